Source: an optimization exercise on an open RTL-to-GDS flow (aim: small area). Production flows keep margins and buffers that such runs may drop. RTL that was checked went through simulation tests only; none was proved equivalent to the original. Runs are listed by start time; runs that overlapped did not see each other's results, and the first one shown may already differ from the original design. Not every run is shown, and edits may drop behaviour that the tests do not exercise. The RTL of runs 15, 31 and 32 was laid out without a check of its function. The clock port is modelled as an ideal driver; clocking choices that lean on that would not hold on a real chip. No activity file was given, so power comes from the tool's default toggle rates.

**run.sh**
```bash
#!/bin/bash
# synth_recipe.tcl (not shown) runs the flow's synth.tcl, then flattens the netlist and writes it again
# the make line also repeats each setting of config.mk as NAME=value (left out here)
make -C /OpenROAD-flow-scripts/flow DESIGN_CONFIG=/design/flow/config.mk WORK_HOME=/design/flow/orfs CLKGATE_MAP_FILE= SYNTH_SCRIPT=/design/flow/synth_recipe.tcl finish
```
**config.mk**
```make
export PLATFORM = sky130hd
export DESIGN_NAME = uart_string_loopback
export DESIGN_NICKNAME = uart_string_loopback
export VERILOG_FILES = /design/flow/design.v
export SDC_FILE = /design/flow/constraint.sdc
export NUM_CORES = 4
export LEC_CHECK = 0
export CAP_MARGIN = 20
export CORE_MARGIN = 2
export CORE_UTILIZATION = 40
export SLEW_MARGIN = 20
```
**constraint.sdc**
```tcl
create_clock -name core_clock -period 20.0 [get_ports {clk}]
set_input_delay 4.0000 -clock core_clock [delete_from_list [all_inputs] [get_ports {clk}]]
set_output_delay 4.0000 -clock core_clock [all_outputs]
set_load 0.01 [all_outputs]
```
**design.v**
```verilog
module uart_rx(
    input clk,          
    input rst_n,        
    input rx,           
    output reg [7:0] data_out,   
    output reg valid           
);
    parameter BAUD_DIV = 434;    
    localparam IDLE  = 2'd0,
               START = 2'd1,
               DATA  = 2'd2,
               STOP  = 2'd3;
    reg [1:0] state;
    reg [12:0] counter;    
    reg [3:0] bit_index;   
    reg [7:0] rx_shift;    
    always @(posedge clk or negedge rst_n) begin
        if (!rst_n) begin
            state     <= IDLE;
            counter   <= 0;
            bit_index <= 0;
            rx_shift  <= 0;
            data_out  <= 0;
            valid     <= 0;
        end else begin
            case (state)
                IDLE: begin
                    valid <= 0;
                    counter <= 0;
                    bit_index <= 0;
                    if (rx == 1'b0) begin   
                        state <= START;
                    end
                    else state <= IDLE;
                end
                START: begin
                    if (counter < (BAUD_DIV >> 1)) begin
                        counter <= counter + 1;
                    end else begin
                        if (rx == 1'b0) begin
                            counter <= 0;
                            state <= DATA;
                        end else begin
                            state <= IDLE;   
                        end
                    end
                end
                DATA: begin
                    if (counter < BAUD_DIV - 1) begin
                        counter <= counter + 1;
                    end else begin
                        counter <= 0;
                        rx_shift[bit_index] <= rx;
                        if (bit_index < 7)
                            bit_index <= bit_index + 1;
                        else begin
                            bit_index <= 0;
                            state <= STOP;
                        end
                    end
                end
                STOP: begin
                    if (counter < BAUD_DIV - 1) begin
                        counter <= counter + 1;
                    end else begin
                        counter <= 0;
                        if (rx == 1'b1) begin
                            data_out <= rx_shift;
                            valid <= 1;
                        end
                        state <= IDLE;
                    end
                end
                default: state <= IDLE;
            endcase
        end
    end
endmodule
module uart_tx(
    input clk,               
    input rst_n,             
    input trigger,           
    input [7:0] data_in,     
    output reg tx,           
    output reg busy          
);
    parameter BAUD_DIV = 434;    
    localparam STATE_IDLE  = 2'd0,
               STATE_START = 2'd1,
               STATE_DATA  = 2'd2,
               STATE_STOP  = 2'd3;
    reg [1:0] state;
    reg [12:0] baud_counter;  
    reg [3:0] bit_index;      
    reg [7:0] tx_shift;       
    always @(posedge clk or negedge rst_n) begin
        if (!rst_n) begin
            state       <= STATE_IDLE;
            tx          <= 1'b1;   
            baud_counter<= 0;
            bit_index   <= 0;
            busy        <= 0;
        end else begin
            case(state)
                STATE_IDLE: begin
                    tx          <= 1'b1;
                    baud_counter<= 0;
                    bit_index   <= 0;
                    busy        <= 0;
                    if (trigger) begin
                        busy     <= 1;
                        tx_shift <= data_in;   
                        state    <= STATE_START;
                    end
                end
                STATE_START: begin
                    tx <= 1'b0;  
                    if (baud_counter < BAUD_DIV-1)
                        baud_counter <= baud_counter + 1;
                    else begin
                        baud_counter <= 0;
                        state <= STATE_DATA;
                    end
                end
                STATE_DATA: begin
                    tx <= tx_shift[0];  
                    if (baud_counter < BAUD_DIV-1)
                        baud_counter <= baud_counter + 1;
                    else begin
                        baud_counter <= 0;
                        tx_shift <= {1'b0, tx_shift[7:1]};
                        if (bit_index < 7)
                            bit_index <= bit_index + 1;
                        else begin
                            bit_index <= 0;
                            state <= STATE_STOP;
                        end
                    end
                end
                STATE_STOP: begin
                    tx <= 1'b1;  
                    if (baud_counter < BAUD_DIV-1)
                        baud_counter <= baud_counter + 1;
                    else begin
                        baud_counter <= 0;
                        state <= STATE_IDLE;
                    end
                end
                default: state <= STATE_IDLE;
            endcase
        end
    end
endmodule
module uart_string_loopback (
    input  wire clk,
    input  wire rst_n,
    input  wire rx,
    output wire tx
);
parameter BUFFER_SIZE = 32;  
parameter DATA_WIDTH = 8;      
reg [DATA_WIDTH-1:0] buffer [0:BUFFER_SIZE-1];  
reg [$clog2(BUFFER_SIZE)-1:0] write_ptr;        
reg [$clog2(BUFFER_SIZE)-1:0] read_ptr;         
wire [DATA_WIDTH-1:0] rx_data;                  
wire rx_valid;                                  
reg [DATA_WIDTH-1:0] tx_data;                   
reg trigger;                                    
wire tx_busy;                                   
reg full, empty;                                
reg [31:0] rx_count;                            
reg [31:0] tx_count;                            
wire buffer_full  = (write_ptr == read_ptr - 1) || (write_ptr == BUFFER_SIZE-1 && read_ptr == 0);
wire buffer_empty = (write_ptr == read_ptr);
uart_rx uart_rx_inst (
    .clk(clk),
    .rst_n(rst_n),
    .rx(rx),
    .data_out(rx_data),
    .valid(rx_valid)
);
uart_tx uart_tx_inst (
    .clk(clk),
    .rst_n(rst_n),
    .trigger(trigger),
    .data_in(tx_data),
    .tx(tx),
    .busy(tx_busy)
);
always @(posedge clk or negedge rst_n) begin
    if (!rst_n) begin
        write_ptr <= 0;
        read_ptr  <= 0;
        trigger   <= 0;
        full      <= 0;
        empty     <= 1;
        rx_count  <= 0;
        tx_count  <= 0;
    end else begin
        if (rx_valid && !buffer_full) begin
            buffer[write_ptr] <= rx_data;
            write_ptr <= (write_ptr == BUFFER_SIZE-1) ? 0 : write_ptr + 1;
            rx_count <= rx_count + 1;
        end
        if (!tx_busy && !buffer_empty && !trigger) begin
            tx_data <= buffer[read_ptr];
            trigger <= 1;
            read_ptr <= (read_ptr == BUFFER_SIZE-1) ? 0 : read_ptr + 1;
            tx_count <= tx_count + 1; 
        end 
		  else begin
            trigger <= 0;
        end
    end
end
endmodule
```
==> results.json, run 1 <==
{
  "pwr-share-seq": 0.406,
  "portBuffers": 3,
  "clockRootBuffer": "clkbuf_16",
  "clk_pin_slew_ns": 0.06,
  "postCtsHoldBufs": 0,
  "cts_buffer_depth": 3,
  "cp_num_buf_inv": 2,
  "min-delay-path-class": "reg -> reg",
  "worstSetupStartpointType": "input pin",
  "synth_commonest_cells": "272 x edfxtp_1, 67 x dfrtp_1, 58 x nand2_1",
  "row_count": 70,
  "synth_enable_flop_cells": 272,
  "crit_type": "in -> reg",
  "hpwl_um": 26100,
  "diodes": 0,
  "yosysWarningCount": 4,
  "cts_resized": 0,
  "internal-power_w": 0.00141,
  "cts_tree": "yes",
  "critPathCaptureType": "register",
  "avgViaCountPerCell": 6.10,
  "p_sw_w": 0.000750,
  "syn_to_final_growth_pct": 10.7,
  "drv_cap": 0,
  "postRouteAntennaNets": 0,
  "post-route-period-util": 0.295,
  "worstPathRequired_ns": 20.15,
  "drt-pass1-iter-count": 8,
  "synthCells": 1054,
  "fillers": 3170,
  "setup-tns-final_ns": 0,
  "drive_gt1_frac": 0.139,
  "die-height_um": 196,
  "htreeDepth": 2,
  "vias": 9428,
  "slew_violations": 0,
  "ys_ff_latch": 340,
  "die_area_mm2": 0.0385,
  "drt_iter0_drc": 1292,
  "yosys.area.top_type": "edfxtp_1",
  "synth_most_common_cell": "edfxtp_1",
  "post_cts_buffers": 0,
  "rsz0062_at_grt": "false",
  "finalHoldViolCount": 0,
  "grt_usage": 0.218,
  "grt_pass1_vias": 9196,
  "hold_depth": 1,
  "clkSinkCount": 340,
  "gp_congestion": 0.971,
  "vdd.ir_drop.worst_mv": 0.0815,
  "dieWidth_um": 196,
  "insertion_delay_ns": 0.55,
  "crit_arrival_ns": 6.05,
  "wl_um": 41600,
  "crit_slowest_cell": "nor4b_2",
  "powerDensity_mw_per_mm2": 132,
  "synth_top_area_share": 0.553,
  "regArea_mm2": 0.00988,
  "fin_skew_ns": 0.0305,
  "synth-async-reset-ratio": 0.200,
  "swShare": 0.347,
  "grt_start_max_net_pins": 77,
  "final_nets": 1080,
  "worst_pin_slew_ns": 1.06,
  "syn_area_per_cell_um2": 14.0,
  "syn_area_mm2": 0.0148,
  "reg2reg_depth": 7,
  "gr-total-overflow": 0,
  "p_leak_nw": 5.73,
  "cp_max_fo": 19,
  "io_pins": 4,
  "synthDistinctLibCells": 85,
  "max_freq_ghz": 0.169,
  "drc": 0,
  "p_comb_frac": 0.301,
  "wl_per_cell_um": 26.9,
  "period_needed_ns": 5.90,
  "max_stage_delay_ns": 0.81,
  "status": "complete, no violations",
  "antenna_found_initial": 1,
  "cp_cell_sequence": "buf_4, inv_1, nor2_1, nand2_1, nor4b_2",
  "cp.depth": 5,
  "p_total_w": 0.00216,
  "slew_headroom": 0.290,
  "finalSetupViolations": 0,
  "core_mm2": 0.0365,
  "multiInputGateArea_mm2": 0.00451,
  "grt_pass1_wl_um": 61700,
  "ys_seq_area_frac": 0.668,
  "synthFlopType": "edfxtp_1",
  "cts_made_buffers": 37,
  "initial_utilization": 0.404,
  "crit_family": "simple AND/OR/NAND/NOR gates",
  "p_clk_frac": 0.293,
  "netlist_top_cells_area": "edfxtp_1 55%, dfrtp_1 11%, mux2_2 3.1%"
}
[registers in the layout (all words and copies together), names as in the netlist, 2 cells and up, named ones only]
signal and count:
buffer 256, read_ptr 5, tx_data 8, uart_rx_inst.bit_index 4, uart_rx_inst.counter 13, uart_rx_inst.data_out 8, uart_rx_inst.rx_shift 8, uart_tx_inst.baud_counter 13
uart_tx_inst.bit_index 4, uart_tx_inst.state 2, uart_tx_inst.tx_shift 8, write_ptr 5
[layer usage]
metal	share of wire	wire length, um	global-route usage	vias to the layer above
li1	-	-	-	4096
met1	0.42	17600	0.309	4696
met2	0.44	18200	0.327	516
met3	0.093	3870	0.0456	120
met4	0.046	1910	0.0946	0
met5	0	0	0	-
[stage by stage]
step	util	area, um^2	hold WS (ns)	cells	worst slack (ns)
2_1_floorplan	-	14800	0.439	1057	14.52
3_3_place_gp	0.416	15200	0.458	1480	13.59
3_5_place_dp	0.416	15200	0.465	1480	13.53
4_1_cts	0.446	16300	0.472	1546	14.05
5_1_grt	0.448	16300	0.490	1546	14.03
6_report	0.448	16300	0.465	1546	14.10
[kinds of logic (layout without fill, tap and decap cells)]
group / after synthesis / count (layout) / share of synthesized area
AO/OA/AOI/OAI: 220 / 220 / 0.111
XOR/XNOR: 17 / 17 / 0.0101
adder cells (fa/ha/maj): 26 / 26 / 0.0220
buffers and inverters: 95 / 116 / 0.0312
flip-flops: 340 / 340 / 0.668
multiplexers: 66 / 66 / 0.0507
other: 1 / 4 / 0.000254
AND/OR/NAND/NOR: 289 / 289 / 0.106
[power groups by stage]
stage,logic [W],clock network [W],registers (W)
final,0.000650,0.000632,0.000876
after global placement,0.000624,0,0.000888
after detailed placement,0.000627,0,0.000889
after CTS,0.000630,0.000638,0.000875
after floorplan,0.000437,0,0.000869
after global routing,0.000686,0.000663,0.000881
[cells in the final DEF (no fill, tap or decap), types with 23 or more instances in the layout]
| cell type | n |
|---|---|
| nand2_1 | 58 |
| a22oi_1 | 29 |
| ha_1 | 26 |
| mux2_2 | 40 |
| edfxtp_1 | 272 |
| o21ai_0 | 39 |
| nand3_1 | 51 |
| clkbuf_16 | 39 |
| inv_1 | 29 |
| mux2i_1 | 23 |
| dfrtp_1 | 58 |
| nor2_1 | 44 |
[cell type report]
| cell class | instances | share of cell area |
|---|---|---|
| flip-flops and latches | 340 | 0.605 |
| multi-input cells | 622 | 0.276 |
| clock buffers | 54 | 0.0638 |
| well taps | 468 | 0.0358 |
| repair buffers | 19 | 0.00903 |
| inverters | 31 | 0.00712 |
| clock inverters | 12 | 0.00360 |
[final timing paths]
check,end,slack [ns],start
max in group asynchronous,uart_rx_inst.data_out[5],15.57,rst_n
hold reg to reg,uart_tx_inst.baud_counter[0],0.47,uart_tx_inst.baud_counter[0]
hold / removal,uart_tx_inst.baud_counter[0],0.47,uart_tx_inst.baud_counter[0]
setup reg to reg,tx_data[2],15.77,read_ptr[4]
setup / recovery,buffer[5][1],14.10,rst_n
min in group asynchronous,read_ptr[1],3.36,rst_n
[worst register-to-register path, stage by stage (launching register included)]
cell and delay (ns):
dfrtp_2 0.33, buf_4 0.72, clkinv_1 0.72, ha_1 0.57
a222oi_1 0.50, o311ai_0 0.30, a2111oi_0 0.56, a31oi_1 0.24
==> run 2, diff against run 1 <==
==> design.v (replaced) <==
module uart_rx (
    input        clk,
    input        rst_n,
    input        rx,
    input  [2:0] sel,        
    output       wbit,
    output       valid,      
    output       shift_en    
);
    localparam [3:0] STOP  = 4'b0000,
                     VALID = 4'b0001,   
                     IDLE  = 4'b0011,
                     START = 4'b0111;   
    reg [3:0] ph;
    reg [8:0] counter;       
    reg [7:0] rx_shift;
    wire idle  = ~ph[3] & ~ph[2] & ph[0];    
    wire start = ~ph[3] & ph[2];
    wire stop  = ~ph[3] & ~ph[0] & ~ph[2];
    wire term  = (counter == 9'd433);
    assign valid    = (ph == VALID);
    assign shift_en = ph[3] & term;
    assign wbit     = rx_shift[sel];
    always @(posedge clk or negedge rst_n) begin
        if (!rst_n)
            ph <= IDLE;
        else if (idle)
            ph <= rx ? IDLE : START;
        else if (term) begin
            if (start)
                ph <= rx ? IDLE : ph + 4'd1;
            else if (stop)
                ph <= rx ? VALID : IDLE;
            else
                ph <= ph + 4'd1;
        end
    end
    always @(posedge clk) begin
        if (idle)
            counter <= 9'd216;
        else if (term)
            counter <= 9'd0;
        else
            counter <= counter + 9'd1;
        if (shift_en)
            rx_shift <= {rx, rx_shift[7:1]};
    end
endmodule
module uart_tx (
    input        clk,
    input        rst_n,
    input        start,      
    input        cap,        
    input        din,
    output [2:0] bsel,
    output reg   frame,
    output reg   tx
);
    reg [8:0] bc;
    reg [3:0] ph;            
    reg       nb;
    wire tick = frame & (bc == 9'd433);
    assign bsel = ph[2:0];
    always @(posedge clk) begin
        if (start) begin
            bc <= 9'd432;
            ph <= 4'd15;
        end else begin
            bc <= (bc == 9'd433) ? 9'd0 : bc + 9'd1;
            if (tick)
                ph <= ph + 4'd1;
        end
        if (cap)
            nb <= din;
    end
    always @(posedge clk or negedge rst_n) begin
        if (!rst_n) begin
            frame <= 1'b0;
            tx    <= 1'b1;
        end else begin
            if (start)
                frame <= 1'b1;
            else if (tick && ph == 4'd9)
                frame <= 1'b0;
            if (tick)
                tx <= ph[3] ? ~ph[2] : nb;
        end
    end
endmodule
module uart_string_loopback (
    input  wire clk,
    input  wire rst_n,
    input  wire rx,
    output wire tx
);
reg  [255:0] ring;
reg  [7:0]   cnt;
reg  [4:0]   write_ptr;
reg  [4:0]   read_ptr;
reg          acc;            
wire       wbit, valid, shift_en, frame;
wire [2:0] bsel;
wire full   = (write_ptr + 5'd1) == read_ptr;
wire empty  = write_ptr == read_ptr;
wire start  = ~frame & ~empty;
wire wen    = acc & (cnt[7:3] == write_ptr);
wire din    = wen ? wbit : ring[255];
wire cap    = cnt == {read_ptr, bsel};
uart_rx uart_rx_inst (
    .clk(clk),
    .rst_n(rst_n),
    .rx(rx),
    .sel(cnt[2:0]),
    .wbit(wbit),
    .valid(valid),
    .shift_en(shift_en)
);
uart_tx uart_tx_inst (
    .clk(clk),
    .rst_n(rst_n),
    .start(start),
    .cap(cap),
    .din(din),
    .bsel(bsel),
    .frame(frame),
    .tx(tx)
);
always @(posedge clk) begin
    ring <= {ring[254:0], din};
    cnt  <= cnt + 8'd1;
end
always @(posedge clk or negedge rst_n) begin
    if (!rst_n) begin
        write_ptr <= 5'd0;
        read_ptr  <= 5'd0;
        acc       <= 1'b0;
    end else begin
        if (valid && !full) begin
            write_ptr <= write_ptr + 5'd1;
            acc       <= 1'b1;
        end else if (shift_en)
            acc <= 1'b0;
        if (start)
            read_ptr <= read_ptr + 5'd1;
    end
end
endmodule
==> results.json, run 2 <==
{
  "status": "complete, no violations",
  "place_area_mm2": 0.00812,
  "final_util": 0.467,
  "fin_skew_ns": 0.00968,
  "ys_seq_area_frac": 0.825,
  "synth_top_area_share": 0.735,
  "drv_cap": 0,
  "synthCells": 511,
  "wl_per_cell_um": 11.6,
  "synth_enable_flop_cells": 9,
  "io_pins": 4,
  "crit_family": "flip-flops",
  "die_area_mm2": 0.0206,
  "worst_pin_slew_ns": 0.778,
  "post-route-period-util": 0.279,
  "worstPathRequired_ns": 16.00,
  "drt-pass1-iter-count": 4,
  "portBuffers": 3,
  "antenna_found_initial": 0,
  "drt_iter0_drc": 111,
  "crit_slowest_cell": "dfstp_2",
  "drive_gt1_frac": 0.101,
  "drc": 0,
  "period_needed_ns": 5.58,
  "grt_usage": 0.0993,
  "yosysWarningCount": 3,
  "finalHoldViolCount": 0,
  "gr-total-overflow": 0,
  "post_cts_buffers": 0,
  "regArea_mm2": 0.00642,
  "rsz0062_at_grt": "false",
  "core_mm2": 0.0193,
  "syn_to_final_growth_pct": 15.6,
  "finalSetupViolations": 0,
  "worst_slack_ns": 14.42,
  "worstSetupStartpointType": "register",
  "grt_pass1_wl_um": 16700,
  "synthFlopType": "dfxtp_1",
  "cp_cell_sequence": "clkdlybuf4s50_1",
  "row_count": 51,
  "postRouteAntennaNets": 0,
  "min-delay-path-class": "reg -> reg",
  "cp_max_fo": 2,
  "crit_arrival_ns": 1.58,
  "cts_buffer_depth": 3,
  "dieWidth_um": 144,
  "preCtsSetupSlack_ns": 14.83,
  "grt_pass1_vias": 3473,
  "initial_utilization": 0.404,
  "slew_headroom": 0.480,
  "netlist_top_cells_area": "dfxtp_1 73%, dfrtp_1 4.5%, edfxtp_1 3.5%",
  "syn_area_mm2": 0.00779,
  "ys_ff_latch": 312,
  "layout_commonest_cell": "dfxtp_1",
  "synthDistinctLibCells": 45,
  "diodes": 0,
  "insertion_delay_ns": 0.53,
  "grt_start_max_net_pins": 18,
  "postCtsHoldBufs": 0,
  "setup-tns-final_ns": 0,
  "cts_resized": 0,
  "die-height_um": 144,
  "gp_congestion": 0.733,
  "synth_commonest_cells": "286 x dfxtp_1, 27 x xnor2_1, 22 x nor2_1",
  "htreeDepth": 1,
  "clockRootBuffer": "clkbuf_16",
  "max_freq_ghz": 0.179,
  "cts_tree": "yes",
  "multiInputGateArea_mm2": 0.00131,
  "clk_pin_slew_ns": 0.06,
  "final_cell_area_mm2": 0.00900,
  "hpwl_um": 5420,
  "syn_area_per_cell_um2": 15.2,
  "vias": 3366,
  "wl_um": 9470,
  "most-common-layout-cells": "286 x dfxtp_1, 29 x clkbuf_16, 27 x xnor2_1",
  "cts_made_buffers": 28,
  "avgViaCountPerCell": 4.11,
  "final_nets": 551,
  "yosys.area.top_type": "dfxtp_1",
  "largest_register_ffs": 256,
  "synth-async-reset-ratio": 0.0545,
  "cp_num_buf_inv": 1,
  "critPathCaptureType": "output port",
  "max_stage_delay_ns": 0.53,
  "synth_most_common_cell": "dfxtp_1",
  "fillers": 1695,
  "slew_violations": 0,
  "clkSinkCount": 312,
  "top_regs": "ring (256), uart_rx_inst.counter (9), uart_tx_inst.bc (9)",
  "crit_type": "reg -> out",
  "largest-register": "ring"
}
run 2: cell count changes after synthesis, moves of 19 or more:
cell	before	now
a22oi_1	29	0
buf_2	20	1
dfrtp_1	67	14
dfxtp_1	0	286
edfxtp_1	272	9
inv_1	29	8
mux2_2	40	2
mux2i_1	23	2
nand2_1	58	20
nand3_1	51	21
nor2_1	44	22
nor3_1	34	3
o21ai_0	39	13
xnor2_1	8	27
run 2: worst paths after layout:
path | end | slack, ns | startpoint | cells after the start
max in group asynchronous | uart_tx_inst.frame | 15.58 | rst_n | 1
worst max register to register | uart_rx_inst.rx_shift[0] | 18.05 | uart_rx_inst.counter[2] | 4
worst max-delay path | tx | 14.42 | uart_tx_inst.tx | 1
worst min-delay path | ring[4] | 0.32 | ring[3] | 0
worst min register to register | ring[4] | 0.32 | ring[3] | 0
min in group asynchronous | uart_rx_inst.ph[2] | 3.93 | rst_n | 1
run 2: kinds of logic after synthesis:
| family | after synthesis | share of synthesized area |
|---|---|---|
| flops | 312 | 0.825 |
| buf+inv | 15 | 0.00755 |
| compound gates | 28 | 0.0233 |
| simple gates | 91 | 0.0615 |
| mux | 6 | 0.0112 |
| fa+ha+maj | 11 | 0.0177 |
| xor+xnor | 48 | 0.0540 |
run 2: metal layers:
layer	up-vias	routed length [um]	track usage	part of all wire
li1	1712	-	-	-
met1	1579	4860	0.140	0.51
met4	0	291	0.0387	0.031
met2	49	3960	0.146	0.42
met5	-	0	0	0
met3	26	366	0.0263	0.039
run 2: per-stage QoR:
step / hold WS, ns / cells
floorplan: 0.310 / 511
global placement: 0.313 / 772
detailed placement: 0.312 / 772
CTS: 0.325 / 819
global route: 0.326 / 819
finish: 0.323 / 819
run 2: area by class of cell:
class                   instances  share of cell area
flip-flops and latches        312               0.714
inverters                       8             0.00334
multi-input cells             184               0.145
well taps                     265              0.0368
clock buffers                  38              0.0877
repair buffers                  3             0.00334
clock inverters                 9              0.0100
Power of run 2 is not shown: the default activity estimate is doubtful for this run.
==> run 3, diff against run 2 <==
--- a/config.mk
+++ b/config.mk
@@ -9,3 +9,6 @@
 export CORE_MARGIN = 2
-export CORE_UTILIZATION = 40
+export CORE_UTILIZATION = 60
+export CTS_BUF_LIST = sky130_fd_sc_hd__clkbuf_4
+export CTS_CLUSTER_DIAMETER = 40
+export CTS_CLUSTER_SIZE = 12
 export SLEW_MARGIN = 20
==> results.json, run 3 <==
{
  "status": "complete, no violations",
  "drt_iter0_drc": 101,
  "final_cells": 726,
  "clkSinkCount": 312,
  "grt_usage": 0.137,
  "crit_type": "reg -> out",
  "cts_resized": 0,
  "hpwl_um": 5050,
  "postRouteAntennaNets": 0,
  "gr-total-overflow": 0,
  "dp_cells": 679,
  "row_count": 41,
  "largest-register": "ring",
  "fin_skew_ns": 0.0366,
  "critPathCaptureType": "output port",
  "synth_commonest_cells": "286 x dfxtp_1, 27 x xnor2_1, 22 x nor2_1",
  "synth_most_common_cell": "dfxtp_1",
  "finalHoldViolCount": 0,
  "synthCells": 511,
  "layout_commonest_cell": "dfxtp_1",
  "grt_pass1_wl_um": 15700,
  "crit_family": "flip-flops",
  "cts_made_buffers": 34,
  "yosys.area.top_type": "dfxtp_1",
  "cp_num_buf_inv": 1,
  "max_stage_delay_ns": 0.55,
  "die-height_um": 118,
  "initial_utilization": 0.615,
  "synthAdderAreaFrac": 0.0177,
  "wl_per_cell_um": 12.1,
  "diodes": 0,
  "fillers": 961,
  "drv_cap": 0,
  "synth.area.mux_share": 0.0112,
  "antenna_found_initial": 0,
  "worstSetupStartpointType": "register",
  "synth-simple-area-share": 0.0615,
  "grt_start_max_net_pins": 18,
  "max_freq_ghz": 0.178,
  "syn_area_per_cell_um2": 15.2,
  "worstPathRequired_ns": 16.00,
  "postCtsHoldBufs": 0,
  "synth_top_family_by_area": "simple AND/OR/NAND/NOR gates",
  "crit_slowest_cell": "dfstp_2",
  "cts_tree": "yes",
  "slew_violations": 0,
  "cts_buffer_depth": 3,
  "rsz0062_at_grt": "false",
  "synth-async-reset-ratio": 0.0545,
  "syn_area_mm2": 0.00779,
  "cp_cell_sequence": "clkdlybuf4s50_1",
  "die_area_mm2": 0.0139,
  "avgViaCountPerCell": 4.62,
  "post_cts_buffers": 0,
  "finalSetupViolations": 0,
  "synth_enable_flop_cells": 9,
  "syn_to_final_growth_pct": 7.29,
  "drive_gt1_frac": 0.110,
  "crit_arrival_ns": 1.63,
  "portBuffers": 3,
  "clockRootBuffer": "clkbuf_4",
  "synth-compound-area-share": 0.0233,
  "drt-pass1-iter-count": 4,
  "period_needed_ns": 5.63,
  "slew_headroom": 0.476,
  "synthDistinctLibCells": 45,
  "htreeDepth": 2,
  "drc": 0,
  "clk_pin_slew_ns": 0.12,
  "synth-xor-area-share": 0.0540,
  "wl_um": 8800,
  "synthFlopType": "dfxtp_1",
  "largest_register_ffs": 256,
  "worst_pin_slew_ns": 0.783,
  "netlist_top_cells_area": "dfxtp_1 73%, dfrtp_1 4.5%, edfxtp_1 3.5%",
  "grt_pass1_vias": 3392,
  "final_nets": 557,
  "most-common-layout-cells": "286 x dfxtp_1, 41 x clkbuf_4, 27 x xnor2_1",
  "setup-tns-final_ns": 0,
  "ys_ff_latch": 312,
  "dieWidth_um": 118,
  "insertion_delay_ns": 0.57,
  "post-route-period-util": 0.282,
  "yosysWarningCount": 3,
  "core_mm2": 0.0127,
  "min-delay-path-class": "reg -> reg",
  "gp_congestion": 0.741,
  "ys_seq_area_frac": 0.825,
  "cp_max_fo": 2,
  "vias": 3353,
  "top_regs": "ring (256), uart_rx_inst.counter (9), uart_tx_inst.bc (9)",
  "synth_top_area_share": 0.735,
  "io_pins": 4
}
## run 3: cell counts after synthesis
Identical to the previous run, type by type.
## run 3: per-stage QoR
| step | worst slack [ns] | util | area (um^2) | hold slack [ns] |
|---|---|---|---|---|
| 6_report | 14.37 | 0.660 | 8360 | 0.318 |
| 5_1_grt | 14.28 | 0.660 | 8360 | 0.319 |
| 4_1_cts | 14.31 | 0.660 | 8360 | 0.321 |
| 3_5_place_dp | 14.82 | 0.632 | 8010 | 0.312 |
| 3_3_place_gp | 14.93 | 0.632 | 8010 | 0.312 |
| 2_1_floorplan | 15.47 | - | 7790 | 0.310 |
## run 3: path summary, 6_finish.rpt
kind / slack [ns] / to / from / depth (start not counted)
max in group asynchronous: 15.60 / write_ptr[4] / rst_n / 1
min in group asynchronous: 3.87 / write_ptr[1] / rst_n / 1
max reg2reg: 18.02 / uart_rx_inst.rx_shift[3] / uart_rx_inst.counter[3] / 4
max: 14.37 / tx / uart_tx_inst.tx / 1
min: 0.32 / ring[39] / ring[38] / 0
min reg2reg: 0.32 / ring[39] / ring[38] / 0
## run 3: per-layer routing
metal  GRT usage  vias up  part of all wire
met4      0.0527        0             0.025
met3      0.0436       19             0.044
li1            -     1724                 -
met1       0.200     1568              0.52
met5           0        -                 0
met2       0.191       42              0.41
## run 3: cell type report
| type | instances | area (um^2) | share of cell area |
|---|---|---|---|
| repair buffers | 3 | 30.0 | 0.00359 |
| well taps | 172 | 215 | 0.0257 |
| clock buffers | 41 | 308 | 0.0368 |
| multi-input cells | 184 | 1310 | 0.156 |
| inverters | 8 | 30.0 | 0.00359 |
| flip-flops and latches | 312 | 6420 | 0.769 |
| clock inverters | 6 | 43.8 | 0.00524 |
## run 3: cells by family after synthesis
group                      Yosys count
DFF                                312
and+or+nand+nor                     91
xor gates and xnor gates            48
AOI/OAI and AO/OA                   28
buffers and inverters               15
adders and majority gates           11
muxes                                6
Power of run 3 is not shown: the default activity estimate is doubtful for this run.
==> run 4, diff against run 3 <==
--- a/config.mk
+++ b/config.mk
@@ -10,5 +10,5 @@
 export CORE_UTILIZATION = 60
-export CTS_BUF_LIST = sky130_fd_sc_hd__clkbuf_4
-export CTS_CLUSTER_DIAMETER = 40
-export CTS_CLUSTER_SIZE = 12
+export CTS_BUF_LIST = sky130_fd_sc_hd__clkbuf_8
+export CTS_CLUSTER_DIAMETER = 50
+export CTS_CLUSTER_SIZE = 20
 export SLEW_MARGIN = 20
==> results.json, run 4 <==
{
  "postRouteAntennaNets": 0,
  "die-height_um": 118,
  "period_needed_ns": 5.56,
  "slew_headroom": 0.499,
  "drive_gt1_frac": 0.0852,
  "rsz0062_at_grt": "false",
  "io_pins": 4,
  "cp_num_buf_inv": 1,
  "grt_pass1_wl_um": 15500,
  "dieWidth_um": 118,
  "vias": 3274,
  "wl_um": 8730,
  "syn_area_per_cell_um2": 15.2,
  "netlist_top_cells_area": "dfxtp_1 73%, dfrtp_1 4.5%, edfxtp_1 3.5%",
  "crit_arrival_ns": 1.56,
  "portBuffers": 3,
  "core_mm2": 0.0127,
  "synth_commonest_cells": "286 x dfxtp_1, 27 x xnor2_1, 22 x nor2_1",
  "gp_congestion": 0.741,
  "place_area_mm2": 0.00801,
  "die_area_mm2": 0.0139,
  "cts_resized": 0,
  "slew_violations": 0,
  "synth_enable_flop_cells": 9,
  "synthCells": 511,
  "finalHoldViolCount": 0,
  "top_regs": "ring (256), uart_rx_inst.counter (9), uart_tx_inst.bc (9)",
  "clockRootBuffer": "clkbuf_8",
  "reg2reg_depth": 4,
  "final_cells": 712,
  "final_nets": 545,
  "diodes": 0,
  "most-common-layout-cells": "286 x dfxtp_1, 27 x xnor2_1, 23 x clkbuf_8",
  "finalSetupViolations": 0,
  "cp_max_fo": 2,
  "gr-total-overflow": 0,
  "largest-register": "ring",
  "fin_skew_ns": 0.0193,
  "post_cts_buffers": 0,
  "crit_family": "flip-flops",
  "min_to": "ring[232]",
  "clkSinkCount": 312,
  "ys_ff_latch": 312,
  "wl_per_cell_um": 12.3,
  "timing.rr.end": "uart_rx_inst.rx_shift[3]",
  "grt_usage": 0.135,
  "min_from": "ring[231]",
  "cts_made_buffers": 22,
  "drt-pass1-iter-count": 4,
  "crit_slowest_cell": "dfstp_2",
  "syn_area_mm2": 0.00779,
  "setup-tns-final_ns": 0,
  "max_freq_ghz": 0.180,
  "grt_start_max_net_pins": 22,
  "postCtsHoldBufs": 0,
  "clk_pin_slew_ns": 0.11,
  "drt_iter0_drc": 108,
  "drv_cap": 0,
  "cts_tree": "yes",
  "layout_commonest_cell": "dfxtp_1",
  "syn_to_final_growth_pct": 8.35,
  "critPathCaptureType": "output port",
  "dp_cells": 679,
  "synthDistinctLibCells": 45,
  "crit_type": "reg -> out",
  "synth-async-reset-ratio": 0.0545,
  "insertion_delay_ns": 0.52,
  "r2r_slack_ns": 18.02,
  "cts_buffer_depth": 3,
  "worstPathRequired_ns": 16.00,
  "avgViaCountPerCell": 4.60,
  "largest_register_ffs": 256,
  "fillers": 934,
  "row_count": 41,
  "worstSetupStartpointType": "register",
  "regArea_mm2": 0.00642,
  "final_cell_area_mm2": 0.00844,
  "max_stage_delay_ns": 0.54,
  "antenna_found_initial": 0,
  "synth_top_area_share": 0.735,
  "drc": 0,
  "multiInputGateArea_mm2": 0.00131,
  "htreeDepth": 1,
  "yosys.area.top_type": "dfxtp_1",
  "r2r-start": "uart_rx_inst.counter[3]",
  "synthFlopType": "dfxtp_1",
  "hpwl_um": 5050,
  "yosysWarningCount": 3,
  "ys_seq_area_frac": 0.825,
  "final_util": 0.666,
  "worst_pin_slew_ns": 0.749,
  "cp_cell_sequence": "clkdlybuf4s50_1",
  "hold_depth": 0,
  "post-route-period-util": 0.278,
  "synth_most_common_cell": "dfxtp_1",
  "status": "complete, no violations",
  "grt_pass1_vias": 3296,
  "initial_utilization": 0.615,
  "min-delay-path-class": "reg -> reg"
}
## run 4: cell counts after synthesis
Identical to the previous run, type by type.
## run 4: area by class of cell
class,instances,area share
Clock inverter,10,0.0139
Clock buffer,23,0.0375
Inverter,8,0.00356
Tap cell,172,0.0255
Sequential cell,312,0.761
Multi-Input combinational cell,184,0.155
Timing Repair Buffer,3,0.00356
## run 4: logic make-up after synthesis
| kind of cell | synth area share |
|---|---|
| xor gates and xnor gates | 0.0540 |
| adders and majority gates | 0.0177 |
| buffers and inverters | 0.00755 |
| muxes | 0.0112 |
| and+or+nand+nor | 0.0615 |
| DFF | 0.825 |
| AOI/OAI and AO/OA | 0.0233 |
## run 4: worst max-delay path by stage
stage | start | to | slack, ns | depth (start not counted)
after floorplan | uart_tx_inst.tx | tx | 15.47 | 0
after global placement | rx | uart_rx_inst.ph[2] | 14.93 | 3
after detailed placement | rx | uart_rx_inst.ph[1] | 14.82 | 5
after CTS | uart_tx_inst.tx | tx | 14.40 | 1
after global routing | uart_tx_inst.tx | tx | 14.39 | 1
final | uart_tx_inst.tx | tx | 14.44 | 1
## run 4: metrics by stage
step                hold slack [ns]  setup WS (ns)
detailed placement            0.312          14.82
CTS                           0.330          14.40
finish                        0.323          14.44
global route                  0.321          14.39
floorplan                     0.310          15.47
global placement              0.312          14.93
## run 4: routing by layer
layer	GRT usage	up-vias	part of all wire
met1	0.205	1524	0.53
li1	-	1692	-
met5	0	-	0
met4	0.0550	0	0.035
met2	0.188	35	0.40
met3	0.0276	23	0.029
Power of run 4 is not shown: the default activity estimate is doubtful for this run.
==> run 5, diff against run 4 <==
--- a/config.mk
+++ b/config.mk
@@ -10,5 +10,2 @@
 export CORE_UTILIZATION = 60
-export CTS_BUF_LIST = sky130_fd_sc_hd__clkbuf_8
-export CTS_CLUSTER_DIAMETER = 50
-export CTS_CLUSTER_SIZE = 20
 export SLEW_MARGIN = 20
==> results.json, run 5 <==
{
  "crit_slowest_cell": "dfstp_2",
  "clk_pin_slew_ns": 0.06,
  "top_regs": "ring (256), uart_rx_inst.counter (9), uart_tx_inst.bc (9)",
  "synth_top_area_share": 0.735,
  "syn_area_mm2": 0.00779,
  "postCtsHoldBufs": 0,
  "antenna_found_initial": 0,
  "hpwl_um": 5050,
  "drive_gt1_frac": 0.110,
  "cts_tree": "yes",
  "drc": 0,
  "synthCells": 511,
  "fin_skew_ns": 0.0180,
  "portBuffers": 3,
  "htreeDepth": 1,
  "row_count": 41,
  "largest-register": "ring",
  "min-delay-path-class": "reg -> reg",
  "cp.depth": 1,
  "drt-pass1-iter-count": 4,
  "synthDistinctLibCells": 45,
  "crit_type": "reg -> out",
  "worstPathRequired_ns": 16.00,
  "crit_family": "flip-flops",
  "worstSetupStartpointType": "register",
  "final_nets": 550,
  "yosys.area.top_type": "dfxtp_1",
  "syn_to_final_growth_pct": 14.1,
  "cp_max_fo": 2,
  "grt_start_max_net_pins": 18,
  "most-common-layout-cells": "286 x dfxtp_1, 27 x xnor2_1, 27 x clkbuf_16",
  "synthFlopType": "dfxtp_1",
  "crit_arrival_ns": 1.57,
  "synth_enable_flop_cells": 9,
  "layout_commonest_cell": "dfxtp_1",
  "status": "complete, no violations",
  "grt_usage": 0.146,
  "diodes": 0,
  "cp_cell_sequence": "clkdlybuf4s50_1",
  "reg2reg_depth": 4,
  "rsz0062_at_grt": "false",
  "post-route-period-util": 0.278,
  "period_needed_ns": 5.57,
  "netlist_top_cells_area": "dfxtp_1 73%, dfrtp_1 4.5%, edfxtp_1 3.5%",
  "grt_pass1_wl_um": 16800,
  "drt_iter0_drc": 142,
  "wl_per_cell_um": 13.0,
  "die_area_mm2": 0.0139,
  "gp_congestion": 0.741,
  "slew_violations": 0,
  "cts_made_buffers": 27,
  "cts_buffer_depth": 3,
  "synth_commonest_cells": "286 x dfxtp_1, 27 x xnor2_1, 22 x nor2_1",
  "hold_depth": 0,
  "finalHoldViolCount": 0,
  "vias": 3351,
  "drv_cap": 0,
  "max_freq_ghz": 0.180,
  "gr-total-overflow": 0,
  "ys_seq_area_frac": 0.825,
  "worst_pin_slew_ns": 0.755,
  "ys_ff_latch": 312,
  "yosysWarningCount": 3,
  "avgViaCountPerCell": 4.60,
  "io_pins": 4,
  "cts_resized": 0,
  "critPathCaptureType": "output port",
  "wl_um": 9440,
  "dieWidth_um": 118,
  "postRouteAntennaNets": 0,
  "largest_register_ffs": 256,
  "initial_utilization": 0.615,
  "core_mm2": 0.0127,
  "post_cts_buffers": 0,
  "grt_pass1_vias": 3484,
  "clockRootBuffer": "clkbuf_16",
  "finalSetupViolations": 0,
  "insertion_delay_ns": 0.52,
  "setup-tns-final_ns": 0,
  "die-height_um": 118,
  "clkSinkCount": 312,
  "cp_num_buf_inv": 1,
  "synth-async-reset-ratio": 0.0545,
  "synth_most_common_cell": "dfxtp_1",
  "max_stage_delay_ns": 0.53,
  "syn_area_per_cell_um2": 15.2,
  "slew_headroom": 0.495
}
==> run 5: worst register-to-register path: stages, from the launching register on <==
cell     delay (ns)
dfxtp_1        0.35
or4b_4         0.55
nor3_4         0.36
nand2_1        0.14
inv_1          0.26
==> run 5: final timing paths <==
kind                                         startpoint                       end  slack [ns]
min in group asynchronous                         rst_n              write_ptr[1]        3.92
max in group asynchronous                         rst_n              write_ptr[4]       15.59
worst max-delay path                    uart_tx_inst.tx                        tx       14.43
worst min-delay path                            ring[8]                   ring[9]        0.32
worst max register to register  uart_rx_inst.counter[2]  uart_rx_inst.rx_shift[3]       18.03
worst min register to register                  ring[8]                   ring[9]        0.32
==> run 5: layout make-up <==
| class | count | area, um^2 |
|---|---|---|
| multi-input cells | 184 | 1310 |
| clock buffers | 37 | 783 |
| well taps | 172 | 215 |
| repair buffers | 3 | 30.0 |
| clock inverters | 12 | 97.6 |
| inverters | 8 | 30.0 |
| fillers | 881 | 3780 |
| flip-flops and latches | 312 | 6420 |
==> run 5: cell families after synthesis <==
family	after synthesis	share of synthesized area
flops	312	0.825
mux	6	0.0112
simple gates	91	0.0615
xor+xnor	48	0.0540
buf+inv	15	0.00755
compound gates	28	0.0233
fa+ha+maj	11	0.0177
==> run 5: metal layers <==
metal,GRT usage,part of all wire,vias to the layer above
li1,-,-,1719
met1,0.209,0.50,1567
met2,0.220,0.44,37
met3,0.0339,0.033,28
met4,0.0527,0.029,0
met5,0,0,-
==> run 5: through the flow <==
step	instance area, um^2	util	hold WS, ns	setup slack, ns	cells
5_1_grt	8890	0.701	0.330	14.39	728
4_1_cts	8890	0.701	0.321	14.41	728
6_report	8890	0.701	0.319	14.43	728
3_3_place_gp	8010	0.632	0.312	14.93	679
2_1_floorplan	7790	-	0.310	15.47	511
3_5_place_dp	8010	0.632	0.312	14.82	679
Power of run 5 is not shown: the default activity estimate is doubtful for this run.
==> run 6, diff against run 5 <==
--- a/config.mk
+++ b/config.mk
@@ -10,2 +10,5 @@
 export CORE_UTILIZATION = 60
+export CTS_BUF_LIST = sky130_fd_sc_hd__clkbuf_16
+export CTS_CLUSTER_DIAMETER = 60
+export CTS_CLUSTER_SIZE = 40
 export SLEW_MARGIN = 20
==> results.json, run 6 <==
{
  "drv_cap": 0,
  "netlist_top_cells_area": "dfxtp_1 73%, dfrtp_1 4.5%, edfxtp_1 3.5%",
  "grt_usage": 0.131,
  "dieWidth_um": 118,
  "avgViaCountPerCell": 4.59,
  "ys_seq_area_frac": 0.825,
  "worstSetupStartpointType": "register",
  "slew_violations": 0,
  "crit_arrival_ns": 1.52,
  "fillers": 935,
  "syn_area_mm2": 0.00779,
  "grt_start_max_net_pins": 42,
  "core_mm2": 0.0127,
  "cts_resized": 0,
  "synth_top_family_by_area": "simple AND/OR/NAND/NOR gates",
  "portBuffers": 3,
  "drive_gt1_frac": 0.0659,
  "max_freq_ghz": 0.181,
  "synth-simple-area-share": 0.0615,
  "finalHoldViolCount": 0,
  "grtUsageMet2": 0.185,
  "synth_top_area_share": 0.735,
  "hpwl_um": 5050,
  "diodes": 0,
  "grt.busiest_layer": "met1",
  "grt_pass1_wl_um": 15300,
  "largest_register_ffs": 256,
  "setup-tns-final_ns": 0,
  "cp_max_fo": 2,
  "worstPathRequired_ns": 16.00,
  "vias": 3228,
  "ys_ff_latch": 312,
  "final_nets": 537,
  "met1_usage": 0.207,
  "largest-register": "ring",
  "max_stage_delay_ns": 0.54,
  "holdWs_ns": 0.290,
  "synth_commonest_cells": "286 x dfxtp_1, 27 x xnor2_1, 22 x nor2_1",
  "synthCells": 511,
  "rsz0062_at_grt": "false",
  "yosys.area.top_type": "dfxtp_1",
  "fin_skew_ns": 0.0435,
  "synth.area.mux_share": 0.0112,
  "antenna_found_initial": 0,
  "most-common-layout-cells": "286 x dfxtp_1, 27 x xnor2_1, 22 x nor2_1",
  "drc": 0,
  "cts_buffer_depth": 3,
  "synthDistinctLibCells": 45,
  "period_needed_ns": 5.52,
  "layout_commonest_cell": "dfxtp_1",
  "cts_tree": "yes",
  "postCtsHoldBufs": 0,
  "grt_pass1_vias": 3171,
  "synth-async-reset-ratio": 0.0545,
  "cp_cell_sequence": "clkdlybuf4s50_1",
  "critPathCaptureType": "output port",
  "insertion_delay_ns": 0.49,
  "wl_um": 8540,
  "yosysWarningCount": 3,
  "finalSetupViolations": 0,
  "post_cts_buffers": 0,
  "gp_congestion": 0.741,
  "post-route-period-util": 0.276,
  "top_regs": "ring (256), uart_rx_inst.counter (9), uart_tx_inst.bc (9)",
  "use_met3": 0.0252,
  "die_area_mm2": 0.0139,
  "gr-total-overflow": 0,
  "cp_num_buf_inv": 1,
  "status": "complete, no violations",
  "drt_iter0_drc": 144,
  "synthAdderAreaFrac": 0.0177,
  "syn_area_per_cell_um2": 15.2,
  "synth-compound-area-share": 0.0233,
  "min-delay-path-class": "reg -> reg",
  "clkSinkCount": 312,
  "syn_to_final_growth_pct": 8.58,
  "crit_family": "flip-flops",
  "initial_utilization": 0.615,
  "clk_pin_slew_ns": 0.13,
  "synthFlopType": "dfxtp_1",
  "io_pins": 4,
  "synth_enable_flop_cells": 9,
  "worst_pin_slew_ns": 0.750,
  "final_util": 0.668,
  "slew_headroom": 0.499,
  "postRouteAntennaNets": 0,
  "crit_type": "reg -> out",
  "cts_made_buffers": 14,
  "htreeDepth": 1,
  "crit_slowest_cell": "dfstp_2",
  "synth-xor-area-share": 0.0540,
  "drt-pass1-iter-count": 4,
  "die-height_um": 118,
  "clockRootBuffer": "clkbuf_16",
  "wl_per_cell_um": 12.1,
  "synth_most_common_cell": "dfxtp_1",
  "row_count": 41
}
-- run 6: cell counts after synthesis --
No cell type changed its count.
-- run 6: cell families (layout without fill, tap and decap cells) --
kind of cell	Yosys count	count (layout)
buf+inv	15	35
mux	6	6
xor+xnor	48	48
flops	312	312
simple gates	91	91
compound gates	28	28
fa+ha+maj	11	11
-- run 6: path summary, 6_finish.rpt --
kind,endpoint,slack [ns],cells after the start,startpoint
max,tx,14.48,1,uart_tx_inst.tx
min in group asynchronous,uart_tx_inst.frame,3.98,1,rst_n
min,ring[151],0.29,0,ring[150]
min reg2reg,ring[151],0.29,0,ring[150]
max reg2reg,uart_rx_inst.rx_shift[3],18.02,4,uart_rx_inst.counter[2]
max in group asynchronous,uart_rx_inst.ph[2],15.55,1,rst_n
-- run 6: cell type report --
type / instances / area [um^2] / area share
clock buffer: 15 / 375 / 0.0444
clock inverter: 9 / 76.3 / 0.00902
inverter: 8 / 30.0 / 0.00355
multi-input combinational: 184 / 1310 / 0.154
sequential: 312 / 6420 / 0.760
tap: 172 / 215 / 0.0254
timing repair buffer: 3 / 30.0 / 0.00355
-- run 6: through the flow --
stage | cells | setup slack, ns | instance area (um^2)
floorplan | 511 | 15.47 | 7790
global placement | 679 | 14.93 | 8010
detailed placement | 679 | 14.82 | 8010
CTS | 703 | 14.46 | 8460
global route | 703 | 14.43 | 8460
finish | 703 | 14.48 | 8460
-- run 6: routing by layer --
layer  up-vias  share of wire
li1       1681              -
met4         0          0.021
met3        17          0.032
met2        23           0.40
met1      1507           0.55
met5         -              0
Power of run 6 is not shown: the default activity estimate is doubtful for this run.
==> run 7, diff against run 6 <==
--- a/design.v
+++ b/design.v
@@ -14,3 +14,5 @@
     reg [3:0] ph;
-    reg [8:0] counter;       
+    reg       ta;
+    reg [2:0] tb;
+    reg [4:0] tc;
     reg [7:0] rx_shift;
@@ -19,3 +21,3 @@
     wire stop  = ~ph[3] & ~ph[0] & ~ph[2];
-    wire term  = (counter == 9'd433);
+    wire term  = ta & (&tb) & (&tc);
     assign valid    = (ph == VALID);
@@ -38,8 +40,11 @@
     always @(posedge clk) begin
-        if (idle)
-            counter <= 9'd216;
-        else if (term)
-            counter <= 9'd0;
-        else
-            counter <= counter + 9'd1;
+        if (idle) begin
+            ta <= 1'b0;
+            tb <= 3'b111;
+            tc <= 5'b11111;
+        end else begin
+            ta <= ~ta;
+            tb <= {tb[1:0], tb[2] ^ tb[1]};
+            tc <= {tc[3:0], tc[4] ^ tc[2]};
+        end
         if (shift_en)
@@ -58,13 +63,19 @@
 );
-    reg [8:0] bc;
+    reg       ta;
+    reg [2:0] tb;
+    reg [4:0] tc;
     reg [3:0] ph;            
     reg       nb;
-    wire tick = frame & (bc == 9'd433);
+    wire tick = frame & ta & (&tb) & (&tc);
     assign bsel = ph[2:0];
     always @(posedge clk) begin
-        if (start) begin
-            bc <= 9'd432;
+        if (!frame) begin
+            ta <= 1'b0;
+            tb <= 3'b011;
+            tc <= 5'b01111;
             ph <= 4'd15;
         end else begin
-            bc <= (bc == 9'd433) ? 9'd0 : bc + 9'd1;
+            ta <= ~ta;
+            tb <= {tb[1:0], tb[2] ^ tb[1]};
+            tc <= {tc[3:0], tc[4] ^ tc[2]};
             if (tick)
@@ -102,3 +113,7 @@
 wire [2:0] bsel;
-wire full   = (write_ptr + 5'd1) == read_ptr;
+function [4:0] nxt(input [4:0] p);
+    nxt = {p[3:0], p[4] ^ p[2] ^ (p[3:0] == 4'd0)};
+endfunction
+wire [4:0] wp_next = nxt(write_ptr);
+wire full   = wp_next == read_ptr;
 wire empty  = write_ptr == read_ptr;
@@ -129,3 +144,7 @@
     ring <= {ring[254:0], din};
-    cnt  <= cnt + 8'd1;
+    cnt  <= {cnt[6:0], cnt[7] ^ cnt[5] ^ cnt[4] ^ cnt[3] ^ (cnt[6:0] == 7'd0)};
+    if (valid && !full)
+        acc <= 1'b1;
+    else if (shift_en)
+        acc <= 1'b0;
 end
@@ -135,11 +154,7 @@
         read_ptr  <= 5'd0;
-        acc       <= 1'b0;
     end else begin
-        if (valid && !full) begin
-            write_ptr <= write_ptr + 5'd1;
-            acc       <= 1'b1;
-        end else if (shift_en)
-            acc <= 1'b0;
+        if (valid && !full)
+            write_ptr <= wp_next;
         if (start)
-            read_ptr <= read_ptr + 5'd1;
+            read_ptr <= nxt(read_ptr);
     end
--- a/config.mk
+++ b/config.mk
@@ -9,6 +9,3 @@
 export CORE_MARGIN = 2
-export CORE_UTILIZATION = 60
-export CTS_BUF_LIST = sky130_fd_sc_hd__clkbuf_16
-export CTS_CLUSTER_DIAMETER = 60
-export CTS_CLUSTER_SIZE = 40
+export CORE_UTILIZATION = 40
 export SLEW_MARGIN = 20
==> results.json, run 7 <==
{
  "status": "complete, no violations",
  "layout_commonest_cell": "dfxtp_1",
  "clk_pin_slew_ns": 0.06,
  "postCtsHoldBufs": 0,
  "period_needed_ns": 5.58,
  "worst_pin_slew_ns": 0.789,
  "place_area_mm2": 0.00791,
  "synthFlopType": "dfxtp_1",
  "synthCells": 488,
  "min_from": "ring[79]",
  "fillers": 1575,
  "synth_top_area_share": 0.749,
  "crit_slowest_cell": "dfstp_2",
  "portBuffers": 3,
  "worstSetupStartpointType": "register",
  "synth_commonest_cells": "287 x dfxtp_1, 22 x xnor2_1, 17 x nand2_1",
  "finalHoldViolCount": 0,
  "slew_headroom": 0.472,
  "post_cts_buffers": 0,
  "wl_um": 8770,
  "wl_per_cell_um": 11.6,
  "io_pins": 4,
  "cts_buffer_depth": 3,
  "synth-async-reset-ratio": 0.0513,
  "cp_cell_sequence": "clkdlybuf4s50_1",
  "drt-pass1-iter-count": 4,
  "rsz0062_at_grt": "false",
  "critPathCaptureType": "output port",
  "slew_violations": 0,
  "final_cell_area_mm2": 0.00871,
  "vias": 3186,
  "multiInputGateArea_mm2": 0.00113,
  "diodes": 0,
  "post-route-period-util": 0.279,
  "drt_iter0_drc": 177,
  "clkSinkCount": 312,
  "cp_max_fo": 2,
  "max_stage_delay_ns": 0.54,
  "yosysWarningCount": 3,
  "ys_ff_latch": 312,
  "drv_cap": 0,
  "drc": 0,
  "crit_type": "reg -> out",
  "wl_met2_um": 3430,
  "holdWs_ns": 0.322,
  "regArea_mm2": 0.00642,
  "cp-startpoint": "uart_tx_inst.tx",
  "postRouteAntennaNets": 0,
  "top_regs": "ring (256), cnt (8), uart_rx_inst.rx_shift (8)",
  "insertion_delay_ns": 0.51,
  "synth_most_common_cell": "dfxtp_1",
  "final_nets": 512,
  "avgViaCountPerCell": 4.21,
  "hpwl_um": 4850,
  "htreeDepth": 1,
  "syn_area_per_cell_um2": 15.7,
  "worst_slack_ns": 14.42,
  "netlist_top_cells_area": "dfxtp_1 75%, dfrtp_1 4.2%, edfxtp_1 3.5%",
  "crit_family": "flip-flops",
  "grt_usage": 0.0918,
  "largest-register": "ring",
  "ys_seq_area_frac": 0.837,
  "die-height_um": 142,
  "wl_met1_um": 4680,
  "grt_pass1_wl_um": 15200,
  "preCtsSetupSlack_ns": 14.77,
  "initial_utilization": 0.409,
  "core_mm2": 0.0188,
  "die_area_mm2": 0.0203,
  "grt_pass1_vias": 3188,
  "antenna_found_initial": 0,
  "largest_register_ffs": 256,
  "dieWidth_um": 142,
  "row_count": 50,
  "clockRootBuffer": "clkbuf_16",
  "synthDistinctLibCells": 46,
  "finalSetupViolations": 0,
  "setup-tns-final_ns": 0,
  "most-common-layout-cells": "287 x dfxtp_1, 27 x clkbuf_16, 22 x xnor2_1",
  "cts_made_buffers": 27,
  "worstPathRequired_ns": 16.00,
  "cts_tree": "yes",
  "drive_gt1_frac": 0.111,
  "cp_num_buf_inv": 1,
  "r2r-start": "uart_tx_inst.frame",
  "gp_congestion": 0.709,
  "yosys.area.top_type": "dfxtp_1",
  "synth_enable_flop_cells": 9,
  "grt_start_max_net_pins": 19,
  "max_freq_ghz": 0.179,
  "syn_area_mm2": 0.00767,
  "highest_layer": "met4",
  "cts_resized": 0,
  "min-delay-path-class": "reg -> reg",
  "gr-total-overflow": 0,
  "syn_to_final_growth_pct": 13.5,
  "fin_skew_ns": 0.00929,
  "crit_arrival_ns": 1.58,
  "route.met3.wl_um": 389
}
==> run 7: worst reg2reg max path: cells and delay by family (launching register included) <==
kind	cells	cell delay, ns
and+or+nand+nor	4	0.92
DFF	1	0.69
xor gates and xnor gates	1	0.17
==> run 7: metal layers <==
layer | track usage | vias up
met5 | 0 | -
met4 | 0.0339 | 0
met1 | 0.136 | 1499
met2 | 0.127 | 45
li1 | - | 1620
met3 | 0.0269 | 22
==> run 7: cell type report <==
cell class,count,share of cell area
multi-input cells,153,0.130
clock inverters,5,0.00345
well taps,234,0.0336
flip-flops and latches,312,0.737
clock buffers,41,0.0882
inverters,8,0.00345
repair buffers,3,0.00345
==> run 7: cells by family (layout without fill, tap and decap cells) <==
| kind of cell | count (synthesis) | after routing | share of synthesized area |
|---|---|---|---|
| AND/OR/NAND/NOR | 69 | 69 | 0.0496 |
| XOR/XNOR | 34 | 34 | 0.0408 |
| flip-flops | 312 | 312 | 0.837 |
| adder cells (fa/ha/maj) | 4 | 4 | 0.00653 |
| AO/OA/AOI/OAI | 35 | 35 | 0.0323 |
| buffers and inverters | 23 | 57 | 0.0150 |
| multiplexers | 11 | 11 | 0.0188 |
==> run 7: through the flow <==
stage                util  std cells
finish              0.464        756
global route        0.464        756
CTS                 0.464        756
detailed placement  0.421        710
global placement    0.421        710
floorplan               -        488
==> run 7: worst paths after layout <==
path,end,slack (ns),cells past startpoint
setup reg to reg,uart_tx_inst.ph[3],18.09,5
hold / removal,ring[80],0.32,0
min in group asynchronous,write_ptr[3],3.95,1
max in group asynchronous,uart_tx_inst.frame,15.55,1
setup / recovery,tx,14.42,1
hold reg to reg,ring[80],0.32,0
Power of run 7 is not shown: the default activity estimate is doubtful for this run.
==> run 8, diff against run 7 <==
--- a/config.mk
+++ b/config.mk
@@ -9,3 +9,6 @@
 export CORE_MARGIN = 2
-export CORE_UTILIZATION = 40
+export CORE_UTILIZATION = 60
+export CTS_BUF_LIST = sky130_fd_sc_hd__clkbuf_4
+export CTS_CLUSTER_DIAMETER = 40
+export CTS_CLUSTER_SIZE = 12
 export SLEW_MARGIN = 20
==> results.json, run 8 <==
{
  "status": "complete, no violations",
  "top_regs": "ring (256), cnt (8), uart_rx_inst.rx_shift (8)",
  "period_needed_ns": 5.74,
  "post-route-period-util": 0.287,
  "postCtsHoldBufs": 0,
  "crit_family": "flip-flops",
  "min_from": "ring[142]",
  "synth_commonest_cells": "287 x dfxtp_1, 22 x xnor2_1, 17 x nand2_1",
  "core_mm2": 0.0126,
  "final_cells": 688,
  "critPathCaptureType": "output port",
  "post_cts_buffers": 0,
  "synth_enable_flop_cells": 9,
  "wl_um": 8470,
  "slew_headroom": 0.465,
  "clockRootBuffer": "clkbuf_4",
  "drt_iter0_drc": 130,
  "layout_commonest_cell": "dfxtp_1",
  "yosys.area.top_type": "dfxtp_1",
  "r2r_slack_ns": 18.07,
  "ys_seq_area_frac": 0.837,
  "diodes": 0,
  "grtUsageMet2": 0.176,
  "synthCells": 488,
  "worst_pin_slew_ns": 0.800,
  "crit_arrival_ns": 1.74,
  "die_area_mm2": 0.0137,
  "cp_max_fo": 2,
  "portBuffers": 3,
  "synthFlopType": "dfxtp_1",
  "hold_depth": 0,
  "drive_gt1_frac": 0.120,
  "grt_pass1_vias": 3010,
  "rsz0062_at_grt": "false",
  "cts_resized": 0,
  "cts_tree": "yes",
  "cts_made_buffers": 31,
  "slew_violations": 0,
  "drc": 0,
  "clk_pin_slew_ns": 0.12,
  "drt-pass1-iter-count": 4,
  "min-delay-path-class": "reg -> reg",
  "netlist_top_cells_area": "dfxtp_1 75%, dfrtp_1 4.2%, edfxtp_1 3.5%",
  "finalHoldViolCount": 0,
  "worstSetupStartpointType": "register",
  "finalSetupViolations": 0,
  "most-common-layout-cells": "287 x dfxtp_1, 35 x clkbuf_4, 22 x xnor2_1",
  "vias": 3158,
  "syn_to_final_growth_pct": 6.57,
  "max_freq_ghz": 0.174,
  "cp_num_buf_inv": 1,
  "synth-async-reset-ratio": 0.0513,
  "min_to": "ring[143]",
  "fillers": 926,
  "synth_most_common_cell": "dfxtp_1",
  "wl_per_cell_um": 12.3,
  "gr-total-overflow": 0,
  "syn_area_mm2": 0.00767,
  "cp_cell_sequence": "clkdlybuf4s50_1",
  "insertion_delay_ns": 0.62,
  "cts_buffer_depth": 3,
  "dieWidth_um": 117,
  "grt_start_max_net_pins": 19,
  "initial_utilization": 0.610,
  "die-height_um": 117,
  "regArea_mm2": 0.00642,
  "grt_usage": 0.130,
  "grt_pass1_wl_um": 14100,
  "dp_cells": 648,
  "row_count": 41,
  "synth-compound-area-share": 0.0323,
  "timing.rr.end": "uart_tx_inst.ph[3]",
  "synth-simple-area-share": 0.0496,
  "largest-register": "ring",
  "drv_cap": 0,
  "use_met3": 0.0391,
  "max_stage_delay_ns": 0.55,
  "ys_ff_latch": 312,
  "setup-tns-final_ns": 0,
  "crit_type": "reg -> out",
  "hpwl_um": 4680,
  "io_pins": 4,
  "worstPathRequired_ns": 16.00,
  "synthAdderAreaFrac": 0.00653,
  "largest_register_ffs": 256,
  "r2r-start": "uart_tx_inst.frame",
  "synth_top_area_share": 0.749,
  "met1_usage": 0.196,
  "final_util": 0.650,
  "synth-xor-area-share": 0.0408,
  "syn_area_per_cell_um2": 15.7,
  "gp_congestion": 0.682,
  "multiInputGateArea_mm2": 0.00113,
  "antenna_found_initial": 0,
  "reg2reg_depth": 5,
  "crit_slowest_cell": "dfstp_2",
  "final_nets": 516,
  "synthDistinctLibCells": 46,
  "synth.area.mux_share": 0.0188,
  "clkSinkCount": 312,
  "yosysWarningCount": 3,
  "grt.busiest_layer": "met1",
  "avgViaCountPerCell": 4.59,
  "htreeDepth": 1,
  "postRouteAntennaNets": 0,
  "fin_skew_ns": 0.0259,
  "synth_top_family_by_area": "simple AND/OR/NAND/NOR gates"
}
run 8: cell count changes in the layout (fill, tap and decap cells not counted), moves of 2 or more:
| cell | previous run | this run |
|---|---|---|
| bufinv_16 | 0 | 2 |
| clkbuf_1 | 10 | 0 |
| clkbuf_16 | 27 | 0 |
| clkbuf_4 | 0 | 35 |
| clkbuf_8 | 4 | 0 |
| clkinv_2 | 3 | 0 |
run 8: worst max path at each step:
stage,to,slack [ns],cells past startpoint,from
final,tx,14.26,1,uart_tx_inst.tx
after global routing,tx,14.16,1,uart_tx_inst.tx
after CTS,tx,14.20,1,uart_tx_inst.tx
after detailed placement,uart_rx_inst.ph[1],14.82,4,rx
after global placement,uart_rx_inst.ph[1],14.89,4,rx
after floorplan,tx,15.47,0,uart_tx_inst.tx
run 8: logic make-up after synthesis:
| kind of cell | after synthesis |
|---|---|
| adder cells (fa/ha/maj) | 4 |
| AND/OR/NAND/NOR | 69 |
| multiplexers | 11 |
| flip-flops | 312 |
| XOR/XNOR | 34 |
| buffers and inverters | 23 |
| AO/OA/AOI/OAI | 35 |
run 8: cell type report:
| type | instances | area share |
|---|---|---|
| Clock buffer | 35 | 0.0321 |
| Tap cell | 172 | 0.0263 |
| Inverter | 8 | 0.00367 |
| Sequential cell | 312 | 0.785 |
| Timing Repair Buffer | 3 | 0.00367 |
| Multi-Input combinational cell | 153 | 0.139 |
| Clock inverter | 5 | 0.00995 |
run 8: through the flow:
step	cell area [um^2]	hold WS, ns	setup slack [ns]
2_1_floorplan	7670	0.310	15.47
3_3_place_gp	7830	0.313	14.89
3_5_place_dp	7830	0.312	14.82
4_1_cts	8170	0.312	14.20
5_1_grt	8170	0.302	14.16
6_report	8170	0.309	14.26
run 8: metal layers:
layer	share of wire	up-vias	routed length, um
li1	-	1630	-
met1	0.55	1469	4640
met2	0.39	42	3300
met3	0.039	17	331
met4	0.023	0	199
met5	0	-	0
Power of run 8 is not shown: the default activity estimate is doubtful for this run.
==> run 9, diff against run 8 <==
==> flow/run.sh (new file) <==
#!/bin/bash
# Own layout flow: the standard synthesis, its logic remapped for area (the
# flip-flops untouched), then the standard layout of that netlist. Each tool
# writes its own log here.
set -euo pipefail
W=$PWD
F=$W/flow
LIB=$FLOW_HOME/platforms/sky130hd/lib/sky130_fd_sc_hd__tt_025C_1v80.lib
R=orfs/results/$FLOW_PLATFORM/uart_string_loopback/base

bash standard.sh synth > log_synth.log 2>&1
cp $R/1_2_yosys.v std_synth.v

# remap, then prove the remapped netlist equal to the standard one; keep the
# standard netlist if either step fails
python3 $F/mkmap.py $LIB std_synth.v std_map.v > log_mkmap.log 2>&1
NET=$W/std_synth.v
if RS_LIB=$LIB RS_IN=std_synth.v RS_TOP=$FLOW_TOP RS_MAP=std_map.v RS_ABC=$F/area.abc \
     RS_OUT=resynth.v yosys -c $F/resynth.tcl > log_resynth.log 2>&1 \
   && python3 $F/mkmap.py $LIB resynth.v resynth_map.v > log_mkmap2.log 2>&1 \
   && RS_LIB=$LIB RS_IN=std_synth.v RS_OUT=resynth.v RS_TOP=$FLOW_TOP RS_MAP=std_map.v \
     RS_MAP2=resynth_map.v RS_FFMAP=$F/ffmap.v yosys -c $F/equiv.tcl > log_equiv.log 2>&1; then
  NET=$W/resynth.v
fi
echo "netlist: $NET"

mv orfs orfs_std
ARGS=("SYNTH_NETLIST_FILES=$NET")
if [[ -f $F/cts_args ]]; then
  ARGS+=("CTS_ARGS=$(cat $F/cts_args)")
fi
bash standard.sh "${ARGS[@]}" finish > log_layout.log 2>&1
test -f out/final.def
==> flow/area.abc (new file) <==
strash
&get -n
&st
&deepsyn -T 20
&nf -a -R 1000
&put
topo
dnsize
==> flow/equiv.tcl (new file) <==
# Prove the remapped netlist does what the standard one does. Both netlists are
# turned into plain logic and flip-flops, which pair by name.
yosys -import
set lib $::env(RS_LIB)
foreach {net map name} [list $::env(RS_IN) $::env(RS_MAP) gold $::env(RS_OUT) $::env(RS_MAP2) gate] {
  yosys design -reset
  read_verilog $net
  read_verilog $map
  read_verilog $::env(RS_FFMAP)
  hierarchy -top $::env(RS_TOP)
  flatten
  yosys proc
  async2sync
  opt_clean
  yosys rename -hide w:_*
  yosys rename $::env(RS_TOP) $name
  yosys design -stash $name
}
yosys design -reset
yosys design -copy-from gold -as gold gold
yosys design -copy-from gate -as gate gate
equiv_make gold gate equiv
hierarchy -top equiv
equiv_simple -seq 2
equiv_induct
equiv_status -assert
==> flow/ffmap.v (new file) <==
module sky130_fd_sc_hd__dfxtp_1 (CLK, D, Q);
  input CLK, D; output reg Q;
  always @(posedge CLK) Q <= D;
endmodule
module sky130_fd_sc_hd__edfxtp_1 (CLK, D, DE, Q);
  input CLK, D, DE; output reg Q;
  always @(posedge CLK) if (DE) Q <= D;
endmodule
module sky130_fd_sc_hd__dfrtp_1 (CLK, D, RESET_B, Q);
  input CLK, D, RESET_B; output reg Q;
  always @(posedge CLK or negedge RESET_B) if (!RESET_B) Q <= 1'b0; else Q <= D;
endmodule
module sky130_fd_sc_hd__dfstp_2 (CLK, D, SET_B, Q);
  input CLK, D, SET_B; output reg Q;
  always @(posedge CLK or negedge SET_B) if (!SET_B) Q <= 1'b1; else Q <= D;
endmodule
==> flow/mkmap.py (new file) <==
#!/usr/bin/env python3
"""Write a Yosys techmap file that turns each combinational standard cell used in a
netlist into plain logic (its Liberty function), so ABC can map that logic again.
usage: mkmap.py LIB NETLIST OUT"""
import re, sys

lib, netlist, out = sys.argv[1:4]
used = set(re.findall(r'^\s*(sky130_fd_sc_hd__\w+)\s', open(netlist).read(), re.M))

text = open(lib).read()
cells = {}
for m in re.finditer(r'\n\s*cell\s*\(\s*"?(\w+)"?\s*\)\s*\{', text):
    name = m.group(1)
    # find the matching brace
    i = m.end(); depth = 1
    while depth:
        c = text[i]
        if c == '{': depth += 1
        elif c == '}': depth -= 1
        i += 1
    cells[name] = text[m.end():i]

def conv(f):
    f = f.replace('!', '~')
    # liberty allows space as AND between operands; sky130 uses explicit &
    return f

lines = []
for name in sorted(used):
    body = cells.get(name)
    if body is None or re.search(r'\b(ff|latch|statetable)\s*\(', body):
        continue
    pins = []
    for pm in re.finditer(r'\n\s*pin\s*\(\s*"?(\w+)"?\s*\)\s*\{', body):
        j = pm.end(); depth = 1
        while depth:
            c = body[j]
            if c == '{': depth += 1
            elif c == '}': depth -= 1
            j += 1
        pb = body[pm.end():j]
        d = re.search(r'direction\s*:\s*"?(\w+)"?', pb)
        f = re.search(r'\bfunction\s*:\s*"([^"]*)"', pb)
        pins.append((pm.group(1), d.group(1) if d else None, f.group(1) if f else None))
    outs = [p for p in pins if p[1] == 'output']
    if not outs or any(p[2] is None for p in outs):
        continue
    ins = [p for p in pins if p[1] == 'input']
    ports = [p[0] for p in ins] + [p[0] for p in outs]
    lines.append(f'module {name} ({", ".join(ports)});')
    for p in ins:
        lines.append(f'  input {p[0]};')
    for p in outs:
        lines.append(f'  output {p[0]};')
        lines.append(f'  assign {p[0]} = {conv(p[2])};')
    lines.append('endmodule')
open(out, 'w').write('\n'.join(lines) + '\n')
==> flow/resynth.tcl (new file) <==
# Map the standard synthesis's logic again, for area. The flip-flops stay as
# they are, with their names and cell types; only the cells between them are
# turned back into plain logic (mkmap.py's map) and mapped again by ABC.
yosys -import
set lib $::env(RS_LIB)
read_liberty -lib $lib
read_verilog $::env(RS_IN)
hierarchy -top $::env(RS_TOP)
techmap -map $::env(RS_MAP)
techmap
opt -purge
abc -liberty $lib -dont_use *lpflow* -dont_use *probe* -script $::env(RS_ABC)
opt_clean -purge
hilomap -singleton -hicell sky130_fd_sc_hd__conb_1 HI -locell sky130_fd_sc_hd__conb_1 LO
splitnets
opt_clean -purge
insbuf -buf sky130_fd_sc_hd__buf_1 A X
stat -liberty $lib
write_verilog -noattr -noexpr -nohex -nodec $::env(RS_OUT)
==> standard.sh (new file) <==
#!/bin/bash
# synth_recipe.tcl (not shown) runs the flow's synth.tcl, then flattens the netlist and writes it again
# the make line also repeats each setting of config.mk as NAME=value (left out here)
make -C /OpenROAD-flow-scripts/flow DESIGN_CONFIG=/design/flow/config.mk WORK_HOME=/design/flow/orfs CLKGATE_MAP_FILE= SYNTH_SCRIPT=/design/flow/synth_recipe.tcl "${@:-finish}"
removed: run.sh
==> results.json, run 9 <==
{
  "status": "complete, no violations",
  "post_cts_buffers": 0,
  "rsz0062_at_grt": "false",
  "grt_start_max_net_pins": 17,
  "largest_register_ffs": 256,
  "grt_pass1_wl_um": 14700,
  "core_mm2": 0.0120,
  "grt_pass1_vias": 3142,
  "yosysWarningCount": 0,
  "final_cells": 655,
  "clk_pin_slew_ns": 0.12,
  "initial_utilization": 0.612,
  "setup-tns-final_ns": 0,
  "post-route-period-util": 0.284,
  "htreeDepth": 1,
  "clkSinkCount": 312,
  "postCtsHoldBufs": 0,
  "clockRootBuffer": "clkbuf_4",
  "cp_num_buf_inv": 1,
  "cts_resized": 0,
  "insertion_delay_ns": 0.65,
  "portBuffers": 3,
  "gp_congestion": 0.810,
  "cts_buffer_depth": 3,
  "r2r_slack_ns": 17.82,
  "min-delay-path-class": "reg -> reg",
  "dieWidth_um": 114,
  "worstPathRequired_ns": 16.00,
  "max_freq_ghz": 0.176,
  "crit_arrival_ns": 1.68,
  "syn_area_mm2": 0.00732,
  "finalSetupViolations": 0,
  "cp_cell_sequence": "clkdlybuf4s50_1",
  "hold_depth": 0,
  "syn_to_final_growth_pct": 7.44,
  "min_to": "ring[39]",
  "finalHoldViolCount": 0,
  "crit_type": "reg -> out",
  "synthCells": 462,
  "gr-total-overflow": 0,
  "layout_commonest_cell": "dfxtp_1",
  "period_needed_ns": 5.68,
  "max_stage_delay_ns": 0.54,
  "wl_per_cell_um": 12.5,
  "hpwl_um": 4590,
  "r2r-start": "write_ptr[3]",
  "critPathCaptureType": "output port",
  "worstSetupStartpointType": "register",
  "largest-register": "ring",
  "cts_made_buffers": 31,
  "drt-pass1-iter-count": 6,
  "fillers": 892,
  "dp_cells": 612,
  "wl_um": 8160,
  "postRouteAntennaNets": 0,
  "drt_iter0_drc": 148,
  "worst_slack_ns": 14.32,
  "worst_pin_slew_ns": 0.895,
  "drive_gt1_frac": 0.0866,
  "die-height_um": 114,
  "die_area_mm2": 0.0131,
  "syn_area_per_cell_um2": 15.8,
  "place_area_mm2": 0.00753,
  "vias": 3083,
  "final_nets": 501,
  "avgViaCountPerCell": 4.71,
  "diodes": 0,
  "antenna_found_initial": 0,
  "slew_headroom": 0.397,
  "timing.rr.end": "acc",
  "final_cell_area_mm2": 0.00786,
  "drc": 0,
  "most-common-layout-cells": "287 x dfxtp_1, 35 x clkbuf_4, 20 x nand2_1",
  "fin_skew_ns": 0.0251,
  "row_count": 40,
  "preCtsSetupSlack_ns": 14.87,
  "min_from": "ring[38]",
  "drv_cap": 0,
  "cts_tree": "yes",
  "cp_max_fo": 2,
  "top_regs": "ring (256), cnt (8), uart_rx_inst.rx_shift (8)",
  "io_pins": 4,
  "grt_usage": 0.139,
  "reg2reg_depth": 6,
  "slew_violations": 0,
  "crit_slowest_cell": "dfstp_2",
  "crit_family": "flip-flops"
}
[run 9: cell count changes in the layout (fill, tap and decap cells not counted), moves of 4 or more]
cell      previous run  this run
nand4_1              9         5
xor2_1              10         3
mux2_2               4         0
a21oi_1             11         7
o22ai_1              1         7
xnor2_1             22        18
ha_1                 4         0
clkinv_1             0        18
inv_1                8         0
o21ai_0              5        14
and2_0               0         4
[run 9: worst reg2reg max path: stages (launching register included)]
cell      delay [ns]
dfrtp_1         0.42
clkinv_1        0.19
a31oi_1         0.25
xnor2_1         0.19
xnor2_1         0.09
o21ai_0         0.72
o21ai_0         0.18
[run 9: routing by layer]
metal | share of wire | global-route usage | vias up
met5 | 0 | 0 | -
met4 | 0.020 | 0.0537 | 0
met3 | 0.040 | 0.0413 | 18
met2 | 0.41 | 0.193 | 42
met1 | 0.53 | 0.206 | 1441
li1 | - | - | 1582
[run 9: cell type report]
type	count	area, um^2	area share
Tap cell	147	184	0.0234
Sequential cell	312	6420	0.817
Inverter	15	56.3	0.00716
Multi-Input combinational cell	135	842	0.107
Clock inverter	8	67.6	0.00859
Clock buffer	35	263	0.0334
Timing Repair Buffer	3	30.0	0.00382
[run 9: how the worst max path moves through the flow]
stage                                from                  to  slack [ns]  cells past startpoint
after floorplan                        rx  uart_rx_inst.ph[0]       15.47                      4
after global placement                 rx  uart_rx_inst.ph[0]       14.92                      5
after detailed placement               rx  uart_rx_inst.ph[0]       14.87                      5
after CTS                 uart_tx_inst.tx                  tx       14.24                      1
after global routing      uart_tx_inst.tx                  tx       14.21                      1
final                     uart_tx_inst.tx                  tx       14.32                      1
[run 9: per-stage QoR]
step / utilization / hold WS, ns
3_3_place_gp: 0.630 / 0.312
3_5_place_dp: 0.630 / 0.312
4_1_cts: 0.657 / 0.328
2_1_floorplan: - / 0.310
6_report: 0.657 / 0.316
5_1_grt: 0.657 / 0.327
Power of run 9 is not shown: the default activity estimate is doubtful for this run.
==> run 10, diff against run 9 <==
==> flow/cts_args (new file) <==
-sink_clustering_enable -repair_clock_nets -dont_use_dummy_load -buf_list sky130_fd_sc_hd__clkbuf_8 -sink_clustering_size 24 -sink_clustering_max_diameter 50
--- a/config.mk
+++ b/config.mk
@@ -10,5 +10,2 @@
 export CORE_UTILIZATION = 60
-export CTS_BUF_LIST = sky130_fd_sc_hd__clkbuf_4
-export CTS_CLUSTER_DIAMETER = 40
-export CTS_CLUSTER_SIZE = 12
 export SLEW_MARGIN = 20
==> results.json, run 10 <==
{
  "layout_commonest_cell": "dfxtp_1",
  "slew_violations": 0,
  "vias": 2996,
  "crit_slowest_cell": "dfstp_2",
  "syn_area_mm2": 0.00732,
  "cp_num_buf_inv": 1,
  "most-common-layout-cells": "287 x dfxtp_1, 20 x nand2_1, 18 x xnor2_1, 18 x clkbuf_8, 15 x clkinv_1",
  "initial_utilization": 0.612,
  "synthCells": 462,
  "cp-startpoint": "uart_tx_inst.tx",
  "worstPathRequired_ns": 16.00,
  "worstSetupStartpointType": "register",
  "grt_start_max_net_pins": 25,
  "slew_headroom": 0.400,
  "yosysWarningCount": 0,
  "top_regs": "ring (256), cnt (8), uart_rx_inst.rx_shift (8)",
  "drc": 0,
  "grt_pass1_vias": 2978,
  "wl_um": 7990,
  "fillers": 892,
  "r2r-start": "write_ptr[1]",
  "postRouteAntennaNets": 0,
  "htreeDepth": 1,
  "gp_congestion": 0.810,
  "drive_gt1_frac": 0.0455,
  "drv_cap": 0,
  "regArea_mm2": 0.00642,
  "postCtsHoldBufs": 0,
  "drt-pass1-iter-count": 4,
  "drt_iter0_drc": 135,
  "min_from": "ring[183]",
  "post_cts_buffers": 0,
  "crit_type": "reg -> out",
  "largest_register_ffs": 256,
  "crit_arrival_ns": 1.55,
  "min-delay-path-class": "reg -> reg",
  "portBuffers": 3,
  "max_stage_delay_ns": 0.55,
  "finalHoldViolCount": 0,
  "grt_usage": 0.132,
  "holdWs_ns": 0.259,
  "final_util": 0.650,
  "crit_family": "flip-flops",
  "avgViaCountPerCell": 4.76,
  "status": "complete, no violations",
  "finalSetupViolations": 0,
  "cts_resized": 0,
  "max_freq_ghz": 0.180,
  "cp_cell_sequence": "clkdlybuf4s50_1",
  "multiInputGateArea_um2": 842,
  "post-route-period-util": 0.277,
  "cts_buffer_depth": 3,
  "clkSinkCount": 312,
  "die-height_um": 114,
  "hpwl_um": 4590,
  "grt_pass1_wl_um": 14000,
  "antenna_found_initial": 0,
  "dp_cells": 612,
  "rsz0062_at_grt": "false",
  "syn_to_final_growth_pct": 6.31,
  "largest-register": "ring",
  "die_area_mm2": 0.0131,
  "core_mm2": 0.0120,
  "wl_per_cell_um": 12.7,
  "worst_pin_slew_ns": 0.891,
  "period_needed_ns": 5.55,
  "dieWidth_um": 114,
  "final_nets": 488,
  "insertion_delay_ns": 0.52,
  "critPathCaptureType": "output port",
  "syn_area_per_cell_um2": 15.8,
  "cts_made_buffers": 18,
  "clockRootBuffer": "clkbuf_8",
  "clk_pin_slew_ns": 0.12,
  "final_cells": 630,
  "fin_skew_ns": 0.0866,
  "setup-tns-final_ns": 0,
  "io_pins": 4,
  "cts_tree": "yes",
  "diodes": 0,
  "row_count": 40,
  "gr-total-overflow": 0,
  "cp_max_fo": 2
}
run 10: worst paths after layout:
check	end	slack (ns)	cells past startpoint
worst max-delay path	tx	14.45	1
worst min-delay path	ring[184]	0.26	0
worst max register to register	acc	17.78	6
worst min register to register	ring[184]	0.26	0
max in group asynchronous	read_ptr[4]	15.57	1
min in group asynchronous	write_ptr[1]	3.92	1
run 10: per-stage QoR:
stage          setup slack, ns  cell area [um^2]
3_3_place_gp             14.92              7530
4_1_cts                  14.42              7780
6_report                 14.45              7780
5_1_grt                  14.39              7780
3_5_place_dp             14.87              7530
2_1_floorplan            15.47              7320
run 10: area by class of cell:
class,instances,share of cell area
flip-flops and latches,312,0.825
multi-input cells,135,0.108
clock buffers,18,0.0318
well taps,147,0.0236
inverters,15,0.00724
repair buffers,3,0.00386
run 10: metal layers:
layer / wire length (um) / up-vias / share of wire / GRT usage
li1: - / 1534 / - / -
met1: 4270 / 1417 / 0.53 / 0.199
met2: 3270 / 29 / 0.41 / 0.189
met3: 210 / 16 / 0.026 / 0.0296
met4: 241 / 0 / 0.030 / 0.0496
met5: 0 / - / 0 / 0
Power of run 10 is not shown: the default activity estimate is doubtful for this run.
==> run 11, diff against run 10 <==
==> flow/cts_args (replaced) <==
-sink_clustering_enable -repair_clock_nets -dont_use_dummy_load -buf_list sky130_fd_sc_hd__clkbuf_4 -sink_clustering_size 12 -sink_clustering_max_diameter 40
==> results.json, run 11 <==
{
  "period_needed_ns": 5.65,
  "clkSinkCount": 312,
  "cts_made_buffers": 31,
  "timing.rr.end": "acc",
  "synthCells": 462,
  "htreeDepth": 1,
  "dieWidth_um": 114,
  "wl_um": 8180,
  "clk_pin_slew_ns": 0.11,
  "crit_type": "reg -> out",
  "slew_violations": 0,
  "max_freq_ghz": 0.177,
  "cp_num_buf_inv": 1,
  "drive_gt1_frac": 0.0706,
  "postCtsHoldBufs": 0,
  "drc": 0,
  "status": "complete, no violations",
  "drv_cap": 0,
  "worstSetupStartpointType": "register",
  "hold_depth": 0,
  "io_pins": 4,
  "min_to": "ring[254]",
  "top_regs": "ring (256), cnt (8), uart_rx_inst.rx_shift (8)",
  "min_from": "ring[253]",
  "row_count": 40,
  "setup-tns-final_ns": 0,
  "grt_usage": 0.138,
  "post_cts_buffers": 0,
  "worst_pin_slew_ns": 0.894,
  "critPathCaptureType": "output port",
  "die_area_mm2": 0.0131,
  "core_mm2": 0.0120,
  "fillers": 905,
  "layout_commonest_cell": "dfxtp_1",
  "drt-pass1-iter-count": 4,
  "hpwl_um": 4590,
  "cts_buffer_depth": 3,
  "syn_area_per_cell_um2": 15.8,
  "cts_resized": 0,
  "crit_family": "flip-flops",
  "final_cell_area_mm2": 0.00776,
  "avgViaCountPerCell": 4.77,
  "wl_per_cell_um": 12.7,
  "syn_to_final_growth_pct": 6.10,
  "cp_max_fo": 2,
  "place_area_mm2": 0.00753,
  "post-route-period-util": 0.282,
  "most-common-layout-cells": "287 x dfxtp_1, 31 x clkbuf_4, 20 x nand2_1",
  "cts_tree": "yes",
  "crit_arrival_ns": 1.65,
  "insertion_delay_ns": 0.63,
  "r2r_slack_ns": 17.83,
  "die-height_um": 114,
  "diodes": 0,
  "cp_cell_sequence": "clkdlybuf4s50_1",
  "reg2reg_depth": 6,
  "clockRootBuffer": "clkbuf_4",
  "largest-register": "ring",
  "portBuffers": 3,
  "finalSetupViolations": 0,
  "grt_pass1_wl_um": 14600,
  "gp_congestion": 0.810,
  "fin_skew_ns": 0.0333,
  "yosysWarningCount": 0,
  "vias": 3069,
  "min-delay-path-class": "reg -> reg",
  "r2r-start": "write_ptr[1]",
  "crit_slowest_cell": "dfstp_2",
  "initial_utilization": 0.612,
  "gr-total-overflow": 0,
  "postRouteAntennaNets": 0,
  "largest_register_ffs": 256,
  "final_nets": 501,
  "rsz0062_at_grt": "false",
  "antenna_found_initial": 0,
  "worstPathRequired_ns": 16.00,
  "grt_pass1_vias": 3123,
  "drt_iter0_drc": 105,
  "slew_headroom": 0.398,
  "syn_area_mm2": 0.00732,
  "max_stage_delay_ns": 0.53,
  "finalHoldViolCount": 0,
  "grt_start_max_net_pins": 17
}
[run 11: cell count changes in the layout (fill, tap and decap cells not counted)]
cell      before  now
clkbuf_8      18    0
clkbuf_4       0   31
[run 11: worst max path at each step]
stage                         start            endpoint  slack (ns)  cells after the start
floorplan                        rx  uart_rx_inst.ph[0]       15.47                      4
global placement                 rx  uart_rx_inst.ph[0]       14.92                      5
detailed placement               rx  uart_rx_inst.ph[0]       14.87                      5
CTS                 uart_tx_inst.tx                  tx       14.30                      1
global route        uart_tx_inst.tx                  tx       14.27                      1
finish              uart_tx_inst.tx                  tx       14.35                      1
[run 11: final cells by class]
type                            instances  area [um^2]  share of cell area
Clock buffer                           31          233              0.0300
Inverter                               15         56.3             0.00725
Multi-Input combinational cell        135          842               0.108
Sequential cell                       312         6420               0.827
Tap cell                              147          184              0.0237
Timing Repair Buffer                    3         30.0             0.00387
[run 11: metrics by stage]
step,worst slack [ns],std cells,hold WS (ns),utilization
floorplan,15.47,462,0.310,-
global placement,14.92,612,0.312,0.630
detailed placement,14.87,612,0.312,0.630
CTS,14.30,643,0.294,0.649
global route,14.27,643,0.283,0.649
finish,14.35,643,0.307,0.649
[run 11: per-layer routing]
| layer | part of all wire | global-route usage |
|---|---|---|
| met1 | 0.52 | 0.205 |
| met2 | 0.41 | 0.192 |
| met3 | 0.039 | 0.0434 |
| met4 | 0.028 | 0.0512 |
| met5 | 0 | 0 |
Power of run 11 is not shown: the default activity estimate is doubtful for this run.
==> run 12, diff against run 11 <==
==> flow/cts_args (replaced) <==
-sink_clustering_enable -repair_clock_nets -dont_use_dummy_load -buf_list sky130_fd_sc_hd__clkbuf_8 -sink_clustering_size 20 -sink_clustering_max_diameter 40
==> results.json, run 12 <==
{
  "cts_made_buffers": 26,
  "insertion_delay_ns": 0.50,
  "final_nets": 496,
  "gr-total-overflow": 0,
  "htreeDepth": 1,
  "crit_slowest_cell": "dfstp_2",
  "crit_arrival_ns": 1.57,
  "initial_utilization": 0.612,
  "diodes": 0,
  "die-height_um": 114,
  "synthCells": 462,
  "portBuffers": 3,
  "grt_pass1_wl_um": 14400,
  "hpwl_um": 4590,
  "syn_area_mm2": 0.00732,
  "rsz0062_at_grt": "false",
  "grt_usage": 0.135,
  "layout_commonest_cell": "dfxtp_1",
  "max_stage_delay_ns": 0.54,
  "grt_pass1_vias": 3067,
  "r2r_slack_ns": 17.83,
  "largest-register": "ring",
  "finalSetupViolations": 0,
  "die_area_mm2": 0.0131,
  "min-delay-path-class": "reg -> reg",
  "clk_pin_slew_ns": 0.11,
  "syn_to_final_growth_pct": 7.81,
  "worstPathRequired_ns": 16.00,
  "top_regs": "ring (256), cnt (8), uart_rx_inst.rx_shift (8)",
  "drv_cap": 0,
  "grt_start_max_net_pins": 21,
  "vias": 3032,
  "syn_area_per_cell_um2": 15.8,
  "slew_headroom": 0.397,
  "largest_register_ffs": 256,
  "core_mm2": 0.0120,
  "critPathCaptureType": "output port",
  "cp-startpoint": "uart_tx_inst.tx",
  "worst_pin_slew_ns": 0.895,
  "drc": 0,
  "row_count": 40,
  "fin_skew_ns": 0.0432,
  "status": "complete, no violations",
  "cts_tree": "yes",
  "cts_resized": 0,
  "drt-pass1-iter-count": 4,
  "wl_per_cell_um": 12.8,
  "slew_violations": 0,
  "io_pins": 4,
  "antenna_found_initial": 0,
  "min_from": "ring[168]",
  "avgViaCountPerCell": 4.75,
  "cp_cell_sequence": "clkdlybuf4s50_1",
  "period_needed_ns": 5.57,
  "finalHoldViolCount": 0,
  "crit_family": "flip-flops",
  "crit_type": "reg -> out",
  "cp_max_fo": 2,
  "setup-tns-final_ns": 0,
  "postRouteAntennaNets": 0,
  "clkSinkCount": 312,
  "post-route-period-util": 0.278,
  "r2r-start": "write_ptr[1]",
  "drt_iter0_drc": 139,
  "clockRootBuffer": "clkbuf_8",
  "cp_num_buf_inv": 1,
  "gp_congestion": 0.810,
  "cts_buffer_depth": 3,
  "yosysWarningCount": 0,
  "worstSetupStartpointType": "register",
  "wl_um": 8150,
  "max_freq_ghz": 0.180,
  "most-common-layout-cells": "287 x dfxtp_1, 26 x clkbuf_8, 20 x nand2_1",
  "post_cts_buffers": 0,
  "postCtsHoldBufs": 0,
  "drive_gt1_frac": 0.0611,
  "dieWidth_um": 114
}
-- run 12: final timing paths --
check                                   end  depth (start not counted)
worst max-delay path                     tx                          1
worst min-delay path              ring[169]                          0
worst max register to register          acc                          6
worst min register to register    ring[169]                          0
max in group asynchronous       read_ptr[4]                          1
min in group asynchronous       read_ptr[3]                          1
-- run 12: area by class of cell --
class / instances / area (um^2)
sequential: 312 / 6420
fill: 886 / 4070
multi-input combinational: 135 / 842
clock buffer: 26 / 358
tap: 147 / 184
inverter: 15 / 56.3
timing repair buffer: 3 / 30.0
-- run 12: metal layers --
layer | up-vias | global-route usage | part of all wire
met3 | 19 | 0.0334 | 0.035
met1 | 1422 | 0.205 | 0.54
met2 | 35 | 0.189 | 0.40
met5 | - | 0 | 0
met4 | 0 | 0.0480 | 0.027
li1 | 1556 | - | -
-- run 12: per-stage QoR --
step	std cells	setup WS, ns	hold WS (ns)	area, um^2	utilization
detailed placement	612	14.87	0.312	7530	0.630
global placement	612	14.92	0.312	7530	0.630
CTS	638	14.40	0.288	7890	0.660
finish	638	14.43	0.300	7890	0.660
global route	638	14.38	0.288	7890	0.660
floorplan	462	15.47	0.310	7320	-
-- run 12: worst register-to-register path, delay by kind of cell, from the launching register on --
family / cells / cell delay [ns]
compound gates: 3 / 1.12
xor+xnor: 2 / 0.28
buf+inv: 1 / 0.15
flops: 1 / 0.47
Power of run 12 is not shown: the default activity estimate is doubtful for this run.
==> run 13, diff against run 12 <==
==> flow/cts_args (replaced) <==
-sink_clustering_enable -repair_clock_nets -dont_use_dummy_load -buf_list sky130_fd_sc_hd__clkbuf_16 -sink_clustering_size 40 -sink_clustering_max_diameter 50
==> results.json, run 13 <==
{
  "finalSetupViolations": 0,
  "post-route-period-util": 0.276,
  "setup-tns-final_ns": 0,
  "crit_family": "flip-flops",
  "cts_made_buffers": 17,
  "syn_area_mm2": 0.00732,
  "dieWidth_um": 114,
  "crit_type": "reg -> out",
  "final_nets": 487,
  "max_stage_delay_ns": 0.54,
  "largest_register_ffs": 256,
  "cts_tree": "yes",
  "post_cts_buffers": 0,
  "postRouteAntennaNets": 0,
  "period_needed_ns": 5.52,
  "fin_skew_ns": 0.0578,
  "grt_start_max_net_pins": 36,
  "clockRootBuffer": "clkbuf_16",
  "grt_usage": 0.136,
  "grtUsageMet2": 0.191,
  "worstSetupStartpointType": "register",
  "drive_gt1_frac": 0.0436,
  "portBuffers": 3,
  "insertion_delay_ns": 0.48,
  "top_regs": "ring (256), cnt (8), uart_rx_inst.rx_shift (8)",
  "status": "complete, no violations",
  "min-delay-path-class": "reg -> reg",
  "row_count": 40,
  "clkSinkCount": 312,
  "layout_commonest_cell": "dfxtp_1",
  "place_area_mm2": 0.00753,
  "core_mm2": 0.0120,
  "wl_per_cell_um": 13.1,
  "use_met3": 0.0296,
  "drt_iter0_drc": 137,
  "rsz0062_at_grt": "false",
  "avgViaCountPerCell": 4.77,
  "largest-register": "ring",
  "dp_cells": 612,
  "cts_buffer_depth": 3,
  "drv_cap": 0,
  "initial_utilization": 0.612,
  "io_pins": 4,
  "drc": 0,
  "cp_num_buf_inv": 1,
  "grt_pass1_vias": 2983,
  "postCtsHoldBufs": 0,
  "cp_max_fo": 2,
  "vias": 3000,
  "htreeDepth": 1,
  "clk_pin_slew_ns": 0.11,
  "wl_um": 8210,
  "antenna_found_initial": 0,
  "grt.busiest_layer": "met1",
  "yosysWarningCount": 0,
  "cts_resized": 0,
  "slew_violations": 0,
  "slew_headroom": 0.400,
  "final_cells": 629,
  "crit_slowest_cell": "dfstp_2",
  "synthCells": 462,
  "preCtsSetupSlack_ns": 14.87,
  "worstPathRequired_ns": 16.00,
  "syn_area_per_cell_um2": 15.8,
  "final_cell_area_mm2": 0.00796,
  "max_freq_ghz": 0.181,
  "drt-pass1-iter-count": 4,
  "diodes": 0,
  "cp_cell_sequence": "clkdlybuf4s50_1",
  "gr-total-overflow": 0,
  "die-height_um": 114,
  "worst_pin_slew_ns": 0.891,
  "crit_arrival_ns": 1.52,
  "finalHoldViolCount": 0,
  "critPathCaptureType": "output port",
  "hpwl_um": 4590,
  "gp_congestion": 0.810,
  "syn_to_final_growth_pct": 8.74,
  "most-common-layout-cells": "287 x dfxtp_1, 20 x nand2_1, 18 x xnor2_1",
  "worst_slack_ns": 14.48,
  "met1_usage": 0.210,
  "grt_pass1_wl_um": 14400,
  "die_area_mm2": 0.0131
}
## run 13: cell types whose count changed in the layout (fill, tap and decap cells not counted)
cell / previous run / this run
clkbuf_16: 0 / 17
clkbuf_8: 26 / 0
## run 13: worst paths after layout
path / start / cells after the start / endpoint / slack, ns
max: uart_tx_inst.tx / 1 / tx / 14.48
max reg2reg: write_ptr[3] / 6 / acc / 17.79
min: ring[20] / 0 / ring[21] / 0.30
min reg2reg: ring[20] / 0 / ring[21] / 0.30
min in group asynchronous: rst_n / 1 / write_ptr[1] / 3.95
max in group asynchronous: rst_n / 1 / write_ptr[2] / 15.57
## run 13: through the flow
stage               hold slack (ns)  utilization
finish                        0.303        0.665
global route                  0.306        0.665
CTS                           0.306        0.665
detailed placement            0.312        0.630
global placement              0.312        0.630
floorplan                     0.310            -
## run 13: area by class of cell
type,instances,area (um^2)
Inverter,15,56.3
Tap cell,147,184
Clock buffer,17,425
Sequential cell,312,6420
Fill cell,867,4000
Timing Repair Buffer,3,30.0
Multi-Input combinational cell,135,842
## run 13: routing by layer
metal | vias to the layer above | share of wire
met1 | 1419 | 0.54
li1 | 1538 | -
met4 | 0 | 0.031
met5 | - | 0
met3 | 17 | 0.027
met2 | 26 | 0.41
Power of run 13 is not shown: the default activity estimate is doubtful for this run.
==> run 14, diff against run 13 <==
==> flow/cts_args (replaced) <==
-sink_clustering_enable -repair_clock_nets -dont_use_dummy_load -buf_list sky130_fd_sc_hd__clkbuf_2 -sink_clustering_size 6 -sink_clustering_max_diameter 30
==> results.json, run 14 <==
{
  "final_nets": 528,
  "cp.depth": 1,
  "cp_cell_sequence": "clkdlybuf4s50_1",
  "reg2reg_depth": 6,
  "drv_cap": 0,
  "diodes": 0,
  "drive_gt1_frac": 0.119,
  "max_freq_ghz": 0.173,
  "top_regs": "ring (256), cnt (8), uart_rx_inst.rx_shift (8)",
  "fillers": 899,
  "largest-register": "ring",
  "cp_num_buf_inv": 1,
  "crit_arrival_ns": 1.79,
  "clkSinkCount": 312,
  "slew_headroom": 0.400,
  "final_cell_area_mm2": 0.00782,
  "postCtsHoldBufs": 0,
  "max_stage_delay_ns": 0.54,
  "period_needed_ns": 5.79,
  "fin_skew_ns": 0.0680,
  "grt_pass1_vias": 3389,
  "io_pins": 4,
  "place_area_mm2": 0.00753,
  "worst_slack_ns": 14.21,
  "initial_utilization": 0.612,
  "slew_violations": 0,
  "syn_area_mm2": 0.00732,
  "status": "complete, no violations",
  "crit_type": "reg -> out",
  "wl_per_cell_um": 12.7,
  "rsz0062_at_grt": "false",
  "critPathCaptureType": "output port",
  "cts_resized": 0,
  "gp_congestion": 0.810,
  "drt-pass1-iter-count": 4,
  "crit_slowest_cell": "dfstp_2",
  "grt_pass1_wl_um": 15200,
  "yosysWarningCount": 0,
  "cts_buffer_depth": 3,
  "wl_um": 8540,
  "die_area_mm2": 0.0131,
  "row_count": 40,
  "grt_usage": 0.148,
  "dieWidth_um": 114,
  "drt_iter0_drc": 108,
  "avgViaCountPerCell": 4.83,
  "finalHoldViolCount": 0,
  "postRouteAntennaNets": 0,
  "antenna_found_initial": 0,
  "die-height_um": 114,
  "vias": 3237,
  "core_mm2": 0.0120,
  "setup-tns-final_ns": 0,
  "worst_pin_slew_ns": 0.891,
  "worstSetupStartpointType": "register",
  "multiInputGateArea_um2": 842,
  "post_cts_buffers": 0,
  "hpwl_um": 4590,
  "clockRootBuffer": "clkbuf_2",
  "grt_start_max_net_pins": 17,
  "cp_max_fo": 2,
  "layout_commonest_cell": "dfxtp_1",
  "insertion_delay_ns": 0.79,
  "finalSetupViolations": 0,
  "clk_pin_slew_ns": 0.10,
  "htreeDepth": 2,
  "syn_to_final_growth_pct": 6.89,
  "min-delay-path-class": "reg -> reg",
  "most-common-layout-cells": "287 x dfxtp_1, 58 x clkbuf_2, 20 x nand2_1",
  "worstPathRequired_ns": 16.00,
  "preCtsSetupSlack_ns": 14.87,
  "largest_register_ffs": 256,
  "cts_tree": "yes",
  "crit_family": "flip-flops",
  "gr-total-overflow": 0,
  "synthCells": 462,
  "cts_made_buffers": 58,
  "post-route-period-util": 0.290,
  "syn_area_per_cell_um2": 15.8,
  "hold_depth": 0,
  "regArea_mm2": 0.00642,
  "drc": 0,
  "portBuffers": 3
}
==> run 14: cell types whose count changed in the layout (fill, tap and decap cells not counted) <==
cell / before / now
clkbuf_16: 17 / 0
clkbuf_2: 0 / 58
==> run 14: final timing paths <==
path | end | slack (ns) | from
worst min-delay path | ring[135] | 0.28 | ring[134]
worst min register to register | ring[135] | 0.28 | ring[134]
worst max register to register | acc | 17.83 | write_ptr[3]
max in group asynchronous | read_ptr[4] | 15.85 | rst_n
min in group asynchronous | uart_rx_inst.ph[2] | 3.68 | rst_n
worst max-delay path | tx | 14.21 | uart_tx_inst.tx
==> run 14: cell type report <==
type,count,area share
sequential,312,0.821
tap,147,0.0235
inverter,15,0.00720
timing repair buffer,3,0.00384
clock buffer,58,0.0371
multi-input combinational,135,0.108
==> run 14: routing by layer <==
| metal | part of all wire | track usage |
|---|---|---|
| met1 | 0.51 | 0.203 |
| met2 | 0.40 | 0.194 |
| met3 | 0.041 | 0.0482 |
| met4 | 0.042 | 0.109 |
| met5 | 0 | 0 |
==> run 14: per-stage QoR <==
stage	std cells	hold slack, ns	utilization
after floorplan	462	0.310	-
after global placement	612	0.312	0.630
after detailed placement	612	0.312	0.630
after CTS	670	0.244	0.654
after global routing	670	0.265	0.654
final	670	0.281	0.654
Power of run 14 is not shown: the default activity estimate is doubtful for this run.
==> run 15, diff against run 14 <==
--- a/design.v
+++ b/design.v
@@ -114,3 +114,3 @@
 function [4:0] nxt(input [4:0] p);
-    nxt = {p[3:0], p[4] ^ p[2] ^ (p[3:0] == 4'd0)};
+    nxt = p + 5'd1;
 endfunction
--- a/flow/run.sh
+++ b/flow/run.sh
@@ -31,2 +31,7 @@
 fi
+if [[ -f $F/make_args ]]; then
+  while IFS= read -r line; do
+    [[ -n $line ]] && ARGS+=("$line")
+  done < $F/make_args
+fi
 bash standard.sh "${ARGS[@]}" finish > log_layout.log 2>&1
==> flow/cts_args (replaced) <==
-sink_clustering_enable -repair_clock_nets -dont_use_dummy_load -buf_list sky130_fd_sc_hd__clkbuf_4 -sink_clustering_size 12 -sink_clustering_max_diameter 40
==> flow/make_args (new file) <==
BUFFER_PORTS_ARGS=-buffer_cell sky130_fd_sc_hd__buf_1
==> results.json, run 15 <==
{
  "synthCells": 462,
  "insertion_delay_ns": 0.55,
  "drive_gt1_frac": 0.0741,
  "cts_buffer_depth": 3,
  "avgViaCountPerCell": 4.82,
  "largest-register": "ring",
  "final_nets": 504,
  "grt_pass1_vias": 3101,
  "status": "complete, no violations",
  "vias": 3111,
  "cp_max_fo": 2,
  "drt-pass1-iter-count": 4,
  "post_cts_buffers": 0,
  "drc": 0,
  "worst_pin_slew_ns": 0.842,
  "cts_resized": 0,
  "clockRootBuffer": "clkbuf_4",
  "grt_start_max_net_pins": 18,
  "htreeDepth": 2,
  "drt_iter0_drc": 156,
  "fin_skew_ns": 0.0467,
  "core_mm2": 0.0120,
  "grt_usage": 0.138,
  "max_freq_ghz": 0.193,
  "initial_utilization": 0.611,
  "die-height_um": 114,
  "layout_commonest_cell": "dfxtp_1",
  "crit_arrival_ns": 1.19,
  "cp_cell_sequence": "buf_1",
  "portBuffers": 3,
  "max_stage_delay_ns": 0.53,
  "cp_num_buf_inv": 1,
  "io_pins": 4,
  "finalHoldViolCount": 0,
  "hpwl_um": 4520,
  "row_count": 40,
  "min-delay-path-class": "reg -> reg",
  "most-common-layout-cells": "287 x dfxtp_1, 34 x clkbuf_4, 18 x nor2_1, 18 x xnor2_1, 16 x nand2_1",
  "slew_headroom": 0.438,
  "die_area_mm2": 0.0131,
  "crit_type": "reg -> out",
  "worstSetupStartpointType": "register",
  "dieWidth_um": 114,
  "top_regs": "ring (256), cnt (8), uart_rx_inst.rx_shift (8)",
  "postRouteAntennaNets": 0,
  "syn_to_final_growth_pct": 6.16,
  "largest_register_ffs": 256,
  "wl_per_cell_um": 12.6,
  "wl_um": 8160,
  "grt_pass1_wl_um": 14400,
  "clkSinkCount": 312,
  "diodes": 0,
  "finalSetupViolations": 0,
  "period_needed_ns": 5.19,
  "clk_pin_slew_ns": 0.10,
  "rsz0062_at_grt": "false",
  "critPathCaptureType": "output port",
  "syn_area_mm2": 0.00731,
  "slew_violations": 0,
  "yosysWarningCount": 0,
  "antenna_found_initial": 0,
  "post-route-period-util": 0.260,
  "gp_congestion": 0.753,
  "cts_tree": "yes",
  "crit_family": "flip-flops",
  "syn_area_per_cell_um2": 15.8,
  "cts_made_buffers": 34,
  "setup-tns-final_ns": 0,
  "worstPathRequired_ns": 16.00,
  "crit_slowest_cell": "dfstp_2",
  "drv_cap": 0,
  "gr-total-overflow": 0,
  "postCtsHoldBufs": 0
}
==> run 15: per-layer routing <==
layer / global-route usage / wire length, um / vias up
li1: - / - / 1586
met1: 0.210 / 4450 / 1463
met2: 0.179 / 3160 / 51
met3: 0.0461 / 420 / 11
met4: 0.0585 / 137 / 0
met5: 0 / 0 / -
==> run 15: through the flow <==
step	cells	hold WS (ns)	instance area, um^2	util	worst slack [ns]
final	646	0.269	7760	0.649	14.81
after global routing	646	0.256	7760	0.649	14.73
after CTS	646	0.270	7760	0.649	14.76
after detailed placement	612	0.312	7510	0.628	15.25
after global placement	612	0.311	7510	0.628	15.31
after floorplan	462	0.310	7310	-	15.47
==> run 15: worst paths after layout <==
path,startpoint,endpoint,slack (ns),depth (start not counted)
hold reg to reg,ring[163],ring[164],0.27,0
hold / removal,ring[163],ring[164],0.27,0
max in group asynchronous,rst_n,read_ptr[3],15.92,1
setup / recovery,uart_tx_inst.tx,tx,14.81,1
min in group asynchronous,rst_n,read_ptr[0],3.52,1
setup reg to reg,read_ptr[4],write_ptr[4],17.54,10
==> run 15: cell type report <==
class / instances / area [um^2]
Multi-Input combinational cell: 138 / 848
Sequential cell: 312 / 6420
Clock buffer: 34 / 255
Timing Repair Buffer: 3 / 11.3
Inverter: 12 / 45.0
Tap cell: 147 / 184
Fill cell: 876 / 4200
Power of run 15 is not shown: the default activity estimate is doubtful for this run.
==> run 16, diff against run 15 <==
--- a/design.v
+++ b/design.v
@@ -4,11 +4,11 @@
     input        rx,
-    input  [2:0] sel,        
-    output       wbit,
-    output       valid,      
-    output       shift_en    
+    output [2:0] label,      
+    output reg   hb,
+    output       valid       
 );
-    localparam [3:0] STOP  = 4'b0000,
-                     VALID = 4'b0001,   
-                     IDLE  = 4'b0011,
-                     START = 4'b0111;   
+    localparam [3:0] IDLE  = 4'b0000,
+                     START = 4'b0001,
+                     D0    = 4'b0110,   
+                     STOP  = 4'b0111,
+                     VALID = 4'b1111;   
     reg [3:0] ph;
@@ -17,10 +17,7 @@
     reg [4:0] tc;
-    reg [7:0] rx_shift;
-    wire idle  = ~ph[3] & ~ph[2] & ph[0];    
-    wire start = ~ph[3] & ph[2];
-    wire stop  = ~ph[3] & ~ph[0] & ~ph[2];
-    wire term  = ta & (&tb) & (&tc);
-    assign valid    = (ph == VALID);
-    assign shift_en = ph[3] & term;
-    assign wbit     = rx_shift[sel];
+    wire idle = (ph == IDLE) | (ph == VALID);
+    wire data = (ph == D0) | (ph[3] & (ph[2:0] != 3'b111));
+    wire term = ta & (&tb) & (&tc);
+    assign valid = (ph == VALID);
+    assign label = ph[2:0];
     always @(posedge clk or negedge rst_n) begin
@@ -28,12 +25,11 @@
             ph <= IDLE;
-        else if (idle)
-            ph <= rx ? IDLE : START;
-        else if (term) begin
-            if (start)
-                ph <= rx ? IDLE : ph + 4'd1;
-            else if (stop)
-                ph <= rx ? VALID : IDLE;
-            else
-                ph <= ph + 4'd1;
-        end
+        else
+            case (ph)
+                IDLE, VALID: ph <= rx ? IDLE : START;
+                START:   if (term) ph <= rx ? IDLE : D0;
+                D0:      if (term) ph <= 4'b1000;
+                4'b1110: if (term) ph <= STOP;
+                STOP:    if (term) ph <= rx ? VALID : IDLE;
+                default: if (term) ph <= ph + 4'd1;
+            endcase
     end
@@ -49,4 +45,4 @@
         end
-        if (shift_en)
-            rx_shift <= {rx, rx_shift[7:1]};
+        if (data & term)
+            hb <= rx;
     end
@@ -59,3 +55,3 @@
     input        din,
-    output [2:0] bsel,
+    output [3:0] tph,        
     output reg   frame,
@@ -69,3 +65,3 @@
     wire tick = frame & ta & (&tb) & (&tc);
-    assign bsel = ph[2:0];
+    assign tph = ph;
     always @(posedge clk) begin
@@ -110,9 +106,6 @@
 reg  [4:0]   read_ptr;
-reg          acc;            
-wire       wbit, valid, shift_en, frame;
-wire [2:0] bsel;
-function [4:0] nxt(input [4:0] p);
-    nxt = p + 5'd1;
-endfunction
-wire [4:0] wp_next = nxt(write_ptr);
+wire       hb, valid, frame;
+wire [2:0] label;
+wire [3:0] tph;
+wire [4:0] wp_next = write_ptr + 5'd1;
 wire full   = wp_next == read_ptr;
@@ -120,5 +113,6 @@
 wire start  = ~frame & ~empty;
-wire wen    = acc & (cnt[7:3] == write_ptr);
-wire din    = wen ? wbit : ring[255];
-wire cap    = cnt == {read_ptr, bsel};
+wire sent   = ~frame | (tph != 4'd15 && tph > {1'b0, label});
+wire wen    = (cnt == {wp_next, label}) & (~full | sent);
+wire din    = wen ? hb : ring[255];
+wire cap    = cnt == {read_ptr, tph[2:0]};
 uart_rx uart_rx_inst (
@@ -127,6 +121,5 @@
     .rx(rx),
-    .sel(cnt[2:0]),
-    .wbit(wbit),
-    .valid(valid),
-    .shift_en(shift_en)
+    .label(label),
+    .hb(hb),
+    .valid(valid)
 );
@@ -138,3 +131,3 @@
     .din(din),
-    .bsel(bsel),
+    .tph(tph),
     .frame(frame),
@@ -145,6 +138,2 @@
     cnt  <= {cnt[6:0], cnt[7] ^ cnt[5] ^ cnt[4] ^ cnt[3] ^ (cnt[6:0] == 7'd0)};
-    if (valid && !full)
-        acc <= 1'b1;
-    else if (shift_en)
-        acc <= 1'b0;
 end
@@ -158,3 +147,3 @@
         if (start)
-            read_ptr <= nxt(read_ptr);
+            read_ptr <= read_ptr + 5'd1;
     end
--- a/flow/run.sh
+++ b/flow/run.sh
@@ -36,2 +36,5 @@
 fi
+# POST_CTS_TCL: a leaf clock buffer whose flip-flops see a slow clock edge
+# gets a larger cell
+ARGS+=("POST_CTS_TCL=$F/fixclk.tcl")
 bash standard.sh "${ARGS[@]}" finish > log_layout.log 2>&1
==> flow/cts_args (replaced) <==
-sink_clustering_enable -repair_clock_nets -dont_use_dummy_load -buf_list sky130_fd_sc_hd__clkbuf_4 -sink_clustering_size 16 -sink_clustering_max_diameter 45
==> flow/fixclk.tcl (new file) <==
# POST_CTS_TCL hook: a leaf clock buffer whose flip-flop clock pins see a slow
# edge (placement estimate) is swapped for the next larger clock buffer, then
# the placement is legalised again.
set th 0.115
set next {sky130_fd_sc_hd__clkbuf_1 sky130_fd_sc_hd__clkbuf_2 sky130_fd_sc_hd__clkbuf_2 sky130_fd_sc_hd__clkbuf_4 sky130_fd_sc_hd__clkbuf_4 sky130_fd_sc_hd__clkbuf_8 sky130_fd_sc_hd__clkbuf_8 sky130_fd_sc_hd__clkbuf_16}
array set up $next
for {set pass 0} {$pass < 4} {incr pass} {
  estimate_parasitics -placement
  set changed 0
  foreach inst [get_cells *] {
    set m [get_property $inst ref_name]
    if {![info exists up($m)]} continue
    set opin [get_pins -of_objects $inst -filter "direction == output"]
    set net [get_nets -of_objects $opin]
    set mx 0
    set ff 0
    foreach p [get_pins -of_objects $net -filter "direction == input"] {
      if {[get_property $p lib_pin_name] == "CLK"} {
        incr ff
        set s [get_property $p slew_max]
        if {$s > $mx} {set mx $s}
      }
    }
    if {$ff > 0 && $mx > $th} {
      puts "fixclk: upsize [get_property $inst name] $m -> $up($m) (slew $mx)"
      replace_cell $inst $up($m)
      incr changed
    }
  }
  if {$changed == 0} break
}
detailed_placement
check_placement -verbose
estimate_parasitics -placement
==> results.json, run 16 <==
{
  "status": "complete, no violations",
  "timing.rr.end": "uart_rx_inst.ph[0]",
  "row_count": 39,
  "clk_pin_slew_ns": 0.09,
  "grt_pass1_vias": 3077,
  "post-route-period-util": 0.263,
  "syn_to_final_growth_pct": 6.84,
  "top_regs": "ring (256), cnt (8)",
  "clkSinkCount": 304,
  "yosysWarningCount": 0,
  "crit_slowest_cell": "dfstp_2",
  "dieWidth_um": 113,
  "largest-register": "ring",
  "portBuffers": 3,
  "synthCells": 465,
  "gr-total-overflow": 0,
  "cp.depth": 1,
  "grt_pass1_wl_um": 14500,
  "r2r_slack_ns": 17.03,
  "core_mm2": 0.0116,
  "syn_area_per_cell_um2": 15.4,
  "drive_gt1_frac": 0.0527,
  "worst_pin_slew_ns": 0.864,
  "max_stage_delay_ns": 0.54,
  "worst_slack_ns": 14.73,
  "cp_num_buf_inv": 1,
  "io_pins": 4,
  "postRouteAntennaNets": 0,
  "grt_start_max_net_pins": 17,
  "worstPathRequired_ns": 16.00,
  "wl_per_cell_um": 13.3,
  "powerDensity_mw_per_mm2": 136,
  "crit_arrival_ns": 1.27,
  "preCtsSetupSlack_ns": 14.59,
  "holdWs_ns": 0.274,
  "reg2reg_depth": 9,
  "antenna_found_initial": 0,
  "max_freq_ghz": 0.190,
  "drt_iter0_drc": 153,
  "finalHoldViolCount": 0,
  "fillers": 867,
  "r2r-start": "uart_rx_inst.ph[1]",
  "worstSetupEndpoint": "tx",
  "gp_congestion": 0.847,
  "diodes": 0,
  "worstSetupStartpointType": "register",
  "fin_skew_ns": 0.0749,
  "vias": 3091,
  "cp_max_fo": 2,
  "most-common-layout-cells": "286 x dfxtp_1, 22 x xnor2_1, 18 x clkbuf_8",
  "initial_utilization": 0.620,
  "syn_area_mm2": 0.00717,
  "drv_cap": 0,
  "die_area_mm2": 0.0128,
  "p_leak_nw": 3.04,
  "critPathCaptureType": "output port",
  "slew_violations": 0,
  "hpwl_um": 4680,
  "largest_register_ffs": 256,
  "setup-tns-final_ns": 0,
  "crit_type": "reg -> out",
  "wl_um": 8480,
  "cts_tree": "yes",
  "drt-pass1-iter-count": 5,
  "insertion_delay_ns": 0.64,
  "cp_cell_sequence": "buf_1",
  "layout_commonest_cell": "dfxtp_1",
  "drc": 0,
  "die-height_um": 113,
  "min-delay-path-class": "reg -> reg",
  "crit_family": "flip-flops",
  "final_util": 0.663,
  "rsz0062_at_grt": "false",
  "vdd.ir_drop.worst_mv": 0.0906,
  "final_nets": 498,
  "cp-startpoint": "uart_tx_inst.tx",
  "period_needed_ns": 5.27,
  "avgViaCountPerCell": 4.86,
  "grt_usage": 0.138,
  "slew_headroom": 0.424,
  "finalSetupViolations": 0
}
-- run 16: area by class of cell --
type	instances	area, um^2	share of cell area
flip-flops and latches	304	6190	0.807
multi-input cells	148	938	0.122
inverters	13	48.8	0.00637
well taps	143	179	0.0233
clock buffers	25	300	0.0392
repair buffers	3	11.3	0.00147
-- run 16: per-stage QoR --
step	power [W]	instance area [um^2]	cells
after floorplan	0.000768	7170	465
after global placement	0.000790	7360	611
after detailed placement	0.000796	7360	611
after global routing	0.00109	7660	636
final	0.00104	7660	636
-- run 16: report_power, final --
part | internal, W | leakage, nW | total [W] | switching (W)
Sequential | 0.000655 | 2.53 | 0.000696 | 0.0000405
Clock | 0.0000955 | 0.162 | 0.000257 | 0.000161
Combinational | 0.0000441 | 0.346 | 0.0000870 | 0.0000428
-- run 16: worst min-delay path by stage --
stage | startpoint | to | depth (start not counted)
finish | ring[1] | ring[2] | 0
global route | ring[1] | ring[2] | 0
detailed placement | ring[109] | ring[110] | 0
global placement | ring[241] | ring[242] | 0
floorplan | ring[99] | ring[100] | 0
-- run 16: layer usage --
layer	routed length [um]	share of wire	global-route usage	up-vias
met5	0	0	0	-
met4	173	0.020	0.0537	0
met3	435	0.051	0.0364	17
met2	3340	0.39	0.194	61
met1	4530	0.53	0.207	1449
li1	-	-	-	1564
==> run 17, diff against run 16 <==
==> flow/cts_args (replaced) <==
-sink_clustering_enable -repair_clock_nets -dont_use_dummy_load -buf_list sky130_fd_sc_hd__clkbuf_4 -sink_clustering_size 12 -sink_clustering_max_diameter 40
==> results.json, run 17 <==
{
  "status": "complete, no violations",
  "slew_violations": 0,
  "drt_iter0_drc": 161,
  "grt_pass1_wl_um": 14700,
  "p_clk_frac": 0.234,
  "swShare": 0.238,
  "diodes": 0,
  "insertion_delay_ns": 0.63,
  "reg2reg_depth": 9,
  "rsz0062_at_grt": "false",
  "most-common-layout-cells": "286 x dfxtp_1, 27 x clkbuf_4, 22 x xnor2_1",
  "critPathCaptureType": "output port",
  "grt_start_max_net_pins": 17,
  "clkSinkCount": 304,
  "place_area_mm2": 0.00736,
  "wl_per_cell_um": 13.2,
  "die_area_mm2": 0.0128,
  "clk_pin_slew_ns": 0.11,
  "cts_tree": "yes",
  "top_regs": "ring (256), cnt (8)",
  "antenna_found_initial": 0,
  "layout_commonest_cell": "dfxtp_1",
  "io_pins": 4,
  "core_mm2": 0.0116,
  "period_needed_ns": 5.34,
  "max_stage_delay_ns": 0.55,
  "cp_max_fo": 2,
  "syn_area_per_cell_um2": 15.4,
  "powerDensity_mw_per_mm2": 134,
  "syn_area_mm2": 0.00717,
  "dieWidth_um": 113,
  "portBuffers": 3,
  "setup-tns-final_ns": 0,
  "r2r_slack_ns": 17.01,
  "drv_cap": 0,
  "slew_headroom": 0.419,
  "min-delay-path-class": "reg -> reg",
  "p_comb_frac": 0.085,
  "vdd.ir_drop.worst_mv": 0.0649,
  "crit_family": "flip-flops",
  "syn_to_final_growth_pct": 6.24,
  "final_util": 0.659,
  "gr-total-overflow": 0,
  "final_cell_area_mm2": 0.00762,
  "finalSetupViolations": 0,
  "largest-register": "ring",
  "r2r-start": "uart_rx_inst.ph[2]",
  "final_nets": 504,
  "row_count": 39,
  "grt_pass1_vias": 3112,
  "crit_slowest_cell": "dfstp_2",
  "hpwl_um": 4680,
  "worst_pin_slew_ns": 0.872,
  "drc": 0,
  "worstSetupStartpointType": "register",
  "holdWs_ns": 0.262,
  "cp-startpoint": "uart_tx_inst.tx",
  "drt-pass1-iter-count": 4,
  "drive_gt1_frac": 0.0641,
  "die-height_um": 113,
  "grt_usage": 0.141,
  "cp_cell_sequence": "buf_1",
  "postRouteAntennaNets": 0,
  "internal-power_w": 0.000779,
  "timing.rr.end": "uart_rx_inst.ph[0]",
  "gp_congestion": 0.847,
  "yosysWarningCount": 0,
  "worstSetupEndpoint": "tx",
  "vias": 3111,
  "p_leak_nw": 3.03,
  "max_freq_ghz": 0.187,
  "crit_arrival_ns": 1.34,
  "wl_um": 8480,
  "largest_register_ffs": 256,
  "fin_skew_ns": 0.0582,
  "cp.depth": 1,
  "p_sw_w": 0.000243,
  "initial_utilization": 0.620,
  "post-route-period-util": 0.267,
  "crit_type": "reg -> out",
  "finalHoldViolCount": 0,
  "synthCells": 465,
  "worstPathRequired_ns": 16.00,
  "avgViaCountPerCell": 4.85,
  "cp_num_buf_inv": 1,
  "pwr-share-seq": 0.681
}
-- run 17: cell count changes in the layout (fill, tap and decap cells not counted) --
cell      change
clkbuf_8     -14
clkbuf_4     +20
-- run 17: power by group through the flow --
stage	Sequential, W	Clock, W	Combinational [W]
2_1_floorplan	0.000697	0	0.0000718
3_3_place_gp	0.000707	0	0.0000828
3_5_place_dp	0.000709	0	0.0000869
5_1_grt	0.000704	0.000274	0.0000985
6_report	0.000696	0.000239	0.0000868
-- run 17: how the worst min path moves through the flow --
stage                     end  cells after the start      start
global route        ring[128]                      0  ring[127]
floorplan           ring[100]                      0   ring[99]
detailed placement  ring[110]                      0  ring[109]
global placement    ring[242]                      0  ring[241]
finish              ring[128]                      0  ring[127]
-- run 17: worst reg2reg max path, stage by stage (launching register included) --
cell and delay (ns):
dfrtp_1 0.42, clkinv_1 0.18, nor3_1 0.36, and2_0 0.29, a21oi_1 0.18, nor2b_1 0.25
nor3b_1 0.45, nor3_1 0.14, a222oi_1 0.43, a2bb2oi_1 0.20
-- run 17: cell type report --
class                      instances  area [um^2]
clock buffer                      31          258
fill                             875         3940
inverter                          13         48.8
multi-input combinational        148          938
sequential                       304         6190
tap                              143          179
timing repair buffer               3         11.3
-- run 17: layer usage --
metal | GRT usage | part of all wire
met1 | 0.211 | 0.53
met2 | 0.193 | 0.40
met3 | 0.0418 | 0.053
met4 | 0.0537 | 0.017
met5 | 0 | 0
-- run 17: metrics by stage --
step	cells	setup slack [ns]	total power [W]
2_1_floorplan	465	14.97	0.000768
3_3_place_gp	611	14.74	0.000790
3_5_place_dp	611	14.59	0.000796
5_1_grt	642	14.54	0.00108
6_report	642	14.66	0.00102
==> run 18, diff against run 17 <==
--- a/flow/run.sh
+++ b/flow/run.sh
@@ -13,13 +13,24 @@
 
-# remap, then prove the remapped netlist equal to the standard one; keep the
-# standard netlist if either step fails
+# remap with each ABC script (in parallel), then take the smallest netlist
+# that is proven equal to the standard one; keep the standard netlist if none
 python3 $F/mkmap.py $LIB std_synth.v std_map.v > log_mkmap.log 2>&1
 NET=$W/std_synth.v
-if RS_LIB=$LIB RS_IN=std_synth.v RS_TOP=$FLOW_TOP RS_MAP=std_map.v RS_ABC=$F/area.abc \
-     RS_OUT=resynth.v yosys -c $F/resynth.tcl > log_resynth.log 2>&1 \
-   && python3 $F/mkmap.py $LIB resynth.v resynth_map.v > log_mkmap2.log 2>&1 \
-   && RS_LIB=$LIB RS_IN=std_synth.v RS_OUT=resynth.v RS_TOP=$FLOW_TOP RS_MAP=std_map.v \
-     RS_MAP2=resynth_map.v RS_FFMAP=$F/ffmap.v yosys -c $F/equiv.tcl > log_equiv.log 2>&1; then
-  NET=$W/resynth.v
-fi
+for a in $F/abc_*.abc; do
+  n=$(basename $a .abc)
+  RS_LIB=$LIB RS_IN=std_synth.v RS_TOP=$FLOW_TOP RS_MAP=std_map.v RS_ABC=$a \
+    RS_OUT=rs_$n.v yosys -c $F/resynth.tcl > log_resynth_$n.log 2>&1 &
+done
+wait || true
+for n in $(for l in log_resynth_*.log; do
+             a=$(grep "Chip area" $l | tail -1 | awk '{print $NF}')
+             [[ -n $a ]] && echo "$a ${l#log_resynth_}"
+           done | sort -g | awk '{print $2}'); do
+  n=${n%.log}
+  if python3 $F/mkmap.py $LIB rs_$n.v rs_${n}_map.v > log_mkmap_$n.log 2>&1 \
+     && RS_LIB=$LIB RS_IN=std_synth.v RS_OUT=rs_$n.v RS_TOP=$FLOW_TOP RS_MAP=std_map.v \
+       RS_MAP2=rs_${n}_map.v RS_FFMAP=$F/ffmap.v yosys -c $F/equiv.tcl > log_equiv_$n.log 2>&1; then
+    NET=$W/rs_$n.v
+    break
+  fi
+done
 echo "netlist: $NET"
==> flow/abc_1.abc (new file) <==
strash
&get -n
&st
&deepsyn -T 20 -S 1
&nf -a -R 1000
&put
topo
dnsize
==> flow/abc_2.abc (new file) <==
strash
&get -n
&st
&deepsyn -T 20 -S 2
&nf -a -R 1000
&put
topo
dnsize
==> flow/abc_3.abc (new file) <==
strash
&get -n
&st
&deepsyn -T 20 -S 3
&nf -a -R 1000
&put
topo
dnsize
==> flow/abc_4.abc (new file) <==
strash
dc2
&get -n
&st
&synch2
&nf -a
&put
--- a/flow/fixclk.tcl
+++ b/flow/fixclk.tcl
@@ -3,3 +3,3 @@
 # the placement is legalised again.
-set th 0.115
+set th 0.122
 set next {sky130_fd_sc_hd__clkbuf_1 sky130_fd_sc_hd__clkbuf_2 sky130_fd_sc_hd__clkbuf_2 sky130_fd_sc_hd__clkbuf_4 sky130_fd_sc_hd__clkbuf_4 sky130_fd_sc_hd__clkbuf_8 sky130_fd_sc_hd__clkbuf_8 sky130_fd_sc_hd__clkbuf_16}
removed: flow/area.abc
==> results.json, run 18 <==
{
  "grt_start_max_net_pins": 18,
  "core_mm2": 0.0115,
  "insertion_delay_ns": 0.62,
  "worst_pin_slew_ns": 0.835,
  "portBuffers": 3,
  "top_regs": "ring (256), cnt (8)",
  "vdd.ir_drop.worst_mv": 0.0715,
  "crit_slowest_cell": "dfstp_2",
  "worst_slack_ns": 14.73,
  "max_stage_delay_ns": 0.53,
  "grtUsageMet2": 0.185,
  "largest-register": "ring",
  "slew_violations": 0,
  "final_nets": 514,
  "max_freq_ghz": 0.190,
  "reg2reg_depth": 10,
  "syn_to_final_growth_pct": 5.91,
  "drc": 0,
  "grt_pass1_vias": 3059,
  "clk_pin_slew_ns": 0.12,
  "hold_depth": 0,
  "setup-tns-final_ns": 0,
  "cp_cell_sequence": "buf_1",
  "powerDensity_mw_per_mm2": 131,
  "met1_usage": 0.214,
  "finalSetupViolations": 0,
  "slew_headroom": 0.443,
  "regArea_mm2": 0.00619,
  "syn_area_per_cell_um2": 15.1,
  "critPathCaptureType": "output port",
  "fin_skew_ns": 0.0535,
  "hpwl_um": 4700,
  "gr-total-overflow": 0,
  "drt_iter0_drc": 197,
  "period_needed_ns": 5.27,
  "min-delay-path-class": "reg -> reg",
  "die-height_um": 113,
  "worstSetupStartpointType": "register",
  "die_area_mm2": 0.0128,
  "wl_per_cell_um": 12.7,
  "dieWidth_um": 113,
  "clkSinkCount": 304,
  "preCtsSetupSlack_ns": 15.21,
  "diodes": 0,
  "drv_cap": 0,
  "vias": 3128,
  "use_met3": 0.0321,
  "status": "complete, no violations",
  "cp.depth": 1,
  "initial_utilization": 0.621,
  "yosysWarningCount": 0,
  "worstPathRequired_ns": 16.00,
  "synthCells": 475,
  "post-route-period-util": 0.264,
  "gp_congestion": 0.857,
  "finalHoldViolCount": 0,
  "drt-pass1-iter-count": 16,
  "antenna_found_initial": 0,
  "io_pins": 4,
  "avgViaCountPerCell": 4.80,
  "row_count": 39,
  "cp_max_fo": 2,
  "cts_tree": "yes",
  "p_leak_nw": 3.02,
  "final_cell_area_mm2": 0.00757,
  "crit_arrival_ns": 1.27,
  "crit_family": "flip-flops",
  "fillers": 873,
  "multiInputGateArea_um2": 920,
  "drive_gt1_frac": 0.0629,
  "layout_commonest_cell": "dfxtp_1",
  "syn_area_mm2": 0.00715,
  "grt_usage": 0.138,
  "most-common-layout-cells": "286 x dfxtp_1, 31 x clkbuf_4, 25 x nor2_1",
  "grt.busiest_layer": "met1",
  "cp_num_buf_inv": 1,
  "rsz0062_at_grt": "false",
  "wl_um": 8290,
  "largest_register_ffs": 256,
  "grt_pass1_wl_um": 14400,
  "place_area_mm2": 0.00734,
  "postRouteAntennaNets": 0,
  "crit_type": "reg -> out"
}
==> run 18: cell count changes in the layout (fill, tap and decap cells not counted), sizes merged, moves of 2 or more <==
cell,before,now
or3,3,1
nand3,6,8
nor2,12,25
a31oi,0,2
a21o,2,0
a21oi,9,13
nand2,17,22
nor2b,5,7
nor4,0,3
xor2,6,4
xnor2,22,17
==> run 18: metrics by stage <==
| stage | total power (W) | hold slack (ns) | utilization | instances |
|---|---|---|---|---|
| final | 0.000992 | 0.264 | 0.658 | 652 |
| after global placement | 0.000771 | 0.310 | 0.638 | 621 |
| after global routing | 0.00104 | 0.262 | 0.658 | 652 |
| after floorplan | 0.000751 | 0.310 | - | 475 |
| after detailed placement | 0.000776 | 0.312 | 0.638 | 621 |
==> run 18: path summary, 6_finish.rpt <==
| check | start | end | slack (ns) |
|---|---|---|---|
| setup / recovery | uart_tx_inst.tx | tx | 14.73 |
| hold / removal | ring[147] | ring[148] | 0.26 |
| setup reg to reg | write_ptr[1] | read_ptr[4] | 17.64 |
| hold reg to reg | ring[147] | ring[148] | 0.26 |
| max in group asynchronous | rst_n | uart_rx_inst.ph[2] | 15.99 |
| min in group asynchronous | rst_n | read_ptr[4] | 3.47 |
==> run 18: power by group <==
group / leakage, nW / internal, W / switching [W] / total, W
combinational: 0.350 / 0.0000417 / 0.0000447 / 0.0000864
sequential: 2.53 / 0.000641 / 0.0000354 / 0.000676
clock: 0.143 / 0.0000711 / 0.000158 / 0.000229
total: 3.02 / 0.000754 / 0.000238 / 0.000992
==> run 18: routing by layer <==
metal  vias up  part of all wire
met3        22             0.034
met4         0             0.032
met5         -                 0
met2        46              0.39
met1      1457              0.55
li1       1603                 -
==> run 18: final cells by class <==
type | count | share of cell area
multi-input cells | 159 | 0.121
well taps | 143 | 0.0236
flip-flops and latches | 304 | 0.817
repair buffers | 3 | 0.00149
clock buffers | 31 | 0.0307
inverters | 12 | 0.00595
==> run 19, diff against run 18 <==
--- a/design.v
+++ b/design.v
@@ -109,3 +109,6 @@
 wire [3:0] tph;
-wire [4:0] wp_next = write_ptr + 5'd1;
+function [4:0] nxt(input [4:0] p);
+    nxt = {p[3:0], p[4] ^ p[2] ^ (p[3:0] == 4'd0)};
+endfunction
+wire [4:0] wp_next = nxt(write_ptr);
 wire full   = wp_next == read_ptr;
@@ -147,3 +150,3 @@
         if (start)
-            read_ptr <= read_ptr + 5'd1;
+            read_ptr <= nxt(read_ptr);
     end
==> flow/cts_args (replaced) <==
-sink_clustering_enable -repair_clock_nets -dont_use_dummy_load -buf_list sky130_fd_sc_hd__clkbuf_4 -sink_clustering_size 14 -sink_clustering_max_diameter 40
--- a/config.mk
+++ b/config.mk
@@ -9,3 +9,3 @@
 export CORE_MARGIN = 2
-export CORE_UTILIZATION = 60
+export CORE_UTILIZATION = 70
 export SLEW_MARGIN = 20
==> results.json, run 19 <==
{
  "cp_cell_sequence": "buf_1",
  "drc": 0,
  "finalHoldViolCount": 0,
  "slew_headroom": 0.420,
  "cts_tree": "yes",
  "syn_area_per_cell_um2": 15.9,
  "avgViaCountPerCell": 4.89,
  "grt_pass1_wl_um": 15300,
  "grt_usage": 0.175,
  "min-delay-path-class": "reg -> reg",
  "gp_congestion": 0.760,
  "yosysWarningCount": 0,
  "grt_pass1_vias": 3048,
  "io_pins": 4,
  "syn_to_final_growth_pct": 6.76,
  "drt-pass1-iter-count": 4,
  "wl_um": 9020,
  "syn_area_mm2": 0.00713,
  "finalSetupViolations": 0,
  "hpwl_um": 4980,
  "die_area_mm2": 0.0110,
  "row_count": 36,
  "largest-register": "ring",
  "r2r-start": "write_ptr[1]",
  "clk_pin_slew_ns": 0.12,
  "worstSetupStartpointType": "register",
  "core_mm2": 0.00982,
  "period_needed_ns": 5.27,
  "critPathCaptureType": "output port",
  "multiInputGateArea_um2": 901,
  "portBuffers": 3,
  "most-common-layout-cells": "286 x dfxtp_1, 23 x xnor2_1, 17 x clkbuf_8",
  "drt_iter0_drc": 110,
  "regArea_mm2": 0.00619,
  "antenna_found_initial": 1,
  "layout_commonest_cell": "dfxtp_1",
  "final_nets": 483,
  "slew_violations": 0,
  "fin_skew_ns": 0.0894,
  "cp_max_fo": 2,
  "drive_gt1_frac": 0.0565,
  "crit_slowest_cell": "dfstp_2",
  "fillers": 561,
  "min_from": "ring[208]",
  "largest_register_ffs": 256,
  "clkSinkCount": 304,
  "synthCells": 449,
  "cp_num_buf_inv": 1,
  "setup-tns-final_ns": 0,
  "dieWidth_um": 105,
  "worst_pin_slew_ns": 0.870,
  "gr-total-overflow": 0,
  "wl_per_cell_um": 14.7,
  "worstPathRequired_ns": 16.00,
  "crit_family": "flip-flops",
  "hold_depth": 0,
  "die-height_um": 105,
  "timing.rr.end": "uart_tx_inst.nb",
  "reg2reg_depth": 7,
  "max_freq_ghz": 0.190,
  "top_regs": "ring (256), cnt (8)",
  "min_to": "ring[209]",
  "status": "complete, no violations",
  "rsz0062_at_grt": "false",
  "insertion_delay_ns": 0.67,
  "grt_start_max_net_pins": 17,
  "drv_cap": 0,
  "postRouteAntennaNets": 0,
  "initial_utilization": 0.726,
  "max_stage_delay_ns": 0.53,
  "post-route-period-util": 0.263,
  "crit_type": "reg -> out",
  "vias": 2992,
  "r2r_slack_ns": 17.53,
  "crit_arrival_ns": 1.27
}
run 19: area by class of cell:
| class | instances | area share |
|---|---|---|
| Antenna cell | 1 | 0.000329 |
| Clock buffer | 26 | 0.0396 |
| Inverter | 10 | 0.00493 |
| Multi-Input combinational cell | 135 | 0.118 |
| Sequential cell | 304 | 0.813 |
| Tap cell | 133 | 0.0219 |
| Timing Repair Buffer | 3 | 0.00148 |
run 19: metal layers:
layer / track usage / wire length (um)
met1: 0.250 / 4400
met2: 0.260 / 4000
met3: 0.0418 / 364
met4: 0.0686 / 252
met5: 0 / 0
run 19: how the worst max path moves through the flow:
stage | slack, ns | start | cells after the start | endpoint
finish | 14.73 | uart_tx_inst.tx | 1 | tx
global route | 14.68 | uart_tx_inst.tx | 1 | tx
detailed placement | 14.99 | rx | 7 | uart_rx_inst.ph[2]
global placement | 15.05 | rx | 6 | uart_rx_inst.ph[2]
floorplan | 15.21 | rx | 6 | uart_rx_inst.ph[2]
run 19: metrics by stage:
| stage | utilization | instance area [um^2] | std cells | hold slack [ns] | worst slack [ns] |
|---|---|---|---|---|---|
| after global routing | 0.775 | 7610 | 612 | 0.247 | 14.68 |
| after global placement | 0.744 | 7300 | 585 | 0.312 | 15.05 |
| after detailed placement | 0.744 | 7300 | 585 | 0.312 | 14.99 |
| final | 0.775 | 7610 | 612 | 0.252 | 14.73 |
| after floorplan | - | 7130 | 449 | 0.310 | 15.21 |
Power of run 19 is not shown: the default activity estimate is doubtful for this run.
==> run 20, diff against run 19 <==
==> flow/cts_args (replaced) <==
-sink_clustering_enable -repair_clock_nets -dont_use_dummy_load -buf_list sky130_fd_sc_hd__clkbuf_4 -sink_clustering_size 14 -sink_clustering_max_diameter 36
--- a/config.mk
+++ b/config.mk
@@ -9,3 +9,3 @@
 export CORE_MARGIN = 2
-export CORE_UTILIZATION = 70
+export CORE_UTILIZATION = 60
 export SLEW_MARGIN = 20
==> results.json, run 20 <==
{
  "status": "complete, no violations",
  "wl_um": 8020,
  "gp_congestion": 0.798,
  "gr-total-overflow": 0,
  "insertion_delay_ns": 0.67,
  "io_pins": 4,
  "max_freq_ghz": 0.189,
  "synthCells": 449,
  "grt_start_max_net_pins": 17,
  "grt_pass1_vias": 3017,
  "cp_cell_sequence": "buf_1",
  "vias": 2991,
  "layout_commonest_cell": "dfxtp_1",
  "largest_register_ffs": 256,
  "crit_type": "reg -> out",
  "top_regs": "ring (256), cnt (8)",
  "cts_tree": "yes",
  "diodes": 0,
  "clkSinkCount": 304,
  "syn_area_per_cell_um2": 15.9,
  "crit_family": "flip-flops",
  "largest-register": "ring",
  "grt_pass1_wl_um": 14700,
  "drv_cap": 0,
  "critPathCaptureType": "output port",
  "initial_utilization": 0.619,
  "portBuffers": 3,
  "timing.rr.end": "uart_tx_inst.nb",
  "clk_pin_slew_ns": 0.10,
  "hold_depth": 0,
  "worstPathRequired_ns": 16.00,
  "cp_num_buf_inv": 1,
  "dieWidth_um": 113,
  "holdWs_ns": 0.284,
  "final_cell_area_mm2": 0.00760,
  "row_count": 39,
  "die_area_mm2": 0.0128,
  "most-common-layout-cells": "286 x dfxtp_1, 23 x xnor2_1, 23 x clkbuf_4",
  "place_area_mm2": 0.00732,
  "reg2reg_depth": 7,
  "final_nets": 488,
  "slew_violations": 0,
  "r2r_slack_ns": 17.68,
  "drt-pass1-iter-count": 15,
  "hpwl_um": 4420,
  "drive_gt1_frac": 0.0663,
  "r2r-start": "write_ptr[1]",
  "cp_max_fo": 2,
  "fin_skew_ns": 0.0939,
  "min_to": "ring[1]",
  "min_from": "ring[0]",
  "core_mm2": 0.0115,
  "die-height_um": 113,
  "max_stage_delay_ns": 0.54,
  "wl_per_cell_um": 12.8,
  "crit_slowest_cell": "dfstp_2",
  "period_needed_ns": 5.28,
  "antenna_found_initial": 0,
  "post-route-period-util": 0.264,
  "final_util": 0.660,
  "crit_arrival_ns": 1.28,
  "setup-tns-final_ns": 0,
  "worstSetupStartpointType": "register",
  "yosysWarningCount": 0,
  "min-delay-path-class": "reg -> reg",
  "rsz0062_at_grt": "false",
  "syn_to_final_growth_pct": 6.64,
  "avgViaCountPerCell": 4.78,
  "syn_area_mm2": 0.00713,
  "drt_iter0_drc": 134,
  "fillers": 870,
  "drc": 0,
  "finalHoldViolCount": 0,
  "grt_usage": 0.140,
  "worst_pin_slew_ns": 0.875,
  "slew_headroom": 0.417,
  "postRouteAntennaNets": 0,
  "finalSetupViolations": 0
}
==> run 20: changes by cell type in the layout (fill, tap and decap cells not counted) <==
cell      previous run  this run
clkbuf_8            17         8
diode_2              1         0
clkbuf_4             9        23
==> run 20: worst max path at each step <==
stage                    startpoint                 end  slack (ns)  cells after the start
floorplan                        rx  uart_rx_inst.ph[2]       15.21                      6
global placement                 rx  uart_rx_inst.ph[2]       15.06                      7
detailed placement               rx  uart_rx_inst.ph[2]       15.00                      6
global route        uart_tx_inst.tx                  tx       14.62                      1
finish              uart_tx_inst.tx                  tx       14.72                      1
==> run 20: area by class of cell <==
class	count	area, um^2	share of cell area
flip-flops and latches	304	6190	0.814
well taps	143	179	0.0235
inverters	10	37.5	0.00494
clock buffers	31	283	0.0372
multi-input cells	135	901	0.119
repair buffers	3	11.3	0.00148
==> run 20: routing by layer <==
metal / global-route usage / vias up / routed length, um / share of wire
met4: 0.0602 / 0 / 262 / 0.033
li1: - / 1524 / - / -
met3: 0.0364 / 25 / 232 / 0.029
met5: 0 / - / 0 / 0
met2: 0.182 / 51 / 3100 / 0.39
met1: 0.222 / 1391 / 4430 / 0.55
==> run 20: metrics by stage <==
step / setup slack (ns) / instances
after global placement: 15.06 / 595
final: 14.72 / 626
after detailed placement: 15.00 / 595
after floorplan: 15.21 / 449
after global routing: 14.62 / 626
Power of run 20 is not shown: the default activity estimate is doubtful for this run.
==> run 21, diff against run 20 <==
==> flow/cts_args (replaced) <==
-sink_clustering_enable -repair_clock_nets -dont_use_dummy_load -buf_list sky130_fd_sc_hd__clkbuf_4 -sink_clustering_size 12 -sink_clustering_max_diameter 40
==> results.json, run 21 <==
{
  "syn_area_mm2": 0.00713,
  "crit_arrival_ns": 1.23,
  "antenna_found_initial": 0,
  "reg2reg_depth": 7,
  "crit_slowest_cell": "dfstp_2",
  "worst_pin_slew_ns": 0.861,
  "wl_per_cell_um": 12.9,
  "timing.rr.end": "uart_tx_inst.nb",
  "synthCells": 449,
  "die-height_um": 113,
  "syn_area_per_cell_um2": 15.9,
  "max_stage_delay_ns": 0.53,
  "drc": 0,
  "critPathCaptureType": "output port",
  "diodes": 0,
  "most-common-layout-cells": "286 x dfxtp_1, 31 x clkbuf_4, 23 x xnor2_1",
  "largest-register": "ring",
  "avgViaCountPerCell": 4.77,
  "hpwl_um": 4420,
  "layout_commonest_cell": "dfxtp_1",
  "insertion_delay_ns": 0.63,
  "yosysWarningCount": 0,
  "cp_num_buf_inv": 1,
  "fillers": 871,
  "min-delay-path-class": "reg -> reg",
  "cp_max_fo": 2,
  "wl_um": 8080,
  "portBuffers": 3,
  "crit_family": "flip-flops",
  "core_mm2": 0.0115,
  "cp-startpoint": "uart_tx_inst.tx",
  "drv_cap": 0,
  "final_nets": 488,
  "cp_cell_sequence": "buf_1",
  "period_needed_ns": 5.23,
  "drive_gt1_frac": 0.0663,
  "cp.depth": 1,
  "grt_start_max_net_pins": 17,
  "dieWidth_um": 113,
  "vias": 2986,
  "grt_pass1_vias": 3032,
  "r2r-start": "write_ptr[3]",
  "gr-total-overflow": 0,
  "drt_iter0_drc": 155,
  "status": "complete, no violations",
  "fin_skew_ns": 0.0823,
  "postRouteAntennaNets": 0,
  "finalHoldViolCount": 0,
  "worstPathRequired_ns": 16.00,
  "clk_pin_slew_ns": 0.11,
  "post-route-period-util": 0.261,
  "syn_to_final_growth_pct": 5.94,
  "gp_congestion": 0.798,
  "top_regs": "ring (256), cnt (8)",
  "grt_pass1_wl_um": 14600,
  "slew_headroom": 0.426,
  "finalSetupViolations": 0,
  "max_freq_ghz": 0.191,
  "slew_violations": 0,
  "drt-pass1-iter-count": 15,
  "worstSetupEndpoint": "tx",
  "row_count": 39,
  "crit_type": "reg -> out",
  "cts_tree": "yes",
  "largest_register_ffs": 256,
  "rsz0062_at_grt": "false",
  "io_pins": 4,
  "die_area_mm2": 0.0128,
  "r2r_slack_ns": 17.64,
  "clkSinkCount": 304,
  "worstSetupStartpointType": "register",
  "grt_usage": 0.140,
  "setup-tns-final_ns": 0,
  "initial_utilization": 0.619
}
## run 21: cell types whose count changed in the layout (fill, tap and decap cells not counted)
cell	previous run	this run
clkbuf_4	23	31
clkbuf_8	8	0
## run 21: how the worst min path moves through the flow
stage,start,depth (start not counted),slack [ns],endpoint
after floorplan,ring[99],0,0.31,ring[100]
after global placement,ring[113],0,0.31,ring[114]
after detailed placement,ring[149],0,0.31,ring[150]
after global routing,ring[77],0,0.29,ring[78]
final,ring[75],0,0.29,ring[76]
## run 21: metrics by stage
stage / area (um^2) / instances / util / setup WS (ns) / hold slack [ns]
floorplan: 7130 / 449 / - / 15.21 / 0.310
detailed placement: 7320 / 595 / 0.635 / 15.00 / 0.312
global placement: 7320 / 595 / 0.635 / 15.06 / 0.313
finish: 7550 / 626 / 0.655 / 14.77 / 0.286
global route: 7550 / 626 / 0.655 / 14.69 / 0.287
## run 21: area by class of cell
cell class / count / area (um^2) / share of cell area
Clock buffer: 31 / 233 / 0.0308
Inverter: 10 / 37.5 / 0.00497
Multi-Input combinational cell: 135 / 901 / 0.119
Sequential cell: 304 / 6190 / 0.820
Tap cell: 143 / 179 / 0.0237
Timing Repair Buffer: 3 / 11.3 / 0.00149
## run 21: layer usage
layer	GRT usage	vias up	routed length [um]
met2	0.182	53	3150
met5	0	-	0
met3	0.0348	21	323
li1	-	1517	-
met4	0.0593	0	218
met1	0.221	1395	4380
Power of run 21 is not shown: the default activity estimate is doubtful for this run.
==> run 22, diff against run 21 <==
==> flow/cts_args (replaced) <==
-sink_clustering_enable -repair_clock_nets -dont_use_dummy_load -buf_list sky130_fd_sc_hd__clkbuf_4 -sink_clustering_size 13 -sink_clustering_max_diameter 40
==> results.json, run 22 <==
{
  "worstPathRequired_ns": 16.00,
  "grt_pass1_wl_um": 14600,
  "drt-pass1-iter-count": 15,
  "max_freq_ghz": 0.190,
  "regArea_mm2": 0.00619,
  "vias": 3010,
  "syn_area_per_cell_um2": 15.9,
  "gr-total-overflow": 0,
  "worst_pin_slew_ns": 0.858,
  "cts_tree": "yes",
  "final_cells": 624,
  "cp_num_buf_inv": 1,
  "die_area_mm2": 0.0128,
  "final_nets": 486,
  "drv_cap": 0,
  "avgViaCountPerCell": 4.82,
  "top_regs": "ring (256), cnt (8)",
  "fin_skew_ns": 0.0521,
  "syn_area_mm2": 0.00713,
  "crit_slowest_cell": "dfstp_2",
  "period_needed_ns": 5.26,
  "grt_usage": 0.139,
  "crit_type": "reg -> out",
  "fillers": 870,
  "dieWidth_um": 113,
  "dp_cells": 595,
  "cp_max_fo": 2,
  "status": "complete, no violations",
  "grt_pass1_vias": 3001,
  "post-route-period-util": 0.263,
  "rsz0062_at_grt": "false",
  "slew_violations": 0,
  "largest-register": "ring",
  "worstSetupStartpointType": "register",
  "wl_um": 7980,
  "multiInputGateArea_um2": 901,
  "slew_headroom": 0.428,
  "use_met3": 0.0332,
  "antenna_found_initial": 0,
  "syn_to_final_growth_pct": 6.16,
  "cp_cell_sequence": "buf_1",
  "max_stage_delay_ns": 0.53,
  "initial_utilization": 0.619,
  "largest_register_ffs": 256,
  "grt.busiest_layer": "met1",
  "finalSetupViolations": 0,
  "setup-tns-final_ns": 0,
  "row_count": 39,
  "wl_per_cell_um": 12.8,
  "most-common-layout-cells": "286 x dfxtp_1, 24 x clkbuf_4, 23 x xnor2_1",
  "clkSinkCount": 304,
  "core_mm2": 0.0115,
  "grtUsageMet2": 0.181,
  "portBuffers": 3,
  "drc": 0,
  "gp_congestion": 0.798,
  "synthCells": 449,
  "clk_pin_slew_ns": 0.12,
  "io_pins": 4,
  "hpwl_um": 4420,
  "critPathCaptureType": "output port",
  "layout_commonest_cell": "dfxtp_1",
  "met1_usage": 0.223,
  "min-delay-path-class": "reg -> reg",
  "diodes": 0,
  "drive_gt1_frac": 0.0624,
  "yosysWarningCount": 0,
  "die-height_um": 113,
  "insertion_delay_ns": 0.63,
  "drt_iter0_drc": 133,
  "postRouteAntennaNets": 0,
  "crit_family": "flip-flops",
  "finalHoldViolCount": 0,
  "grt_start_max_net_pins": 17,
  "crit_arrival_ns": 1.26
}
[run 22: cell types whose count changed in the layout (fill, tap and decap cells not counted)]
cell,previous run,this run
clkbuf_4,31,24
clkbuf_8,0,5
[run 22: final timing paths]
kind	start	to	slack [ns]	depth (start not counted)
setup reg to reg	write_ptr[3]	uart_tx_inst.nb	17.64	7
max in group asynchronous	rst_n	read_ptr[3]	15.98	1
min in group asynchronous	rst_n	uart_tx_inst.frame	3.48	1
hold / removal	ring[78]	ring[79]	0.28	0
setup / recovery	uart_tx_inst.tx	tx	14.74	1
hold reg to reg	ring[78]	ring[79]	0.28	0
[run 22: area by class of cell]
cell class	count	area share
Multi-Input combinational cell	135	0.119
Inverter	10	0.00496
Sequential cell	304	0.818
Timing Repair Buffer	3	0.00149
Clock buffer	29	0.0329
Tap cell	143	0.0237
[run 22: layer usage]
layer | part of all wire | up-vias
met2 | 0.39 | 53
met3 | 0.038 | 25
met4 | 0.034 | 0
met5 | 0 | -
met1 | 0.54 | 1416
li1 | - | 1516
[run 22: stage by stage]
step	hold slack [ns]	setup slack, ns	instance area [um^2]	utilization
floorplan	0.310	15.21	7130	-
global placement	0.313	15.06	7320	0.635
detailed placement	0.312	15.00	7320	0.635
global route	0.281	14.67	7560	0.657
finish	0.285	14.74	7560	0.657
Power of run 22 is not shown: the default activity estimate is doubtful for this run.
==> run 23, diff against run 22 <==
==> flow/cts_args (replaced) <==
-sink_clustering_enable -repair_clock_nets -dont_use_dummy_load -buf_list sky130_fd_sc_hd__clkbuf_4 -sink_clustering_size 12 -sink_clustering_max_diameter 46
==> results.json, run 23 <==
{
  "wl_um": 8130,
  "fillers": 869,
  "syn_to_final_growth_pct": 5.94,
  "drc": 0,
  "grt_start_max_net_pins": 17,
  "largest-register": "ring",
  "most-common-layout-cells": "286 x dfxtp_1, 27 x clkbuf_4, 23 x xnor2_1",
  "status": "complete, no violations",
  "worstPathRequired_ns": 16.00,
  "fin_skew_ns": 0.0482,
  "worstSetupEndpoint": "tx",
  "layout_commonest_cell": "dfxtp_1",
  "drt-pass1-iter-count": 15,
  "max_freq_ghz": 0.191,
  "cp_cell_sequence": "buf_1",
  "dieWidth_um": 113,
  "r2r-start": "write_ptr[3]",
  "clk_pin_slew_ns": 0.11,
  "crit_family": "flip-flops",
  "drt_iter0_drc": 157,
  "postRouteAntennaNets": 0,
  "cp-startpoint": "uart_tx_inst.tx",
  "insertion_delay_ns": 0.64,
  "core_mm2": 0.0115,
  "antenna_found_initial": 1,
  "final_cells": 625,
  "drive_gt1_frac": 0.0624,
  "grt_usage": 0.140,
  "slew_headroom": 0.427,
  "finalSetupViolations": 0,
  "gp_congestion": 0.798,
  "initial_utilization": 0.619,
  "top_regs": "ring (256), cnt (8)",
  "grt_pass1_wl_um": 14700,
  "avgViaCountPerCell": 4.79,
  "r2r_slack_ns": 17.65,
  "worst_pin_slew_ns": 0.859,
  "cts_tree": "yes",
  "die_area_mm2": 0.0128,
  "portBuffers": 3,
  "die-height_um": 113,
  "syn_area_mm2": 0.00713,
  "max_stage_delay_ns": 0.54,
  "finalHoldViolCount": 0,
  "timing.rr.end": "uart_tx_inst.nb",
  "largest_register_ffs": 256,
  "preCtsSetupSlack_ns": 15.00,
  "wl_per_cell_um": 13.0,
  "cp_num_buf_inv": 1,
  "clkSinkCount": 304,
  "period_needed_ns": 5.25,
  "critPathCaptureType": "output port",
  "grt_pass1_vias": 3010,
  "setup-tns-final_ns": 0,
  "reg2reg_depth": 7,
  "worstSetupStartpointType": "register",
  "crit_arrival_ns": 1.25,
  "row_count": 39,
  "drv_cap": 0,
  "dp_cells": 595,
  "cp.depth": 1,
  "hpwl_um": 4420,
  "io_pins": 4,
  "crit_slowest_cell": "dfstp_2",
  "post-route-period-util": 0.262,
  "vias": 2992,
  "rsz0062_at_grt": "false",
  "min-delay-path-class": "reg -> reg",
  "syn_area_per_cell_um2": 15.9,
  "gr-total-overflow": 0,
  "cp_max_fo": 2,
  "crit_type": "reg -> out",
  "synthCells": 449,
  "worst_slack_ns": 14.75,
  "yosysWarningCount": 0,
  "slew_violations": 0,
  "final_nets": 486
}
==> run 23: worst register-to-register path, cell delays in order (launching register included) <==
cell and delay (ns):
dfrtp_1 0.48, nor3_1 0.21, nor2_1 0.07, xnor2_1 0.35
xnor2_1 0.20, nor2_1 0.09, a221oi_1 0.33, mux2_1 0.38
==> run 23: area by class of cell <==
type | instances | area, um^2 | area share
Clock buffer | 29 | 230 | 0.0305
Tap cell | 143 | 179 | 0.0237
Antenna cell | 1 | 2.50 | 0.000332
Multi-Input combinational cell | 135 | 901 | 0.119
Sequential cell | 304 | 6190 | 0.820
Inverter | 10 | 37.5 | 0.00497
Timing Repair Buffer | 3 | 11.3 | 0.00149
==> run 23: layer usage <==
layer  vias to the layer above  global-route usage  share of wire
met1                      1395               0.223           0.55
met4                         0              0.0634          0.039
met3                        30              0.0316          0.041
met5                         -                   0              0
li1                       1514                   -              -
met2                        53               0.182           0.37
==> run 23: worst min path at each step <==
stage / start / endpoint / slack, ns / depth (start not counted)
finish: ring[77] / ring[78] / 0.30 / 0
global route: ring[77] / ring[78] / 0.30 / 0
detailed placement: ring[149] / ring[150] / 0.31 / 0
global placement: ring[113] / ring[114] / 0.31 / 0
floorplan: ring[99] / ring[100] / 0.31 / 0
==> run 23: stage by stage <==
stage	area, um^2	hold WS [ns]	util
2_1_floorplan	7130	0.310	-
3_3_place_gp	7320	0.313	0.635
3_5_place_dp	7320	0.312	0.635
5_1_grt	7550	0.299	0.655
6_report	7550	0.296	0.655
Power of run 23 is not shown: the default activity estimate is doubtful for this run.
==> run 24, diff against run 23 <==
==> flow/cts_args (replaced) <==
-sink_clustering_enable -repair_clock_nets -dont_use_dummy_load -buf_list sky130_fd_sc_hd__clkbuf_4 -sink_clustering_size 12 -sink_clustering_max_diameter 40
--- a/config.mk
+++ b/config.mk
@@ -9,3 +9,3 @@
 export CORE_MARGIN = 2
-export CORE_UTILIZATION = 60
+export CORE_UTILIZATION = 65
 export SLEW_MARGIN = 20
==> results.json, run 24 <==
{
  "core_mm2": 0.0107,
  "drv_cap": 0,
  "hpwl_um": 4880,
  "antenna_found_initial": 0,
  "crit_slowest_cell": "dfstp_2",
  "grt_pass1_wl_um": 14500,
  "vias": 2999,
  "most-common-layout-cells": "286 x dfxtp_1, 30 x clkbuf_4, 23 x xnor2_1",
  "layout_commonest_cell": "dfxtp_1",
  "r2r_slack_ns": 17.76,
  "diodes": 0,
  "postRouteAntennaNets": 0,
  "portBuffers": 3,
  "syn_area_per_cell_um2": 15.9,
  "min-delay-path-class": "reg -> reg",
  "finalHoldViolCount": 0,
  "cts_tree": "yes",
  "syn_area_mm2": 0.00713,
  "grt_pass1_vias": 3068,
  "period_needed_ns": 5.23,
  "drt-pass1-iter-count": 4,
  "rsz0062_at_grt": "false",
  "grt_start_max_net_pins": 17,
  "status": "complete, no violations",
  "row_count": 38,
  "largest-register": "ring",
  "die-height_um": 109,
  "post-route-period-util": 0.261,
  "max_freq_ghz": 0.191,
  "gr-total-overflow": 0,
  "gp_congestion": 0.802,
  "slew_headroom": 0.440,
  "cp_num_buf_inv": 1,
  "finalSetupViolations": 0,
  "worstSetupStartpointType": "register",
  "top_regs": "ring (256), cnt (8)",
  "wl_per_cell_um": 13.5,
  "clk_pin_slew_ns": 0.11,
  "crit_arrival_ns": 1.23,
  "syn_to_final_growth_pct": 5.78,
  "drt_iter0_drc": 144,
  "cp_max_fo": 2,
  "clkSinkCount": 304,
  "cp_cell_sequence": "buf_1",
  "critPathCaptureType": "output port",
  "setup-tns-final_ns": 0,
  "worst_pin_slew_ns": 0.840,
  "insertion_delay_ns": 0.60,
  "crit_type": "reg -> out",
  "final_nets": 487,
  "synthCells": 449,
  "dieWidth_um": 109,
  "crit_family": "flip-flops",
  "drc": 0,
  "io_pins": 4,
  "largest_register_ffs": 256,
  "max_stage_delay_ns": 0.53,
  "yosysWarningCount": 0,
  "drive_gt1_frac": 0.0643,
  "grt_usage": 0.154,
  "worstPathRequired_ns": 16.00,
  "die_area_mm2": 0.0118,
  "avgViaCountPerCell": 4.82,
  "slew_violations": 0,
  "fin_skew_ns": 0.0495,
  "initial_utilization": 0.663,
  "wl_um": 8370
}
-- run 24: per-stage QoR --
stage,instance area [um^2],cells,worst slack [ns],utilization,hold slack [ns]
2_1_floorplan,7130,449,15.21,-,0.310
3_3_place_gp,7310,592,15.06,0.680,0.312
3_5_place_dp,7310,592,14.95,0.680,0.312
5_1_grt,7540,622,14.67,0.701,0.320
6_report,7540,622,14.77,0.701,0.308
-- run 24: path summary, 6_finish.rpt --
| kind | startpoint | endpoint | depth (start not counted) |
|---|---|---|---|
| max | uart_tx_inst.tx | tx | 1 |
| min | ring[126] | ring[127] | 0 |
| max reg2reg | write_ptr[3] | uart_tx_inst.nb | 7 |
| min reg2reg | ring[126] | ring[127] | 0 |
| max in group asynchronous | rst_n | read_ptr[0] | 1 |
| min in group asynchronous | rst_n | uart_rx_inst.ph[0] | 1 |
-- run 24: cell type report --
type	instances	area [um^2]
inverter	10	37.5
multi-input combinational	135	901
clock buffer	30	225
sequential	304	6190
timing repair buffer	3	11.3
tap	140	175
fill	738	3210
-- run 24: routing by layer --
metal / vias up / GRT usage / share of wire
met4: 0 / 0.0559 / 0.017
met5: - / 0 / 0
li1: 1525 / - / -
met3: 11 / 0.0389 / 0.030
met1: 1430 / 0.235 / 0.53
met2: 33 / 0.215 / 0.42
Power of run 24 is not shown: the default activity estimate is doubtful for this run.
==> run 25, diff against run 24 <==
==> flow/cts_args (replaced) <==
-sink_clustering_enable -repair_clock_nets -dont_use_dummy_load -buf_list sky130_fd_sc_hd__clkbuf_4 -sink_clustering_size 13 -sink_clustering_max_diameter 44
==> results.json, run 25 <==
{
  "status": "complete, no violations",
  "worstSetupStartpointType": "register",
  "wl_um": 8480,
  "most-common-layout-cells": "286 x dfxtp_1, 23 x xnor2_1, 19 x clkbuf_4",
  "drt_iter0_drc": 142,
  "syn_to_final_growth_pct": 6.36,
  "postRouteAntennaNets": 0,
  "avgViaCountPerCell": 4.81,
  "post-route-period-util": 0.264,
  "initial_utilization": 0.663,
  "worst_pin_slew_ns": 0.837,
  "place_area_mm2": 0.00731,
  "gr-total-overflow": 0,
  "grt_start_max_net_pins": 17,
  "rsz0062_at_grt": "false",
  "dp_cells": 592,
  "slew_violations": 0,
  "finalSetupViolations": 0,
  "drt-pass1-iter-count": 4,
  "core_mm2": 0.0107,
  "antenna_found_initial": 0,
  "critPathCaptureType": "output port",
  "cp_max_fo": 2,
  "die-height_um": 109,
  "min-delay-path-class": "reg -> reg",
  "use_met3": 0.0365,
  "largest-register": "ring",
  "drive_gt1_frac": 0.0604,
  "top_regs": "ring (256), cnt (8)",
  "period_needed_ns": 5.29,
  "crit_type": "reg -> out",
  "dieWidth_um": 109,
  "fin_skew_ns": 0.0458,
  "portBuffers": 3,
  "insertion_delay_ns": 0.63,
  "yosysWarningCount": 0,
  "syn_area_per_cell_um2": 15.9,
  "clkSinkCount": 304,
  "final_nets": 485,
  "worstPathRequired_ns": 16.00,
  "slew_headroom": 0.442,
  "grt_pass1_wl_um": 14600,
  "crit_slowest_cell": "dfstp_2",
  "drv_cap": 0,
  "grt.busiest_layer": "met1",
  "finalHoldViolCount": 0,
  "synthCells": 449,
  "final_cells": 620,
  "max_stage_delay_ns": 0.55,
  "max_freq_ghz": 0.189,
  "hpwl_um": 4880,
  "cp_num_buf_inv": 1,
  "vias": 2985,
  "drc": 0,
  "gp_congestion": 0.802,
  "layout_commonest_cell": "dfxtp_1",
  "crit_family": "flip-flops",
  "final_cell_area_mm2": 0.00758,
  "row_count": 38,
  "grt_usage": 0.156,
  "setup-tns-final_ns": 0,
  "crit_arrival_ns": 1.29,
  "diodes": 0,
  "holdWs_ns": 0.275,
  "wl_per_cell_um": 13.7,
  "clk_pin_slew_ns": 0.12,
  "die_area_mm2": 0.0118,
  "grt_pass1_vias": 3053,
  "cp_cell_sequence": "buf_1",
  "syn_area_mm2": 0.00713,
  "largest_register_ffs": 256,
  "cts_tree": "yes",
  "grtUsageMet2": 0.216,
  "io_pins": 4,
  "met1_usage": 0.241
}
-- run 25: cell types whose count changed in the layout (fill, tap and decap cells not counted), sizes merged --
cell    change
clkbuf      -2
-- run 25: path summary, 6_finish.rpt --
path	from	endpoint	slack, ns	cells after the start
setup / recovery	uart_tx_inst.tx	tx	14.71	1
min in group asynchronous	rst_n	read_ptr[2]	3.47	1
setup reg to reg	write_ptr[3]	uart_tx_inst.nb	17.75	7
hold / removal	ring[126]	ring[127]	0.28	0
max in group asynchronous	rst_n	uart_rx_inst.ph[1]	15.98	1
hold reg to reg	ring[126]	ring[127]	0.28	0
-- run 25: stage by stage --
stage	utilization	worst slack, ns
after detailed placement	0.680	14.95
final	0.705	14.71
after floorplan	-	15.21
after global placement	0.680	15.06
after global routing	0.705	14.62
-- run 25: cell type report --
| class | count | area [um^2] |
|---|---|---|
| Sequential cell | 304 | 6190 |
| Tap cell | 140 | 175 |
| Multi-Input combinational cell | 135 | 901 |
| Fill cell | 726 | 3170 |
| Timing Repair Buffer | 3 | 11.3 |
| Clock buffer | 28 | 267 |
| Inverter | 10 | 37.5 |
-- run 25: worst register-to-register path, cell delays in order (launching register included) --
cell and delay [ns]:
dfrtp_1 0.47, nor3_1 0.21, nor2_1 0.07, xnor2_1 0.34, xnor2_1 0.19, nor2_1 0.08
a221oi_1 0.29, mux2_1 0.39
-- run 25: routing by layer --
metal / routed length [um] / share of wire
met5: 0 / 0
met4: 129 / 0.015
met3: 392 / 0.046
met2: 3560 / 0.42
met1: 4400 / 0.52
Power of run 25 is not shown: the default activity estimate is doubtful for this run.
==> run 26, diff against run 25 <==
==> flow/cts_args (replaced) <==
-sink_clustering_enable -repair_clock_nets -dont_use_dummy_load -buf_list sky130_fd_sc_hd__clkbuf_4 -sink_clustering_size 13 -sink_clustering_max_diameter 40
--- a/config.mk
+++ b/config.mk
@@ -9,3 +9,3 @@
 export CORE_MARGIN = 2
-export CORE_UTILIZATION = 65
+export CORE_UTILIZATION = 72
 export SLEW_MARGIN = 20
==> results.json, run 26 <==
{
  "status": "complete, no violations",
  "row_count": 36,
  "antenna_found_initial": 0,
  "wl_um": 8940,
  "slew_violations": 0,
  "crit_slowest_cell": "dfstp_2",
  "crit_arrival_ns": 1.24,
  "worstSetupStartpointType": "register",
  "drt_iter0_drc": 104,
  "r2r_slack_ns": 17.61,
  "crit_family": "flip-flops",
  "cp_cell_sequence": "buf_1",
  "gp_congestion": 0.769,
  "wl_per_cell_um": 14.6,
  "grt_start_max_net_pins": 17,
  "min_from": "ring[81]",
  "post-route-period-util": 0.262,
  "finalHoldViolCount": 0,
  "vias": 3028,
  "slew_headroom": 0.455,
  "die_area_mm2": 0.0107,
  "insertion_delay_ns": 0.63,
  "layout_commonest_cell": "dfxtp_1",
  "postRouteAntennaNets": 0,
  "max_stage_delay_ns": 0.55,
  "top_regs": "ring (256), cnt (8)",
  "die-height_um": 103,
  "final_nets": 485,
  "syn_area_per_cell_um2": 15.9,
  "worstPathRequired_ns": 16.00,
  "drc": 0,
  "drive_gt1_frac": 0.0604,
  "clk_pin_slew_ns": 0.11,
  "timing.rr.end": "uart_tx_inst.nb",
  "initial_utilization": 0.736,
  "largest-register": "ring",
  "portBuffers": 3,
  "grt_usage": 0.178,
  "hpwl_um": 5340,
  "cts_tree": "yes",
  "rsz0062_at_grt": "false",
  "reg2reg_depth": 7,
  "yosysWarningCount": 0,
  "r2r-start": "write_ptr[3]",
  "min-delay-path-class": "reg -> reg",
  "core_mm2": 0.00968,
  "cp_num_buf_inv": 1,
  "max_freq_ghz": 0.191,
  "min_to": "ring[82]",
  "clkSinkCount": 304,
  "largest_register_ffs": 256,
  "syn_to_final_growth_pct": 5.62,
  "most-common-layout-cells": "286 x dfxtp_1, 26 x clkbuf_4, 23 x xnor2_1",
  "crit_type": "reg -> out",
  "critPathCaptureType": "output port",
  "fin_skew_ns": 0.0522,
  "io_pins": 4,
  "setup-tns-final_ns": 0,
  "finalSetupViolations": 0,
  "synthCells": 449,
  "grt_pass1_wl_um": 14500,
  "period_needed_ns": 5.24,
  "worst_pin_slew_ns": 0.818,
  "syn_area_mm2": 0.00713,
  "diodes": 0,
  "grt_pass1_vias": 2975,
  "drv_cap": 0,
  "hold_depth": 0,
  "cp_max_fo": 2,
  "dieWidth_um": 103,
  "gr-total-overflow": 0,
  "avgViaCountPerCell": 4.94,
  "drt-pass1-iter-count": 4
}
-- run 26: cell types whose count changed in the layout (fill, tap and decap cells not counted) --
cell and delta:
clkbuf_4 +7, clkbuf_8 -7
-- run 26: worst max path at each step --
stage,cells past startpoint,startpoint,endpoint
finish,1,uart_tx_inst.tx,tx
global route,1,uart_tx_inst.tx,tx
detailed placement,6,rx,uart_rx_inst.ph[2]
global placement,7,rx,uart_rx_inst.ph[2]
floorplan,6,rx,uart_rx_inst.ph[2]
-- run 26: per-layer routing --
layer | track usage | part of all wire
met2 | 0.274 | 0.45
met4 | 0.0688 | 0.019
met1 | 0.253 | 0.50
met5 | 0 | 0
met3 | 0.0363 | 0.033
-- run 26: per-stage QoR --
stage	instance area, um^2	util	std cells	hold WS (ns)	setup WS (ns)
detailed placement	7300	0.754	585	0.312	15.00
global placement	7300	0.754	585	0.312	15.06
global route	7530	0.777	613	0.290	14.67
finish	7530	0.777	613	0.293	14.76
floorplan	7130	-	449	0.310	15.21
-- run 26: area by class of cell --
| class | instances | area, um^2 |
|---|---|---|
| well taps | 133 | 166 |
| inverters | 10 | 37.5 |
| repair buffers | 3 | 11.3 |
| fillers | 541 | 2160 |
| clock buffers | 28 | 223 |
| multi-input cells | 135 | 901 |
| flip-flops and latches | 304 | 6190 |
Power of run 26 is not shown: the default activity estimate is doubtful for this run.
==> run 27, diff against run 26 <==
==> flow/cts_args (replaced) <==
-sink_clustering_enable -repair_clock_nets -dont_use_dummy_load -buf_list sky130_fd_sc_hd__clkbuf_4 -sink_clustering_size 12 -sink_clustering_max_diameter 40
==> results.json, run 27 <==
{
  "crit_family": "flip-flops",
  "rsz0062_at_grt": "false",
  "largest_register_ffs": 256,
  "final_cell_area_mm2": 0.00752,
  "gp_congestion": 0.769,
  "drive_gt1_frac": 0.0624,
  "initial_utilization": 0.736,
  "max_freq_ghz": 0.190,
  "die_area_mm2": 0.0107,
  "fillers": 539,
  "clkSinkCount": 304,
  "syn_area_per_cell_um2": 15.9,
  "clk_pin_slew_ns": 0.12,
  "syn_to_final_growth_pct": 5.55,
  "finalHoldViolCount": 0,
  "layout_commonest_cell": "dfxtp_1",
  "post-route-period-util": 0.263,
  "antenna_found_initial": 0,
  "worstPathRequired_ns": 16.00,
  "slew_violations": 0,
  "top_regs": "ring (256), cnt (8)",
  "min-delay-path-class": "reg -> reg",
  "syn_area_mm2": 0.00713,
  "cp_max_fo": 2,
  "crit_slowest_cell": "dfstp_2",
  "final_nets": 486,
  "period_needed_ns": 5.26,
  "avgViaCountPerCell": 4.95,
  "cp_cell_sequence": "buf_1",
  "place_area_mm2": 0.00730,
  "most-common-layout-cells": "286 x dfxtp_1, 29 x clkbuf_4, 23 x xnor2_1",
  "largest-register": "ring",
  "grt_usage": 0.176,
  "vias": 3041,
  "drt_iter0_drc": 105,
  "critPathCaptureType": "output port",
  "status": "complete, no violations",
  "crit_arrival_ns": 1.26,
  "grt_pass1_wl_um": 14500,
  "drv_cap": 0,
  "io_pins": 4,
  "die-height_um": 103,
  "wl_um": 8930,
  "insertion_delay_ns": 0.61,
  "hpwl_um": 5340,
  "core_mm2": 0.00968,
  "worst_pin_slew_ns": 0.810,
  "finalSetupViolations": 0,
  "drt-pass1-iter-count": 4,
  "postRouteAntennaNets": 0,
  "yosysWarningCount": 0,
  "worstSetupStartpointType": "register",
  "slew_headroom": 0.460,
  "drc": 0,
  "wl_per_cell_um": 14.5,
  "portBuffers": 3,
  "cts_tree": "yes",
  "max_stage_delay_ns": 0.55,
  "grt_pass1_vias": 2987,
  "cp_num_buf_inv": 1,
  "crit_type": "reg -> out",
  "gr-total-overflow": 0,
  "setup-tns-final_ns": 0,
  "final_util": 0.777,
  "grt_start_max_net_pins": 17,
  "dieWidth_um": 103,
  "row_count": 36,
  "synthCells": 449,
  "diodes": 0,
  "fin_skew_ns": 0.0619
}
run 27: area by class of cell:
| class | instances | area [um^2] | share of cell area |
|---|---|---|---|
| Sequential cell | 304 | 6190 | 0.823 |
| Clock buffer | 29 | 218 | 0.0289 |
| Multi-Input combinational cell | 135 | 901 | 0.120 |
| Timing Repair Buffer | 3 | 11.3 | 0.00150 |
| Tap cell | 133 | 166 | 0.0221 |
| Inverter | 10 | 37.5 | 0.00499 |
run 27: stage by stage:
step	instances	setup slack, ns	hold slack [ns]
floorplan	449	15.21	0.310
global placement	585	15.06	0.312
detailed placement	585	15.00	0.312
global route	614	14.63	0.302
finish	614	14.74	0.289
run 27: worst paths after layout:
kind                                 startpoint            endpoint  slack, ns  cells after the start
worst max register to register     write_ptr[3]     uart_tx_inst.nb      17.68                      7
max in group asynchronous                 rst_n  uart_rx_inst.ph[1]      16.01                      1
worst max-delay path            uart_tx_inst.tx                  tx      14.74                      1
worst min-delay path                  ring[156]           ring[157]       0.29                      0
min in group asynchronous                 rst_n         read_ptr[0]       3.44                      1
worst min register to register        ring[156]           ring[157]       0.29                      0
run 27: per-layer routing:
| metal | up-vias | routed length, um | track usage | part of all wire |
|---|---|---|---|---|
| li1 | 1515 | - | - | - |
| met1 | 1463 | 4400 | 0.254 | 0.49 |
| met2 | 52 | 4080 | 0.274 | 0.46 |
| met3 | 11 | 331 | 0.0349 | 0.037 |
| met4 | 0 | 124 | 0.0516 | 0.014 |
| met5 | - | 0 | 0 | 0 |
Power of run 27 is not shown: the default activity estimate is doubtful for this run.
==> run 28, diff against run 27 <==
==> flow/cts_args (replaced) <==
-sink_clustering_enable -repair_clock_nets -dont_use_dummy_load -buf_list {sky130_fd_sc_hd__clkbuf_2 sky130_fd_sc_hd__clkbuf_4} -sink_clustering_size 12 -sink_clustering_max_diameter 40
==> results.json, run 28 <==
{
  "status": "complete, no violations",
  "diodes": 0,
  "crit_family": "flip-flops",
  "gp_congestion": 0.769,
  "synthCells": 449,
  "slew_headroom": 0.460,
  "regArea_mm2": 0.00619,
  "r2r_slack_ns": 17.68,
  "hpwl_um": 5340,
  "worstPathRequired_ns": 16.00,
  "holdWs_ns": 0.289,
  "final_cell_area_mm2": 0.00752,
  "grt_pass1_vias": 2987,
  "fillers": 539,
  "drv_cap": 0,
  "min-delay-path-class": "reg -> reg",
  "largest-register": "ring",
  "crit_arrival_ns": 1.26,
  "dieWidth_um": 103,
  "grt_usage": 0.176,
  "layout_commonest_cell": "dfxtp_1",
  "largest_register_ffs": 256,
  "multiInputGateArea_um2": 901,
  "most-common-layout-cells": "286 x dfxtp_1, 29 x clkbuf_4, 23 x xnor2_1",
  "vias": 3041,
  "cp_max_fo": 2,
  "worstSetupStartpointType": "register",
  "antenna_found_initial": 0,
  "wl_um": 8930,
  "cp_num_buf_inv": 1,
  "drt-pass1-iter-count": 4,
  "place_area_mm2": 0.00730,
  "clkSinkCount": 304,
  "cts_tree": "yes",
  "yosysWarningCount": 0,
  "drt_iter0_drc": 105,
  "post-route-period-util": 0.263,
  "clk_pin_slew_ns": 0.12,
  "worst_pin_slew_ns": 0.810,
  "io_pins": 4,
  "syn_area_mm2": 0.00713,
  "grt_start_max_net_pins": 17,
  "finalSetupViolations": 0,
  "row_count": 36,
  "syn_area_per_cell_um2": 15.9,
  "gr-total-overflow": 0,
  "final_cells": 614,
  "fin_skew_ns": 0.0619,
  "avgViaCountPerCell": 4.95,
  "max_stage_delay_ns": 0.55,
  "critPathCaptureType": "output port",
  "syn_to_final_growth_pct": 5.55,
  "max_freq_ghz": 0.190,
  "die_area_mm2": 0.0107,
  "core_mm2": 0.00968,
  "setup-tns-final_ns": 0,
  "wl_per_cell_um": 14.5,
  "crit_type": "reg -> out",
  "finalHoldViolCount": 0,
  "dp_cells": 585,
  "portBuffers": 3,
  "postRouteAntennaNets": 0,
  "top_regs": "ring (256), cnt (8)",
  "initial_utilization": 0.736,
  "insertion_delay_ns": 0.61,
  "grt_pass1_wl_um": 14500,
  "crit_slowest_cell": "dfstp_2",
  "drive_gt1_frac": 0.0624,
  "slew_violations": 0,
  "rsz0062_at_grt": "false",
  "cp_cell_sequence": "buf_1",
  "die-height_um": 103,
  "period_needed_ns": 5.26,
  "drc": 0,
  "final_nets": 486
}
[run 28: cell counts in the layout (fill, tap and decap cells not counted)]
Identical to the previous run, type by type.
[run 28: routing by layer]
layer | up-vias | track usage | share of wire
met5 | - | 0 | 0
met4 | 0 | 0.0516 | 0.014
met3 | 11 | 0.0349 | 0.037
met2 | 52 | 0.274 | 0.46
met1 | 1463 | 0.254 | 0.49
li1 | 1515 | - | -
[run 28: area by class of cell]
| type | count | share of cell area |
|---|---|---|
| repair buffers | 3 | 0.00150 |
| inverters | 10 | 0.00499 |
| multi-input cells | 135 | 0.120 |
| clock buffers | 29 | 0.0289 |
| flip-flops and latches | 304 | 0.823 |
| well taps | 133 | 0.0221 |
[run 28: worst reg2reg max path, cell delays in order, from the launching register on]
cell and delay [ns]:
dfrtp_1 0.49, nor3_1 0.25, nor2_1 0.08, xnor2_1 0.34, xnor2_1 0.19, nor2_1 0.07
a221oi_1 0.32, mux2_1 0.40
[run 28: metrics by stage]
| step | util | setup slack (ns) |
|---|---|---|
| 2_1_floorplan | - | 15.21 |
| 3_3_place_gp | 0.754 | 15.06 |
| 3_5_place_dp | 0.754 | 15.00 |
| 5_1_grt | 0.777 | 14.63 |
| 6_report | 0.777 | 14.74 |
[run 28: path summary, 6_finish.rpt]
path                                      start            endpoint  cells after the start
min in group asynchronous                 rst_n         read_ptr[0]                      1
worst min-delay path                  ring[156]           ring[157]                      0
worst max register to register     write_ptr[3]     uart_tx_inst.nb                      7
max in group asynchronous                 rst_n  uart_rx_inst.ph[1]                      1
worst min register to register        ring[156]           ring[157]                      0
worst max-delay path            uart_tx_inst.tx                  tx                      1
Power of run 28 is not shown: the default activity estimate is doubtful for this run.
==> run 29, diff against run 28 <==
==> flow/cts_args (replaced) <==
-sink_clustering_enable -repair_clock_nets -dont_use_dummy_load -buf_list sky130_fd_sc_hd__clkbuf_4 -root_buf sky130_fd_sc_hd__clkbuf_4 -sink_clustering_size 12 -sink_clustering_max_diameter 40 -tree_buf sky130_fd_sc_hd__clkbuf_2
==> results.json, run 29 <==
{
  "drv_cap": 0,
  "worstSetupStartpointType": "register",
  "vias": 3041,
  "postRouteAntennaNets": 0,
  "rsz0062_at_grt": "false",
  "crit_slowest_cell": "dfstp_2",
  "cp_cell_sequence": "buf_1",
  "post-route-period-util": 0.263,
  "cp_max_fo": 2,
  "top_regs": "ring (256), cnt (8)",
  "synthCells": 449,
  "slew_headroom": 0.460,
  "layout_commonest_cell": "dfxtp_1",
  "worst_pin_slew_ns": 0.810,
  "period_needed_ns": 5.26,
  "critPathCaptureType": "output port",
  "die-height_um": 103,
  "setup-tns-final_ns": 0,
  "drc": 0,
  "fin_skew_ns": 0.0619,
  "row_count": 36,
  "syn_area_per_cell_um2": 15.9,
  "antenna_found_initial": 0,
  "min-delay-path-class": "reg -> reg",
  "yosysWarningCount": 0,
  "diodes": 0,
  "dieWidth_um": 103,
  "finalSetupViolations": 0,
  "grt_pass1_wl_um": 14500,
  "cts_tree": "yes",
  "final_nets": 486,
  "gr-total-overflow": 0,
  "largest-register": "ring",
  "r2r_slack_ns": 17.68,
  "crit_family": "flip-flops",
  "drt-pass1-iter-count": 4,
  "max_stage_delay_ns": 0.55,
  "worstPathRequired_ns": 16.00,
  "portBuffers": 3,
  "gp_congestion": 0.769,
  "most-common-layout-cells": "286 x dfxtp_1, 29 x clkbuf_4, 23 x xnor2_1",
  "io_pins": 4,
  "avgViaCountPerCell": 4.95,
  "crit_type": "reg -> out",
  "finalHoldViolCount": 0,
  "die_area_mm2": 0.0107,
  "clkSinkCount": 304,
  "holdWs_ns": 0.289,
  "syn_to_final_growth_pct": 5.55,
  "grt_start_max_net_pins": 17,
  "largest_register_ffs": 256,
  "hpwl_um": 5340,
  "grt_usage": 0.176,
  "wl_um": 8930,
  "max_freq_ghz": 0.190,
  "crit_arrival_ns": 1.26,
  "drt_iter0_drc": 105,
  "status": "complete, no violations",
  "final_util": 0.777,
  "slew_violations": 0,
  "initial_utilization": 0.736,
  "syn_area_mm2": 0.00713,
  "clk_pin_slew_ns": 0.12,
  "grt_pass1_vias": 2987,
  "cp_num_buf_inv": 1,
  "wl_per_cell_um": 14.5,
  "drive_gt1_frac": 0.0624,
  "insertion_delay_ns": 0.61,
  "core_mm2": 0.00968
}
run 29: cell counts in the layout (fill, tap and decap cells not counted):
Identical to the previous run, type by type.
run 29: layer usage:
| metal | vias up | wire length [um] | part of all wire | track usage |
|---|---|---|---|---|
| li1 | 1515 | - | - | - |
| met1 | 1463 | 4400 | 0.49 | 0.254 |
| met2 | 52 | 4080 | 0.46 | 0.274 |
| met3 | 11 | 331 | 0.037 | 0.0349 |
| met4 | 0 | 124 | 0.014 | 0.0516 |
| met5 | - | 0 | 0 | 0 |
run 29: final timing paths:
kind,start,to,depth (start not counted)
setup / recovery,uart_tx_inst.tx,tx,1
hold / removal,ring[156],ring[157],0
setup reg to reg,write_ptr[3],uart_tx_inst.nb,7
hold reg to reg,ring[156],ring[157],0
max in group asynchronous,rst_n,uart_rx_inst.ph[1],1
min in group asynchronous,rst_n,read_ptr[0],1
run 29: cell type report:
class	count	area, um^2
Fill cell	539	2160
Tap cell	133	166
Inverter	10	37.5
Multi-Input combinational cell	135	901
Sequential cell	304	6190
Clock buffer	29	218
Timing Repair Buffer	3	11.3
run 29: per-stage QoR:
step / area, um^2 / setup slack (ns) / std cells
6_report: 7520 / 14.74 / 614
5_1_grt: 7520 / 14.63 / 614
3_5_place_dp: 7300 / 15.00 / 585
3_3_place_gp: 7300 / 15.06 / 585
2_1_floorplan: 7130 / 15.21 / 449
Power of run 29 is not shown: the default activity estimate is doubtful for this run.
==> run 30, diff against run 29 <==
--- a/flow/run.sh
+++ b/flow/run.sh
@@ -17,2 +17,3 @@
 NET=$W/std_synth.v
+J=0
 for a in $F/abc_*.abc; do
@@ -21,2 +22,4 @@
     RS_OUT=rs_$n.v yosys -c $F/resynth.tcl > log_resynth_$n.log 2>&1 &
+  J=$((J+1))
+  if (( J % ${NUM_CORES:-4} == 0 )); then wait || true; fi
 done
==> flow/abc_4.abc (replaced) <==
strash
&get -n
&st
&deepsyn -T 20 -S 6
&nf -a -R 1000
&put
topo
dnsize
==> flow/abc_5.abc (new file) <==
strash
&get -n
&st
&deepsyn -T 20 -S 8
&nf -a -R 1000
&put
topo
dnsize
==> flow/abc_6.abc (new file) <==
strash
&get -n
&st
&deepsyn -T 20 -S 9
&nf -a -R 1000
&put
topo
dnsize
==> flow/abc_7.abc (new file) <==
strash
&get -n
&st
&deepsyn -T 40 -S 1
&nf -a -R 1000
&put
topo
dnsize
==> flow/abc_8.abc (new file) <==
strash
dc2
&get -n
&st
&synch2
&nf -a
&put
==> flow/cts_args (replaced) <==
-sink_clustering_enable -repair_clock_nets -dont_use_dummy_load -buf_list sky130_fd_sc_hd__clkbuf_4 -sink_clustering_size 12 -sink_clustering_max_diameter 40
==> results.json, run 30 <==
{
  "status": "complete, no violations",
  "slew_violations": 0,
  "fillers": 564,
  "place_area_mm2": 0.00729,
  "largest_register_ffs": 256,
  "initial_utilization": 0.735,
  "syn_area_per_cell_um2": 15.3,
  "top_regs": "ring (256), cnt (8)",
  "grt_pass1_vias": 3033,
  "postRouteAntennaNets": 0,
  "max_freq_ghz": 0.190,
  "period_needed_ns": 5.27,
  "crit_type": "reg -> out",
  "synthCells": 465,
  "most-common-layout-cells": "286 x dfxtp_1, 30 x clkbuf_4, 21 x nand2_1",
  "clk_pin_slew_ns": 0.11,
  "syn_area_mm2": 0.00712,
  "gr-total-overflow": 0,
  "insertion_delay_ns": 0.59,
  "post-route-period-util": 0.264,
  "drive_gt1_frac": 0.0622,
  "cts_tree": "yes",
  "io_pins": 4,
  "crit_slowest_cell": "dfstp_2",
  "yosysWarningCount": 0,
  "layout_commonest_cell": "dfxtp_1",
  "finalHoldViolCount": 0,
  "vias": 3146,
  "grt_pass1_wl_um": 14800,
  "die-height_um": 103,
  "worst_pin_slew_ns": 1.00,
  "setup-tns-final_ns": 0,
  "drt-pass1-iter-count": 4,
  "rsz0062_at_grt": "false",
  "largest-register": "ring",
  "drt_iter0_drc": 66,
  "slew_headroom": 0.326,
  "cp_max_fo": 2,
  "wl_um": 8930,
  "finalSetupViolations": 0,
  "avgViaCountPerCell": 4.99,
  "core_mm2": 0.00968,
  "fin_skew_ns": 0.0371,
  "cp_cell_sequence": "buf_1",
  "grt.busiest_layer": "met2",
  "grt_start_max_net_pins": 17,
  "grtUsageMet2": 0.267,
  "dp_cells": 601,
  "use_met3": 0.0417,
  "worstPathRequired_ns": 16.00,
  "row_count": 36,
  "worstSetupStartpointType": "register",
  "regArea_mm2": 0.00619,
  "met1_usage": 0.263,
  "grt_usage": 0.179,
  "dieWidth_um": 103,
  "crit_family": "flip-flops",
  "hpwl_um": 5330,
  "crit_arrival_ns": 1.27,
  "clkSinkCount": 304,
  "critPathCaptureType": "output port",
  "drc": 0,
  "final_nets": 503,
  "final_cell_area_mm2": 0.00752,
  "multiInputGateArea_um2": 858,
  "drv_cap": 0,
  "die_area_mm2": 0.0107,
  "cp_num_buf_inv": 1,
  "syn_to_final_growth_pct": 5.66,
  "antenna_found_initial": 0,
  "diodes": 0,
  "final_cells": 631,
  "gp_congestion": 0.840,
  "min-delay-path-class": "reg -> reg",
  "wl_per_cell_um": 14.1,
  "max_stage_delay_ns": 0.54,
  "portBuffers": 3
}
-- run 30: cell count changes in the layout (fill, tap and decap cells not counted), sizes merged, moves of 5 or more --
cell and delta:
o21ai +7, xnor2 -11, nand2 +10, clkinv +9
o22ai +11, xor2 -5, mux2 -5
-- run 30: final cells by class --
class / instances / share of cell area
Sequential cell: 304 / 0.823
Multi-Input combinational cell: 142 / 0.114
Clock buffer: 30 / 0.0300
Tap cell: 133 / 0.0221
Inverter: 19 / 0.00948
Timing Repair Buffer: 3 / 0.00150
-- run 30: path summary, 6_finish.rpt --
check,start,endpoint,slack [ns],depth (start not counted)
setup / recovery,uart_tx_inst.tx,tx,14.73,1
hold / removal,ring[171],ring[172],0.30,0
setup reg to reg,write_ptr[1],uart_tx_inst.nb,17.74,6
hold reg to reg,ring[171],ring[172],0.30,0
max in group asynchronous,rst_n,write_ptr[3],15.98,1
min in group asynchronous,rst_n,read_ptr[1],3.47,1
-- run 30: through the flow --
step | hold slack, ns | setup slack [ns] | util
2_1_floorplan | 0.310 | 15.13 | -
3_3_place_gp | 0.313 | 14.95 | 0.753
3_5_place_dp | 0.312 | 14.75 | 0.753
5_1_grt | 0.312 | 14.65 | 0.776
6_report | 0.296 | 14.73 | 0.776
-- run 30: routing by layer --
layer  vias up  wire length, um
li1       1604                -
met1      1467             4490
met2        56             3940
met5         -                0
met4         0              206
met3        19              285
Power of run 30 is not shown: the default activity estimate is doubtful for this run.
==> run 31, diff against run 30 <==
--- a/design.v
+++ b/design.v
@@ -104,4 +104,3 @@
 reg  [7:0]   cnt;
-reg  [4:0]   write_ptr;
-reg  [4:0]   read_ptr;
+reg  [4:0]   count;          
 wire       hb, valid, frame;
@@ -109,13 +108,10 @@
 wire [3:0] tph;
-function [4:0] nxt(input [4:0] p);
-    nxt = {p[3:0], p[4] ^ p[2] ^ (p[3:0] == 4'd0)};
-endfunction
-wire [4:0] wp_next = nxt(write_ptr);
-wire full   = wp_next == read_ptr;
-wire empty  = write_ptr == read_ptr;
+wire full   = count == 5'd31;
+wire empty  = count == 5'd0;
 wire start  = ~frame & ~empty;
+wire accept = valid & ~full;
 wire sent   = ~frame | (tph != 4'd15 && tph > {1'b0, label});
-wire wen    = (cnt == {wp_next, label}) & (~full | sent);
+wire wen    = (cnt == {count + 5'd1, label}) & (~full | sent);
 wire din    = wen ? hb : ring[255];
-wire cap    = cnt == {read_ptr, tph[2:0]};
+wire cap    = cnt == {5'd0, tph[2:0]};
 uart_rx uart_rx_inst (
@@ -140,14 +136,11 @@
     ring <= {ring[254:0], din};
-    cnt  <= {cnt[6:0], cnt[7] ^ cnt[5] ^ cnt[4] ^ cnt[3] ^ (cnt[6:0] == 7'd0)};
+    cnt  <= cnt + (start ? 8'd249 : 8'd1);
 end
 always @(posedge clk or negedge rst_n) begin
-    if (!rst_n) begin
-        write_ptr <= 5'd0;
-        read_ptr  <= 5'd0;
-    end else begin
-        if (valid && !full)
-            write_ptr <= wp_next;
-        if (start)
-            read_ptr <= nxt(read_ptr);
-    end
+    if (!rst_n)
+        count <= 5'd0;
+    else if (accept && !start)
+        count <= count + 5'd1;
+    else if (start && !accept)
+        count <= count - 5'd1;
 end
==> results.json, run 31 <==
{
  "status": "complete, no violations",
  "antenna_found_initial": 0,
  "timing.rr.end": "count[4]",
  "holdWs_ns": 0.307,
  "drc": 0,
  "min-delay-path-class": "reg -> reg",
  "die_area_mm2": 0.0105,
  "setup-tns-final_ns": 0,
  "drive_gt1_frac": 0.0643,
  "reg2reg_depth": 9,
  "max_stage_delay_ns": 0.54,
  "cp-startpoint": "uart_tx_inst.tx",
  "portBuffers": 3,
  "cp_cell_sequence": "buf_1",
  "drt-pass1-iter-count": 4,
  "synthCells": 450,
  "syn_area_per_cell_um2": 15.5,
  "drt_iter0_drc": 46,
  "drv_cap": 0,
  "rsz0062_at_grt": "false",
  "top_regs": "ring (256), cnt (8)",
  "fillers": 503,
  "grt_start_max_net_pins": 16,
  "crit_slowest_cell": "dfstp_2",
  "crit_family": "flip-flops",
  "worstSetupStartpointType": "register",
  "grt_pass1_wl_um": 14600,
  "worstPathRequired_ns": 16.00,
  "io_pins": 4,
  "largest-register": "ring",
  "layout_commonest_cell": "dfxtp_1",
  "grt_usage": 0.178,
  "period_needed_ns": 5.25,
  "final_nets": 487,
  "slew_headroom": 0.456,
  "gp_congestion": 0.794,
  "initial_utilization": 0.746,
  "worst_pin_slew_ns": 0.809,
  "vias": 3024,
  "clk_pin_slew_ns": 0.11,
  "syn_to_final_growth_pct": 5.70,
  "core_mm2": 0.00933,
  "yosysWarningCount": 0,
  "grt_pass1_vias": 3046,
  "min_to": "ring[249]",
  "wl_um": 8560,
  "min_from": "ring[248]",
  "die-height_um": 102,
  "clkSinkCount": 299,
  "finalSetupViolations": 0,
  "diodes": 0,
  "finalHoldViolCount": 0,
  "most-common-layout-cells": "286 x dfxtp_1, 29 x clkbuf_4, 20 x nand2_1",
  "crit_type": "reg -> out",
  "insertion_delay_ns": 0.61,
  "crit_arrival_ns": 1.25,
  "largest_register_ffs": 256,
  "avgViaCountPerCell": 4.95,
  "gr-total-overflow": 0,
  "post-route-period-util": 0.262,
  "critPathCaptureType": "output port",
  "hpwl_um": 5030,
  "syn_area_mm2": 0.00696,
  "r2r-start": "uart_rx_inst.ph[2]",
  "hold_depth": 0,
  "cts_tree": "yes",
  "r2r_slack_ns": 17.39,
  "slew_violations": 0,
  "cp_max_fo": 2,
  "row_count": 35,
  "wl_per_cell_um": 14.0,
  "postRouteAntennaNets": 0,
  "dieWidth_um": 102,
  "cp_num_buf_inv": 1,
  "max_freq_ghz": 0.191,
  "fin_skew_ns": 0.0559
}
-- run 31: cell count changes in the layout (fill, tap and decap cells not counted), sizes merged, moves of 6 or more --
cell	before	now
xor2	3	10
a221oi	6	0
nand2b	12	5
or3	1	8
clkinv	19	12
o22ai	13	3
-- run 31: per-layer routing --
metal  vias up  GRT usage  share of wire
li1       1539          -              -
met1      1420      0.255           0.50
met2        43      0.272           0.44
met3        22     0.0410          0.032
met4         0     0.0636          0.026
met5         -          0              0
-- run 31: cell type report --
class,instances,area [um^2],share of cell area
multi-input cells,139,858,0.117
repair buffers,3,11.3,0.00153
inverters,12,45.0,0.00612
well taps,129,161,0.0219
flip-flops and latches,299,6060,0.824
clock buffers,29,218,0.0296
-- run 31: metrics by stage --
stage / instance area (um^2) / std cells / util / worst slack [ns]
after floorplan: 6960 / 450 / - / 15.47
after global placement: 7130 / 582 / 0.765 / 15.28
after detailed placement: 7130 / 582 / 0.765 / 15.19
after global routing: 7360 / 611 / 0.789 / 14.68
final: 7360 / 611 / 0.789 / 14.75
-- run 31: worst max path at each step --
| stage | endpoint | depth (start not counted) |
|---|---|---|
| 2_1_floorplan | tx | 0 |
| 3_3_place_gp | uart_rx_inst.ph[2] | 4 |
| 3_5_place_dp | uart_rx_inst.ph[2] | 4 |
| 5_1_grt | tx | 1 |
| 6_report | tx | 1 |
Power of run 31 is not shown: the default activity estimate is doubtful for this run.
==> run 32, diff against run 31 <==
--- a/config.mk
+++ b/config.mk
@@ -9,3 +9,3 @@
 export CORE_MARGIN = 2
-export CORE_UTILIZATION = 72
+export CORE_UTILIZATION = 65
 export SLEW_MARGIN = 20
==> results.json, run 32 <==
{
  "grt_pass1_vias": 2932,
  "syn_area_per_cell_um2": 15.5,
  "gp_congestion": 0.829,
  "dp_cells": 589,
  "max_stage_delay_ns": 0.55,
  "die-height_um": 107,
  "worst_pin_slew_ns": 0.727,
  "rsz0062_at_grt": "false",
  "period_needed_ns": 5.28,
  "r2r-start": "uart_rx_inst.ph[1]",
  "holdWs_ns": 0.300,
  "clk_pin_slew_ns": 0.11,
  "fillers": 703,
  "postRouteAntennaNets": 0,
  "drt_iter0_drc": 171,
  "cp.depth": 1,
  "cts_tree": "yes",
  "finalSetupViolations": 0,
  "drive_gt1_frac": 0.0643,
  "regArea_mm2": 0.00606,
  "timing.rr.end": "count[4]",
  "slew_headroom": 0.511,
  "wl_um": 7920,
  "status": "complete, no violations",
  "cp_num_buf_inv": 1,
  "finalHoldViolCount": 0,
  "avgViaCountPerCell": 4.83,
  "layout_commonest_cell": "dfxtp_1",
  "reg2reg_depth": 9,
  "worstSetupEndpoint": "tx",
  "clkSinkCount": 299,
  "final_cells": 618,
  "cp_max_fo": 2,
  "wl_per_cell_um": 12.8,
  "worstPathRequired_ns": 16.00,
  "fin_skew_ns": 0.0612,
  "io_pins": 4,
  "vias": 2987,
  "portBuffers": 3,
  "largest_register_ffs": 256,
  "core_mm2": 0.0104,
  "drt-pass1-iter-count": 7,
  "yosysWarningCount": 0,
  "syn_to_final_growth_pct": 5.83,
  "grt_start_max_net_pins": 16,
  "multiInputGateArea_um2": 858,
  "synthCells": 450,
  "crit_arrival_ns": 1.28,
  "initial_utilization": 0.671,
  "slew_violations": 0,
  "max_freq_ghz": 0.189,
  "diodes": 0,
  "final_nets": 487,
  "r2r_slack_ns": 17.38,
  "crit_slowest_cell": "dfstp_2",
  "dieWidth_um": 107,
  "antenna_found_initial": 0,
  "cp_cell_sequence": "buf_1",
  "critPathCaptureType": "output port",
  "gr-total-overflow": 0,
  "crit_family": "flip-flops",
  "worstSetupStartpointType": "register",
  "grt_usage": 0.148,
  "drc": 0,
  "syn_area_mm2": 0.00696,
  "most-common-layout-cells": "286 x dfxtp_1, 29 x clkbuf_4, 20 x nand2_1",
  "post-route-period-util": 0.264,
  "crit_type": "reg -> out",
  "largest-register": "ring",
  "cp-startpoint": "uart_tx_inst.tx",
  "die_area_mm2": 0.0115,
  "insertion_delay_ns": 0.62,
  "min-delay-path-class": "reg -> reg",
  "grt_pass1_wl_um": 13700,
  "drv_cap": 0,
  "hpwl_um": 4420,
  "setup-tns-final_ns": 0,
  "row_count": 37,
  "top_regs": "ring (256), cnt (8)"
}
run 32: area by class of cell:
type	instances	area share
Sequential cell	299	0.823
Multi-Input combinational cell	139	0.117
Timing Repair Buffer	3	0.00153
Inverter	12	0.00612
Tap cell	136	0.0231
Clock buffer	29	0.0296
run 32: per-stage QoR:
step | cell area, um^2 | setup slack [ns] | utilization
global placement | 7140 | 15.26 | 0.689
floorplan | 6960 | 15.47 | -
finish | 7360 | 14.72 | 0.710
global route | 7360 | 14.64 | 0.710
detailed placement | 7140 | 15.22 | 0.689
run 32: how the worst min path moves through the flow:
stage               from         to  slack, ns  cells after the start
6_report        ring[98]   ring[99]       0.30                      0
5_1_grt         ring[98]   ring[99]       0.30                      0
3_5_place_dp   ring[138]  ring[139]       0.31                      0
3_3_place_gp   ring[170]  ring[171]       0.31                      0
2_1_floorplan   ring[99]  ring[100]       0.31                      0
run 32: worst register-to-register path: stages (launching register included):
cell and delay (ns):
dfrtp_1 0.50, nand2_1 0.13, nand2_1 0.10, o21ai_0 0.10
nor2_1 0.57, nand3_1 0.21, clkinv_1 0.08, o21ai_0 0.16
or3_1 0.41, a22o_1 0.25
run 32: routing by layer:
layer  routed length (um)  share of wire  vias to the layer above  GRT usage
li1                     -              -                     1536          -
met1                 4350           0.55                     1381      0.230
met2                 3030           0.38                       49      0.199
met3                  270          0.034                       21     0.0321
met4                  257          0.032                        0     0.0650
met5                    0              0                        -          0
Power of run 32 is not shown: the default activity estimate is doubtful for this run.
==> run 33, diff against run 32 <==
--- a/design.v
+++ b/design.v
@@ -104,3 +104,3 @@
 reg  [7:0]   cnt;
-reg  [4:0]   count;          
+reg  [4:0]   rslot;          
 wire       hb, valid, frame;
@@ -108,4 +108,4 @@
 wire [3:0] tph;
-wire full   = count == 5'd31;
-wire empty  = count == 5'd0;
+wire full   = rslot == 5'd0;
+wire empty  = rslot == 5'd1;
 wire start  = ~frame & ~empty;
@@ -113,3 +113,3 @@
 wire sent   = ~frame | (tph != 4'd15 && tph > {1'b0, label});
-wire wen    = (cnt == {count + 5'd1, label}) & (~full | sent);
+wire wen    = (cnt == {rslot, label}) & (~full | sent);
 wire din    = wen ? hb : ring[255];
@@ -140,7 +140,7 @@
     if (!rst_n)
-        count <= 5'd0;
+        rslot <= 5'd1;
     else if (accept && !start)
-        count <= count + 5'd1;
+        rslot <= rslot + 5'd1;
     else if (start && !accept)
-        count <= count - 5'd1;
+        rslot <= rslot - 5'd1;
 end
--- a/config.mk
+++ b/config.mk
@@ -9,3 +9,3 @@
 export CORE_MARGIN = 2
-export CORE_UTILIZATION = 65
+export CORE_UTILIZATION = 72
 export SLEW_MARGIN = 20
==> results.json, run 33 <==
{
  "final_cell_area_mm2": 0.00734,
  "hold_depth": 0,
  "reg2reg_depth": 6,
  "die_area_mm2": 0.0104,
  "worstSetupStartpointType": "register",
  "top_regs": "ring (256), cnt (8)",
  "synthCells": 445,
  "critPathCaptureType": "output port",
  "diodes": 0,
  "clk_pin_slew_ns": 0.11,
  "regArea_mm2": 0.00606,
  "most-common-layout-cells": "286 x dfxtp_1, 26 x clkbuf_4, 16 x nand2_1",
  "max_stage_delay_ns": 0.54,
  "gp_congestion": 0.837,
  "portBuffers": 3,
  "core_mm2": 0.00928,
  "cp.depth": 1,
  "yosysWarningCount": 0,
  "r2r_slack_ns": 17.34,
  "die-height_um": 102,
  "cts_tree": "yes",
  "preCtsSetupSlack_ns": 14.88,
  "dieWidth_um": 102,
  "worst_pin_slew_ns": 0.916,
  "grt_start_max_net_pins": 21,
  "place_area_mm2": 0.00711,
  "drc": 0,
  "hpwl_um": 4940,
  "worstPathRequired_ns": 16.00,
  "max_freq_ghz": 0.189,
  "multiInputGateArea_um2": 832,
  "drt-pass1-iter-count": 4,
  "period_needed_ns": 5.29,
  "syn_area_mm2": 0.00693,
  "worst_slack_ns": 14.71,
  "grt_pass1_vias": 3106,
  "insertion_delay_ns": 0.61,
  "wl_um": 8780,
  "syn_to_final_growth_pct": 5.90,
  "drv_cap": 0,
  "holdWs_ns": 0.300,
  "vias": 2993,
  "wl_per_cell_um": 14.5,
  "rsz0062_at_grt": "false",
  "crit_type": "reg -> out",
  "min-delay-path-class": "reg -> reg",
  "slew_violations": 0,
  "grt_pass1_wl_um": 14600,
  "drive_gt1_frac": 0.0650,
  "io_pins": 4,
  "cp_num_buf_inv": 1,
  "postRouteAntennaNets": 0,
  "largest_register_ffs": 256,
  "crit_arrival_ns": 1.29,
  "crit_slowest_cell": "dfstp_2",
  "initial_utilization": 0.747,
  "grt_usage": 0.181,
  "final_nets": 482,
  "slew_headroom": 0.384,
  "row_count": 35,
  "syn_area_per_cell_um2": 15.6,
  "fillers": 499,
  "avgViaCountPerCell": 4.94,
  "cp_cell_sequence": "buf_1",
  "finalHoldViolCount": 0,
  "finalSetupViolations": 0,
  "largest-register": "ring",
  "cp_max_fo": 2,
  "status": "complete, no violations",
  "antenna_found_initial": 0,
  "post-route-period-util": 0.264,
  "setup-tns-final_ns": 0,
  "layout_commonest_cell": "dfxtp_1",
  "crit_family": "flip-flops",
  "gr-total-overflow": 0,
  "clkSinkCount": 299,
  "drt_iter0_drc": 56,
  "fin_skew_ns": 0.0356
}
-- run 33: cell types whose count changed in the layout (fill, tap and decap cells not counted), moves of 2 or more --
cell,before,now
nand2_1,20,16
clkbuf_4,29,26
clkbuf_8,0,3
nor4_1,2,5
o21ai_0,11,14
xor2_1,10,13
a2111oi_0,2,0
a21oi_1,10,12
clkinv_1,12,10
o2111ai_1,0,2
or2_0,3,1
xnor2_1,12,14
-- run 33: stage by stage --
stage	utilization	instances
2_1_floorplan	-	445
3_3_place_gp	0.765	577
3_5_place_dp	0.765	577
5_1_grt	0.791	606
6_report	0.791	606
-- run 33: path summary, 6_finish.rpt --
path	startpoint	to
max	uart_tx_inst.tx	tx
min	ring[1]	ring[2]
max reg2reg	rslot[2]	cnt[6]
min reg2reg	ring[1]	ring[2]
max in group asynchronous	rst_n	rslot[1]
min in group asynchronous	rst_n	uart_rx_inst.ph[3]
-- run 33: metal layers --
layer	global-route usage	vias to the layer above	routed length, um
li1	-	1514	-
met1	0.254	1419	4270
met3	0.0479	18	364
met2	0.275	42	3980
met5	0	-	0
met4	0.0687	0	174
-- run 33: area by class of cell --
cell class | instances | area share
Timing Repair Buffer | 3 | 0.00153
Inverter | 10 | 0.00511
Clock buffer | 29 | 0.0322
Multi-Input combinational cell | 136 | 0.113
Tap cell | 129 | 0.0220
Sequential cell | 299 | 0.826
Power of run 33 is not shown: the default activity estimate is doubtful for this run.
==> run 34, diff against run 33 <==
==> flow/fixclk.tcl (replaced) <==
# POST_CTS_TCL hook: a clock buffer whose loads see a slow edge (placement
# estimate) is swapped for the next larger clock buffer: a leaf buffer when
# its flip-flop clock pins are slower than th, a buffer driving other clock
# buffers when their inputs are slower than th_tree. Then the placement is
# legalised again.
set th 0.115
set th_tree 0.13
set next {sky130_fd_sc_hd__clkbuf_1 sky130_fd_sc_hd__clkbuf_2 sky130_fd_sc_hd__clkbuf_2 sky130_fd_sc_hd__clkbuf_4 sky130_fd_sc_hd__clkbuf_4 sky130_fd_sc_hd__clkbuf_8 sky130_fd_sc_hd__clkbuf_8 sky130_fd_sc_hd__clkbuf_16}
array set up $next
for {set pass 0} {$pass < 6} {incr pass} {
  estimate_parasitics -placement
  set changed 0
  foreach inst [get_cells *] {
    set m [get_property $inst ref_name]
    if {![info exists up($m)]} continue
    set opin [get_pins -of_objects $inst -filter "direction == output"]
    set net [get_nets -of_objects $opin]
    set ffmx 0
    set bufmx 0
    foreach p [get_pins -of_objects $net -filter "direction == input"] {
      set s [get_property $p slew_max]
      if {[get_property $p lib_pin_name] == "CLK"} {
        if {$s > $ffmx} {set ffmx $s}
      } elseif {[string match "*clkbuf*" [get_property [get_cells -of_objects $p] ref_name]]} {
        if {$s > $bufmx} {set bufmx $s}
      }
    }
    if {$ffmx > $th || $bufmx > $th_tree} {
      puts "fixclk: upsize [get_property $inst name] $m -> $up($m) (slew $ffmx $bufmx)"
      replace_cell $inst $up($m)
      incr changed
    }
  }
  if {$changed == 0} break
}
detailed_placement
check_placement -verbose
estimate_parasitics -placement
==> results.json, run 34 <==
{
  "regArea_mm2": 0.00606,
  "grt_pass1_wl_um": 14700,
  "final_cell_area_mm2": 0.00740,
  "critPathCaptureType": "output port",
  "cp_cell_sequence": "buf_1",
  "avgViaCountPerCell": 4.96,
  "setup-tns-final_ns": 0,
  "rsz0062_at_grt": "false",
  "clkSinkCount": 299,
  "diodes": 0,
  "syn_area_per_cell_um2": 15.6,
  "wl_per_cell_um": 14.6,
  "r2r_slack_ns": 17.26,
  "hpwl_um": 4940,
  "yosysWarningCount": 0,
  "insertion_delay_ns": 0.51,
  "layout_commonest_cell": "dfxtp_1",
  "max_stage_delay_ns": 0.54,
  "period_needed_ns": 5.20,
  "worst_pin_slew_ns": 0.917,
  "grt_start_max_net_pins": 21,
  "dieWidth_um": 102,
  "gr-total-overflow": 0,
  "worstSetupStartpointType": "register",
  "wl_um": 8850,
  "antenna_found_initial": 0,
  "crit_type": "reg -> out",
  "final_nets": 482,
  "reg2reg_depth": 6,
  "gp_congestion": 0.837,
  "status": "complete, no violations",
  "grt_pass1_vias": 3116,
  "r2r-start": "rslot[1]",
  "initial_utilization": 0.747,
  "finalSetupViolations": 0,
  "slew_violations": 0,
  "finalHoldViolCount": 0,
  "postRouteAntennaNets": 0,
  "top_regs": "ring (256), cnt (8)",
  "worstPathRequired_ns": 16.00,
  "cp_max_fo": 2,
  "crit_arrival_ns": 1.20,
  "core_mm2": 0.00928,
  "drt_iter0_drc": 76,
  "fillers": 493,
  "min_to": "ring[89]",
  "die_area_mm2": 0.0104,
  "max_freq_ghz": 0.192,
  "grt_usage": 0.183,
  "row_count": 35,
  "crit_slowest_cell": "dfstp_2",
  "die-height_um": 102,
  "io_pins": 4,
  "min_from": "ring[88]",
  "fin_skew_ns": 0.0371,
  "place_area_mm2": 0.00711,
  "largest-register": "ring",
  "hold_depth": 0,
  "min-delay-path-class": "reg -> reg",
  "portBuffers": 3,
  "timing.rr.end": "cnt[6]",
  "largest_register_ffs": 256,
  "clk_pin_slew_ns": 0.11,
  "drv_cap": 0,
  "slew_headroom": 0.383,
  "most-common-layout-cells": "286 x dfxtp_1, 21 x clkbuf_4, 16 x nand2_1",
  "multiInputGateArea_um2": 832,
  "syn_to_final_growth_pct": 6.68,
  "post-route-period-util": 0.260,
  "vias": 3006,
  "drc": 0,
  "cp_num_buf_inv": 1,
  "crit_family": "flip-flops",
  "drive_gt1_frac": 0.0650,
  "cts_tree": "yes",
  "syn_area_mm2": 0.00693,
  "drt-pass1-iter-count": 4,
  "synthCells": 445
}
-- run 34: changes by cell type in the layout (fill, tap and decap cells not counted) --
cell / previous run / this run
clkbuf_16: 0 / 2
clkbuf_4: 26 / 21
clkbuf_8: 3 / 6
-- run 34: routing by layer --
metal / vias up / part of all wire / GRT usage
met5: - / 0 / 0
met4: 0 / 0.023 / 0.0759
met3: 20 / 0.040 / 0.0527
met2: 51 / 0.46 / 0.279
met1: 1422 / 0.48 / 0.251
li1: 1513 / - / -
-- run 34: worst max-delay path by stage --
stage | startpoint | end | depth (start not counted)
2_1_floorplan | rx | uart_rx_inst.ph[2] | 5
3_3_place_gp | rx | uart_rx_inst.ph[2] | 6
3_5_place_dp | rx | uart_rx_inst.ph[2] | 6
5_1_grt | uart_tx_inst.tx | tx | 1
6_report | uart_tx_inst.tx | tx | 1
-- run 34: cell type report --
cell class / count / share of cell area
Tap cell: 129 / 0.0218
Timing Repair Buffer: 3 / 0.00152
Sequential cell: 299 / 0.820
Inverter: 10 / 0.00508
Multi-Input combinational cell: 136 / 0.113
Clock buffer: 29 / 0.0392
-- run 34: stage by stage --
step / hold slack [ns] / setup WS (ns) / utilization / std cells
after global routing: 0.301 / 14.76 / 0.797 / 606
final: 0.292 / 14.80 / 0.797 / 606
after detailed placement: 0.312 / 14.88 / 0.765 / 577
after floorplan: 0.310 / 15.10 / - / 445
after global placement: 0.311 / 14.91 / 0.765 / 577
Power of run 34 is not shown: the default activity estimate is doubtful for this run.
==> run 35, diff against run 34 <==
==> flow/cts_args (replaced) <==
-sink_clustering_enable -repair_clock_nets -dont_use_dummy_load -buf_list sky130_fd_sc_hd__clkbuf_4 -sink_clustering_size 15 -sink_clustering_max_diameter 45
==> results.json, run 35 <==
{
  "cp-startpoint": "uart_tx_inst.tx",
  "largest_register_ffs": 256,
  "row_count": 35,
  "postRouteAntennaNets": 0,
  "syn_to_final_growth_pct": 7.22,
  "min-delay-path-class": "reg -> reg",
  "cp_num_buf_inv": 1,
  "dp_cells": 577,
  "holdWs_ns": 0.310,
  "multiInputGateArea_um2": 832,
  "drt-pass1-iter-count": 4,
  "syn_area_mm2": 0.00693,
  "grt_pass1_wl_um": 14500,
  "setup-tns-final_ns": 0,
  "cp_max_fo": 2,
  "final_cells": 601,
  "worstPathRequired_ns": 16.00,
  "initial_utilization": 0.747,
  "critPathCaptureType": "output port",
  "fillers": 485,
  "core_mm2": 0.00928,
  "gr-total-overflow": 0,
  "crit_type": "reg -> out",
  "most-common-layout-cells": "286 x dfxtp_1, 18 x clkbuf_8, 16 x nand2_1",
  "period_needed_ns": 5.20,
  "timing.rr.end": "cnt[6]",
  "r2r_slack_ns": 17.40,
  "gp_congestion": 0.837,
  "cp_cell_sequence": "buf_1",
  "max_freq_ghz": 0.192,
  "crit_family": "flip-flops",
  "final_nets": 477,
  "cp.depth": 1,
  "grt_start_max_net_pins": 21,
  "die-height_um": 102,
  "synthCells": 445,
  "worstSetupStartpointType": "register",
  "yosysWarningCount": 0,
  "post-route-period-util": 0.260,
  "final_util": 0.801,
  "reg2reg_depth": 6,
  "drv_cap": 0,
  "fin_skew_ns": 0.0213,
  "crit_slowest_cell": "dfstp_2",
  "wl_per_cell_um": 14.8,
  "drt_iter0_drc": 96,
  "clkSinkCount": 299,
  "antenna_found_initial": 0,
  "vias": 2967,
  "drive_gt1_frac": 0.0551,
  "grt_usage": 0.183,
  "die_area_mm2": 0.0104,
  "finalHoldViolCount": 0,
  "status": "complete, no violations",
  "r2r-start": "rslot[1]",
  "clk_pin_slew_ns": 0.10,
  "insertion_delay_ns": 0.54,
  "diodes": 0,
  "slew_violations": 0,
  "slew_headroom": 0.385,
  "grt_pass1_vias": 3029,
  "avgViaCountPerCell": 4.94,
  "max_stage_delay_ns": 0.54,
  "syn_area_per_cell_um2": 15.6,
  "wl_um": 8920,
  "worstSetupEndpoint": "tx",
  "io_pins": 4,
  "portBuffers": 3,
  "drc": 0,
  "hpwl_um": 4940,
  "crit_arrival_ns": 1.20,
  "finalSetupViolations": 0,
  "top_regs": "ring (256), cnt (8)",
  "worst_pin_slew_ns": 0.914,
  "cts_tree": "yes",
  "largest-register": "ring",
  "regArea_mm2": 0.00606,
  "rsz0062_at_grt": "false",
  "layout_commonest_cell": "dfxtp_1",
  "dieWidth_um": 102
}
run 35: cell types whose count changed in the layout (fill, tap and decap cells not counted):
cell	before	now
clkbuf_4	21	4
clkbuf_8	6	18
run 35: metrics by stage:
stage / worst slack (ns) / area (um^2)
floorplan: 15.10 / 6930
global placement: 14.91 / 7110
detailed placement: 14.88 / 7110
global route: 14.77 / 7430
finish: 14.80 / 7430
run 35: metal layers:
metal | GRT usage | vias up | share of wire
met5 | 0 | - | 0
met4 | 0.0656 | 0 | 0.023
met3 | 0.0451 | 19 | 0.035
met2 | 0.284 | 45 | 0.46
met1 | 0.256 | 1414 | 0.48
li1 | - | 1489 | -
run 35: worst min-delay path by stage:
stage	from	endpoint	slack (ns)	depth (start not counted)
floorplan	ring[99]	ring[100]	0.31	0
global placement	ring[240]	ring[241]	0.31	0
detailed placement	ring[215]	ring[216]	0.31	0
global route	ring[77]	ring[78]	0.32	0
finish	ring[77]	ring[78]	0.31	0
run 35: cell type report:
class	instances	area share
sequential	299	0.816
multi-input combinational	136	0.112
clock buffer	24	0.0441
tap	129	0.0217
inverter	10	0.00505
timing repair buffer	3	0.00151
Power of run 35 is not shown: the default activity estimate is doubtful for this run.

afterwards: timing with drivers on the ports:
Ports are ideal in the flow. The routed layouts listed here were re-timed in OpenROAD.
Step 1 (the two cells are an assumption about what drives the block):
set clk [get_ports {clk}]
set_driving_cell -lib_cell sky130_fd_sc_hd__clkbuf_16 $clk
set_driving_cell -lib_cell sky130_fd_sc_hd__buf_2 [delete_from_list [all_inputs] $clk]
Step 2 also shifts input and output timing later by t, the mid clock arrival at the registers, as if the neighbouring blocks saw the same clock.
Slacks: ideal ports / drivers / drivers and shift; pairs: ideal ports / drivers.
| run | shift t [ns] | slack for setup (ns) | hold WS [ns] |
|---|---|---|---|
| run 1 | 0.583 | 14.096 / 14.125 / 13.543 | 0.465 / 0.465 / 0.465 |
| run 2 | 0.562 | 14.419 / 14.377 / 14.821 | 0.323 / 0.323 / 0.323 |
| run 3 | 0.586 | 14.369 / 14.339 / 14.853 | 0.318 / 0.318 / 0.318 |
| run 4 | 0.543 | 14.441 / 14.406 / 14.836 | 0.323 / 0.323 / 0.323 |
| run 5 | 0.555 | 14.433 / 14.393 / 14.832 | 0.319 / 0.319 / 0.319 |
| run 6 | 0.506 | 14.481 / 14.443 / 14.807 | 0.290 / 0.290 / 0.290 |
| run 7 | 0.542 | 14.422 / 14.383 / 14.751 | 0.322 / 0.322 / 0.322 |
| run 8 | 0.647 | 14.263 / 14.231 / 14.795 | 0.309 / 0.309 / 0.309 |
| run 9 | 0.663 | 14.316 / 14.284 / 14.865 | 0.316 / 0.316 / 0.316 |
| run 10 | 0.508 | 14.450 / 14.417 / 14.840 | 0.259 / 0.259 / 0.259 |
| run 11 | 0.647 | 14.351 / 14.319 / 14.865 | 0.307 / 0.307 / 0.307 |
| run 12 | 0.528 | 14.432 / 14.398 / 14.849 | 0.300 / 0.300 / 0.300 |
| run 13 | 0.501 | 14.482 / 14.444 / 14.834 | 0.303 / 0.303 / 0.303 |
| run 14 | 0.783 | 14.205 / 14.174 / 14.832 | 0.281 / 0.281 / 0.281 |
| run 15 | 0.565 | 14.807 / 14.776 / 15.237 | 0.269 / 0.269 / 0.269 |
| run 16 | 0.641 | 14.731 / 14.699 / 14.539 | 0.274 / 0.274 / 0.274 |
| run 17 | 0.635 | 14.656 / 14.625 / 14.572 | 0.262 / 0.262 / 0.262 |
| run 18 | 0.628 | 14.726 / 14.695 / 15.158 | 0.264 / 0.264 / 0.264 |
| run 19 | 0.656 | 14.732 / 14.700 / 14.911 | 0.252 / 0.252 / 0.252 |
| run 20 | 0.654 | 14.716 / 14.684 / 14.966 | 0.284 / 0.284 / 0.284 |
| run 21 | 0.628 | 14.773 / 14.742 / 14.982 | 0.286 / 0.286 / 0.286 |
| run 22 | 0.637 | 14.739 / 14.707 / 14.962 | 0.285 / 0.285 / 0.285 |
| run 23 | 0.640 | 14.753 / 14.718 / 14.974 | 0.296 / 0.296 / 0.296 |
| run 24 | 0.607 | 14.774 / 14.742 / 14.950 | 0.308 / 0.308 / 0.308 |
| run 25 | 0.627 | 14.712 / 14.679 / 14.833 | 0.275 / 0.275 / 0.275 |
| run 26 | 0.622 | 14.757 / 14.723 / 14.945 | 0.293 / 0.293 / 0.293 |
| run 27 | 0.615 | 14.738 / 14.705 / 14.917 | 0.289 / 0.289 / 0.289 |
| run 28 | 0.615 | 14.738 / 14.705 / 14.917 | 0.289 / 0.289 / 0.289 |
| run 29 | 0.615 | 14.738 / 14.705 / 14.917 | 0.289 / 0.289 / 0.289 |
| run 30 | 0.615 | 14.730 / 14.698 / 14.698 | 0.296 / 0.296 / 0.296 |
| run 31 | 0.617 | 14.752 / 14.721 / 15.135 | 0.307 / 0.307 / 0.307 |
| run 32 | 0.624 | 14.718 / 14.687 / 15.181 | 0.300 / 0.300 / 0.300 |
| run 33 | 0.626 | 14.714 / 14.683 / 14.859 | 0.300 / 0.300 / 0.300 |
| run 34 | 0.532 | 14.802 / 14.770 / 14.866 | 0.292 / 0.292 / 0.292 |
| run 35 | 0.550 | 14.800 / 14.769 / 14.839 | 0.310 / 0.310 / 0.310 |
After both steps every run listed still meets setup and hold. For run 1, which loses most, drivers alone change the setup slack by +0.029 ns; drivers and shift together by -0.553 ns.
